What follows belongs to an exercise in optimizing a design on an open flow for small area and a short achievable clock period; a production flow would make more cautious choices. At most, simulation tests tie the RTL to the original design; equivalence was not proved. The runs stand in the order in which they began. Some may have run side by side, so a run need not build on the results above it, and the first need not be the original design. The series may have gaps, and a smaller design here may also do less where the tests do not look. The RTL of runs 7 to 9, 12, 13, 15 and 16 was laid out without a check of its function. In runs 5 to 25 the design's own scripts or RTL, not TritonCTS, make the clock network. The clock port is modelled as an ideal driver, which makes a skipped or thinned clock tree look cheaper than it is; a real chip needs a root buffer or a tree. No activity file was given, so power comes from the tool's default toggle rates.

--- flow/config.mk ---
export PLATFORM = sky130hd
export DESIGN_NAME = sync_fifo
export DESIGN_NICKNAME = sync_fifo
export VERILOG_FILES = /design/flow/design.v
export SDC_FILE = /design/flow/constraint.sdc
export NUM_CORES = 4
export LEC_CHECK = 0
export CAP_MARGIN = 20
export CORE_MARGIN = 2
export CORE_UTILIZATION = 40
export SLEW_MARGIN = 20
export SYNTH_HIERARCHICAL = 1
export SYNTH_MINIMUM_KEEP_SIZE = 0
--- flow/constraint.sdc ---
create_clock -name core_clock -period 3.6 [get_ports {i_clk}]
set_input_delay 0.7200 -clock core_clock [delete_from_list [all_inputs] [get_ports {i_clk}]]
set_output_delay 0.7200 -clock core_clock [all_outputs]
set_load 0.01 [all_outputs]
--- flow/run.sh ---
#!/bin/bash
# synth_recipe.tcl (not shown) runs the flow's synth.tcl, then flattens the netlist and writes it again
# the make line also repeats each setting of config.mk as NAME=value (left out here)
make -C /OpenROAD-flow-scripts/flow DESIGN_CONFIG=/design/flow/config.mk WORK_HOME=/design/flow/orfs CLKGATE_MAP_FILE= SYNTH_SCRIPT=/design/flow/synth_recipe.tcl finish
--- flow/design.v ---
`timescale 1ns/1ps
module sync_fifo #(
    parameter WIDTH = 32,
    parameter DEPTH = 8,
    parameter ADDR_WIDTH = $clog2(DEPTH)
)(
    i_clk,
    i_rstn,
    i_wren,
    i_rden,
    i_wdata,
    o_rdata,
    o_empty,
    o_full
);
    input           i_clk;
    input           i_rstn;
    input           i_wren;
    input           i_rden;
    input [31:0]    i_wdata;
    output [31:0]   o_rdata;
    output          o_empty;
    output          o_full;
    reg  [31:0] head;            
    reg  [31:0] mem [0:6];       
    reg  [2:0]  rptr;            
    reg  [2:0]  wptr;            
    reg         empty;           
    reg         one;             
    reg         full;            
    function [2:0] lfsr_next;
        input [2:0] s;
        lfsr_next = {s[1:0], s[2] ^ s[1]};
    endfunction
    wire [2:0] rptr_nx = lfsr_next(rptr);
    wire [2:0] wptr_nx = lfsr_next(wptr);
    wire       two   = (wptr == rptr_nx);    
    wire       seven = (rptr == wptr_nx);    
    wire sel_w  = empty | (one & i_rden);    
    wire sel_m  = i_rden & ~one;             
    wire hold   = ~empty & ~i_rden;
    wire mem_we = i_wren & ~sel_w;           
    wire [6:0] sel_m_k;
    genvar g;
    generate
        for (g = 0; g < 7; g = g + 1) begin : g_sel
            assign sel_m_k[g] = sel_m & (rptr == g + 1);
        end
    endgenerate
    wire [31:0] head_nx;
    generate
        for (g = 0; g < 32; g = g + 1) begin : g_head
            wire y0, y1, y2;
            sync_fifo_aoi222 u0 (.a1(hold), .b1(head[g]), .a2(sel_w), .b2(i_wdata[g]), .a3(sel_m_k[0]), .b3(mem[0][g]), .y(y0));
            sync_fifo_aoi222 u1 (.a1(sel_m_k[1]), .b1(mem[1][g]), .a2(sel_m_k[2]), .b2(mem[2][g]), .a3(sel_m_k[3]), .b3(mem[3][g]), .y(y1));
            sync_fifo_aoi222 u2 (.a1(sel_m_k[4]), .b1(mem[4][g]), .a2(sel_m_k[5]), .b2(mem[5][g]), .a3(sel_m_k[6]), .b3(mem[6][g]), .y(y2));
            sync_fifo_nand3  u3 (.a(y0), .b(y1), .c(y2), .y(head_nx[g]));
        end
    endgenerate
    always @(posedge i_clk) begin
        head <= head_nx;
    end
    generate
        for (g = 0; g < 7; g = g + 1) begin : g_mem
            always @(posedge i_clk)
                if (mem_we && wptr == g + 1)
                    mem[g] <= i_wdata;
        end
    endgenerate
    always @(posedge i_clk or negedge i_rstn) begin
        if (!i_rstn) begin
            rptr  <= 3'd1;
            wptr  <= 3'd1;
            empty <= 1'b1;
            one   <= 1'b0;
            full  <= 1'b0;
        end else begin
            if (sel_m)  rptr <= rptr_nx;
            if (mem_we) wptr <= wptr_nx;
            empty <= ~i_wren & sel_w;
            one   <= (empty & i_wren) | (one & (i_wren == i_rden)) | (two & i_rden & ~i_wren);
            full  <= ~i_rden & (full | (i_wren & seven));
        end
    end
    assign o_rdata = head;
    assign o_empty = empty;
    assign o_full  = full;
endmodule
module sync_fifo_aoi222 (
    input  a1, b1, a2, b2, a3, b3,
    output y
);
    assign y = ~((a1 & b1) | (a2 & b2) | (a3 & b3));
endmodule
module sync_fifo_nand3 (
    input  a, b, c,
    output y
);
    assign y = ~(a & b & c);
endmodule
==> results by group, run 1 <==
Worst setup path
  – CP startpoint kind: input pin
  – Worst EP required: 4.06 ns
  – CP endpoint kind: register
  – Critical-path cell list: clkdlybuf4s50_1 -> buf_4 -> nor2b_4 -> nand2_1 -> nor2_2 -> buf_4 -> a222oi_1 -> nand3_1
  – Delay-heaviest family, CP: simple AND/OR/NAND/NOR gates
  – Buffers plus inverters on the worst setup path: 3
  – CP Class: in -> reg
  – Critical Path Most Common Cell: buf_4
  – Crit-path slowest cell: nor2_2
  – Arr. time, crit path: 3.09 ns
  – CP max stage delay: just over 0.6 ns
  – CP Max Fanout: 18

Flow run
  – Maxcap violations: 0

STA
  – Setup Skew: 0.00668 ns
  – Pins over their slew limit: 0
  – Worst slew margin: around half
  – Final Hold Fails: 0
  – Setup violators final: 0
  – RSZ-0062 raised after global routing: false
  – Crit share post-route: roughly three quarters
  – Fmax: 0.379 GHz
  – Worst slew pin tran: 0.734 ns
  – Final min period: approximately 2.6 ns
  – Setup TNS: 0 ns

Power
  – Sequential power share: between 40% and 50%
  – Sw Ratio: between 20% and 30%
  – Net switching power: roughly 0.002 W
  – Lkg Pwr: around 3.7 nW
  – Pwr/cell area: about 700 mW/mm²
  – Clock power frac: between 30% and 40%
  – Internal: about 0.0059 W
  – Worst VDD drop: 0.337 mV
  – Gate power share: between 10% and 20%

Logic synthesis
  – Synth unique cells: 28
  – Synth top area share: around 74%
  – Mapped Cells: 450
  – Synth top area cells: edfxtp_1 (74%), a222oi_1 (11%), dfxtp_1 (7.0%)
  – Seq cells post-synth: 265
  – Area leader, netlist: edfxtp_1
  – Syn Nets: ~490
  – Register area share after synthesis: roughly 83%
  – Synthesized cell area: roughly 0.0091 mm²
  – Yosys warns: 9
  – Syn Area/Cell: 20.3 µm²

Clock network
  – Clock sinks: between 200 and 300
  – Clock latency on the worst-skew pair: ~0.52 ns
  – Root Buffer: clkbuf_16
  – CTS tree: yes
  – Buffer levels on the longest clock path: 3
  – Post-CTS sizing: 0
  – TritonCTS Buffers: 28
  – Hold buffer count at CTS: 0
  – Reg clk slew, reported paths: about 0.060 ns
  – H-tree depth: 1
  – # Post-CTS Setup Buffers: 0

Routing
  – Vias: between 5000 and 6000
  – DRC violations left: 0
  – Initial drt markers: roughly 670
  – Post-route ant nets: 0
  – DR WL/cell: about 24 µm
  – Final wirelength: between 20 and 25 mm
  – First drt pass iteration count: 6
  – Vias per inst: ~5.9

Floorplanning
  – Chip Height: roughly 150 µm
  – Width of the die: around 150 µm
  – Placement row count: 55
  – Die area: between 0.02 and 0.025 mm²
  – IO Pins: 70
  – Initial Utilization: about 41%
  – Core ar.: 0.0225 mm²

Hold path
  – Hold WC Path Type: reg -> reg

Global routing
  – Total grt overflow: 0
  – Initial antenna violation count: 1
  – Vias in the first global route: between 5000 and 6000
  – Global-route wire length before repair: about 32 mm
  – Largest net degree at the start of global routing: 23
  – GRT Resource Usage Total: approximately 17%

Final layout
  – Core Util, Final: 50.3%
  – Growth of design area from synthesis to finish: 24.1%
  – Fin nets: 610
  – Diodes inserted: 0
  – Commonest cells after routing, fill and taps aside: edfxtp_1 (224), a222oi_1 (96), clkdlybuf4s50_1 (69)
  – Fillers: 1821
  – Share of layout cells above drive strength 1: ~16%
  – Commonest non-fill, non-tap cell in the layout: edfxtp_1

Placement
  – Port buffer count: 69
  – GPL Wtd Cong: around 0.75
  – Detail Placement HPWL: 12.1 mm

Outcome
  – Status: timing/DRC/antenna clean
## sequential cells by signal, summed over array words and instances (netlist names)
signal and count:
full 1, head 32, mem 224, wptr 3, one 1, empty 1, rptr 3
## Yosys stat by module (local to each module, per instance)
module	copies in the design	cells inside
sync_fifo	1	322
sync_fifo_aoi222	96	1
sync_fifo_nand3	32	1
## path summary, 6_finish.rpt
kind | slack (ns) | cells after the start | from | to
worst max-delay path | 0.96 | 8 | i_rden | head[21]$_DFF_P_
worst min-delay path | 0.46 | 2 | mem[2][4]$_DFFE_PP_ | head[4]$_DFF_P_
worst max register to register | 1.40 | 6 | one$_DFF_PN0_ | head[21]$_DFF_P_
worst min register to register | 0.46 | 2 | mem[2][4]$_DFFE_PP_ | head[4]$_DFF_P_
max in group asynchronous | 2.74 | 1 | i_rstn | rptr[0]$_DFFE_PN1P_
min in group asynchronous | 0.52 | 1 | i_rstn | rptr[2]$_DFFE_PN0P_
## power by group through the flow
stage,clock (W),sequential (W),combinational (W)
global route,0.00285,0.00374,0.00164
CTS,0.00274,0.00371,0.00153
finish,0.00268,0.00371,0.00152
detailed placement,0,0.00377,0.00152
global placement,0,0.00377,0.00149
floorplan,0,0.00380,0.000708
## per-layer routing
metal | share of wire, % | global-route usage, %
met3 | 7.9 | 2.95
met5 | 0 | 0
met4 | 1.2 | 3.53
met2 | 49 | 29.0
met1 | 42 | 24.5
## synth_stat cells (all sizes together)
master / number
edfxtp: 224
a222oi: 96
dfxtp: 32
nand3: 32
nor2: 8
nor3: 8
nand2: 7
xnor2: 7
dfrtp: 6
nand2b: 6
buf: 4
mux2: 4
dfstp: 3
nand4b: 3
clkbuf: 2
a22oi: 1
a31oi: 1
and2b: 1
inv: 1
nand3b: 1
nor2b: 1
o21ai: 1
o22ai: 1
## tightest hold or removal path: cells and delay by family, from the launching register on
family	cells	cell delay (ns)
AO/OA/AOI/OAI	1	0.06
flip-flops	1	0.31
AND/OR/NAND/NOR	1	0.06
## final cells by class
class | count | area (µm²) | area share, %
flip-flops and latches | 265 | 7600 | 67.1
multi-input cells | 178 | 1560 | 13.8
repair buffers | 100 | 927 | 8.19
clock buffers | 40 | 787 | 6.95
well taps | 285 | 357 | 3.15
clock inverters | 12 | 85.1 | 0.752
inverters | 1 | 3.75 | 0.0332
## kinds of logic (layout without fill, tap and decap cells)
family	count (synthesis)	after routing	synth area share, %
flops	265	265	83.3
compound gates	100	100	10.8
simple gates	67	67	4.06
xor+xnor	7	7	0.755
mux	4	4	0.617
buf+inv	7	153	0.466
## stage by stage
| stage | cells | hold WS (ns) | setup WS (ns) | cell area [µm²] | total power, W |
|---|---|---|---|---|---|
| 2_1_floorplan | 450 | 0.424 | -0.190 | 9130 | 0.00450 |
| 3_3_place_gp | 828 | 0.446 | 0.497 | 10400 | 0.00526 |
| 3_5_place_dp | 828 | 0.451 | 0.471 | 10400 | 0.00529 |
| 4_1_cts | 880 | 0.459 | 0.982 | 11300 | 0.00799 |
| 5_1_grt | 881 | 0.483 | 0.830 | 11300 | 0.00823 |
| 6_report | 881 | 0.463 | 0.962 | 11300 | 0.00791 |
==> run 2, diff against run 1 <==
--- a/flow/config.mk
+++ b/flow/config.mk
@@ -10,2 +10,3 @@
 export CORE_UTILIZATION = 40
+export SETUP_SLACK_MARGIN = 1.9
 export SLEW_MARGIN = 20
==> run 2 against run 1 <==
Against the previous run:
- non-clock buffer count is 38 higher
- critical path depth decreased by 7
- die area unchanged
- hold slack improved by 0.013 ns
- routed wire length rose by 4.2%
- clock skew rose by 0.0025 ns
- combinational power up 14%
- synthesized cell count unchanged
- via count is 2.2% higher
- global-route usage increased by 0.64 points
- critical endpoint is now o_empty
==> results by group, run 2 <==
Hold path
  – Min-Delay Path Depth: 2
  – Worst Hold Launch: mem[2][22]$_DFFE_PP_
  – Hold Path End: head[22]$_DFF_P_
  – Hold WC Path Type: reg -> reg

Logic synthesis
  – Most instantiated cells after synthesis: edfxtp_1 (224), a222oi_1 (96), dfxtp_1 (32), nand3_1 (32)
  – Register area share after synthesis: between 80% and 90%
  – Seq cells post-synth: around 270
  – Synth top area cells: edfxtp_1 (74%), a222oi_1 (11%), dfxtp_1 (7.0%)
  – Top_reg_cell synth: edfxtp_1
  – Yosys warns: 9
  – Syn Nets: just under 500
  – Count leader, synth: edfxtp_1
  – Synth top area share: roughly three quarters
  – Syn Area/Cell: 20.3 µm²
  – Synth unique cells: 28
  – Mapped Cells: 450
  – Area leader, netlist: edfxtp_1
  – Synth async-reset ratio: between 3 and 4%
  – EDFF count, synth: around 220
  – Synthesized cell area: roughly 0.0091 mm²

Final layout
  – Register name with the most flops: mem
  – Commonest cells after routing, fill and taps aside: edfxtp_1 (224), a222oi_1 (96), buf_6 (46)
  – Largest regs: mem (224), head (32)
  – Fillers: ~1700
  – Commonest non-fill, non-tap cell in the layout: edfxtp_1
  – Share of layout cells above drive strength 1: 33.4%
  – Diodes inserted: 0
  – Growth of design area from synthesis to finish: 32.1%
  – Fin nets: around 650
  – Finished Cell Area: 0.0120 mm²
  – Max reg flops: approximately 220

Global routing
  – Initial antenna violation count: 0
  – Layer with the highest usage: met2
  – Global-route wire length before repair: 32.9 mm
  – Vias in the first global route: around 5400
  – Total grt overflow: 0
  – Met2 Usage GRT: ~29%
  – Largest net degree at the start of global routing: 26
  – M3 GR Usage: roughly 3.1%
  – GRT Resource Usage Total: roughly 18%
  – Met1 usage: 25.4%

STA
  – Worst slew pin tran: 0.463 ns
  – Final Worst Setup Slack: around 1.7 ns
  – WHS: 0.476 ns
  – Pins over their slew limit: 0
  – Setup TNS: 0 ns
  – Fmax: roughly 0.53 GHz
  – Final Hold Fails: 0
  – Crit share post-route: between 50 and 60%
  – RSZ-0062 raised after global routing: true
  – Worst slew margin: between 60% and 70%
  – Setup Skew: 0.00916 ns
  – Final min period: approximately 1.9 ns
  – Setup violators final: 0

Routing
  – DRC violations left: 0
  – Vias: between 5000 and 6000
  – Initial drt markers: just under 800
  – DR WL/cell: approximately 24 µm
  – Vias per inst: ~5.8
  – Post-route ant nets: 0
  – Final wirelength: approximately 22 mm
  – First drt pass iteration count: 5

Worst setup path
  – CP Max Fanout: 2
  – CP Class: reg -> out
  – Worst R2R End: mem[6][13]$_DFFE_PP_
  – Worst Reg2Reg Path Length in Cells: 7
  – Critical-path cell list: buf_6
  – CP endpoint kind: output pin
  – Arr. time, crit path: roughly 1.2 ns
  – Delay-heaviest family, CP: flip-flops
  – Crit-path slowest cell: dfstp_2
  – Buffers plus inverters on the worst setup path: 1
  – Reg-to-Reg Start: empty$_DFF_PN1_
  – Worst EP required: ~2.9 ns
  – CP startpoint kind: register
  – CP max stage delay: 0.54 ns
  – FF-to-FF setup slack: about 1.9 ns

Clock network
  – Root Buffer: clkbuf_16
  – Buffer levels on the longest clock path: 3
  – Clock latency on the worst-skew pair: 0.52 ns
  – Clock sinks: 265
  – Hold buffer count at CTS: 0
  – CTS tree: yes
  – Reg clk slew, reported paths: approximately 0.06 ns
  – H-tree depth: 1
  – TritonCTS Buffers: 27

Flow run
  – Maxcap violations: 0

Power
  – Pwr/cell area: between 600 and 700 mW/mm²
  – Worst VDD drop: 0.313 mV
  – Lkg Pwr: 4.05 nW

Placement
  – Port buffer count: slightly below 70
  – GPL Wtd Cong: about 0.75
  – Area post-placement: between 0.01 and 0.015 mm²
  – Pre-CTS setup slack: about 0.52 ns
  – Detail Placement HPWL: between 10 and 15 mm

Floorplanning
  – IO Pins: 70
  – Die area: 0.0240 mm²
  – Core ar.: roughly 0.023 mm²
  – Width of the die: 155 µm
  – Chip Height: roughly 150 µm
  – Placement row count: 55
  – Initial Utilization: 40.5%

Outcome
  – Status: timing/DRC/antenna clean
==> run 2: cell types whose count changed in the layout (fill, tap and decap cells not counted), sizes merged <==
| cell | before | now |
|---|---|---|
| clkdlybuf4s15 | 0 | 1 |
| clkbuf | 40 | 39 |
| clkinvlp | 1 | 0 |
| inv | 2 | 3 |
| buf | 31 | 101 |
| bufinv | 1 | 2 |
| clkdlybuf4s50 | 69 | 33 |
==> run 2: worst max-delay path by stage <==
stage,startpoint,endpoint,slack (ns),depth (start not counted)
global route,empty$_DFF_PN1_,o_empty,1.70,1
finish,empty$_DFF_PN1_,o_empty,1.73,1
global placement,i_rden,head[24]$_DFF_P_,0.58,7
detailed placement,i_rden,head[24]$_DFF_P_,0.52,7
CTS,empty$_DFF_PN1_,o_empty,1.71,1
floorplan,i_rden,mem[2][0]$_DFFE_PP_,1.10,4
==> run 2: cells by family (layout without fill, tap and decap cells) <==
group | after synthesis | in the layout | synth area share, %
muxes | 4 | 4 | 0.617
AOI/OAI and AO/OA | 100 | 100 | 10.8
and+or+nand+nor | 67 | 67 | 4.06
DFF | 265 | 265 | 83.3
xor gates and xnor gates | 7 | 7 | 0.755
buffers and inverters | 7 | 188 | 0.466
==> run 2: stage by stage <==
| stage | instances | total power [W] | util, % |
|---|---|---|---|
| after floorplan | 450 | 0.00455 | - |
| after global placement | 824 | 0.00529 | 46.6 |
| after detailed placement | 824 | 0.00532 | 46.6 |
| after CTS | 902 | 0.00815 | 52.4 |
| after global routing | 916 | 0.00854 | 53.5 |
| final | 916 | 0.00821 | 53.5 |
==> run 2: area by class of cell <==
class                      instances  area, µm²  area share (%)
tap                              285        357            2.96
timing repair buffer             138       1550            12.8
multi-input combinational        178       1640            13.6
sequential                       265       7650            63.5
clock buffer                      36        729            6.06
inverter                           1       3.75          0.0312
clock inverter                    13        121            1.01
==> run 2: per-layer routing <==
layer | up-vias | part of all wire [%]
li1 | 2380 | -
met1 | 2709 | 42
met2 | 223 | 48
met3 | 31 | 7.6
met4 | 0 | 1.9
met5 | - | 0
==> run 2: where the power goes <==
group          switching [W]  internal [W]
clock                0.00111       0.00157
combinational       0.000832      0.000909
sequential          0.000201       0.00359
total                0.00214       0.00607
==> run 2: what timing repair did <==
item	4_1_cts	5_1_grt
setup buffers	25	11
setup endpoints to repair	290	179
pin swaps	16	9
resized for setup	233	20
cloned	4	3
==> run 2: modules after synthesis, one instance, submodules excluded <==
| module | cell area [µm²] | cells | times used |
|---|---|---|---|
| sync_fifo | 8000 | 322 | 1 |
| sync_fifo_nand3 | 5.00 | 1 | 32 |
| sync_fifo_aoi222 | 10.0 | 1 | 96 |
==> run 3, diff against run 2 <==
--- a/flow/config.mk
+++ b/flow/config.mk
@@ -9,3 +9,5 @@
 export CORE_MARGIN = 2
-export CORE_UTILIZATION = 40
+export CORE_UTILIZATION = 60
+export CTS_BUF_LIST = sky130_fd_sc_hd__clkbuf_4 sky130_fd_sc_hd__clkbuf_8
+export CTS_CLUSTER_SIZE = 30
 export SETUP_SLACK_MARGIN = 1.9
==> run 3 against run 2 <==
Against the previous run:
- cell count down 9.9%
- final area down 3.1%
- sequential power about the same
- still clean
- synthesized cell count unchanged
- highest routed layer unchanged
- worst setup slack better by 0.0055 ns
- clock skew up 0.011 ns
- critical path type unchanged
- clock-buffer cell count up 34
- critical path depth unchanged
- global-route usage up 7.4 points
- non-clock buffer count down 21
- largest power group unchanged
- die area down 33%
- sequential share of layout area up 2.0 points
==> results by group, run 3 <==
Hold path
  – Hold WC Path Type: reg -> reg
  – Worst Hold Launch: mem[2][23]$_DFFE_PP_
  – Min-Delay Path Depth: 2
  – Hold Path End: head[23]$_DFF_P_

Floorplanning
  – Placement row count: 45
  – Width of the die: 127 µm
  – IO Pins: 70
  – Core ar.: ~0.015 mm²
  – Chip Height: roughly 130 µm
  – Initial Utilization: 60.7%
  – Die area: between 0.015 and 0.02 mm²

Logic synthesis
  – EDFF count, synth: between 200 and 250
  – Xor and xnor area share after synthesis: 0.755%
  – Largest family of logic cells by synthesized area: compound AO/OA/AOI/OAI gates
  – Synth Area in Simple Gates: roughly 4%
  – Seq cells post-synth: between 200 and 300
  – Syn Area/Cell: a little over 20 µm²
  – Mapped Cells: 450
  – Top_reg_cell synth: edfxtp_1
  – Register area share after synthesis: between 80 and 90%
  – Yosys warns: 9
  – Synth top area share: approximately three quarters
  – Post-synthesis adder-cell area fraction: 0%
  – Area leader, netlist: edfxtp_1
  – Synth unique cells: 28
  – Post-synthesis compound-gate area fraction: a little over a tenth
  – Syn Nets: 486
  – Most instantiated cells after synthesis: edfxtp_1 (224), a222oi_1 (96), dfxtp_1 (32), nand3_1 (32)
  – Synth async-reset ratio: ~3.4%
  – Post-synthesis mux area share: less than 1%
  – Synthesized cell area: between 0.009 and 0.01 mm²
  – Synth top area cells: edfxtp_1 (74%), a222oi_1 (11%), dfxtp_1 (7.0%)
  – Count leader, synth: edfxtp_1

Worst setup path
  – Arr. time, crit path: between 1 and 1.5 ns
  – Worst EP required: about 2.9 ns
  – CP Class: reg -> out
  – Worst Reg2Reg Path Length in Cells: 6
  – FF-to-FF setup slack: about 1.9 ns
  – Reg-to-Reg Start: rptr[0]$_DFFE_PN1P_
  – Delay-heaviest family, CP: flip-flops
  – CP Max Fanout: 2
  – Worst R2R End: head[27]$_DFF_P_
  – Buffers plus inverters on the worst setup path: 1
  – Crit-path slowest cell: dfstp_2
  – CP max stage delay: 0.53 ns
  – CP startpoint kind: register
  – Critical-path cell list: buf_6
  – CP endpoint kind: output pin

Final layout
  – Share of layout cells above drive strength 1: between 30% and 40%
  – Max reg flops: between 200 and 250
  – Largest regs: mem (224), head (32)
  – Fin nets: roughly 640
  – Commonest cells after routing, fill and taps aside: edfxtp_1 (224), a222oi_1 (96), clkbuf_8 (48)
  – Growth of design area from synthesis to finish: 28.0%
  – Commonest non-fill, non-tap cell in the layout: edfxtp_1
  – Register name with the most flops: mem
  – Diodes inserted: 0

Clock network
  – Hold buffer count at CTS: 0
  – Clock sinks: 265
  – Buffer levels on the longest clock path: 3
  – Reg clk slew, reported paths: 0.06 ns
  – CTS tree: yes
  – Root Buffer: clkbuf_8
  – H-tree depth: 2
  – Clock latency on the worst-skew pair: approximately 0.53 ns
  – TritonCTS Buffers: 42

Placement
  – Port buffer count: 69
  – Detail Placement HPWL: around 11 mm
  – GPL Wtd Cong: roughly 0.75

Routing
  – Post-route ant nets: 0
  – Vias: around 5500
  – Vias per inst: 6.64
  – Initial drt markers: 796
  – DRC violations left: 0
  – DR WL/cell: approximately 25 µm
  – Final wirelength: slightly above 20 mm
  – First drt pass iteration count: 6

STA
  – Crit share post-route: between 50% and 60%
  – Fmax: around 0.54 GHz
  – Pins over their slew limit: 0
  – RSZ-0062 raised after global routing: true
  – Worst slew margin: a little under two thirds
  – Setup Skew: roughly 0.02 ns
  – Setup violators final: 0
  – Final Hold Fails: 0
  – Setup TNS: 0 ns
  – Worst slew pin tran: roughly 0.55 ns
  – Final min period: around 1.9 ns

Global routing
  – GRT Resource Usage Total: around 25%
  – Global-route wire length before repair: just over 30 mm
  – Initial antenna violation count: 0
  – Total grt overflow: 0
  – Largest net degree at the start of global routing: 33
  – Vias in the first global route: roughly 5700

Flow run
  – Maxcap violations: 0

Outcome
  – Status: timing/DRC/antenna clean

Power
  – Pwr/cell area: just over 700 mW/mm²
  – Lkg Pwr: 3.96 nW
  – Overall power: 0.00822 W
  – Worst VDD drop: 0.611 mV
run 3: kinds of logic (layout without fill, tap and decap cells):
| family | count (synthesis) | after routing |
|---|---|---|
| compound gates | 100 | 100 |
| xor+xnor | 7 | 7 |
| buf+inv | 7 | 194 |
| flops | 265 | 265 |
| mux | 4 | 4 |
| simple gates | 67 | 67 |
run 3: what timing repair did:
item	4_1_cts	5_1_grt
resized for setup	227	26
endpoints found under the setup margin	291	202
pin swaps	4	6
setup buffers	15	7
cloned	0	1
run 3: power by group:
group / switching [W] / internal (W) / total (W) / leakage [nW]
combinational: 0.000843 / 0.000934 / 0.00178 / 1.08
clock: 0.00108 / 0.00159 / 0.00266 / 0.484
sequential: 0.000195 / 0.00359 / 0.00379 / 2.39
run 3: worst max path at each step:
stage	from	end	slack, ns	cells past startpoint
after global placement	i_rden	mem[4][18]$_DFFE_PP_	0.63	5
after global routing	empty$_DFF_PN1_	o_empty	1.70	1
after floorplan	i_rden	mem[2][0]$_DFFE_PP_	1.10	4
after detailed placement	i_rden	mem[6][1]$_DFFE_PP_	0.59	5
after CTS	empty$_DFF_PN1_	o_empty	1.71	1
final	empty$_DFF_PN1_	o_empty	1.73	1
run 3: modules after synthesis (local to each module, per instance):
module | flip-flops and latches | times used
sync_fifo | 265 | 1
sync_fifo_nand3 | 0 | 32
sync_fifo_aoi222 | 0 | 96
run 3: per-layer routing:
metal	global-route usage [%]	routed length [µm]	up-vias	part of all wire, %
li1	-	-	2367	-
met1	36.2	8150	2765	40
met2	41.3	9960	317	49
met3	4.40	2030	30	9.9
met4	7.69	315	0	1.5
met5	0	0	-	0
run 3: per-stage QoR:
step	cells	hold WS, ns	setup WS (ns)	util, %	area (µm²)
finish	825	0.464	1.73	77.7	11700
global route	825	0.486	1.70	77.7	11700
CTS	817	0.465	1.71	76.5	11500
detailed placement	726	0.452	0.589	68.9	10400
global placement	726	0.450	0.631	68.9	10400
floorplan	450	0.424	1.10	-	9230
run 3: layout make-up:
cell class	instances	area (µm²)
multi-input cells	178	1660
clock inverters	6	81.3
flip-flops and latches	265	7640
well taps	188	235
fillers	846	3360
inverters	1	3.75
repair buffers	117	1230
clock buffers	70	826
==> run 4, diff against run 3 <==
--- a/flow/design.v
+++ b/flow/design.v
@@ -27,3 +27,4 @@
     reg  [2:0]  wptr;            
-    reg         empty;           
+    reg         nempty;          
+    wire        empty = ~nempty;
     reg         one;             
@@ -73,3 +74,3 @@
             wptr  <= 3'd1;
-            empty <= 1'b1;
+            nempty <= 1'b0;
             one   <= 1'b0;
@@ -79,3 +80,3 @@
             if (mem_we) wptr <= wptr_nx;
-            empty <= ~i_wren & sel_w;
+            nempty <= i_wren | ~sel_w;
             one   <= (empty & i_wren) | (one & (i_wren == i_rden)) | (two & i_rden & ~i_wren);
--- a/flow/config.mk
+++ b/flow/config.mk
@@ -9,6 +9,4 @@
 export CORE_MARGIN = 2
-export CORE_UTILIZATION = 60
-export CTS_BUF_LIST = sky130_fd_sc_hd__clkbuf_4 sky130_fd_sc_hd__clkbuf_8
-export CTS_CLUSTER_SIZE = 30
-export SETUP_SLACK_MARGIN = 1.9
+export CORE_UTILIZATION = 40
+export SETUP_SLACK_MARGIN = 2.0
 export SLEW_MARGIN = 20
==> run 4 against run 3 <==
Against the previous run:
- combinational power up 22%
- critical path type is now reg -> reg
- still clean on timing, DRC and antenna
- cell count up 18%
- critical endpoint is now mem[6][21]$_DFFE_PP_
- routed wire length up 31%
- first-iteration DRC count up 29%
==> results by group, run 4 <==
Worst setup path
  – Worst EP required: about 3.8 ns
  – Crit-path slowest cell: dfstp_2
  – Delay-heaviest family, CP: buffers and inverters
  – Arr. time, crit path: roughly 2.1 ns
  – CP startpoint kind: register
  – CP max stage delay: roughly 0.54 ns
  – CP Class: reg -> reg
  – Buffers plus inverters on the worst setup path: 6
  – CP Max Fanout: 6
  – Critical-path cell list: nand4_1 -> buf_6 -> buf_12 -> buf_8 -> nor2_4 -> buf_6 -> buf_12 -> buf_8
  – CP endpoint kind: register

Flow run
  – Maxcap violations: 0

Clock network
  – Clock sinks: 265
  – Reg clk slew, reported paths: around 0.06 ns
  – TritonCTS Buffers: 27
  – H-tree depth: 1
  – Root Buffer: clkbuf_16
  – Clock latency on the worst-skew pair: around 0.53 ns
  – CTS tree: yes
  – Buffer levels on the longest clock path: 3

Final layout
  – Reg area: 0.00765 mm²
  – Max reg flops: about 220
  – Register name with the most flops: mem
  – Largest regs: mem (224), head (32)
  – Growth of design area from synthesis to finish: 44.6%
  – Commonest non-fill, non-tap cell in the layout: edfxtp_1
  – Share of layout cells above drive strength 1: between 30% and 40%
  – Diodes inserted: 0
  – Fin nets: about 700
  – Final std cells w/o fill: 975
  – Fillers: approximately 1600
  – Commonest cells after routing, fill and taps aside: edfxtp_1 (224), a222oi_1 (96), buf_6 (69)
  – Area of the multi-input gates: 0.00167 mm²

Routing
  – Post-route ant nets: 0
  – First drt pass iteration count: 7
  – Final wirelength: 26.9 mm
  – Vias: 5894
  – Vias per inst: 6.05
  – Initial drt markers: slightly above 1000
  – DRC violations left: 0
  – DR WL/cell: approximately 28 µm

Logic synthesis
  – Area leader, netlist: edfxtp_1
  – Synth unique cells: 27
  – Count leader, synth: edfxtp_1
  – Synth top area share: about three quarters
  – Yosys warns: 9
  – Synthesized cell area: 0.00912 mm²
  – Synth top area cells: edfxtp_1 (74%), a222oi_1 (11%), dfxtp_1 (7.0%)
  – Top_reg_cell synth: edfxtp_1
  – EDFF count, synth: between 200 and 250
  – Synth async-reset ratio: 3.40%
  – Seq cells post-synth: roughly 270
  – Register area share after synthesis: 83.3%
  – Mapped Cells: 451
  – Most instantiated cells after synthesis: edfxtp_1 (224), a222oi_1 (96), dfxtp_1 (32), nand3_1 (32)
  – Syn Nets: ~500
  – Syn Area/Cell: between 20 and 25 µm²

STA
  – Final min period: between 1.5 and 2 ns
  – Pins over their slew limit: 0
  – Setup violators final: 0
  – Crit share post-route: between 50 and 60%
  – Worst slew pin tran: 0.516 ns
  – Fmax: 0.542 GHz
  – Worst slew margin: between 60% and 70%
  – RSZ-0062 raised after global routing: true
  – Setup Skew: roughly 0.011 ns
  – Final Hold Fails: 0
  – Setup TNS: 0 ns

Global routing
  – GRT Resource Usage Total: around a fifth
  – Initial antenna violation count: 0
  – Largest net degree at the start of global routing: 34
  – Global-route wire length before repair: approximately 36 mm
  – Total grt overflow: 0
  – Vias in the first global route: about 5800

Hold path
  – Hold WC Path Type: reg -> reg

Floorplanning
  – Placement row count: 55
  – Chip Height: between 150 and 200 µm
  – Initial Utilization: 40.5%
  – Width of the die: between 150 and 200 µm
  – Core ar.: 0.0225 mm²
  – Die area: around 0.024 mm²
  – IO Pins: 70

Power
  – Lkg Pwr: about 4.5 nW
  – Worst VDD drop: just over 0.3 mV
  – Pwr/cell area: ~660 mW/mm²

Placement
  – GPL Wtd Cong: between 0.7 and 0.8
  – Port buffer count: 69
  – Detail Placement HPWL: between 10 and 15 mm
  – Placed Cells: roughly 800

Outcome
  – Status: timing/DRC/antenna clean
-- run 4: per-stage QoR --
stage	hold WS [ns]	total power (W)	area (µm²)	utilization, %	worst slack (ns)
2_1_floorplan	0.424	0.00455	9230	-	1.11
3_3_place_gp	0.447	0.00530	10500	46.5	0.491
3_5_place_dp	0.454	0.00533	10500	46.5	0.484
4_1_cts	0.468	0.00847	12600	55.9	1.80
5_1_grt	0.483	0.00894	13200	58.6	1.74
6_report	0.468	0.00864	13200	58.6	1.75
-- run 4: metal layers --
metal | global-route usage, % | wire length, µm | vias up
li1 | - | - | 2510
met1 | 26.1 | 10300 | 3016
met2 | 33.5 | 13600 | 309
met3 | 3.54 | 2170 | 59
met4 | 7.76 | 750 | 0
met5 | 0 | 0 | -
-- run 4: kinds of logic (layout without fill, tap and decap cells) --
kind of cell / after synthesis / count (layout) / synth area share (%)
simple gates: 67 / 68 / 3.95
xor+xnor: 7 / 7 / 0.837
flops: 265 / 265 / 83.3
compound gates: 100 / 100 / 10.8
buf+inv: 8 / 246 / 0.467
mux: 4 / 4 / 0.618
-- run 4: modules after synthesis, one instance, submodules excluded --
module,cells inside,copies in the design
sync_fifo_nand3,1,32
sync_fifo_aoi222,1,96
sync_fifo,323,1
-- run 4: layout make-up --
| type | count | area share (%) |
|---|---|---|
| sequential | 265 | 58.1 |
| timing repair buffer | 196 | 20.1 |
| multi-input combinational | 179 | 12.7 |
| clock buffer | 39 | 5.85 |
| tap | 285 | 2.71 |
| clock inverter | 9 | 0.532 |
| inverter | 2 | 0.0570 |
-- run 4: path summary, 6_finish.rpt --
| path | from | slack, ns | cells after the start | to |
|---|---|---|---|---|
| max | wptr[0]$_DFFE_PN1P_ | 1.75 | 8 | mem[6][21]$_DFFE_PP_ |
| min | mem[5][12]$_DFFE_PP_ | 0.47 | 2 | head[12]$_DFF_P_ |
| max reg2reg | wptr[0]$_DFFE_PN1P_ | 1.75 | 8 | mem[6][21]$_DFFE_PP_ |
| min reg2reg | mem[5][12]$_DFFE_PP_ | 0.47 | 2 | head[12]$_DFF_P_ |
| max in group asynchronous | i_rstn | 2.76 | 1 | rptr[0]$_DFFE_PN1P_ |
| min in group asynchronous | i_rstn | 0.51 | 1 | full$_DFF_PN0_ |
-- run 4: where the power goes --
part / leakage (nW) / switching [W] / internal [W]
sequential: 2.39 / 0.000212 / 0.00360
combinational: 1.74 / 0.00100 / 0.00118
clock: 0.416 / 0.00110 / 0.00155
total: 4.55 / 0.00232 / 0.00632
-- run 4: tightest hold or removal path: cells and delay by family, from the launching register on --
| family | cells | cell delay, ns |
|---|---|---|
| compound gates | 1 | 0.05 |
| simple gates | 1 | 0.06 |
| flops | 1 | 0.32 |
-- run 4: timing repair --
item | 4_1_cts | 5_1_grt
resized for setup | 301 | 36
gates cloned | 16 | 14
pin swaps | 46 | 56
hold buffers | 0 | 0
setup endpoints to repair | 291 | 290
buffers inserted | 55 | 18
==> run 5, diff against run 4 <==
==> flow/flow/run.sh (new file) <==
#!/bin/bash
# Own layout flow: the standard flow (standard.sh) with a hand-built
# two-level clock tree (flow/mcts.tcl) in place of TritonCTS, and small
# port buffers. Each step's full output goes to a log file in this folder;
# ORFS's per-step logs are under orfs/logs/.
set -euo pipefail
W=$(pwd)
EXTRA=(
  "BUFFER_PORTS_ARGS=-buffer_cell sky130_fd_sc_hd__buf_2"
  "PRE_CTS_TCL=$W/flow/mcts.tcl"
)
bash standard.sh "${EXTRA[@]}" synth > synth.log 2>&1
bash standard.sh "${EXTRA[@]}" finish > layout.log 2>&1
==> flow/flow/mcts.tcl (new file) <==
proc mcts_bisect {sinks depth axis} {
  if {$depth == 0 || [llength $sinks] < 2} { return [list $sinks] }
  set idx [expr {$axis == 0 ? 1 : 2}]
  set s [lsort -real -index $idx $sinks]
  set h [expr {[llength $s] / 2}]
  set a [lrange $s 0 [expr {$h - 1}]]
  set b [lrange $s $h end]
  set na [expr {1 - $axis}]
  return [concat [mcts_bisect $a [expr {$depth - 1}] $na] [mcts_bisect $b [expr {$depth - 1}] $na]]
}
proc mcts_centroid {items} {
  set sx 0.0; set sy 0.0
  foreach s $items { set sx [expr {$sx + [lindex $s 1]}]; set sy [expr {$sy + [lindex $s 2]}] }
  set n [llength $items]
  return [list [expr {int($sx / $n)}] [expr {int($sy / $n)}]]
}
proc mcts_build {clk_port mid_depth leaf_depth mid_cell leaf_cell} {
  set block [ord::get_db_block]
  set db [ord::get_db]
  set clknet [[$block findBTerm $clk_port] getNet]
  set sinks {}
  foreach it [$clknet getITerms] {
    set bb [[$it getInst] getBBox]
    lappend sinks [list $it [expr {([$bb xMin] + [$bb xMax]) / 2}] [expr {([$bb yMin] + [$bb yMax]) / 2}]]
  }
  set mids [mcts_bisect $sinks $mid_depth 0]
  set m 0
  foreach mid $mids {
    set minst [odb::dbInst_create $block [$db findMaster $mid_cell] "clkbuf_mid_$m"]
    set mnet [odb::dbNet_create $block "clknet_mid_$m"]
    $mnet setSigType CLOCK
    [$minst findITerm A] connect $clknet
    [$minst findITerm X] connect $mnet
    set leaves [mcts_bisect $mid [expr {$leaf_depth - $mid_depth}] [expr {$mid_depth % 2}]]
    set lc {}
    set l 0
    foreach leaf $leaves {
      set linst [odb::dbInst_create $block [$db findMaster $leaf_cell] "clkbuf_leaf_${m}_$l"]
      set lnet [odb::dbNet_create $block "clknet_leaf_${m}_$l"]
      $lnet setSigType CLOCK
      foreach s $leaf { set it [lindex $s 0]; $it disconnect; $it connect $lnet }
      [$linst findITerm A] connect $mnet
      [$linst findITerm X] connect $lnet
      set c [mcts_centroid $leaf]
      $linst setLocation [lindex $c 0] [lindex $c 1]
      $linst setPlacementStatus PLACED
      lappend lc [list x [lindex $c 0] [lindex $c 1]]
      puts "mcts: leaf ${m}_$l drives [llength $leaf] sinks"
      incr l
    }
    set c [mcts_centroid $lc]
    $minst setLocation [lindex $c 0] [lindex $c 1]
    $minst setPlacementStatus PLACED
    incr m
  }
  $clknet setSigType CLOCK
}

# Used as PRE_CTS_TCL: build the tree here, then make the CTS step's own
# clock_tree_synthesis call a no-op so the rest of ORFS's CTS step
# (legalisation, timing repair, writing results) runs unchanged.
mcts_build i_clk 2 4 sky130_fd_sc_hd__clkbuf_16 sky130_fd_sc_hd__clkbuf_8
set_propagated_clock [all_clocks]
rename clock_tree_synthesis orig_clock_tree_synthesis
proc clock_tree_synthesis {args} { puts "clock tree built by flow/mcts.tcl" }
==> flow/standard.sh (new file) <==
#!/bin/bash
# synth_recipe.tcl (not shown) runs the flow's synth.tcl, then flattens the netlist and writes it again
# the make line also repeats each setting of config.mk as NAME=value (left out here)
make -C /OpenROAD-flow-scripts/flow DESIGN_CONFIG=/design/flow/config.mk WORK_HOME=/design/flow/orfs CLKGATE_MAP_FILE= SYNTH_SCRIPT=/design/flow/synth_recipe.tcl "${@:-finish}"
--- a/flow/config.mk
+++ b/flow/config.mk
@@ -9,4 +9,4 @@
 export CORE_MARGIN = 2
-export CORE_UTILIZATION = 40
-export SETUP_SLACK_MARGIN = 2.0
+export CORE_UTILIZATION = 55
+export SETUP_SLACK_MARGIN = 2.1
 export SLEW_MARGIN = 20
removed: flow/run.sh
==> run 5 against run 4 <==
Against the previous run:
- still clean
- global-route usage up 4.9 points
- first-iteration DRC count fell by 15%
- utilization grew 14 points
- critical path type unchanged
- critical endpoint is now mem[6][9]$_DFFE_PP_
==> results by group, run 5 <==
Routing
  – Post-Route M1 WL: roughly 9.2 mm
  – Initial drt markers: about 870
  – DRC violations left: 0
  – First drt pass iteration count: 8
  – Final wirelength: about 24 mm
  – Met2 wire len: between 10 and 15 mm
  – Vias: 5563
  – Top Metal Used: met4
  – DR WL/cell: between 20 and 30 µm
  – Post-route ant nets: 0
  – DR WL met3: 2.40 mm
  – Vias per inst: about 6.6

Outcome
  – Status: timing/DRC/antenna clean

Logic synthesis
  – Syn Area/Cell: 20.2 µm²
  – Syn Nets: about 500
  – Area leader, netlist: edfxtp_1
  – Mapped Cells: approximately 450
  – Synth top area share: around three quarters
  – Synth top area cells: edfxtp_1 (74%), a222oi_1 (11%), dfxtp_1 (7.0%)
  – Top_reg_cell synth: edfxtp_1
  – Synth async-reset ratio: under 10%
  – Most instantiated cells after synthesis: edfxtp_1 (224), a222oi_1 (96), dfxtp_1 (32), nand3_1 (32)
  – EDFF count, synth: 224
  – Synth unique cells: 27
  – Count leader, synth: edfxtp_1
  – Yosys warns: 9
  – Register area share after synthesis: about 83%
  – Seq cells post-synth: between 200 and 300
  – Synthesized cell area: slightly above 0.009 mm²

Clock network
  – Reg clk slew, reported paths: about 0.12 ns
  – Clock latency on the worst-skew pair: approximately 0.32 ns
  – Hold buffer count at CTS: 0

Final layout
  – Diodes inserted: 0
  – Share of layout cells above drive strength 1: around two fifths
  – Commonest non-fill, non-tap cell in the layout: edfxtp_1
  – Largest regs: mem (224), head (32)
  – Commonest cells after routing, fill and taps aside: edfxtp_1 (224), a222oi_1 (96), buf_6 (43)
  – Fin nets: 660
  – Max reg flops: around 220
  – Register name with the most flops: mem
  – Growth of design area from synthesis to finish: 29.8%

Floorplanning
  – Die area: 0.0176 mm²
  – Placement row count: 47
  – Core ar.: between 0.015 and 0.02 mm²
  – Chip Height: about 130 µm
  – Initial Utilization: a little under three fifths
  – IO Pins: 70
  – Width of the die: between 100 and 150 µm

Global routing
  – Total grt overflow: 0
  – Largest net degree at the start of global routing: 34
  – Global-route wire length before repair: 32.9 mm
  – Vias in the first global route: 5462
  – Initial antenna violation count: 0
  – GRT Resource Usage Total: 24.9%

STA
  – Pins over their slew limit: 0
  – Setup Skew: approximately 0.030 ns
  – Fmax: 0.570 GHz
  – Crit share post-route: 48.7%
  – Final Worst Setup Slack: between 1.5 and 2 ns
  – Worst slew pin tran: roughly 0.53 ns
  – Final Hold Fails: 0
  – Setup violators final: 0
  – Final min period: about 1.8 ns
  – WHS: about 0.24 ns
  – RSZ-0062 raised after global routing: true
  – Setup TNS: 0 ns
  – Worst slew margin: between 60% and 70%

Worst setup path
  – CP startpoint kind: register
  – Critical-path cell list: nand4_1 -> buf_6 -> buf_6 -> nor2_4 -> buf_12 -> buf_12 -> clkbuf_16
  – Worst EP required: ~3.6 ns
  – Crit-path slowest cell: dfstp_2
  – CP endpoint kind: register
  – CP Class: reg -> reg
  – CP Max Fanout: 4
  – CP max stage delay: 0.56 ns
  – Delay-heaviest family, CP: buffers and inverters
  – Arr. time, crit path: approximately 1.8 ns
  – Buffers plus inverters on the worst setup path: 5

Hold path
  – Hold WC Path Type: in -> async

Flow run
  – Maxcap violations: 0

Placement
  – Detail Placement HPWL: between 10 and 15 mm
  – GPL Wtd Cong: 0.756
  – Port buffer count: 69
  – Pre-CTS setup slack: ~1 ns

Power
  – Internal: 0.00509 W
  – Pwr/cell area: about 600 mW/mm²
  – Sw Ratio: a little over a quarter
  – Lkg Pwr: approximately 4.0 nW
  – Worst VDD drop: about 0.38 mV
  – Gate power share: 25.7%
  – Net switching power: between 0.0015 and 0.002 W
  – Clock power frac: 20.5%
  – Sequential power share: 53.8%
==> run 5: cell counts after synthesis <==
No cell type changed its count.
==> run 5: stage by stage <==
| stage | power (W) | cell area, µm² | std cells | util (%) |
|---|---|---|---|---|
| after floorplan | 0.00455 | 9230 | 451 | - |
| after global placement | 0.00505 | 9980 | 751 | 60.8 |
| after detailed placement | 0.00510 | 9980 | 751 | 60.8 |
| after CTS | 0.00666 | 11100 | 810 | 67.9 |
| after global routing | 0.00725 | 11800 | 842 | 72.1 |
| final | 0.00701 | 11800 | 842 | 72.1 |
==> run 5: area by class of cell <==
type	count	area (µm²)
sequential	265	7640
fill	987	4570
timing repair buffer	157	1940
multi-input combinational	178	1650
buffer	20	320
tap	220	275
inverter	2	7.51
==> run 5: power groups by stage <==
stage / combinational (W) / clock [W] / sequential (W)
2_1_floorplan: 0.000741 / 0 / 0.00381
3_3_place_gp: 0.00128 / 0 / 0.00377
3_5_place_dp: 0.00132 / 0 / 0.00378
4_1_cts: 0.00149 / 0.00145 / 0.00373
5_1_grt: 0.00192 / 0.00155 / 0.00379
6_report: 0.00180 / 0.00144 / 0.00377
==> run 5: worst register-to-register path, stage by stage (launching register included) <==
cell and delay [ns]:
dfstp_2 0.56, nand4_1 0.13, buf_6 0.16, buf_6 0.11, nor2_4 0.10, buf_12 0.12, buf_12 0.14, clkbuf_16 0.16
==> run 5: metal layers <==
| layer | vias to the layer above | global-route usage, % |
|---|---|---|
| met4 | 0 | 5.20 |
| met5 | - | 0 |
| met3 | 39 | 3.03 |
| met1 | 2839 | 33.9 |
| met2 | 301 | 43.8 |
| li1 | 2384 | - |
==> run 5: final timing paths <==
check                                     start                  end  slack (ns)  cells after the start
min reg2reg                mem[2][30]$_DFFE_PP_     head[30]$_DFF_P_        0.48                      2
max                         wptr[0]$_DFFE_PN1P_  mem[6][9]$_DFFE_PP_        1.85                      7
min                                      i_rstn       full$_DFF_PN0_        0.24                      1
max reg2reg                 wptr[0]$_DFFE_PN1P_  mem[6][9]$_DFFE_PP_        1.85                      7
max in group asynchronous                i_rstn  rptr[0]$_DFFE_PN1P_        3.09                      1
min in group core_clock    mem[2][30]$_DFFE_PP_     head[30]$_DFF_P_        0.48                      2
==> run 5: modules after synthesis, one instance, submodules excluded <==
module            flip-flops and latches  cells inside  copies in the design  area, µm²
sync_fifo                            265           323                     1       8000
sync_fifo_aoi222                       0             1                    96       10.0
sync_fifo_nand3                        0             1                    32       5.00
==> run 5: cell families after synthesis <==
| logic type | after synthesis | synth area share [%] |
|---|---|---|
| AO/OA/AOI/OAI | 100 | 10.8 |
| buffers and inverters | 8 | 0.467 |
| flip-flops | 265 | 83.3 |
| AND/OR/NAND/NOR | 67 | 3.95 |
| multiplexers | 4 | 0.618 |
| XOR/XNOR | 7 | 0.837 |
==> run 5: timing repair <==
item	CTS	global route
cloned	10	14
setup endpoints to repair	279	286
pin swaps	56	25
gates resized for setup	97	56
setup buffers	29	18
==> run 6, diff against run 5 <==
--- a/flow/config.mk
+++ b/flow/config.mk
@@ -9,4 +9,4 @@
 export CORE_MARGIN = 2
-export CORE_UTILIZATION = 55
-export SETUP_SLACK_MARGIN = 2.1
+export CORE_UTILIZATION = 40
+export SETUP_SLACK_MARGIN = 1.9
 export SLEW_MARGIN = 20
==> run 6 against run 5 <==
Against the previous run:
- highest routed layer unchanged
- largest power group unchanged
- still clean on timing, DRC and antenna
- die area up 36%
- critical path type is now in -> reg
- routed wire length down 7.4%
- clock skew down 0.016 ns
- sequential power down 2%
- power down 2.6%
- sequential share of layout area up 3.2 points
==> results by group, run 6 <==
Outcome
  – Status: timing/DRC/antenna clean

Logic synthesis
  – Synth unique cells: 27
  – Top_reg_cell synth: edfxtp_1
  – Synthesized cell area: 0.00912 mm²
  – Synth top area cells: edfxtp_1 (74%), a222oi_1 (11%), dfxtp_1 (7.0%)
  – Syn Nets: 487
  – Syn Area/Cell: slightly above 20 µm²
  – Synth top area share: around three quarters
  – Most instantiated cells after synthesis: edfxtp_1 (224), a222oi_1 (96), dfxtp_1 (32), nand3_1 (32)
  – Count leader, synth: edfxtp_1
  – Mapped Cells: between 400 and 500
  – Yosys warns: 9
  – EDFF count, synth: approximately 220
  – Seq cells post-synth: between 200 and 300
  – Register area share after synthesis: 83.3%
  – Area leader, netlist: edfxtp_1
  – Synth async-reset ratio: under 10%

Power
  – Pwr/cell area: ~610 mW/mm²
  – Sw Ratio: roughly 27%
  – Clock power frac: between 20% and 30%
  – Lkg Pwr: between 3 and 4 nW
  – Overall power: around 0.0068 W
  – Net switching power: 0.00187 W
  – Internal: between 0.004 and 0.005 W
  – Worst VDD drop: around 0.29 mV
  – Sequential power share: between 50% and 60%
  – Gate power share: between 20% and 30%

STA
  – Fmax: 0.550 GHz
  – Crit share post-route: 50.5%
  – Worst slew pin tran: just under 0.4 ns
  – Worst slew margin: 73.9%
  – Final Hold Fails: 0
  – Final min period: roughly 1.8 ns
  – Final Worst Setup Slack: roughly 1.8 ns
  – Pins over their slew limit: 0
  – RSZ-0062 raised after global routing: true
  – Setup Skew: approximately 0.015 ns
  – Setup TNS: 0 ns
  – Setup violators final: 0

Final layout
  – Commonest non-fill, non-tap cell in the layout: edfxtp_1
  – Register name with the most flops: mem
  – Share of layout cells above drive strength 1: 32.1%
  – Commonest cells after routing, fill and taps aside: edfxtp_1 (224), a222oi_1 (96), buf_2 (66)
  – Finished Cell Area: 0.0112 mm²
  – Largest regs: mem (224), head (32)
  – Diodes inserted: 0
  – Fin nets: 640
  – Fillers: about 1800
  – Growth of design area from synthesis to finish: 22.9%
  – Final std cells w/o fill: 887
  – Max reg flops: 224

Flow run
  – Maxcap violations: 0

Worst setup path
  – Worst EP required: roughly 3.8 ns
  – CP endpoint kind: register
  – CP Max Fanout: 7
  – CP startpoint kind: input pin
  – Arr. time, crit path: around 2 ns
  – CP Class: in -> reg

Placement
  – Area post-placement: ~0.01 mm²
  – Port buffer count: about 70
  – Placed Cells: between 800 and 900
  – GPL Wtd Cong: approximately 0.73
  – Detail Placement HPWL: between 10 and 15 mm
  – Pre-CTS setup slack: ~0.82 ns

Routing
  – Post-route ant nets: 0
  – DR WL/cell: 25.4 µm
  – First drt pass iteration count: 6
  – Vias per inst: 6.06
  – Vias: around 5400
  – Final wirelength: about 23 mm
  – DRC violations left: 0
  – Initial drt markers: between 800 and 900

Clock network
  – Hold buffer count at CTS: 0
  – Reg clk slew, reported paths: approximately 0.1 ns
  – Clock latency on the worst-skew pair: around 0.30 ns

Floorplanning
  – IO Pins: 70
  – Initial Utilization: between 40% and 50%
  – Width of the die: 155 µm
  – Die area: 0.0240 mm²
  – Chip Height: roughly 150 µm
  – Core ar.: between 0.02 and 0.025 mm²
  – Placement row count: 55

Global routing
  – GRT Resource Usage Total: 18.0%
  – Global-route wire length before repair: 33.3 mm
  – Largest net degree at the start of global routing: 33
  – Total grt overflow: 0
  – Initial antenna violation count: 0
  – Vias in the first global route: roughly 5500

Hold path
  – Hold WC Path Type: in -> async
## run 6: cell types whose count changed in the layout (fill, tap and decap cells not counted), sizes merged
cell / previous run / this run
buf: 146 / 132
clkbuf: 31 / 24
bufbuf: 0 / 1
## run 6: critical path, cell delays in order
cell and delay, ns:
buf_12 0.11, nor2b_4 0.13, nand2_4 0.13, nor3_4 0.07, buf_6 0.15, buf_6 0.11
buf_8 0.12, a222oi_1 0.33, nand3_1 0.11
## run 6: per-layer routing
layer  track usage (%)  vias up  routed length [µm]
met4              5.34        0                 503
met2              31.6      276               11400
li1                  -     2340                   -
met1              24.0     2726                8870
met3              1.78       35                1810
met5                 0        -                   0
## run 6: final cells by class
type / count / area (µm²) / area share, %
buffer: 20 / 320 / 2.86
inverter: 2 / 7.51 / 0.0670
multi-input combinational: 178 / 1640 / 14.6
sequential: 265 / 7600 / 67.8
tap: 285 / 357 / 3.18
timing repair buffer: 137 / 1280 / 11.5
## run 6: per-module statistics from Yosys, one instance, submodules excluded
module,times used,cells inside,flops+latches,area [µm²]
sync_fifo,1,323,265,8000
sync_fifo_aoi222,96,1,0,10.0
sync_fifo_nand3,32,1,0,5.00
## run 6: per-stage QoR
step                      hold WS (ns)  util, %
after floorplan                  0.424        -
after global placement           0.450     44.8
after detailed placement         0.457     44.8
after CTS                        0.252     48.8
after global routing             0.254     49.8
final                            0.258     49.8
## run 6: kinds of logic (layout without fill, tap and decap cells)
kind of cell,Yosys count,after routing,share of synthesized area (%)
flops,265,265,83.3
compound gates,100,100,10.8
simple gates,67,67,3.95
buf+inv,8,159,0.467
xor+xnor,7,7,0.837
mux,4,4,0.618
## run 6: final timing paths
check	start	to	slack, ns	depth (start not counted)
worst max register to register	rptr[2]$_DFFE_PN0P_	head[31]$_DFF_P_	1.90	5
worst max-delay path	i_rden	head[17]$_DFF_P_	1.78	9
worst min register to register	mem[5][28]$_DFFE_PP_	head[28]$_DFF_P_	0.48	2
worst min-delay path	i_rstn	rptr[2]$_DFFE_PN0P_	0.26	1
min in group core_clock	mem[5][28]$_DFFE_PP_	head[28]$_DFF_P_	0.48	2
max in group asynchronous	i_rstn	rptr[0]$_DFFE_PN1P_	3.09	1
## run 6: power groups by stage
| stage | clock (W) | sequential (W) | combinational [W] |
|---|---|---|---|
| after global placement | 0 | 0.00378 | 0.00132 |
| final | 0.00143 | 0.00370 | 0.00169 |
| after floorplan | 0 | 0.00381 | 0.000741 |
| after detailed placement | 0 | 0.00379 | 0.00134 |
| after CTS | 0.00147 | 0.00371 | 0.00164 |
| after global routing | 0.00158 | 0.00373 | 0.00182 |
## run 6: timing repair
action	in CTS	in global routing
pin swaps	49	56
cloned	6	5
gates resized for setup	42	23
setup endpoints to repair	231	148
setup buffers	31	5
==> run 7, diff against run 6 <==
--- a/flow/design.v
+++ b/flow/design.v
@@ -28,5 +28,5 @@
     reg         nempty;          
-    wire        empty = ~nempty;
     reg         one;             
     reg         full;            
+    wire        empty = ~nempty;
     function [2:0] lfsr_next;
@@ -39,11 +39,23 @@
     wire       seven = (rptr == wptr_nx);    
-    wire sel_w  = empty | (one & i_rden);    
-    wire sel_m  = i_rden & ~one;             
-    wire hold   = ~empty & ~i_rden;
-    wire mem_we = i_wren & ~sel_w;           
-    wire [6:0] sel_m_k;
+    wire [6:0] rslot;    
+    wire [6:0] wslot;    
     genvar g;
     generate
-        for (g = 0; g < 7; g = g + 1) begin : g_sel
-            assign sel_m_k[g] = sel_m & (rptr == g + 1);
+        for (g = 0; g < 7; g = g + 1) begin : g_dec
+            assign rslot[g] = ~one & (rptr == g + 1);
+            assign wslot[g] = nempty & (wptr == g + 1);
+        end
+    endgenerate
+    wire       hold;     
+    wire       sel_w;    
+    wire       wok;      
+    wire [6:0] sel_m;    
+    wire [6:0] mem_we;   
+    sync_fifo_andn2 u_hold  (.a(nempty), .b(i_rden), .y(hold));
+    sync_fifo_a21o  u_selw  (.a1(one), .a2(i_rden), .b1(empty), .y(sel_w));
+    sync_fifo_a21n  u_wok   (.b1(i_wren), .a1(one), .a2(i_rden), .y(wok));
+    generate
+        for (g = 0; g < 7; g = g + 1) begin : g_gate
+            sync_fifo_and2 u_selm (.a(i_rden), .b(rslot[g]), .y(sel_m[g]));
+            sync_fifo_and2 u_we   (.a(wok),    .b(wslot[g]), .y(mem_we[g]));
         end
@@ -54,5 +66,5 @@
             wire y0, y1, y2;
-            sync_fifo_aoi222 u0 (.a1(hold), .b1(head[g]), .a2(sel_w), .b2(i_wdata[g]), .a3(sel_m_k[0]), .b3(mem[0][g]), .y(y0));
-            sync_fifo_aoi222 u1 (.a1(sel_m_k[1]), .b1(mem[1][g]), .a2(sel_m_k[2]), .b2(mem[2][g]), .a3(sel_m_k[3]), .b3(mem[3][g]), .y(y1));
-            sync_fifo_aoi222 u2 (.a1(sel_m_k[4]), .b1(mem[4][g]), .a2(sel_m_k[5]), .b2(mem[5][g]), .a3(sel_m_k[6]), .b3(mem[6][g]), .y(y2));
+            sync_fifo_aoi222 u0 (.a1(hold), .b1(head[g]), .a2(sel_w), .b2(i_wdata[g]), .a3(sel_m[0]), .b3(mem[0][g]), .y(y0));
+            sync_fifo_aoi222 u1 (.a1(sel_m[1]), .b1(mem[1][g]), .a2(sel_m[2]), .b2(mem[2][g]), .a3(sel_m[3]), .b3(mem[3][g]), .y(y1));
+            sync_fifo_aoi222 u2 (.a1(sel_m[4]), .b1(mem[4][g]), .a2(sel_m[5]), .b2(mem[5][g]), .a3(sel_m[6]), .b3(mem[6][g]), .y(y2));
             sync_fifo_nand3  u3 (.a(y0), .b(y1), .c(y2), .y(head_nx[g]));
@@ -66,3 +78,3 @@
             always @(posedge i_clk)
-                if (mem_we && wptr == g + 1)
+                if (mem_we[g])
                     mem[g] <= i_wdata;
@@ -72,13 +84,13 @@
         if (!i_rstn) begin
-            rptr  <= 3'd1;
-            wptr  <= 3'd1;
+            rptr   <= 3'd1;
+            wptr   <= 3'd1;
             nempty <= 1'b0;
-            one   <= 1'b0;
-            full  <= 1'b0;
+            one    <= 1'b0;
+            full   <= 1'b0;
         end else begin
-            if (sel_m)  rptr <= rptr_nx;
-            if (mem_we) wptr <= wptr_nx;
+            if (i_rden & ~one)       rptr <= rptr_nx;
+            if (wok & nempty)        wptr <= wptr_nx;
             nempty <= i_wren | ~sel_w;
-            one   <= (empty & i_wren) | (one & (i_wren == i_rden)) | (two & i_rden & ~i_wren);
-            full  <= ~i_rden & (full | (i_wren & seven));
+            one    <= (empty & i_wren) | (one & (i_wren == i_rden)) | (two & i_rden & ~i_wren);
+            full   <= ~i_rden & (full | (i_wren & seven));
         end
@@ -101 +113,25 @@
 endmodule
+module sync_fifo_and2 (
+    input  a, b,
+    output y
+);
+    assign y = a & b;
+endmodule
+module sync_fifo_andn2 (
+    input  a, b,
+    output y
+);
+    assign y = a & ~b;
+endmodule
+module sync_fifo_a21o (
+    input  a1, a2, b1,
+    output y
+);
+    assign y = (a1 & a2) | b1;
+endmodule
+module sync_fifo_a21n (
+    input  a1, a2, b1,
+    output y
+);
+    assign y = b1 & ~(a1 & a2);
+endmodule
--- a/flow/config.mk
+++ b/flow/config.mk
@@ -10,3 +10,3 @@
 export CORE_UTILIZATION = 40
-export SETUP_SLACK_MARGIN = 1.9
+export SETUP_SLACK_MARGIN = 2.05
 export SLEW_MARGIN = 20
==> run 7 against run 6 <==
Against the previous run:
- still clean
- utilization is 1.5 points higher
- global-route usage is 2.5 points higher
- sequential share of layout area is 2.0 points lower
- maximum frequency is 1.6% higher
- critical path type is now reg -> reg
==> results by group, run 7 <==
Routing
  – Post-route ant nets: 0
  – Vias: approximately 5800
  – First drt pass iteration count: 7
  – DRC violations left: 0
  – Vias per inst: approximately 6.3
  – Final wirelength: 25.4 mm
  – Initial drt markers: ~960
  – DR WL/cell: 27.7 µm

Floorplanning
  – Placement row count: 55
  – Core ar.: about 0.023 mm²
  – Width of the die: between 150 and 200 µm
  – Chip Height: 156 µm
  – Die area: between 0.02 and 0.025 mm²
  – Initial Utilization: about two fifths
  – IO Pins: 70

STA
  – Crit share post-route: between 40% and 50%
  – Worst slew margin: ~55%
  – Setup Skew: 0.0198 ns
  – Final Hold Fails: 0
  – Final min period: around 1.8 ns
  – Pins over their slew limit: 0
  – Worst slew pin tran: roughly 0.68 ns
  – Final Worst Setup Slack: 1.81 ns
  – Setup violators final: 0
  – Setup TNS: 0 ns
  – Fmax: 0.559 GHz
  – RSZ-0062 raised after global routing: true

Global routing
  – Vias in the first global route: around 5900
  – Largest net degree at the start of global routing: 34
  – Initial antenna violation count: 2
  – Total grt overflow: 0
  – Global-route wire length before repair: approximately 37 mm
  – GRT Resource Usage Total: between 20% and 30%

Logic synthesis
  – Register area share after synthesis: around 83%
  – Synth top area share: between 70% and 80%
  – Syn Area/Cell: slightly below 20 µm²
  – EDFF count, synth: 224
  – Mapped Cells: between 400 and 500
  – Synthesized cell area: around 0.0092 mm²
  – Synth top area cells: edfxtp_1 (73%), a222oi_1 (10%), dfxtp_1 (7.0%)
  – Seq cells post-synth: 265
  – Area leader, netlist: edfxtp_1
  – Synth unique cells: 26
  – Syn Nets: roughly 500
  – Synth async-reset ratio: under 10%
  – Yosys warns: 9
  – Top_reg_cell synth: edfxtp_1
  – Count leader, synth: edfxtp_1
  – Most instantiated cells after synthesis: edfxtp_1 (224), a222oi_1 (96), dfxtp_1 (32), nand3_1 (32), and2_1 (14)

Clock network
  – Hold buffer count at CTS: 0
  – Clock latency on the worst-skew pair: slightly above 0.3 ns
  – Reg clk slew, reported paths: roughly 0.11 ns

Power
  – Pwr/cell area: slightly above 600 mW/mm²
  – Worst VDD drop: 0.478 mV
  – Net switching power: 0.00202 W
  – Sequential power share: 52.7%
  – Sw Ratio: ~28%
  – Internal: ~0.0051 W
  – Clock power frac: between 20% and 30%
  – Gate power share: a little over a quarter
  – Lkg Pwr: between 3 and 4 nW

Final layout
  – Area of the multi-input gates: around 0.0019 mm²
  – Commonest cells after routing, fill and taps aside: edfxtp_1 (224), a222oi_1 (96), buf_2 (60)
  – Finished Cell Area: around 0.012 mm²
  – Share of layout cells above drive strength 1: 37.6%
  – Reg area: 0.00762 mm²
  – Fillers: between 1500 and 2000
  – Diodes inserted: 0
  – Core Util, Final: 51.3%
  – Commonest non-fill, non-tap cell in the layout: edfxtp_1
  – Register name with the most flops: mem
  – Largest regs: mem (224), head (32)
  – Max reg flops: between 200 and 250
  – Fin nets: approximately 670
  – Growth of design area from synthesis to finish: 26.0%

Worst setup path
  – Critical-path cell list: buf_4 -> nor3_2 -> and2_4 -> a222oi_1 -> nand3_1
  – Worst Reg2Reg Path Length in Cells: 5
  – Buffers plus inverters on the worst setup path: 1
  – Crit-path slowest cell: dfrtp_2
  – Worst EP required: ~3.8 ns
  – Arr. time, crit path: slightly above 2 ns
  – Worst R2R End: head[10]$_DFF_P_
  – Delay-heaviest family, CP: simple AND/OR/NAND/NOR gates
  – FF-to-FF setup slack: around 1.8 ns
  – CP Max Fanout: 16
  – CP startpoint kind: register
  – Reg-to-Reg Start: one$_DFF_PN0_
  – CP max stage delay: around 0.44 ns
  – CP Class: reg -> reg
  – CP endpoint kind: register

Placement
  – Detail Placement HPWL: roughly 11 mm
  – Port buffer count: between 60 and 70
  – GPL Wtd Cong: between 0.7 and 0.8
  – Area post-placement: 0.00990 mm²
  – Pre-CTS setup slack: between 1 and 1.5 ns

Hold path
  – Hold WC Path Type: in -> async

Outcome
  – Status: timing/DRC/antenna clean

Flow run
  – Maxcap violations: 0
==> run 7: cell types whose count changed in the layout (fill, tap and decap cells not counted), moves of 5 or more <==
| cell | delta |
|---|---|
| buf_12 | +27 |
| buf_16 | -5 |
| dfxtp_1 | -17 |
| buf_2 | -6 |
| buf_4 | -10 |
| nor3_4 | -5 |
| dfxtp_2 | +17 |
| and2_4 | +30 |
==> run 7: power groups by stage <==
stage | clock network, W | logic [W] | registers [W]
6_report | 0.00145 | 0.00190 | 0.00374
5_1_grt | 0.00160 | 0.00201 | 0.00377
4_1_cts | 0.00148 | 0.00181 | 0.00372
3_5_place_dp | 0 | 0.00129 | 0.00380
3_3_place_gp | 0 | 0.00124 | 0.00379
2_1_floorplan | 0 | 0.000754 | 0.00379
==> run 7: per-module statistics from Yosys, one instance, submodules excluded <==
| module | cells | copies in the design | flip-flops and latches | area [µm²] |
|---|---|---|---|---|
| sync_fifo | 318 | 1 | 265 | 7950 |
| sync_fifo_a21o | 1 | 1 | 0 | 7.51 |
| sync_fifo_andn2 | 1 | 1 | 0 | 13.8 |
| sync_fifo_a21n | 1 | 1 | 0 | 11.3 |
| sync_fifo_aoi222 | 1 | 96 | 0 | 10.0 |
| sync_fifo_and2 | 1 | 14 | 0 | 6.26 |
| sync_fifo_nand3 | 1 | 32 | 0 | 5.00 |
==> run 7: cells by family after synthesis <==
family	Yosys count	synth area share, %
DFF	265	82.6
AOI/OAI and AO/OA	103	11.0
and+or+nand+nor	77	4.55
xor gates and xnor gates	8	0.926
buffers and inverters	6	0.436
muxes	4	0.490
==> run 7: metrics by stage <==
step | hold WS [ns] | instances | total power, W
after global routing | 0.249 | 916 | 0.00738
final | 0.243 | 916 | 0.00709
after global placement | 0.447 | 813 | 0.00503
after CTS | 0.247 | 912 | 0.00701
after detailed placement | 0.451 | 813 | 0.00508
after floorplan | 0.424 | 463 | 0.00455
==> run 7: layout make-up <==
type                    count  area share [%]
plain buffers              20            2.77
inverters                   2          0.0648
multi-input cells         209            16.0
flip-flops and latches    265            65.8
well taps                 285            3.08
repair buffers            135            12.2
==> run 7: worst register-to-register path: stages, from the launching register on <==
cell and delay, ns:
dfrtp_2 0.44, buf_4 0.18, nor3_2 0.41, and2_4 0.40
a222oi_1 0.17, nand3_1 0.12
==> run 7: routing by layer <==
| metal | global-route usage [%] | wire, µm | part of all wire [%] |
|---|---|---|---|
| met3 | 2.92 | 2410 | 9.5 |
| met4 | 5.55 | 667 | 2.6 |
| met2 | 33.5 | 12100 | 48 |
| met1 | 29.1 | 10200 | 40 |
| met5 | 0 | 27 | 0.11 |
==> run 7: repair_timing <==
action                     in CTS  in global routing
setup buffers                  61                  3
cloned                         18                  1
setup endpoints to repair     266                273
pin swaps                      44                 16
resized for setup              58                 20
==> run 7: how the worst max path moves through the flow <==
stage	cells after the start	end	slack, ns	from
global placement	4	head[30]$_DFF_P_	1.39	i_rden
finish	5	head[10]$_DFF_P_	1.81	one$_DFF_PN0_
global route	6	head[2]$_DFF_P_	1.77	rptr[2]$_DFFE_PN0P_
detailed placement	4	head[25]$_DFF_P_	1.33	i_rden
floorplan	2	mem[3][0]$_DFFE_PP_	1.95	i_wren
CTS	7	head[19]$_DFF_P_	1.91	rptr[0]$_DFFE_PN1P_
==> run 8, diff against run 7 <==
--- a/flow/design.v
+++ b/flow/design.v
@@ -30,2 +30,5 @@
     reg         full;            
+    reg         nempty_o;        
+    reg         full_o;          
+    reg  [6:0]  rsel;            
     wire        empty = ~nempty;
@@ -39,4 +42,3 @@
     wire       seven = (rptr == wptr_nx);    
-    wire [6:0] rslot;    
-    wire [6:0] wslot;    
+    wire [6:0] wslot;
     genvar g;
@@ -44,3 +46,2 @@
         for (g = 0; g < 7; g = g + 1) begin : g_dec
-            assign rslot[g] = ~one & (rptr == g + 1);
             assign wslot[g] = nempty & (wptr == g + 1);
@@ -50,3 +51,2 @@
     wire       sel_w;    
-    wire       wok;      
     wire [6:0] sel_m;    
@@ -55,7 +55,18 @@
     sync_fifo_a21o  u_selw  (.a1(one), .a2(i_rden), .b1(empty), .y(sel_w));
-    sync_fifo_a21n  u_wok   (.b1(i_wren), .a1(one), .a2(i_rden), .y(wok));
     generate
         for (g = 0; g < 7; g = g + 1) begin : g_gate
-            sync_fifo_and2 u_selm (.a(i_rden), .b(rslot[g]), .y(sel_m[g]));
-            sync_fifo_and2 u_we   (.a(wok),    .b(wslot[g]), .y(mem_we[g]));
+            sync_fifo_and2 u_selm (.a(i_rden), .b(rsel[g]),  .y(sel_m[g]));
+            sync_fifo_and2 u_we   (.a(i_wren), .b(wslot[g]), .y(mem_we[g]));
+        end
+    endgenerate
+    wire       rd_adv    = i_rden & (~one | i_wren);
+    wire       wr_adv    = i_wren & nempty;
+    wire [2:0] rptr_n    = rd_adv ? rptr_nx : rptr;
+    wire       nempty_n  = i_wren | ~sel_w;
+    wire       one_n     = (empty & i_wren) | (one & (i_wren == i_rden)) | (two & i_rden & ~i_wren);
+    wire       full_n    = ~i_rden & (full | (i_wren & seven));
+    wire [6:0] rsel_n;
+    generate
+        for (g = 0; g < 7; g = g + 1) begin : g_rsel
+            assign rsel_n[g] = nempty_n & ~one_n & (rptr_n == g + 1);
         end
@@ -84,18 +95,25 @@
         if (!i_rstn) begin
-            rptr   <= 3'd1;
-            wptr   <= 3'd1;
-            nempty <= 1'b0;
-            one    <= 1'b0;
-            full   <= 1'b0;
+            rptr     <= 3'd1;
+            wptr     <= 3'd1;
+            nempty   <= 1'b0;
+            one      <= 1'b0;
+            full     <= 1'b0;
+            nempty_o <= 1'b0;
+            full_o   <= 1'b0;
         end else begin
-            if (i_rden & ~one)       rptr <= rptr_nx;
-            if (wok & nempty)        wptr <= wptr_nx;
-            nempty <= i_wren | ~sel_w;
-            one    <= (empty & i_wren) | (one & (i_wren == i_rden)) | (two & i_rden & ~i_wren);
-            full   <= ~i_rden & (full | (i_wren & seven));
+            rptr     <= rptr_n;
+            if (wr_adv) wptr <= wptr_nx;
+            nempty   <= nempty_n;
+            one      <= one_n;
+            full     <= full_n;
+            nempty_o <= nempty_n;
+            full_o   <= full_n;
         end
     end
+    always @(posedge i_clk) begin
+        rsel <= rsel_n;
+    end
     assign o_rdata = head;
-    assign o_empty = empty;
-    assign o_full  = full;
+    assign o_empty = ~nempty_o;
+    assign o_full  = full_o;
 endmodule
@@ -131,7 +149 @@
 endmodule
-module sync_fifo_a21n (
-    input  a1, a2, b1,
-    output y
-);
-    assign y = b1 & ~(a1 & a2);
-endmodule
--- a/flow/config.mk
+++ b/flow/config.mk
@@ -9,4 +9,4 @@
 export CORE_MARGIN = 2
-export CORE_UTILIZATION = 40
-export SETUP_SLACK_MARGIN = 2.05
+export CORE_UTILIZATION = 50
+export SETUP_SLACK_MARGIN = 2.1
 export SLEW_MARGIN = 20
==> run 8 against run 7 <==
Against the previous run:
- critical path type is now reg -> out
- worst setup slack improved by 0.14 ns
- sequential share of layout area decreased by 1.1 points
- power increased by 2.3%
- die area decreased by 17%
- largest power group unchanged
- routed wire length increased by 6.0%
- synthesized area increased by 3.0%
- global-route usage increased by 5.1 points
- final area increased by 3.9%
- synthesized cell count increased by 6.0%
- largest cell class unchanged
- utilization increased by 13 points
- register-to-register slack improved by 0.18 ns
==> results by group, run 8 <==
Outcome
  – Status: timing/DRC/antenna clean

Logic synthesis
  – Yosys warns: 9
  – Register area share after synthesis: 81.7%
  – Synth top area share: a little under three quarters
  – Largest family of logic cells by synthesized area: compound AO/OA/AOI/OAI gates
  – Synthesized cell area: about 0.0095 mm²
  – EDFF count, synth: 224
  – Synth Area in Simple Gates: under 10%
  – Most instantiated cells after synthesis: edfxtp_1 (224), a222oi_1 (96), dfxtp_1 (39), nand3_1 (35), and2_1 (15)
  – Synth unique cells: 35
  – Post-synthesis adder-cell area fraction: 0%
  – Seq cells post-synth: around 270
  – Top_reg_cell synth: edfxtp_1
  – Area leader, netlist: edfxtp_1
  – Xor and xnor area share after synthesis: 1.07%
  – Mapped Cells: approximately 490
  – Syn Nets: 527
  – Synth top area cells: edfxtp_1 (71%), a222oi_1 (10%), dfxtp_1 (8.2%)
  – Post-synthesis mux area share: less than 1%
  – Post-synthesis compound-gate area fraction: 11.2%
  – Count leader, synth: edfxtp_1
  – Synth async-reset ratio: between 3 and 4%
  – Syn Area/Cell: between 15 and 20 µm²

Routing
  – DRC violations left: 0
  – Vias: 5933
  – Final wirelength: 26.9 mm
  – Post-route ant nets: 0
  – Vias per inst: 6.63
  – Initial drt markers: ~900
  – DR WL/cell: between 30 and 40 µm
  – First drt pass iteration count: 6

Worst setup path
  – FF-to-FF setup slack: 1.99 ns
  – CP Max Fanout: 4
  – Buffers plus inverters on the worst setup path: 2
  – Arr. time, crit path: slightly above 0.9 ns
  – Crit-path slowest cell: dfrtp_2
  – Delay-heaviest family, CP: flip-flops
  – CP endpoint kind: output pin
  – CP Class: reg -> out
  – CP max stage delay: between 0.4 and 0.5 ns
  – Critical-path cell list: inv_4 -> buf_6
  – Worst EP required: roughly 2.9 ns
  – CP startpoint kind: register

STA
  – Setup Skew: between 0.01 and 0.015 ns
  – Final min period: 1.65 ns
  – Final Hold Fails: 0
  – Pins over their slew limit: 0
  – Fmax: ~0.61 GHz
  – Worst slew margin: approximately 75%
  – RSZ-0062 raised after global routing: true
  – Setup violators final: 0
  – Crit share post-route: a little under half
  – Setup TNS: 0 ns
  – Worst slew pin tran: around 0.37 ns

Power
  – Pwr/cell area: approximately 600 mW/mm²
  – Lkg Pwr: 4.11 nW
  – Worst VDD drop: roughly 0.4 mV

Global routing
  – Initial antenna violation count: 1
  – Vias in the first global route: 5914
  – M3 GR Usage: under 10%
  – Layer with the highest usage: met2
  – Met1 usage: approximately 36%
  – Largest net degree at the start of global routing: 32
  – Met2 Usage GRT: ~43%
  – Global-route wire length before repair: between 30 and 40 mm
  – GRT Resource Usage Total: 25.7%
  – Total grt overflow: 0

Clock network
  – Clock latency on the worst-skew pair: roughly 0.31 ns
  – Reg clk slew, reported paths: 0.11 ns
  – Hold buffer count at CTS: 0

Flow run
  – Maxcap violations: 0

Final layout
  – Fin nets: ~700
  – Share of layout cells above drive strength 1: around 40%
  – Finished Cell Area: between 0.01 and 0.015 mm²
  – Register name with the most flops: mem
  – Max reg flops: approximately 220
  – Growth of design area from synthesis to finish: 27.1%
  – Commonest cells after routing, fill and taps aside: edfxtp_1 (224), a222oi_1 (96), buf_6 (47)
  – Largest regs: mem (224), head (32), rsel (7)
  – Commonest non-fill, non-tap cell in the layout: edfxtp_1

Placement
  – Detail Placement HPWL: 10.4 mm
  – Area post-placement: 0.0102 mm²
  – GPL Wtd Cong: roughly 0.76
  – Port buffer count: 69

Floorplanning
  – Width of the die: roughly 140 µm
  – IO Pins: 70
  – Initial Utilization: roughly half
  – Core ar.: between 0.015 and 0.02 mm²
  – Placement row count: 50
  – Die area: roughly 0.020 mm²
  – Chip Height: 142 µm

Hold path
  – Hold WC Path Type: in -> async
==> run 8: final cells by class <==
| type | instances | area [µm²] |
|---|---|---|
| flip-flops and latches | 272 | 7780 |
| fillers | 1300 | 6610 |
| inverters | 4 | 17.5 |
| well taps | 234 | 293 |
| multi-input cells | 226 | 2050 |
| plain buffers | 20 | 320 |
| repair buffers | 138 | 1570 |
| diodes | 1 | 2.50 |
==> run 8: stage by stage <==
stage / hold slack, ns / utilization (%) / setup WS [ns] / instances / power (W)
2_1_floorplan: 0.424 / - / 2.00 / 491 / 0.00471
3_3_place_gp: 0.446 / 54.6 / 1.41 / 788 / 0.00519
3_5_place_dp: 0.450 / 54.6 / 1.37 / 788 / 0.00522
4_1_cts: 0.251 / 62.2 / 1.94 / 881 / 0.00703
5_1_grt: 0.248 / 64.5 / 1.90 / 894 / 0.00754
6_report: 0.255 / 64.6 / 1.95 / 895 / 0.00726
==> run 8: cell families (layout without fill, tap and decap cells) <==
group / after synthesis / count (layout)
AND/OR/NAND/NOR: 85 / 103
multiplexers: 3 / 3
XOR/XNOR: 10 / 10
flip-flops: 272 / 272
other: 0 / 1
AO/OA/AOI/OAI: 109 / 110
buffers and inverters: 12 / 162
==> run 8: final timing paths <==
check / from / end / cells past startpoint
setup / recovery: nempty$_DFF_PN0_ / o_empty / 2
hold / removal: i_rstn / rptr[2]$_DFF_PN0_ / 1
setup reg to reg: nempty$_DFF_PN0_ / mem[1][11]$_DFFE_PP_ / 6
hold reg to reg: mem[2][4]$_DFFE_PP_ / head[4]$_DFF_P_ / 2
max in group asynchronous: i_rstn / wptr[0]$_DFFE_PN1P_ / 1
min in group core_clock: mem[2][4]$_DFFE_PP_ / head[4]$_DFF_P_ / 2
==> run 8: what timing repair did <==
action	in CTS	in global routing
endpoints found under the setup margin	297	280
gates cloned	20	4
pin swaps	59	37
gates resized for setup	84	56
setup buffers	53	9
==> run 8: where the power goes <==
part / internal (W) / total [W] / leakage [nW] / switching [W]
Clock: 0.000605 / 0.00146 / 0.164 / 0.000852
Combinational: 0.000966 / 0.00189 / 1.50 / 0.000927
Sequential: 0.00368 / 0.00391 / 2.45 / 0.000227
==> run 8: metal layers <==
| layer | vias to the layer above | share of wire [%] |
|---|---|---|
| li1 | 2519 | - |
| met1 | 3034 | 39 |
| met2 | 340 | 49 |
| met3 | 40 | 9.9 |
| met4 | 0 | 2.1 |
| met5 | - | 0 |
==> run 8: per-module statistics from Yosys (local to each module, per instance) <==
module,area (µm²),times used
sync_fifo_andn2,13.8,1
sync_fifo_a21o,7.51,1
sync_fifo_nand3,5.00,32
sync_fifo_and2,6.26,14
sync_fifo_aoi222,10.0,96
sync_fifo,8240,1
==> run 8: worst register-to-register path, stage by stage (launching register included) <==
cell,delay (ns)
dfrtp_2,0.43
buf_4,0.13
buf_6,0.09
nand2b_4,0.09
nor2_4,0.17
and2_4,0.22
clkbuf_16,0.19
==> run 9, diff against run 8 <==
--- a/flow/config.mk
+++ b/flow/config.mk
@@ -9,3 +9,3 @@
 export CORE_MARGIN = 2
-export CORE_UTILIZATION = 50
+export CORE_UTILIZATION = 40
 export SETUP_SLACK_MARGIN = 2.1
==> run 9 against run 8 <==
Against the previous run:
- via count is 1.4% lower
- clock skew is 0.0030 ns higher
- critical path depth stayed put
- highest routed layer is now met5
- synthesized area stayed put
- still clean on timing, DRC and antenna
- sequential power hardly changed
- hold slack worse by 0.015 ns
- cell count is 8.0% higher
- global-route usage is 5.3 points lower
- combinational power is 4% lower
- sequential share of layout area is 0.77 points higher
==> results by group, run 9 <==
Outcome
  – Status: timing/DRC/antenna clean

Global routing
  – Largest net degree at the start of global routing: 28
  – Global-route wire length before repair: approximately 37 mm
  – GRT Resource Usage Total: 20.4%
  – Total grt overflow: 0
  – Vias in the first global route: a little under 6000
  – Initial antenna violation count: 3

Final layout
  – Growth of design area from synthesis to finish: 25.6%
  – Finished Cell Area: ~0.012 mm²
  – Core Util, Final: between 50% and 60%
  – Commonest cells after routing, fill and taps aside: edfxtp_1 (224), a222oi_1 (96), buf_2 (40)
  – Max reg flops: between 200 and 250
  – Largest regs: mem (224), head (32), rsel (7)
  – Register name with the most flops: mem
  – Fillers: 1917
  – Commonest non-fill, non-tap cell in the layout: edfxtp_1
  – Share of layout cells above drive strength 1: between 30% and 40%
  – Fin nets: ~680

Logic synthesis
  – Register area share after synthesis: roughly 80%
  – Syn Area/Cell: 19.3 µm²
  – Synth async-reset ratio: between 3 and 4%
  – Synthesized cell area: between 0.009 and 0.01 mm²
  – Most instantiated cells after synthesis: edfxtp_1 (224), a222oi_1 (96), dfxtp_1 (39), nand3_1 (35), and2_1 (15)
  – EDFF count, synth: 224
  – Syn Nets: about 530
  – Area leader, netlist: edfxtp_1
  – Synth top area share: between 70% and 80%
  – Synth top area cells: edfxtp_1 (71%), a222oi_1 (10%), dfxtp_1 (8.2%)
  – Yosys warns: 9
  – Top_reg_cell synth: edfxtp_1
  – Seq cells post-synth: roughly 270
  – Mapped Cells: ~490
  – Synth unique cells: 35
  – Count leader, synth: edfxtp_1

Worst setup path
  – CP max stage delay: approximately 0.45 ns
  – Crit-path slowest cell: dfrtp_2
  – CP endpoint kind: output pin
  – Critical-path cell list: inv_4 -> buf_6
  – CP Class: reg -> out
  – CP startpoint kind: register
  – Worst EP required: between 2 and 3 ns
  – Buffers plus inverters on the worst setup path: 2
  – Arr. time, crit path: slightly above 0.9 ns
  – CP Max Fanout: 3
  – Delay-heaviest family, CP: flip-flops

Floorplanning
  – Chip Height: about 160 µm
  – IO Pins: 70
  – Die area: between 0.02 and 0.025 mm²
  – Core ar.: approximately 0.023 mm²
  – Initial Utilization: between 40% and 50%
  – Width of the die: 158 µm
  – Placement row count: 56

Power
  – Overall power: between 0.007 and 0.008 W
  – Gate power share: between 20% and 30%
  – Lkg Pwr: 4.00 nW
  – Internal: ~0.0052 W
  – Worst VDD drop: around 0.40 mV
  – Net switching power: 0.00199 W
  – Clock power frac: between 20% and 30%
  – Sw Ratio: between 20% and 30%
  – Pwr/cell area: between 600 and 700 mW/mm²
  – Sequential power share: a little over half

Flow run
  – Maxcap violations: 0

STA
  – Worst slew pin tran: approximately 0.46 ns
  – Fmax: between 0.6 and 0.7 GHz
  – Crit share post-route: a little under half
  – RSZ-0062 raised after global routing: true
  – Final Hold Fails: 0
  – Setup Skew: about 0.016 ns
  – Worst slew margin: a little over two thirds
  – Final min period: roughly 1.6 ns
  – Pins over their slew limit: 0
  – Setup TNS: 0 ns
  – Setup violators final: 0

Placement
  – Area post-placement: around 0.010 mm²
  – Port buffer count: between 60 and 70
  – Detail Placement HPWL: ~11 mm
  – GPL Wtd Cong: between 0.7 and 0.8

Clock network
  – Clock latency on the worst-skew pair: just over 0.3 ns
  – Reg clk slew, reported paths: 0.11 ns

Hold path
  – Hold WC Path Type: in -> async

Routing
  – Final wirelength: about 26 mm
  – Initial drt markers: approximately 910
  – DRC violations left: 0
  – Vias per inst: around 6
  – DR WL/cell: between 20 and 30 µm
  – Vias: between 5000 and 6000
  – First drt pass iteration count: 6
  – Post-route ant nets: 0
[run 9: cell counts after synthesis]
No cell type changed its count.
[run 9: area by class of cell]
type                    instances  area [µm²]  share of cell area [%]
repair buffers                128        1380                    11.6
well taps                     319         399                    3.36
multi-input cells             222        1990                    16.7
flip-flops and latches        272        7780                    65.4
plain buffers                  20         320                    2.69
diodes                          2        5.00                  0.0421
inverters                       4        17.5                   0.147
[run 9: logic make-up after synthesis]
group | after synthesis | synth area share, %
flops | 272 | 81.7
compound gates | 109 | 11.2
simple gates | 85 | 5.03
buf+inv | 12 | 0.634
xor+xnor | 10 | 1.07
mux | 3 | 0.357
[run 9: per-stage QoR]
step	worst slack, ns	cells	hold WS, ns
after floorplan	2.00	491	0.424
after global placement	1.47	872	0.446
after detailed placement	1.42	872	0.455
after CTS	1.97	957	0.246
after global routing	1.93	966	0.242
final	1.97	967	0.241
[run 9: path summary, 6_finish.rpt]
path	startpoint	to	slack, ns	cells past startpoint
worst max register to register	nempty$_DFF_PN0_	head[26]$_DFF_P_	2.03	5
max in group asynchronous	i_rstn	wptr[0]$_DFFE_PN1P_	3.10	1
worst max-delay path	nempty$_DFF_PN0_	o_empty	1.97	2
worst min register to register	mem[2][30]$_DFFE_PP_	head[30]$_DFF_P_	0.48	2
min in group core_clock	mem[2][30]$_DFFE_PP_	head[30]$_DFF_P_	0.48	2
worst min-delay path	i_rstn	rptr[2]$_DFF_PN0_	0.24	1
[run 9: power groups by stage]
| stage | Clock [W] | Combinational (W) | Sequential (W) |
|---|---|---|---|
| 6_report | 0.00145 | 0.00182 | 0.00390 |
| 2_1_floorplan | 0 | 0.000818 | 0.00390 |
| 5_1_grt | 0.00159 | 0.00194 | 0.00392 |
| 4_1_cts | 0.00148 | 0.00168 | 0.00388 |
| 3_3_place_gp | 0 | 0.00130 | 0.00389 |
| 3_5_place_dp | 0 | 0.00135 | 0.00390 |
[run 9: layer usage]
layer / vias to the layer above / global-route usage [%] / part of all wire, %
met3: 54 / 4.41 / 11
met1: 2954 / 27.0 / 38
met5: - / 0 / 0.049
met2: 339 / 34.0 / 48
met4: 2 / 6.02 / 2.6
li1: 2500 / - / -
[run 9: what timing repair did]
item,4_1_cts,5_1_grt
hold buffers,0,0
hold endpoints to repair,0,0
setup endpoints to repair,294,275
setup buffers,47,7
gates cloned,18,1
pin swaps,50,34
gates resized for setup,89,37
[run 9: modules after synthesis, one instance, submodules excluded]
module            cells  copies in the design  area [µm²]  flip-flops and latches
sync_fifo           347                     1        8240                     272
sync_fifo_andn2       1                     1        13.8                       0
sync_fifo_aoi222      1                    96        10.0                       0
sync_fifo_a21o        1                     1        7.51                       0
sync_fifo_and2        1                    14        6.26                       0
sync_fifo_nand3       1                    32        5.00                       0
==> run 10, diff against run 9 <==
--- a/flow/design.v
+++ b/flow/design.v
@@ -67,2 +67,6 @@
     wire       full_n    = ~i_rden & (full | (i_wren & seven));
+    wire       nempty_on;
+    wire       full_on;
+    sync_fifo_orn2   u_ne_o (.a(i_wren), .b(sel_w), .y(nempty_on));
+    sync_fifo_fullnx u_fu_o (.rd(i_rden), .wr(i_wren), .full(full), .seven(seven), .y(full_on));
     wire [6:0] rsel_n;
@@ -108,4 +112,4 @@
             full     <= full_n;
-            nempty_o <= nempty_n;
-            full_o   <= full_n;
+            nempty_o <= nempty_on;
+            full_o   <= full_on;
         end
@@ -149 +153,13 @@
 endmodule
+module sync_fifo_orn2 (
+    input  a, b,
+    output y
+);
+    assign y = a | ~b;
+endmodule
+module sync_fifo_fullnx (
+    input  rd, wr, full, seven,
+    output y
+);
+    assign y = ~rd & (full | (wr & seven));
+endmodule
--- a/flow/config.mk
+++ b/flow/config.mk
@@ -10,3 +10,3 @@
 export CORE_UTILIZATION = 40
-export SETUP_SLACK_MARGIN = 2.1
+export SETUP_SLACK_MARGIN = 2.15
 export SLEW_MARGIN = 20
==> run 10 against run 9 <==
Against the previous run:
- utilization is 2.1 points higher
- critical path depth is 3 higher
- critical endpoint is now mem[0][10]$_DFFE_PP_
- final area is 4.8% higher
- maximum frequency is 2.6% lower
- via count is 6.7% higher
- still clean
- worst setup slack worse by 0.043 ns
- clock power hardly changed
- flip-flop and latch count is 2 higher
- sequential share of layout area is 2.6 points lower
- sequential power is 2% higher
- synthesized area is 0.91% higher
==> results by group, run 10 <==
STA
  – Crit share post-route: 46.5%
  – Pins over their slew limit: 0
  – Fmax: 0.597 GHz
  – Final Worst Setup Slack: roughly 1.9 ns
  – Worst slew margin: 63.3%
  – Setup Skew: ~0.013 ns
  – Final min period: 1.67 ns
  – Setup violators final: 0
  – Setup TNS: 0 ns
  – RSZ-0062 raised after global routing: true
  – Final Hold Fails: 0
  – Worst slew pin tran: roughly 0.55 ns
  – WHS: 0.267 ns

Routing
  – DRC violations left: 0
  – Met2 wire len: 13.8 mm
  – Post-route ant nets: 0
  – Vias: approximately 6200
  – First drt pass iteration count: 6
  – Post-Route M1 WL: 11.2 mm
  – Initial drt markers: approximately 1000
  – DR WL met3: 3.29 mm
  – Final wirelength: between 20 and 30 mm
  – Top Metal Used: met5
  – DR WL/cell: 28.8 µm
  – Vias per inst: 6.16

Logic synthesis
  – Register area share after synthesis: approximately four fifths
  – Most instantiated cells after synthesis: edfxtp_1 (224), a222oi_1 (96), dfxtp_1 (39), nand3_1 (35), and2_1 (15)
  – Synth unique cells: 38
  – Synthesized cell area: around 0.0096 mm²
  – Area leader, netlist: edfxtp_1
  – Top_reg_cell synth: edfxtp_1
  – Mapped Cells: 500
  – Syn Nets: roughly 540
  – Seq cells post-synth: 274
  – Syn Area/Cell: around 19 µm²
  – EDFF count, synth: roughly 220
  – Synth top area share: a little over two thirds
  – Synth async-reset ratio: 4.01%
  – Count leader, synth: edfxtp_1
  – Synth top area cells: edfxtp_1 (70%), a222oi_1 (10%), dfxtp_1 (8.2%)
  – Yosys warns: 9

Power
  – Clock power frac: between 10% and 20%
  – Worst VDD drop: between 0.3 and 0.4 mV
  – Sw Ratio: between 20% and 30%
  – Net switching power: around 0.0021 W
  – Gate power share: ~28%
  – Pwr/cell area: approximately 600 mW/mm²
  – Sequential power share: between 50% and 60%
  – Internal: ~0.0054 W
  – Lkg Pwr: between 4 and 5 nW

Worst setup path
  – CP endpoint kind: register
  – CP Class: reg -> reg
  – Worst EP required: 3.63 ns
  – Worst Reg2Reg Path Length in Cells: 5
  – CP startpoint kind: register
  – Arr. time, crit path: 1.70 ns
  – CP Max Fanout: 6

Final layout
  – Final std cells w/o fill: just over 1000
  – Share of layout cells above drive strength 1: between 40% and 50%
  – Largest regs: mem (224), head (32), rsel (7)
  – Commonest cells after routing, fill and taps aside: edfxtp_1 (224), a222oi_1 (96), buf_6 (42)
  – Commonest non-fill, non-tap cell in the layout: edfxtp_1
  – Fillers: between 1500 and 2000
  – Reg area: 0.00784 mm²
  – Fin nets: 731
  – Register name with the most flops: mem
  – Area of the multi-input gates: roughly 0.0021 mm²
  – Growth of design area from synthesis to finish: 30.5%
  – Max reg flops: ~220

Clock network
  – Hold buffer count at CTS: 0
  – Clock latency on the worst-skew pair: approximately 0.30 ns
  – Reg clk slew, reported paths: 0.11 ns

Global routing
  – GRT Resource Usage Total: ~22%
  – Largest net degree at the start of global routing: 28
  – Initial antenna violation count: 3
  – Vias in the first global route: between 6000 and 7000
  – Global-route wire length before repair: ~40 mm
  – Total grt overflow: 0

Placement
  – Placed Cells: around 880
  – GPL Wtd Cong: ~0.74
  – Pre-CTS setup slack: between 1 and 1.5 ns
  – Detail Placement HPWL: 11.1 mm
  – Port buffer count: approximately 70

Floorplanning
  – Width of the die: between 150 and 200 µm
  – Core ar.: 0.0235 mm²
  – IO Pins: 70
  – Initial Utilization: between 40% and 50%
  – Placement row count: 56
  – Chip Height: 159 µm
  – Die area: 0.0251 mm²

Flow run
  – Maxcap violations: 0

Outcome
  – Status: timing/DRC/antenna clean

Hold path
  – Hold WC Path Type: in -> async
## run 10: power groups by stage
stage          Clock (W)  Combinational, W  Sequential (W)
6_report         0.00147           0.00208         0.00396
5_1_grt          0.00159           0.00220         0.00398
4_1_cts          0.00149           0.00186         0.00397
3_5_place_dp           0           0.00135         0.00393
3_3_place_gp           0           0.00131         0.00393
2_1_floorplan          0          0.000824         0.00392
## run 10: cell families after synthesis
kind of cell    after synthesis  synth area share [%]
compound gates              113                  11.4
xor+xnor                      8                 0.877
buf+inv                      13                 0.668
flops                       274                  81.5
mux                           2                 0.236
simple gates                 90                  5.35
## run 10: worst max-delay path, stage by stage, from the launching register on
cell and delay, ns:
dfstp_2 0.60, nand2_4 0.09, nor3_4 0.24, and2_4 0.23
buf_12 0.11, buf_12 0.12
## run 10: path summary, 6_finish.rpt
check	startpoint	endpoint	slack, ns
min	i_rstn	rptr[1]$_DFF_PN0_	0.27
max in group asynchronous	i_rstn	wptr[0]$_DFFE_PN1P_	3.06
min in group core_clock	mem[2][13]$_DFFE_PP_	head[13]$_DFF_P_	0.48
max reg2reg	wptr[0]$_DFFE_PN1P_	mem[0][10]$_DFFE_PP_	1.93
min reg2reg	mem[2][13]$_DFFE_PP_	head[13]$_DFF_P_	0.48
max	wptr[0]$_DFFE_PN1P_	mem[0][10]$_DFFE_PP_	1.93
## run 10: area by class of cell
cell class                 count  share of cell area, %
sequential                   274                   62.9
buffer                        20                   2.57
multi-input combinational    239                   17.1
tap                          319                   3.20
antenna                        2                 0.0401
timing repair buffer         155                   14.0
inverter                       5                  0.211
## run 10: timing repair
item                                    in CTS  in global routing
endpoints found under the setup margin     300                297
buffers inserted                            59                 20
cloned                                      27                  4
gates resized for setup                    122                 21
pin swaps                                   33                 59
## run 10: Yosys stat by module (local to each module, per instance)
| module | area [µm²] | times used |
|---|---|---|
| sync_fifo_aoi222 | 10.0 | 96 |
| sync_fifo_a21o | 7.51 | 1 |
| sync_fifo_and2 | 6.26 | 14 |
| sync_fifo_andn2 | 13.8 | 1 |
| sync_fifo_orn2 | 6.26 | 1 |
| sync_fifo_fullnx | 8.76 | 1 |
| sync_fifo | 8310 | 1 |
| sync_fifo_nand3 | 5.00 | 32 |
## run 10: routing by layer
metal	track usage (%)	vias to the layer above
li1	-	2612
met1	30.0	3210
met2	36.7	367
met3	5.31	52
met4	4.93	2
met5	0	-
## run 10: metrics by stage
stage | util (%) | cell area [µm²] | total power, W
2_1_floorplan | - | 9680 | 0.00475
3_5_place_dp | 44.1 | 10400 | 0.00528
3_3_place_gp | 44.1 | 10400 | 0.00524
5_1_grt | 53.1 | 12500 | 0.00778
4_1_cts | 51.7 | 12100 | 0.00732
6_report | 53.1 | 12500 | 0.00751
==> run 11, diff against run 10 <==
--- a/flow/config.mk
+++ b/flow/config.mk
@@ -10,3 +10,3 @@
 export CORE_UTILIZATION = 40
-export SETUP_SLACK_MARGIN = 2.15
+export SETUP_SLACK_MARGIN = 2.05
 export SLEW_MARGIN = 20
==> run 11 against run 10 <==
Against the previous run:
- sequential share of layout area grew 4.2 points
- synthesized cell count is the same
- register-to-register slack gained 0.09 ns
==> results by group, run 11 <==
Global routing
  – M3 GR Usage: 2.83%
  – Met2 Usage GRT: between 30% and 40%
  – Global-route wire length before repair: between 30 and 40 mm
  – Initial antenna violation count: 1
  – GRT Resource Usage Total: around a fifth
  – Met1 usage: between 20% and 30%
  – Largest net degree at the start of global routing: 33
  – Total grt overflow: 0
  – Vias in the first global route: approximately 5700
  – Layer with the highest usage: met2

Placement
  – Port buffer count: ~70
  – GPL Wtd Cong: approximately 0.72
  – Detail Placement HPWL: roughly 11 mm
  – Pre-CTS setup slack: about 1.3 ns
  – Area post-placement: just over 0.01 mm²

Worst setup path
  – Reg-to-Reg Start: wptr[0]$_DFFE_PN1P_
  – CP endpoint kind: register
  – CP Max Fanout: 6
  – Worst EP required: 3.62 ns
  – CP Class: reg -> reg
  – CP startpoint kind: register
  – CP max stage delay: a little under 0.6 ns
  – Buffers plus inverters on the worst setup path: 1
  – Worst Setup SP: wptr[0]$_DFFE_PN1P_
  – Critical-path cell list: nand2_4 -> nor3_4 -> and2_4 -> buf_12
  – Delay-heaviest family, CP: flip-flops
  – Crit-path slowest cell: dfstp_2
  – Arr. time, crit path: 1.60 ns

Floorplanning
  – Initial Utilization: around 40%
  – Chip Height: 159 µm
  – Width of the die: between 150 and 200 µm
  – Core ar.: 0.0235 mm²
  – IO Pins: 70
  – Die area: roughly 0.025 mm²
  – Placement row count: 56

Routing
  – Vias per inst: 6.00
  – Vias: approximately 5800
  – Initial drt markers: ~1000
  – Post-route ant nets: 0
  – DR WL/cell: between 20 and 30 µm
  – First drt pass iteration count: 6
  – DRC violations left: 0
  – Final wirelength: roughly 25 mm

Final layout
  – Commonest cells after routing, fill and taps aside: edfxtp_1 (224), a222oi_1 (96), buf_2 (63)
  – Diodes inserted: 0
  – Register name with the most flops: mem
  – Commonest non-fill, non-tap cell in the layout: edfxtp_1
  – Fin nets: between 600 and 700
  – Finished Cell Area: between 0.01 and 0.015 mm²
  – Area of the multi-input gates: roughly 0.0020 mm²
  – Largest regs: mem (224), head (32), rsel (7)
  – Reg area: between 0.007 and 0.008 mm²
  – Fillers: slightly below 2000
  – Growth of design area from synthesis to finish: 21.9%
  – Share of layout cells above drive strength 1: between 30% and 40%
  – Max reg flops: between 200 and 250

Logic synthesis
  – Top_reg_cell synth: edfxtp_1
  – Count leader, synth: edfxtp_1
  – Register area share after synthesis: around 81%
  – Seq cells post-synth: approximately 270
  – Synth top area cells: edfxtp_1 (70%), a222oi_1 (10%), dfxtp_1 (8.2%)
  – Area leader, netlist: edfxtp_1
  – Post-synthesis compound-gate area fraction: 11.4%
  – Synth async-reset ratio: between 4 and 5%
  – Largest family of logic cells by synthesized area: compound AO/OA/AOI/OAI gates
  – Post-synthesis adder-cell area fraction: 0%
  – Synth Area in Simple Gates: roughly 5.4%
  – Mapped Cells: 500
  – Yosys warns: 9
  – Syn Nets: about 540
  – Synth top area share: a little over two thirds
  – Xor and xnor area share after synthesis: less than 1%
  – Post-synthesis mux area share: less than 1%
  – Synthesized cell area: about 0.0096 mm²
  – EDFF count, synth: between 200 and 250
  – Syn Area/Cell: around 19 µm²
  – Most instantiated cells after synthesis: edfxtp_1 (224), a222oi_1 (96), dfxtp_1 (39), nand3_1 (35), and2_1 (15)
  – Synth unique cells: 38

STA
  – Final Hold Fails: 0
  – Pins over their slew limit: 0
  – RSZ-0062 raised after global routing: true
  – Setup Skew: between 0.015 and 0.02 ns
  – Worst slew margin: about two thirds
  – Worst slew pin tran: ~0.52 ns
  – Final min period: between 1.5 and 2 ns
  – Setup violators final: 0
  – Fmax: approximately 0.63 GHz
  – Setup TNS: 0 ns
  – Final Worst Setup Slack: 2.02 ns
  – Crit share post-route: between 40% and 50%
  – WHS: 0.262 ns

Hold path
  – Hold WC Path Type: in -> async

Clock network
  – Hold buffer count at CTS: 0
  – Clock latency on the worst-skew pair: just over 0.3 ns
  – Reg clk slew, reported paths: roughly 0.11 ns

Flow run
  – Maxcap violations: 0

Power
  – Lkg Pwr: around 4 nW
  – Pwr/cell area: approximately 590 mW/mm²
  – Worst VDD drop: between 0.3 and 0.4 mV

Outcome
  – Status: timing/DRC/antenna clean
## run 11: cell counts after synthesis
No cell type changed its count.
## run 11: final timing paths
| kind | to | slack (ns) | cells after the start |
|---|---|---|---|
| max | mem[0][22]$_DFFE_PP_ | 2.02 | 4 |
| min | full_o$_DFF_PN0_ | 0.26 | 1 |
| max reg2reg | mem[0][22]$_DFFE_PP_ | 2.02 | 4 |
| min reg2reg | head[0]$_DFF_P_ | 0.48 | 2 |
| max in group asynchronous | rptr[0]$_DFF_PN1_ | 3.07 | 1 |
| min in group core_clock | head[0]$_DFF_P_ | 0.48 | 2 |
## run 11: worst register-to-register path, stage by stage, from the launching register on
cell,delay [ns]
dfstp_2,0.58
nand2_4,0.09
nor3_4,0.19
and2_4,0.27
buf_12,0.15
## run 11: where the power goes
| group | total, W | internal [W] | switching (W) |
|---|---|---|---|
| Combinational | 0.00155 | 0.000696 | 0.000855 |
| Sequential | 0.00389 | 0.00369 | 0.000206 |
| Clock | 0.00146 | 0.000605 | 0.000858 |
## run 11: area by class of cell
class	count	share of cell area, %
Sequential cell	274	67.1
Multi-Input combinational cell	226	16.9
Timing Repair Buffer	119	9.66
Tap cell	319	3.43
Buffer	20	2.75
Inverter	5	0.161
## run 11: metal layers
layer | part of all wire [%] | routed length, µm
met1 | 40 | 10000
met2 | 47 | 12000
met3 | 11 | 2690
met4 | 2.1 | 518
met5 | 0.052 | 13
## run 11: cells by family after synthesis
kind of cell	Yosys count
AND/OR/NAND/NOR	90
AO/OA/AOI/OAI	113
XOR/XNOR	8
buffers and inverters	13
flip-flops	274
multiplexers	2
## run 11: Yosys stat by module, one instance, submodules excluded
module,cells inside,cell area (µm²),times used,flip-flops and latches
sync_fifo,353,8310,1,274
sync_fifo_a21o,1,7.51,1,0
sync_fifo_and2,1,6.26,14,0
sync_fifo_andn2,1,13.8,1,0
sync_fifo_aoi222,1,10.0,96,0
sync_fifo_fullnx,2,8.76,1,0
sync_fifo_nand3,1,5.00,32,0
sync_fifo_orn2,1,6.26,1,0
## run 11: what timing repair did
action | 4_1_cts | 5_1_grt
setup endpoints to repair | 273 | 262
gates cloned | 9 | 4
buffers inserted | 39 | 10
gates resized for setup | 34 | 35
pin swaps | 8 | 10
## run 11: stage by stage
step | power, W | std cells | util (%)
after floorplan | 0.00475 | 500 | -
final | 0.00691 | 963 | 49.6
after global placement | 0.00523 | 881 | 44.0
after CTS | 0.00678 | 949 | 48.7
after global routing | 0.00720 | 963 | 49.6
after detailed placement | 0.00527 | 881 | 44.0
==> run 12, diff against run 11 <==
--- a/flow/design.v
+++ b/flow/design.v
@@ -28,2 +28,3 @@
     reg         nempty;          
+    reg         nempty_h;        
     reg         one;             
@@ -36,3 +37,3 @@
         input [2:0] s;
-        lfsr_next = {s[1:0], s[2] ^ s[1]};
+        lfsr_next = {s[1:0], ~(s[2] ^ s[1])};
     endfunction
@@ -46,3 +47,3 @@
         for (g = 0; g < 7; g = g + 1) begin : g_dec
-            assign wslot[g] = nempty & (wptr == g + 1);
+            assign wslot[g] = nempty & (wptr == g);
         end
@@ -53,4 +54,4 @@
     wire [6:0] mem_we;   
-    sync_fifo_andn2 u_hold  (.a(nempty), .b(i_rden), .y(hold));
-    sync_fifo_a21o  u_selw  (.a1(one), .a2(i_rden), .b1(empty), .y(sel_w));
+    sync_fifo_andn2 u_hold  (.a(nempty_h), .b(i_rden), .y(hold));
+    sync_fifo_a21bo u_selw  (.a1(one), .a2(i_rden), .b1n(nempty_h), .y(sel_w));
     generate
@@ -68,4 +69,6 @@
     wire       nempty_on;
+    wire       nempty_hn;
     wire       full_on;
     sync_fifo_orn2   u_ne_o (.a(i_wren), .b(sel_w), .y(nempty_on));
+    sync_fifo_orn2   u_ne_h (.a(i_wren), .b(sel_w), .y(nempty_hn));
     sync_fifo_fullnx u_fu_o (.rd(i_rden), .wr(i_wren), .full(full), .seven(seven), .y(full_on));
@@ -74,3 +77,3 @@
         for (g = 0; g < 7; g = g + 1) begin : g_rsel
-            assign rsel_n[g] = nempty_n & ~one_n & (rptr_n == g + 1);
+            assign rsel_n[g] = nempty_n & ~one_n & (rptr_n == g);
         end
@@ -99,5 +102,6 @@
         if (!i_rstn) begin
-            rptr     <= 3'd1;
-            wptr     <= 3'd1;
+            rptr     <= 3'd0;
+            wptr     <= 3'd0;
             nempty   <= 1'b0;
+            nempty_h <= 1'b0;
             one      <= 1'b0;
@@ -110,2 +114,3 @@
             nempty   <= nempty_n;
+            nempty_h <= nempty_hn;
             one      <= one_n;
@@ -147,7 +152,7 @@
 endmodule
-module sync_fifo_a21o (
-    input  a1, a2, b1,
+module sync_fifo_a21bo (
+    input  a1, a2, b1n,
     output y
 );
-    assign y = (a1 & a2) | b1;
+    assign y = (a1 & a2) | ~b1n;
 endmodule
==> run 12 against run 11 <==
Against the previous run:
- die area up 0.52%
- power up 26%
- critical path depth unchanged
- largest cell class unchanged
- highest routed layer is now met4
==> results by group, run 12 <==
Outcome
  – Status: timing/DRC/antenna clean

Routing
  – Post-route ant nets: 0
  – DRC violations left: 0
  – Vias per inst: around 6.1
  – Vias: between 5000 and 6000
  – Final wirelength: ~27 mm
  – DR WL/cell: approximately 28 µm
  – First drt pass iteration count: 5
  – Initial drt markers: about 1000

STA
  – Fmax: approximately 0.61 GHz
  – Worst slew pin tran: roughly 0.6 ns
  – Final Hold Fails: 0
  – Final min period: 1.63 ns
  – Crit share post-route: 45.3%
  – RSZ-0062 raised after global routing: true
  – Setup violators final: 0
  – Setup Skew: roughly 0.018 ns
  – Worst slew margin: between 50% and 60%
  – Pins over their slew limit: 0
  – Setup TNS: 0 ns
  – WHS: 0.262 ns

Floorplanning
  – Width of the die: around 160 µm
  – Die area: between 0.02 and 0.03 mm²
  – Placement row count: 56
  – IO Pins: 70
  – Initial Utilization: between 40 and 50%
  – Core ar.: 0.0235 mm²
  – Chip Height: between 150 and 200 µm

Final layout
  – Share of layout cells above drive strength 1: roughly a third
  – Max reg flops: 224
  – Final std cells w/o fill: between 900 and 1000
  – Commonest non-fill, non-tap cell in the layout: edfxtp_1
  – Register name with the most flops: mem
  – Fin nets: just under 700
  – Commonest cells after routing, fill and taps aside: edfxtp_1 (224), a222oi_1 (96), buf_2 (63)
  – Largest regs: mem (224), head (32), rsel (7)
  – Core Util, Final: roughly half
  – Growth of design area from synthesis to finish: 22.4%

Global routing
  – GRT Resource Usage Total: roughly a fifth
  – Initial antenna violation count: 3
  – Vias in the first global route: 5888
  – Total grt overflow: 0
  – Largest net degree at the start of global routing: 33
  – Global-route wire length before repair: between 30 and 40 mm

Clock network
  – Clock latency on the worst-skew pair: 0.31 ns
  – Reg clk slew, reported paths: 0.11 ns

Logic synthesis
  – Synthesized cell area: between 0.009 and 0.01 mm²
  – Syn Area/Cell: ~19 µm²
  – Yosys warns: 9
  – Synth async-reset ratio: 4.36%
  – Synth top area cells: edfxtp_1 (70%), a222oi_1 (10%), dfxtp_1 (8.1%)
  – Top_reg_cell synth: edfxtp_1
  – Mapped Cells: approximately 500
  – Count leader, synth: edfxtp_1
  – Syn Nets: 535
  – Area leader, netlist: edfxtp_1
  – Synth top area share: between 70% and 80%
  – Synth unique cells: 40
  – Seq cells post-synth: 275
  – Most instantiated cells after synthesis: edfxtp_1 (224), a222oi_1 (96), dfxtp_1 (39), nand3_1 (34), and2_1 (14)
  – EDFF count, synth: 224
  – Register area share after synthesis: just over 80%

Flow run
  – Maxcap violations: 0

Worst setup path
  – Worst EP required: between 3 and 4 ns
  – CP endpoint kind: register
  – CP startpoint kind: register
  – CP Class: reg -> reg
  – CP Max Fanout: 7
  – Arr. time, crit path: around 1.7 ns

Placement
  – Placed Cells: ~880
  – Port buffer count: 69
  – GPL Wtd Cong: a little under 0.7
  – Detail Placement HPWL: around 11 mm

Power
  – Lkg Pwr: 4.02 nW
  – Worst VDD drop: about 0.38 mV
  – Pwr/cell area: between 700 and 800 mW/mm²
  – Overall power: between 0.008 and 0.009 W

Hold path
  – Hold WC Path Type: in -> async
## run 12: what timing repair did
action                                  in CTS  in global routing
pin swaps                                   19                 10
gates resized for setup                     45                 29
endpoints found under the setup margin     276                212
hold buffers                                 0                  0
gates cloned                                11                  9
setup buffers                               33                 13
## run 12: layer usage
metal	part of all wire [%]	up-vias	GRT usage, %
li1	-	2507	-
met4	2.7	0	4.67
met3	12	54	2.76
met1	39	3038	27.1
met5	0	-	0
met2	46	358	32.0
## run 12: power breakdown
group / leakage, nW / switching (W) / internal [W] / total [W]
logic: 1.36 / 0.00150 / 0.00124 / 0.00275
registers: 2.50 / 0.000337 / 0.00413 / 0.00446
clock network: 0.164 / 0.000876 / 0.000605 / 0.00148
total: 4.02 / 0.00272 / 0.00598 / 0.00869
## run 12: worst paths after layout
kind	start	end	slack [ns]	cells past startpoint
max	wptr[0]$_DFFE_PN0P_	mem[0][11]$_DFFE_PP_	1.97	4
min	i_rstn	rptr[2]$_DFF_PN0_	0.26	1
max reg2reg	wptr[0]$_DFFE_PN0P_	mem[0][11]$_DFFE_PP_	1.97	4
min reg2reg	mem[2][22]$_DFFE_PP_	head[22]$_DFF_P_	0.47	2
max in group asynchronous	i_rstn	rptr[1]$_DFF_PN0_	3.09	1
min in group core_clock	mem[2][22]$_DFFE_PP_	head[22]$_DFF_P_	0.47	2
## run 12: per-stage QoR
stage | setup WS, ns | cell area [µm²]
global placement | 1.32 | 10400
global route | 1.97 | 11800
detailed placement | 1.26 | 10400
finish | 1.97 | 11800
floorplan | 2.04 | 9670
CTS | 2.03 | 11400
## run 12: area by class of cell
cell class / instances / area, µm²
multi-input cells: 228 / 2030
repair buffers: 121 / 1160
diodes: 2 / 5.00
fillers: 1953 / 11800
inverters: 4 / 15.0
flip-flops and latches: 275 / 7840
plain buffers: 20 / 320
well taps: 319 / 399
## run 12: critical path, stage by stage (launching register included)
cell	delay, ns
dfrtp_2	0.45
nand2b_4	0.20
nor3_4	0.24
and2_4	0.27
clkbuf_16	0.18
## run 12: kinds of logic after synthesis
kind of cell	count (synthesis)	share of synthesized area, %
flops	275	81.3
xor+xnor	7	0.794
simple gates	94	5.72
compound gates	109	11.2
buf+inv	11	0.586
mux	3	0.469
## run 12: modules after synthesis, one instance, submodules excluded
| module | cells | area [µm²] | times used | flip-flops and latches |
|---|---|---|---|---|
| sync_fifo_and2 | 1 | 6.26 | 14 | 0 |
| sync_fifo_a21bo | 1 | 10.0 | 1 | 0 |
| sync_fifo_aoi222 | 1 | 10.0 | 96 | 0 |
| sync_fifo_andn2 | 1 | 13.8 | 1 | 0 |
| sync_fifo | 351 | 8350 | 1 | 275 |
| sync_fifo_orn2 | 1 | 6.26 | 2 | 0 |
| sync_fifo_fullnx | 2 | 8.76 | 1 | 0 |
| sync_fifo_nand3 | 1 | 5.00 | 32 | 0 |
==> run 13, diff against run 12 <==
--- a/flow/config.mk
+++ b/flow/config.mk
@@ -10,2 +10,3 @@
 export CORE_UTILIZATION = 40
+export PLACE_DENSITY = 0.8
 export SETUP_SLACK_MARGIN = 2.05
==> run 13 against run 12 <==
Against the previous run:
- maximum frequency grew 2.1%
- final area shrank 1.1%
- routed wire length shrank 2.5%
- sequential power grew 0.9%
- clock skew grew 0.00082 ns
- flip-flop and latch count is the same
- sequential share of layout area grew 0.78 points
- critical path type unchanged
- critical endpoint is now mem[0][5]$_DFFE_PP_
==> results by group, run 13 <==
STA
  – Worst slew pin tran: a little under 0.5 ns
  – Setup Skew: 0.0189 ns
  – Crit share post-route: roughly 44%
  – Setup violators final: 0
  – Final Hold Fails: 0
  – RSZ-0062 raised after global routing: true
  – Setup TNS: 0 ns
  – Final Worst Setup Slack: around 2.0 ns
  – Fmax: between 0.6 and 0.7 GHz
  – Worst slew margin: about two thirds
  – Final min period: between 1.5 and 2 ns
  – Pins over their slew limit: 0

Final layout
  – Growth of design area from synthesis to finish: 21.1%
  – Max reg flops: approximately 220
  – Register name with the most flops: mem
  – Commonest non-fill, non-tap cell in the layout: edfxtp_1
  – Largest regs: mem (224), head (32), rsel (7)
  – Share of layout cells above drive strength 1: between 30% and 40%
  – Commonest cells after routing, fill and taps aside: edfxtp_1 (224), a222oi_1 (96), buf_2 (61)
  – Fin nets: around 680

Worst setup path
  – CP Class: reg -> reg
  – CP endpoint kind: register
  – CP max stage delay: 0.49 ns
  – Arr. time, crit path: ~1.6 ns
  – FF-to-FF setup slack: between 2 and 2.5 ns
  – CP startpoint kind: register
  – Critical-path cell list: buf_4 -> nor3_4 -> and2_4 -> buf_12
  – Worst EP required: between 3 and 4 ns
  – Crit-path slowest cell: dfrtp_2
  – CP Max Fanout: 16

Logic synthesis
  – Syn Nets: around 540
  – Synth top area share: a little over two thirds
  – Syn Area/Cell: 19.3 µm²
  – Yosys warns: 9
  – Synthesized cell area: slightly below 0.01 mm²
  – Area leader, netlist: edfxtp_1
  – Register area share after synthesis: 81.3%
  – Mapped Cells: approximately 500
  – Top_reg_cell synth: edfxtp_1
  – EDFF count, synth: ~220
  – Synth unique cells: 40
  – Synth top area cells: edfxtp_1 (70%), a222oi_1 (10%), dfxtp_1 (8.1%)
  – Most instantiated cells after synthesis: edfxtp_1 (224), a222oi_1 (96), dfxtp_1 (39), nand3_1 (34), and2_1 (14)
  – Seq cells post-synth: 275
  – Count leader, synth: edfxtp_1
  – Synth async-reset ratio: 4.36%

Hold path
  – Hold WC Path Type: in -> async

Floorplanning
  – Width of the die: roughly 160 µm
  – Chip Height: 159 µm
  – Initial Utilization: between 40 and 50%
  – Placement row count: 56
  – Die area: 0.0253 mm²
  – IO Pins: 70
  – Core ar.: around 0.024 mm²

Routing
  – Post-route ant nets: 0
  – Vias: roughly 6000
  – Vias per inst: approximately 6.2
  – First drt pass iteration count: 9
  – DRC violations left: 0
  – DR WL/cell: around 28 µm
  – Final wirelength: about 27 mm
  – Initial drt markers: 1054

Clock network
  – Hold buffer count at CTS: 0
  – Clock latency on the worst-skew pair: roughly 0.31 ns
  – Reg clk slew, reported paths: 0.10 ns

Power
  – Pwr/cell area: ~740 mW/mm²
  – Sw Ratio: 31.6%
  – Clock power frac: between 10% and 20%
  – Internal: approximately 0.006 W
  – Lkg Pwr: between 3 and 4 nW
  – Net switching power: around 0.0027 W
  – Worst VDD drop: approximately 0.53 mV
  – Overall power: between 0.008 and 0.009 W
  – Gate power share: 30.8%
  – Sequential power share: 52.3%

Outcome
  – Status: timing/DRC/antenna clean

Placement
  – Detail Placement HPWL: 10.7 mm
  – GPL Wtd Cong: 0.740
  – Port buffer count: 69
  – Pre-CTS setup slack: 1.32 ns

Global routing
  – Initial antenna violation count: 5
  – Total grt overflow: 0
  – Global-route wire length before repair: around 37 mm
  – GRT Resource Usage Total: approximately a fifth
  – Vias in the first global route: around 5800
  – Largest net degree at the start of global routing: 33

Flow run
  – Maxcap violations: 0
## run 13: repair_timing
item | 4_1_cts | 5_1_grt
resized for setup | 47 | 36
cloned | 19 | 3
pin swaps | 17 | 15
endpoints found under the setup margin | 271 | 276
buffers inserted | 22 | 14
## run 13: Yosys stat by module, one instance, submodules excluded
module            cells  times used  area [µm²]
sync_fifo_nand3       1          32        5.00
sync_fifo_a21bo       1           1        10.0
sync_fifo_orn2        1           2        6.26
sync_fifo_andn2       1           1        13.8
sync_fifo_fullnx      2           1        8.76
sync_fifo           351           1        8350
sync_fifo_and2        1          14        6.26
sync_fifo_aoi222      1          96        10.0
## run 13: metrics by stage
step	area (µm²)	util, %	cells	hold WS, ns
after floorplan	9670	-	499	0.424
after global placement	10400	44.1	880	0.450
after detailed placement	10400	44.1	880	0.454
after CTS	11300	48.1	941	0.287
after global routing	11600	49.4	960	0.291
final	11600	49.4	962	0.276
## run 13: final timing paths
check	startpoint	endpoint	cells past startpoint
min in group core_clock	mem[2][29]$_DFFE_PP_	head[29]$_DFF_P_	2
max reg2reg	wptr[1]$_DFFE_PN0P_	mem[0][5]$_DFFE_PP_	4
max	wptr[1]$_DFFE_PN0P_	mem[0][5]$_DFFE_PP_	4
min reg2reg	mem[2][29]$_DFFE_PP_	head[29]$_DFF_P_	2
min	i_rstn	full_o$_DFF_PN0_	1
max in group asynchronous	i_rstn	one$_DFF_PN0_	1
## run 13: power by group through the flow
| stage | Clock, W | Sequential (W) | Combinational, W |
|---|---|---|---|
| 2_1_floorplan | 0 | 0.00441 | 0.00124 |
| 3_3_place_gp | 0 | 0.00446 | 0.00180 |
| 3_5_place_dp | 0 | 0.00448 | 0.00188 |
| 4_1_cts | 0.00146 | 0.00447 | 0.00231 |
| 5_1_grt | 0.00160 | 0.00454 | 0.00278 |
| 6_report | 0.00146 | 0.00450 | 0.00265 |
## run 13: logic make-up after synthesis
kind of cell	share of synthesized area [%]
DFF	81.3
xor gates and xnor gates	0.794
muxes	0.469
AOI/OAI and AO/OA	11.2
and+or+nand+nor	5.72
buffers and inverters	0.586
## run 13: layout make-up
class	instances	area, µm²
Antenna cell	4	10.0
Sequential cell	275	7840
Tap cell	319	399
Timing Repair Buffer	108	971
Fill cell	1913	11900
Multi-Input combinational cell	232	2080
Buffer	20	320
Inverter	4	15.0
## run 13: worst max-delay path, delay by kind of cell (launching register included)
kind	cells	cell delay, ns
flip-flops	1	0.49
AND/OR/NAND/NOR	2	0.45
buffers and inverters	2	0.34
## run 13: layer usage
metal / global-route usage [%] / part of all wire [%]
met5: 0 / 0.053
met4: 5.79 / 2.9
met3: 5.42 / 15
met2: 31.1 / 47
met1: 26.2 / 35
==> run 14, diff against run 13 <==
--- a/flow/design.v
+++ b/flow/design.v
@@ -34,2 +34,3 @@
     reg  [6:0]  rsel;            
+    reg  [6:0]  wslot;           
     wire        empty = ~nempty;
@@ -43,9 +44,3 @@
     wire       seven = (rptr == wptr_nx);    
-    wire [6:0] wslot;
     genvar g;
-    generate
-        for (g = 0; g < 7; g = g + 1) begin : g_dec
-            assign wslot[g] = nempty & (wptr == g);
-        end
-    endgenerate
     wire       hold;     
@@ -65,2 +60,3 @@
     wire [2:0] rptr_n    = rd_adv ? rptr_nx : rptr;
+    wire [2:0] wptr_n    = wr_adv ? wptr_nx : wptr;
     wire       nempty_n  = i_wren | ~sel_w;
@@ -75,5 +71,7 @@
     wire [6:0] rsel_n;
+    wire [6:0] wslot_n;
     generate
         for (g = 0; g < 7; g = g + 1) begin : g_rsel
-            assign rsel_n[g] = nempty_n & ~one_n & (rptr_n == g);
+            assign rsel_n[g]  = nempty_n & ~one_n & (rptr_n == g);
+            assign wslot_n[g] = nempty_n & (wptr_n == g);
         end
@@ -112,3 +110,3 @@
             rptr     <= rptr_n;
-            if (wr_adv) wptr <= wptr_nx;
+            wptr     <= wptr_n;
             nempty   <= nempty_n;
@@ -122,3 +120,4 @@
     always @(posedge i_clk) begin
-        rsel <= rsel_n;
+        rsel  <= rsel_n;
+        wslot <= wslot_n;
     end
--- a/flow/config.mk
+++ b/flow/config.mk
@@ -10,3 +10,2 @@
 export CORE_UTILIZATION = 40
-export PLACE_DENSITY = 0.8
 export SETUP_SLACK_MARGIN = 2.05
==> run 14 against run 13 <==
Against the previous run:
- power is 2.3% lower
- register-to-register slack better by 0.03 ns
- critical path depth is 1 higher
- flip-flop and latch count is 7 higher
- global-route usage is 1.7 points lower
- synthesized cell count is 1.0% higher
- clock skew is 0.0067 ns lower
- utilization is 1.8 points lower
- worst setup slack better by 0.013 ns
- first-iteration DRC count is 2.8% lower
- combinational power is 15% lower
==> results by group, run 14 <==
Outcome
  – Status: timing/DRC/antenna clean

Power
  – Sw Ratio: between 30% and 40%
  – Gate power share: 26.8%
  – Net switching power: 0.00257 W
  – Internal: 0.00585 W
  – Sequential power share: between 50% and 60%
  – Lkg Pwr: 3.76 nW
  – Clock power frac: 17.6%
  – Overall power: around 0.0084 W
  – Worst VDD drop: roughly 0.4 mV
  – Pwr/cell area: 748 mW/mm²

Final layout
  – Commonest non-fill, non-tap cell in the layout: edfxtp_1
  – Largest regs: mem (224), head (32)
  – Commonest cells after routing, fill and taps aside: edfxtp_1 (224), a222oi_1 (96), buf_2 (61)
  – Max reg flops: approximately 220
  – Final std cells w/o fill: ~930
  – Fin nets: 647
  – Growth of design area from synthesis to finish: 16.2%
  – Share of layout cells above drive strength 1: between 20% and 30%
  – Core Util, Final: 47.6%
  – Register name with the most flops: mem

Logic synthesis
  – Synth async-reset ratio: 4.26%
  – EDFF count, synth: between 200 and 250
  – Synth top area cells: edfxtp_1 (70%), a222oi_1 (9.9%), dfxtp_1 (9.5%)
  – Synth unique cells: 35
  – Syn Area/Cell: 19.2 µm²
  – Most instantiated cells after synthesis: edfxtp_1 (224), a222oi_1 (96), dfxtp_1 (46), nand3_1 (33), and2_1 (14)
  – Synthesized cell area: 0.00967 mm²
  – Seq cells post-synth: approximately 280
  – Count leader, synth: edfxtp_1
  – Syn Nets: 540
  – Top_reg_cell synth: edfxtp_1
  – Area leader, netlist: edfxtp_1
  – Register area share after synthesis: between 80% and 90%
  – Synth top area share: 69.5%
  – Mapped Cells: roughly 500
  – Yosys warns: 9

Worst setup path
  – Worst Reg2Reg Path Length in Cells: 5
  – Worst Setup SP: i_wren
  – FF-to-FF setup slack: 2.03 ns
  – CP endpoint kind: register
  – Worst Setup EP: rsel[5]$_DFF_P_
  – Reg-to-Reg Start: rptr[1]$_DFF_PN0_
  – Arr. time, crit path: about 1.8 ns
  – CP startpoint kind: input pin
  – Worst R2R End: rsel[5]$_DFF_P_
  – CP Class: in -> reg
  – CP Max Fanout: 17
  – Worst EP required: about 3.8 ns

Global routing
  – Vias in the first global route: 5704
  – Initial antenna violation count: 2
  – Total grt overflow: 0
  – Largest net degree at the start of global routing: 33
  – GRT Resource Usage Total: between 15 and 20%
  – Global-route wire length before repair: between 30 and 40 mm

Placement
  – GPL Wtd Cong: between 0.7 and 0.8
  – Detail Placement HPWL: 10.7 mm
  – Placed Cells: around 890
  – Port buffer count: 69

STA
  – Setup TNS: 0 ns
  – RSZ-0062 raised after global routing: true
  – WHS: between 0.2 and 0.3 ns
  – Worst slew margin: between 60 and 70%
  – Setup violators final: 0
  – Final Hold Fails: 0
  – Pins over their slew limit: 0
  – Crit share post-route: a little over two fifths
  – Fmax: roughly 0.63 GHz
  – Final min period: ~1.6 ns
  – Worst slew pin tran: around 0.6 ns
  – Setup Skew: approximately 0.012 ns

Hold path
  – Hold WC Path Type: in -> async

Routing
  – Vias: between 5000 and 6000
  – Vias per inst: 6.00
  – First drt pass iteration count: 6
  – DRC violations left: 0
  – Initial drt markers: about 1000
  – Post-route ant nets: 0
  – Final wirelength: between 20 and 25 mm
  – DR WL/cell: between 20 and 30 µm

Floorplanning
  – Width of the die: 159 µm
  – Chip Height: ~160 µm
  – Placement row count: 56
  – Die area: 0.0254 mm²
  – Core ar.: roughly 0.024 mm²
  – Initial Utilization: about two fifths
  – IO Pins: 70

Clock network
  – Reg clk slew, reported paths: between 0.1 and 0.15 ns
  – Clock latency on the worst-skew pair: 0.31 ns
  – Hold buffer count at CTS: 0

Flow run
  – Maxcap violations: 0
==> run 14: cell types whose count changed after synthesis, moves of 2 or more <==
cell	delta
mux2i_1	+4
xor2_1	+3
nor2_1	-2
nor2b_1	-2
nand2_1	-3
inv_1	+5
a2bb2oi_1	-3
nor3b_2	-3
nor4_1	+3
dfxtp_1	+7
==> run 14: kinds of logic after synthesis <==
logic type | Yosys count | share of synthesized area [%]
buffers and inverters | 14 | 0.569
AOI/OAI and AO/OA | 108 | 10.9
xor gates and xnor gates | 10 | 1.05
muxes | 5 | 0.530
DFF | 282 | 82.2
and+or+nand+nor | 85 | 4.83
==> run 14: through the flow <==
| step | cell area [µm²] | worst slack, ns |
|---|---|---|
| final | 11200 | 2.02 |
| after global placement | 10500 | 1.34 |
| after floorplan | 9740 | 2.01 |
| after global routing | 11200 | 1.98 |
| after CTS | 10900 | 1.98 |
| after detailed placement | 10500 | 1.30 |
==> run 14: layout make-up <==
type / instances / area, µm²
diodes: 1 / 2.50
plain buffers: 20 / 320
fillers: 1983 / 12400
inverters: 9 / 36.3
multi-input cells: 214 / 1900
flip-flops and latches: 282 / 7990
well taps: 319 / 399
repair buffers: 84 / 601
==> run 14: worst min-delay path by stage <==
stage	cells after the start	end	slack, ns	from
floorplan	0	full$_DFF_PN0_	0.42	i_rstn
detailed placement	2	head[19]$_DFF_P_	0.45	mem[2][19]$_DFFE_PP_
global placement	2	head[6]$_DFF_P_	0.45	mem[2][6]$_DFFE_PP_
CTS	1	rptr[0]$_DFF_PN0_	0.28	i_rstn
finish	1	rptr[0]$_DFF_PN0_	0.28	i_rstn
global route	1	full_o$_DFF_PN0_	0.28	i_rstn
==> run 14: modules after synthesis, one instance, submodules excluded <==
module,flip-flops and latches,cells inside,copies in the design
sync_fifo_and2,0,1,14
sync_fifo,282,356,1
sync_fifo_aoi222,0,1,96
sync_fifo_a21bo,0,1,1
sync_fifo_andn2,0,1,1
sync_fifo_fullnx,0,2,1
sync_fifo_orn2,0,1,2
sync_fifo_nand3,0,1,32
==> run 14: repair_timing <==
action                                  in CTS  in global routing
setup buffers                                6                  5
endpoints found under the setup margin     287                290
pin swaps                                    5                 12
gates cloned                                 5                  4
gates resized for setup                     32                 46
==> run 14: worst max-delay path, stage by stage <==
cell and delay [ns]:
buf_6 0.15, nand2b_4 0.17, or4_4 0.54, nand3_4 0.14, nor3b_2 0.06
==> run 14: power groups by stage <==
stage,combinational (W),sequential [W],clock [W]
finish,0.00226,0.00468,0.00148
global route,0.00244,0.00474,0.00163
CTS,0.00208,0.00465,0.00152
detailed placement,0.00191,0.00471,0
global placement,0.00186,0.00467,0
floorplan,0.00117,0.00464,0
==> run 14: metal layers <==
| layer | wire (µm) | vias up | global-route usage (%) |
|---|---|---|---|
| met4 | 467 | 2 | 3.47 |
| met2 | 11400 | 299 | 29.1 |
| met5 | 11 | - | 0 |
| li1 | - | 2416 | - |
| met3 | 2480 | 42 | 2.55 |
| met1 | 9720 | 2819 | 25.5 |
==> run 15, diff against run 14 <==
==> flow/design.v (replaced) <==
`timescale 1ns/1ps
module sync_fifo #(
    parameter WIDTH = 32,
    parameter DEPTH = 8,
    parameter ADDR_WIDTH = $clog2(DEPTH)
)(
    i_clk,
    i_rstn,
    i_wren,
    i_rden,
    i_wdata,
    o_rdata,
    o_empty,
    o_full
);
    input           i_clk;
    input           i_rstn;
    input           i_wren;
    input           i_rden;
    input [31:0]    i_wdata;
    output [31:0]   o_rdata;
    output          o_empty;
    output          o_full;
    reg  [31:0] head;            
    reg  [31:0] mem [0:6];       
    reg         nempty;          
    reg         nempty_h;        
    reg         one;             
    reg         full;            
    reg         nempty_o;        
    reg         full_o;          
    reg  [6:0]  rsel;            
    reg  [6:0]  wslot;           
    wire        empty = ~nempty;
    wire [6:0] rnx = {rsel[3], rsel[6], rsel[2], rsel[1], rsel[5], rsel[0], rsel[4]};
    wire [6:0] wnx = {wslot[3], wslot[6], wslot[2], wslot[1], wslot[5], wslot[0], wslot[4]};
    wire       two   = |(rnx & wslot);       
    wire       seven = |(rsel & wnx);        
    wire [1:0] hold;     
    wire [1:0] sel_w;    
    wire [6:0] sel_m  [0:1];    
    wire [6:0] mem_we [0:1];    
    genvar g, h;
    generate
        for (h = 0; h < 2; h = h + 1) begin : g_half
            sync_fifo_andn2 u_hold (.a(nempty_h), .b(i_rden), .y(hold[h]));
            sync_fifo_a21bo u_selw (.a1(one), .a2(i_rden), .b1n(nempty_h), .y(sel_w[h]));
            for (g = 0; g < 7; g = g + 1) begin : g_gate
                sync_fifo_and2 u_selm (.a(i_rden), .b(rsel[g]),  .y(sel_m[h][g]));
                sync_fifo_and2 u_we   (.a(i_wren), .b(wslot[g]), .y(mem_we[h][g]));
            end
        end
    endgenerate
    wire       nempty_n  = i_wren | ~sel_w[0];
    wire       one_n     = (empty & i_wren) | (one & (i_wren == i_rden)) | (two & i_rden & ~i_wren);
    wire       full_n    = ~i_rden & (full | (i_wren & seven));
    wire       nempty_on;
    wire       nempty_hn;
    wire       full_on;
    sync_fifo_orn2   u_ne_o (.a(i_wren), .b(sel_w[0]), .y(nempty_on));
    sync_fifo_orn2   u_ne_h (.a(i_wren), .b(sel_w[0]), .y(nempty_hn));
    sync_fifo_fullnx u_fu_o (.rd(i_rden), .wr(i_wren), .full(full), .seven(seven), .y(full_on));
    wire [6:0] rsel_n  = i_rden ? (rnx & ~{7{two & ~i_wren}})
                                : (rsel | ({7{i_wren & one}} & wslot));
    wire [6:0] wslot_n = i_wren ? (nempty ? wnx : 7'b0000001)
                                : (wslot & ~{7{i_rden & one}});
    wire [31:0] head_nx;
    generate
        for (g = 0; g < 32; g = g + 1) begin : g_head
            wire y0, y1, y2;
            sync_fifo_aoi222 u0 (.a1(hold[g/16]), .b1(head[g]), .a2(sel_w[g/16]), .b2(i_wdata[g]), .a3(sel_m[g/16][0]), .b3(mem[0][g]), .y(y0));
            sync_fifo_aoi222 u1 (.a1(sel_m[g/16][1]), .b1(mem[1][g]), .a2(sel_m[g/16][2]), .b2(mem[2][g]), .a3(sel_m[g/16][3]), .b3(mem[3][g]), .y(y1));
            sync_fifo_aoi222 u2 (.a1(sel_m[g/16][4]), .b1(mem[4][g]), .a2(sel_m[g/16][5]), .b2(mem[5][g]), .a3(sel_m[g/16][6]), .b3(mem[6][g]), .y(y2));
            sync_fifo_nand3  u3 (.a(y0), .b(y1), .c(y2), .y(head_nx[g]));
        end
    endgenerate
    always @(posedge i_clk) begin
        head <= head_nx;
    end
    generate
        for (g = 0; g < 7; g = g + 1) begin : g_mem
            always @(posedge i_clk)
                if (mem_we[0][g])
                    mem[g][15:0] <= i_wdata[15:0];
            always @(posedge i_clk)
                if (mem_we[1][g])
                    mem[g][31:16] <= i_wdata[31:16];
        end
    endgenerate
    always @(posedge i_clk or negedge i_rstn) begin
        if (!i_rstn) begin
            nempty   <= 1'b0;
            nempty_h <= 1'b0;
            one      <= 1'b0;
            full     <= 1'b0;
            nempty_o <= 1'b0;
            full_o   <= 1'b0;
            rsel     <= 7'b0;
            wslot    <= 7'b0;
        end else begin
            nempty   <= nempty_n;
            nempty_h <= nempty_hn;
            one      <= one_n;
            full     <= full_n;
            nempty_o <= nempty_on;
            full_o   <= full_on;
            rsel     <= rsel_n;
            wslot    <= wslot_n;
        end
    end
    assign o_rdata = head;
    assign o_empty = ~nempty_o;
    assign o_full  = full_o;
endmodule
module sync_fifo_aoi222 (
    input  a1, b1, a2, b2, a3, b3,
    output y
);
    assign y = ~((a1 & b1) | (a2 & b2) | (a3 & b3));
endmodule
module sync_fifo_nand3 (
    input  a, b, c,
    output y
);
    assign y = ~(a & b & c);
endmodule
module sync_fifo_and2 (
    input  a, b,
    output y
);
    assign y = a & b;
endmodule
module sync_fifo_andn2 (
    input  a, b,
    output y
);
    assign y = a & ~b;
endmodule
module sync_fifo_a21bo (
    input  a1, a2, b1n,
    output y
);
    assign y = (a1 & a2) | ~b1n;
endmodule
module sync_fifo_orn2 (
    input  a, b,
    output y
);
    assign y = a | ~b;
endmodule
module sync_fifo_fullnx (
    input  rd, wr, full, seven,
    output y
);
    assign y = ~rd & (full | (wr & seven));
endmodule
==> run 15 against run 14 <==
Against the previous run:
- critical endpoint is now rsel[3]$_DFF_PN0_
- critical path type is now reg -> reg
- die area shrank 0.83%
- first-iteration DRC count grew 1.2%
- clock power shrank 3%
- still clean on timing, DRC and antenna
- hold slack gained 0.078 ns
- critical path depth shrank 1
- sequential power shrank 7.9%
==> results by group, run 15 <==
STA
  – Worst slew margin: around three fifths
  – Setup Skew: 0.0148 ns
  – Final Worst Setup Slack: 1.92 ns
  – WHS: around 0.35 ns
  – Setup TNS: 0 ns
  – Fmax: between 0.5 and 0.6 GHz
  – Pins over their slew limit: 0
  – RSZ-0062 raised after global routing: true
  – Final Hold Fails: 0
  – Worst slew pin tran: approximately 0.57 ns
  – Crit share post-route: a little under half
  – Final min period: ~1.7 ns
  – Setup violators final: 0

Routing
  – Initial drt markers: roughly 1000
  – First drt pass iteration count: 8
  – Final wirelength: roughly 22 mm
  – Vias per inst: between 5 and 6
  – Vias: about 5600
  – DR WL/cell: approximately 24 µm
  – Post-route ant nets: 0
  – DRC violations left: 0

Logic synthesis
  – Syn Area/Cell: 19.0 µm²
  – Synth async-reset ratio: 7.25%
  – EDFF count, synth: between 200 and 250
  – Synth top area share: 70.1%
  – Mapped Cells: 504
  – Synthesized cell area: 0.00959 mm²
  – Synth unique cells: 24
  – Top_reg_cell synth: edfxtp_1
  – Seq cells post-synth: about 280
  – Register area share after synthesis: between 80% and 90%
  – Count leader, synth: edfxtp_1
  – Syn Nets: 540
  – Yosys warns: 9
  – Synth top area cells: edfxtp_1 (70%), a222oi_1 (10%), dfxtp_1 (6.7%)
  – Most instantiated cells after synthesis: edfxtp_1 (224), a222oi_1 (98), nand3_1 (39), dfxtp_1 (32), and2_1 (28)
  – Area leader, netlist: edfxtp_1

Power
  – Pwr/cell area: around 680 mW/mm²
  – Lkg Pwr: about 3.6 nW
  – Worst VDD drop: about 0.28 mV

Worst setup path
  – Worst R2R End: rsel[3]$_DFF_PN0_
  – Reg-to-Reg Start: rsel[6]$_DFF_PN0_
  – CP startpoint kind: register
  – CP Max Fanout: 4
  – FF-to-FF setup slack: 1.92 ns
  – Arr. time, crit path: 1.90 ns
  – Worst EP required: 3.82 ns
  – CP Class: reg -> reg
  – Worst Reg2Reg Path Length in Cells: 4
  – CP endpoint kind: register

Floorplanning
  – IO Pins: 70
  – Core ar.: ~0.023 mm²
  – Placement row count: 56
  – Chip Height: ~160 µm
  – Die area: 0.0252 mm²
  – Initial Utilization: 40.9%
  – Width of the die: between 150 and 200 µm

Final layout
  – Share of layout cells above drive strength 1: about 28%
  – Commonest non-fill, non-tap cell in the layout: edfxtp_1
  – Diodes inserted: 0
  – Register name with the most flops: mem
  – Fillers: between 1500 and 2000
  – Fin nets: around 650
  – Commonest cells after routing, fill and taps aside: edfxtp_1 (224), a222oi_1 (98), buf_2 (67)
  – Growth of design area from synthesis to finish: 15.3%
  – Largest regs: mem (224), head (32)
  – Max reg flops: 224

Placement
  – GPL Wtd Cong: between 0.7 and 0.8
  – Pre-CTS setup slack: about 1.1 ns
  – Detail Placement HPWL: roughly 13 mm
  – Port buffer count: 69

Global routing
  – GRT Resource Usage Total: between 10% and 20%
  – Initial antenna violation count: 0
  – Vias in the first global route: between 5000 and 6000
  – Largest net degree at the start of global routing: around 40
  – Global-route wire length before repair: around 33 mm
  – Total grt overflow: 0

Clock network
  – Clock latency on the worst-skew pair: roughly 0.3 ns
  – Reg clk slew, reported paths: 0.11 ns

Flow run
  – Maxcap violations: 0

Hold path
  – Hold WC Path Type: in -> async

Outcome
  – Status: timing/DRC/antenna clean
-- run 15: worst max path at each step --
stage	startpoint	to	slack (ns)	depth (start not counted)
3_3_place_gp	i_wren	mem[0][12]$_DFFE_PP_	1.19	2
4_1_cts	i_wren	mem[6][17]$_DFFE_PP_	1.98	2
3_5_place_dp	i_wren	mem[0][15]$_DFFE_PP_	1.08	2
6_report	rsel[6]$_DFF_PN0_	rsel[3]$_DFF_PN0_	1.92	4
5_1_grt	rsel[6]$_DFF_PN0_	rsel[3]$_DFF_PN0_	1.90	4
2_1_floorplan	i_rden	rsel[0]$_DFF_PN0_	2.05	4
-- run 15: critical path, cell delays in order, from the launching register on --
cell and delay (ns):
dfrtp_1 0.44, a222oi_1 0.54, a311oi_4 0.22, buf_12 0.19
nor3_2 0.20
-- run 15: area by class of cell --
class / count / area (µm²) / area share [%]
Sequential cell: 276 / 7900 / 71.4
Inverter: 4 / 15.0 / 0.136
Timing Repair Buffer: 86 / 587 / 5.31
Tap cell: 319 / 399 / 3.61
Multi-Input combinational cell: 223 / 1840 / 16.6
Buffer: 20 / 320 / 2.90
-- run 15: cells by family (layout without fill, tap and decap cells) --
kind of cell	after synthesis	count (layout)	share of synthesized area, %
flip-flops	276	276	82.0
AO/OA/AOI/OAI	124	124	12.3
AND/OR/NAND/NOR	95	99	5.31
buffers and inverters	9	110	0.365
-- run 15: metrics by stage --
stage | cell area [µm²] | cells | utilization, % | power [W]
final | 11100 | 928 | 47.1 | 0.00757
after global routing | 11100 | 928 | 47.1 | 0.00791
after CTS | 10900 | 920 | 46.4 | 0.00745
after detailed placement | 10300 | 887 | 44.0 | 0.00590
after global placement | 10300 | 887 | 44.0 | 0.00583
after floorplan | 9610 | 504 | - | 0.00519
-- run 15: what timing repair did --
action / 4_1_cts / 5_1_grt
setup endpoints to repair: 271 / 192
resized for setup: 54 / 36
cloned: 1 / 5
hold buffers: 0 / 0
pin swaps: 17 / 40
buffers inserted: 12 / 3
-- run 15: power by group --
group	leakage [nW]	total (W)	switching [W]	internal (W)
Clock	0.164	0.00143	0.000829	0.000604
Sequential	2.54	0.00431	0.000321	0.00399
Combinational	0.915	0.00183	0.00107	0.000754
-- run 15: per-layer routing --
metal  vias up  part of all wire [%]  GRT usage [%]
met1      2851                    43           23.3
li1       2443                     -              -
met4         0                   1.4           2.46
met3        28                   7.4           1.85
met5         -                     0              0
met2       244                    49           26.9
-- run 15: Yosys stat by module (local to each module, per instance) --
module	flops+latches	cells inside	copies in the design
sync_fifo_orn2	0	1	2
sync_fifo_a21bo	0	1	2
sync_fifo_aoi222	0	1	96
sync_fifo_nand3	0	1	32
sync_fifo	276	340	1
sync_fifo_andn2	0	1	2
sync_fifo_and2	0	1	28
sync_fifo_fullnx	0	2	1
==> run 16, diff against run 15 <==
--- a/flow/design.v
+++ b/flow/design.v
@@ -25,2 +25,4 @@
     reg  [31:0] mem [0:6];       
+    reg  [2:0]  rptr;            
+    reg  [2:0]  wptr;            
     reg         nempty;          
@@ -34,6 +36,11 @@
     wire        empty = ~nempty;
-    wire [6:0] rnx = {rsel[3], rsel[6], rsel[2], rsel[1], rsel[5], rsel[0], rsel[4]};
-    wire [6:0] wnx = {wslot[3], wslot[6], wslot[2], wslot[1], wslot[5], wslot[0], wslot[4]};
-    wire       two   = |(rnx & wslot);       
-    wire       seven = |(rsel & wnx);        
+    function [2:0] lfsr_next;
+        input [2:0] s;
+        lfsr_next = {s[1:0], ~(s[2] ^ s[1])};
+    endfunction
+    wire [2:0] rptr_nx = lfsr_next(rptr);
+    wire [2:0] wptr_nx = lfsr_next(wptr);
+    wire       two   = (wptr == rptr_nx);    
+    wire       seven = (rptr == wptr_nx);    
+    genvar g;
     wire [1:0] hold;     
@@ -42,3 +49,3 @@
     wire [6:0] mem_we [0:1];    
-    genvar g, h;
+    genvar h;
     generate
@@ -53,2 +60,6 @@
     endgenerate
+    wire       rd_adv    = i_rden & (~one | i_wren);
+    wire       wr_adv    = i_wren & nempty;
+    wire [2:0] rptr_n    = rd_adv ? rptr_nx : rptr;
+    wire [2:0] wptr_n    = wr_adv ? wptr_nx : wptr;
     wire       nempty_n  = i_wren | ~sel_w[0];
@@ -62,6 +73,10 @@
     sync_fifo_fullnx u_fu_o (.rd(i_rden), .wr(i_wren), .full(full), .seven(seven), .y(full_on));
-    wire [6:0] rsel_n  = i_rden ? (rnx & ~{7{two & ~i_wren}})
-                                : (rsel | ({7{i_wren & one}} & wslot));
-    wire [6:0] wslot_n = i_wren ? (nempty ? wnx : 7'b0000001)
-                                : (wslot & ~{7{i_rden & one}});
+    wire [6:0] rsel_n;
+    wire [6:0] wslot_n;
+    generate
+        for (g = 0; g < 7; g = g + 1) begin : g_rsel
+            assign rsel_n[g]  = nempty_n & ~one_n & (rptr_n == g);
+            assign wslot_n[g] = nempty_n & (wptr_n == g);
+        end
+    endgenerate
     wire [31:0] head_nx;
@@ -91,2 +106,4 @@
         if (!i_rstn) begin
+            rptr     <= 3'd0;
+            wptr     <= 3'd0;
             nempty   <= 1'b0;
@@ -97,5 +114,5 @@
             full_o   <= 1'b0;
-            rsel     <= 7'b0;
-            wslot    <= 7'b0;
         end else begin
+            rptr     <= rptr_n;
+            wptr     <= wptr_n;
             nempty   <= nempty_n;
@@ -106,5 +123,7 @@
             full_o   <= full_on;
-            rsel     <= rsel_n;
-            wslot    <= wslot_n;
         end
+    end
+    always @(posedge i_clk) begin
+        rsel  <= rsel_n;
+        wslot <= wslot_n;
     end
==> run 16 against run 15 <==
Against the previous run:
- sequential share of layout area decreased by 0.25 points
- maximum frequency grew 4.4%
- power increased by 8.6%
- synthesized area increased by 2.0%
- critical endpoint is now rsel[6]$_DFF_P_
- largest cell class unchanged
==> results by group, run 16 <==
STA
  – Setup TNS: 0 ns
  – RSZ-0062 raised after global routing: true
  – Final min period: between 1.5 and 2 ns
  – Worst slew margin: about two thirds
  – Fmax: 0.623 GHz
  – Final Hold Fails: 0
  – Crit share post-route: ~45%
  – Worst slew pin tran: roughly 0.50 ns
  – Setup violators final: 0
  – Pins over their slew limit: 0
  – Setup Skew: between 0.015 and 0.02 ns
  – WHS: around 0.27 ns

Routing
  – Initial drt markers: ~780
  – Vias: roughly 5400
  – DRC violations left: 0
  – First drt pass iteration count: 6
  – DR WL/cell: around 22 µm
  – Final wirelength: 20.7 mm
  – Vias per inst: around 5.7
  – Post-route ant nets: 0

Floorplanning
  – Die area: 0.0257 mm²
  – IO Pins: 70
  – Initial Utilization: about two fifths
  – Width of the die: approximately 160 µm
  – Placement row count: 57
  – Core ar.: between 0.02 and 0.025 mm²
  – Chip Height: 160 µm

Logic synthesis
  – Largest family of logic cells by synthesized area: compound AO/OA/AOI/OAI gates
  – Syn Area/Cell: around 19 µm²
  – Xor and xnor area share after synthesis: under 10%
  – Most instantiated cells after synthesis: edfxtp_1 (224), a222oi_1 (96), dfxtp_1 (46), nand3_1 (33), and2_1 (28)
  – Syn Nets: between 500 and 600
  – Top_reg_cell synth: edfxtp_1
  – Synth unique cells: 35
  – Synth top area share: just under 70%
  – Seq cells post-synth: between 200 and 300
  – Post-synthesis compound-gate area fraction: 10.8%
  – Post-synthesis adder-cell area fraction: 0%
  – Synth Area in Simple Gates: approximately 5.8%
  – Synth async-reset ratio: 4.26%
  – Yosys warns: 9
  – Synthesized cell area: between 0.009 and 0.01 mm²
  – EDFF count, synth: about 220
  – Register area share after synthesis: about four fifths
  – Count leader, synth: edfxtp_1
  – Mapped Cells: 520
  – Post-synthesis mux area share: 0.524%
  – Area leader, netlist: edfxtp_1
  – Synth top area cells: edfxtp_1 (69%), a222oi_1 (9.8%), dfxtp_1 (9.4%)

Final layout
  – Share of layout cells above drive strength 1: approximately 29%
  – Fin nets: 653
  – Area of the multi-input gates: between 0.0015 and 0.002 mm²
  – Largest regs: mem (224), head (32)
  – Commonest cells after routing, fill and taps aside: edfxtp_1 (224), a222oi_1 (96), buf_2 (65)
  – Commonest non-fill, non-tap cell in the layout: edfxtp_1
  – Max reg flops: approximately 220
  – Growth of design area from synthesis to finish: 14.6%
  – Register name with the most flops: mem
  – Reg area: about 0.008 mm²
  – Fillers: between 2000 and 2500

Global routing
  – GRT Resource Usage Total: ~16%
  – Total grt overflow: 0
  – Global-route wire length before repair: 31.6 mm
  – Initial antenna violation count: 3
  – Vias in the first global route: about 5500
  – Largest net degree at the start of global routing: 25

Worst setup path
  – Delay-heaviest family, CP: compound AO/OA/AOI/OAI gates
  – Arr. time, crit path: between 1.5 and 2 ns
  – Buffers plus inverters on the worst setup path: 2
  – Critical-path cell list: buf_8 -> o21ai_4 -> buf_4 -> or3_1 -> a211oi_2
  – Crit-path slowest cell: or3_1
  – Worst EP required: about 3.8 ns
  – CP Class: in -> reg
  – CP max stage delay: 0.32 ns
  – CP endpoint kind: register
  – CP startpoint kind: input pin
  – CP Max Fanout: 24

Placement
  – Port buffer count: between 60 and 70
  – Detail Placement HPWL: roughly 12 mm
  – GPL Wtd Cong: roughly 0.72

Power
  – Worst VDD drop: ~0.3 mV
  – Pwr/cell area: ~730 mW/mm²
  – Overall power: 0.00822 W
  – Lkg Pwr: between 3 and 4 nW

Clock network
  – Hold buffer count at CTS: 0
  – Clock latency on the worst-skew pair: 0.31 ns
  – Reg clk slew, reported paths: between 0.1 and 0.15 ns

Hold path
  – Hold WC Path Type: in -> async

Outcome
  – Status: timing/DRC/antenna clean

Flow run
  – Maxcap violations: 0
run 16: changes by cell type in the layout (fill, tap and decap cells not counted), sizes merged, moves of 5 or more:
cell	change
a311oi	-8
buf	-6
dfrtp	-8
dfxtp	+14
inv	+5
nand3	-5
xor2	+5
run 16: path summary, 6_finish.rpt:
path / endpoint / depth (start not counted) / startpoint / slack (ns)
max: rsel[6]$_DFF_P_ / 5 / i_rden / 1.99
min: full_o$_DFF_PN0_ / 1 / i_rstn / 0.27
max reg2reg: rsel[6]$_DFF_P_ / 5 / one$_DFF_PN0_ / 2.01
min reg2reg: head[26]$_DFF_P_ / 2 / mem[2][26]$_DFFE_PP_ / 0.48
max in group asynchronous: wptr[2]$_DFF_PN0_ / 1 / i_rstn / 3.07
min in group core_clock: head[26]$_DFF_P_ / 2 / mem[2][26]$_DFFE_PP_ / 0.48
run 16: layer usage:
| metal | wire [µm] | GRT usage [%] |
|---|---|---|
| met5 | 27 | 0 |
| met4 | 456 | 3.24 |
| met3 | 1270 | 2.07 |
| met2 | 10700 | 28.3 |
| met1 | 8310 | 20.1 |
run 16: logic make-up after synthesis:
| logic type | Yosys count |
|---|---|
| compound gates | 109 |
| simple gates | 100 |
| mux | 5 |
| buf+inv | 14 |
| flops | 282 |
| xor+xnor | 10 |
run 16: final cells by class:
type,instances,area share [%]
Sequential cell,282,71.2
Multi-Input combinational cell,224,17.6
Timing Repair Buffer,80,4.48
Tap cell,324,3.62
Buffer,20,2.86
Inverter,9,0.301
Antenna cell,1,0.0223
run 16: power by group:
group	total (W)	switching, W	internal (W)	leakage [nW]
Sequential	0.00465	0.000316	0.00434	2.55
Clock	0.00146	0.000856	0.000605	0.164
Combinational	0.00211	0.00126	0.000843	1.05
run 16: timing repair:
| action | CTS | global route |
|---|---|---|
| setup endpoints to repair | 284 | 45 |
| setup buffers | 6 | 4 |
| gates cloned | 1 | 0 |
| resized for setup | 65 | 26 |
| pin swaps | 11 | 11 |
run 16: stage by stage:
step                cells  utilization, %  cell area, µm²  worst slack [ns]
finish                940            46.4           11200              1.99
global route          939            46.4           11200              1.98
CTS                   935            45.9           11100              2.01
detailed placement    908            43.7           10600              1.19
global placement      908            43.7           10600              1.31
floorplan             520               -            9830              2.00
run 16: modules after synthesis (local to each module, per instance):
module,cells,flops+latches,copies in the design
sync_fifo,356,282,1
sync_fifo_a21bo,1,0,2
sync_fifo_and2,1,0,28
sync_fifo_andn2,1,0,2
sync_fifo_aoi222,1,0,96
sync_fifo_fullnx,2,0,1
sync_fifo_nand3,1,0,32
sync_fifo_orn2,1,0,2
==> run 17, diff against run 16 <==
==> flow/design.v: back to that of run 14 <==
--- a/flow/config.mk
+++ b/flow/config.mk
@@ -10,2 +10,3 @@
 export CORE_UTILIZATION = 40
+export PLACE_DENSITY = 0.8
 export SETUP_SLACK_MARGIN = 2.05
==> run 17 against run 16 <==
Against the previous run:
- still clean on timing, DRC and antenna
- utilization grew 0.80 points
- synthesized cell count shrank 3.1%
- synthesized area shrank 1.1%
- critical path type is now reg -> out
- critical endpoint is now o_empty
- highest routed layer unchanged
==> results by group, run 17 <==
Global routing
  – Largest net degree at the start of global routing: 33
  – GRT Resource Usage Total: roughly 17%
  – Total grt overflow: 0
  – Vias in the first global route: roughly 5400
  – Initial antenna violation count: 5
  – Global-route wire length before repair: between 30 and 40 mm

STA
  – Final Hold Fails: 0
  – Worst slew margin: between 60% and 70%
  – Setup Skew: 0.0194 ns
  – Crit share post-route: 43.4%
  – RSZ-0062 raised after global routing: true
  – Final min period: 1.56 ns
  – Fmax: around 0.64 GHz
  – Pins over their slew limit: 0
  – Setup TNS: 0 ns
  – Worst slew pin tran: about 0.57 ns
  – WHS: about 0.27 ns
  – Setup violators final: 0

Placement
  – Port buffer count: 69
  – Detail Placement HPWL: ~11 mm
  – GPL Wtd Cong: just under 0.8

Final layout
  – Share of layout cells above drive strength 1: 25.4%
  – Largest regs: mem (224), head (32)
  – Commonest non-fill, non-tap cell in the layout: edfxtp_1
  – Core Util, Final: 47.2%
  – Register name with the most flops: mem
  – Growth of design area from synthesis to finish: 15.1%
  – Max reg flops: approximately 220
  – Commonest cells after routing, fill and taps aside: edfxtp_1 (224), a222oi_1 (96), buf_2 (60)
  – Fillers: between 1500 and 2000
  – Fin nets: approximately 650

Routing
  – Vias per inst: ~6
  – Final wirelength: roughly 23 mm
  – First drt pass iteration count: 6
  – Initial drt markers: around 930
  – Post-route ant nets: 0
  – DRC violations left: 0
  – Vias: approximately 5600
  – DR WL/cell: around 25 µm

Power
  – Clock power frac: ~18%
  – Net switching power: roughly 0.0025 W
  – Internal: 0.00578 W
  – Gate power share: 26.3%
  – Sequential power share: a little under three fifths
  – Lkg Pwr: between 3 and 4 nW
  – Worst VDD drop: 0.411 mV
  – Sw Ratio: a little under a third
  – Overall power: 0.00826 W
  – Pwr/cell area: between 700 and 800 mW/mm²

Flow run
  – Maxcap violations: 0

Worst setup path
  – Reg-to-Reg Start: rptr[2]$_DFF_PN0_
  – CP Class: reg -> out
  – Worst Reg2Reg Path Length in Cells: 4
  – Worst Setup EP: o_empty
  – CP Max Fanout: 1
  – Worst R2R End: rsel[0]$_DFF_P_
  – FF-to-FF setup slack: approximately 2.1 ns
  – Crit-path slowest cell: dfrtp_1
  – CP max stage delay: roughly 0.38 ns
  – Arr. time, crit path: between 0.8 and 0.9 ns
  – CP endpoint kind: output pin
  – Critical-path cell list: inv_1 -> buf_2
  – Worst EP required: 2.88 ns
  – CP startpoint kind: register
  – Worst Setup SP: nempty_o$_DFF_PN0_

Floorplanning
  – IO Pins: 70
  – Core ar.: ~0.024 mm²
  – Placement row count: 56
  – Initial Utilization: 41.0%
  – Chip Height: approximately 160 µm
  – Die area: about 0.025 mm²
  – Width of the die: between 150 and 200 µm

Logic synthesis
  – Syn Area/Cell: 19.2 µm²
  – EDFF count, synth: 224
  – Area leader, netlist: edfxtp_1
  – Synthesized cell area: 0.00967 mm²
  – Syn Nets: 540
  – Synth top area cells: edfxtp_1 (70%), a222oi_1 (9.9%), dfxtp_1 (9.5%)
  – Register area share after synthesis: slightly above 80%
  – Most instantiated cells after synthesis: edfxtp_1 (224), a222oi_1 (96), dfxtp_1 (46), nand3_1 (33), and2_1 (14)
  – Top_reg_cell synth: edfxtp_1
  – Synth unique cells: 35
  – Count leader, synth: edfxtp_1
  – Synth top area share: approximately 70%
  – Seq cells post-synth: between 200 and 300
  – Synth async-reset ratio: under 10%
  – Yosys warns: 9
  – Mapped Cells: just over 500

Outcome
  – Status: timing/DRC/antenna clean

Clock network
  – Clock latency on the worst-skew pair: 0.30 ns
  – Reg clk slew, reported paths: 0.11 ns

Hold path
  – Hold WC Path Type: in -> async
run 17: cell count changes after synthesis:
cell     before  now
nor2b_4       2    1
and2_1       28   14
a21bo_1       2    1
run 17: how the worst min path moves through the flow:
stage	startpoint	to	cells past startpoint
5_1_grt	i_rstn	full_o$_DFF_PN0_	1
3_3_place_gp	mem[2][23]$_DFFE_PP_	head[23]$_DFF_P_	2
2_1_floorplan	i_rstn	full$_DFF_PN0_	0
4_1_cts	i_rstn	rptr[0]$_DFF_PN0_	1
3_5_place_dp	mem[2][23]$_DFFE_PP_	head[23]$_DFF_P_	2
6_report	i_rstn	rptr[0]$_DFF_PN0_	1
run 17: power by group through the flow:
| stage | Clock (W) | Combinational, W | Sequential, W |
|---|---|---|---|
| floorplan | 0 | 0.00117 | 0.00464 |
| global placement | 0 | 0.00186 | 0.00464 |
| detailed placement | 0 | 0.00192 | 0.00468 |
| CTS | 0.00146 | 0.00208 | 0.00461 |
| global route | 0.00158 | 0.00233 | 0.00470 |
| finish | 0.00145 | 0.00217 | 0.00464 |
run 17: cells by family after synthesis:
group | after synthesis | synth area share, %
XOR/XNOR | 10 | 1.05
multiplexers | 5 | 0.530
AO/OA/AOI/OAI | 108 | 10.9
buffers and inverters | 14 | 0.569
AND/OR/NAND/NOR | 85 | 4.83
flip-flops | 282 | 82.2
run 17: worst max-delay path, delay by kind of cell (launching register included):
| family | cells | cell delay, ns |
|---|---|---|
| flops | 1 | 0.38 |
| buf+inv | 2 | 0.17 |
run 17: final cells by class:
cell class / count / area [µm²] / share of cell area, %
antenna: 4 / 10.0 / 0.0899
buffer: 20 / 320 / 2.88
inverter: 9 / 33.8 / 0.303
multi-input combinational: 214 / 1840 / 16.5
sequential: 282 / 7970 / 71.5
tap: 319 / 399 / 3.58
timing repair buffer: 86 / 573 / 5.15
run 17: routing by layer:
metal	wire length (µm)	share of wire [%]	track usage (%)
met5	13	0.056	0
met3	2270	9.9	3.52
met2	10800	47	26.5
met4	555	2.4	4.30
met1	9380	41	23.3
run 17: metrics by stage:
step,setup WS [ns],cells,area [µm²]
2_1_floorplan,2.01,504,9740
3_3_place_gp,1.37,889,10500
3_5_place_dp,1.32,889,10500
4_1_cts,2.03,920,11000
5_1_grt,2.00,932,11100
6_report,2.04,934,11100
run 17: Yosys stat by module, one instance, submodules excluded, a selection:
module            times used  flip-flops and latches  cells inside  area (µm²)
sync_fifo_and2            14                       0             1        6.26
sync_fifo_aoi222          96                       0             1        10.0
sync_fifo_nand3           32                       0             1        5.00
sync_fifo_fullnx           1                       0             2        8.76
sync_fifo                  1                     282           356        8420
sync_fifo_andn2            1                       0             1        13.8
run 17: timing repair:
item | 4_1_cts | 5_1_grt
endpoints found under the hold margin | 0 | 0
pin swaps | 11 | 16
gates cloned | 4 | 3
setup endpoints to repair | 280 | 57
setup buffers | 7 | 7
hold buffers | 0 | 0
gates resized for setup | 20 | 26
==> run 18, diff against run 17 <==
--- a/flow/config.mk
+++ b/flow/config.mk
@@ -9,4 +9,4 @@
 export CORE_MARGIN = 2
-export CORE_UTILIZATION = 40
-export PLACE_DENSITY = 0.8
+export CORE_UTILIZATION = 50
+export PLACE_DENSITY = 0.85
 export SETUP_SLACK_MARGIN = 2.05
==> run 18 against run 17 <==
Against the previous run:
- still clean on timing, DRC and antenna
- clock power barely moved
- synthesized area did not move
- maximum frequency fell by 4.2%
- final area rose by 0.76%
- worst setup slack got worse by 0.069 ns
- flip-flop and latch count did not move
- power rose by 2.1%
- combinational power rose by 5%
- utilization rose by 12 points
- largest power group unchanged
==> results by group, run 18 <==
Flow run
  – Maxcap violations: 0

Logic synthesis
  – Area leader, netlist: edfxtp_1
  – Synthesized cell area: approximately 0.0097 mm²
  – Count leader, synth: edfxtp_1
  – Most instantiated cells after synthesis: edfxtp_1 (224), a222oi_1 (96), dfxtp_1 (46), nand3_1 (33), and2_1 (14)
  – Synth top area share: a little over two thirds
  – Synth unique cells: 35
  – Seq cells post-synth: roughly 280
  – Mapped Cells: between 500 and 600
  – Syn Nets: 540
  – Syn Area/Cell: about 19 µm²
  – Synth async-reset ratio: 4.26%
  – Top_reg_cell synth: edfxtp_1
  – EDFF count, synth: 224
  – Yosys warns: 9
  – Register area share after synthesis: 82.2%
  – Synth top area cells: edfxtp_1 (70%), a222oi_1 (9.9%), dfxtp_1 (9.5%)

Floorplanning
  – Core ar.: 0.0188 mm²
  – IO Pins: 70
  – Die area: just over 0.02 mm²
  – Placement row count: 50
  – Chip Height: ~140 µm
  – Initial Utilization: between 50% and 60%
  – Width of the die: between 100 and 150 µm

Final layout
  – Fillers: approximately 1300
  – Fin nets: between 600 and 700
  – Commonest cells after routing, fill and taps aside: edfxtp_1 (224), a222oi_1 (96), buf_2 (65)
  – Growth of design area from synthesis to finish: 16.0%
  – Largest regs: mem (224), head (32)
  – Finished Cell Area: approximately 0.011 mm²
  – Commonest non-fill, non-tap cell in the layout: edfxtp_1
  – Reg area: approximately 0.0080 mm²
  – Register name with the most flops: mem
  – Core Util, Final: between 50% and 60%
  – Area of the multi-input gates: ~0.0019 mm²
  – Final std cells w/o fill: between 800 and 900
  – Share of layout cells above drive strength 1: a little under 30%
  – Max reg flops: 224

Worst setup path
  – Worst R2R End: head[12]$_DFF_P_
  – CP Class: in -> reg
  – CP Max Fanout: 32
  – CP endpoint kind: register
  – Worst Reg2Reg Path Length in Cells: 4
  – Worst EP required: between 3 and 4 ns
  – Reg-to-Reg Start: one$_DFF_PN0_
  – Arr. time, crit path: ~1.8 ns
  – CP startpoint kind: input pin
  – FF-to-FF setup slack: between 1.5 and 2 ns

Global routing
  – Initial antenna violation count: 3
  – GRT Resource Usage Total: between 20% and 30%
  – Global-route wire length before repair: roughly 34 mm
  – Largest net degree at the start of global routing: 33
  – Vias in the first global route: just under 6000
  – Total grt overflow: 0

STA
  – Pins over their slew limit: 0
  – Final min period: around 1.6 ns
  – Setup Skew: 0.0139 ns
  – RSZ-0062 raised after global routing: true
  – Worst slew margin: between 50% and 60%
  – Final Hold Fails: 0
  – Setup violators final: 0
  – Worst slew pin tran: around 0.64 ns
  – Fmax: just over 0.6 GHz
  – Crit share post-route: a little under half
  – Setup TNS: 0 ns

Placement
  – GPL Wtd Cong: 0.873
  – Detail Placement HPWL: 11.3 mm
  – Placed Cells: 828
  – Area post-placement: 0.0104 mm²
  – Port buffer count: 69

Power
  – Overall power: 0.00843 W
  – Sw Ratio: roughly 30%
  – Pwr/cell area: about 750 mW/mm²
  – Lkg Pwr: 3.82 nW
  – Clock power frac: ~17%
  – Sequential power share: between 50% and 60%
  – Worst VDD drop: 0.448 mV
  – Net switching power: between 0.002 and 0.003 W
  – Gate power share: 27.1%
  – Internal: 0.00585 W

Routing
  – DR WL/cell: roughly 27 µm
  – DRC violations left: 0
  – Vias: a little under 6000
  – Vias per inst: roughly 6.6
  – Initial drt markers: approximately 1200
  – Final wirelength: 24.1 mm
  – First drt pass iteration count: 6
  – Post-route ant nets: 0

Hold path
  – Hold WC Path Type: in -> async

Clock network
  – Reg clk slew, reported paths: ~0.1 ns
  – Clock latency on the worst-skew pair: 0.31 ns
  – Hold buffer count at CTS: 0

Outcome
  – Status: timing/DRC/antenna clean
-- run 18: cell counts after synthesis --
Identical to the previous run, type by type.
-- run 18: power groups by stage --
stage | combinational, W | clock [W] | sequential, W
after floorplan | 0.00117 | 0 | 0.00464
after global placement | 0.00180 | 0 | 0.00466
after detailed placement | 0.00190 | 0 | 0.00472
after CTS | 0.00204 | 0.00146 | 0.00466
after global routing | 0.00241 | 0.00158 | 0.00476
final | 0.00228 | 0.00144 | 0.00470
-- run 18: Yosys stat by module, one instance, submodules excluded --
| module | flops+latches | area, µm² |
|---|---|---|
| sync_fifo_a21bo | 0 | 10.0 |
| sync_fifo_nand3 | 0 | 5.00 |
| sync_fifo_and2 | 0 | 6.26 |
| sync_fifo_fullnx | 0 | 8.76 |
| sync_fifo_andn2 | 0 | 13.8 |
| sync_fifo | 282 | 8420 |
| sync_fifo_aoi222 | 0 | 10.0 |
| sync_fifo_orn2 | 0 | 6.26 |
-- run 18: what timing repair did --
item / CTS / global route
pin swaps: 14 / 9
endpoints found under the setup margin: 282 / 88
resized for setup: 23 / 36
cloned: 6 / 3
setup buffers: 5 / 16
-- run 18: final cells by class --
| class | instances | share of cell area (%) |
|---|---|---|
| Sequential cell | 282 | 71.1 |
| Multi-Input combinational cell | 214 | 16.7 |
| Timing Repair Buffer | 93 | 6.08 |
| Tap cell | 260 | 2.90 |
| Buffer | 20 | 2.85 |
| Inverter | 9 | 0.301 |
| Antenna cell | 2 | 0.0446 |
-- run 18: metrics by stage --
step                      hold slack (ns)  setup WS, ns
final                               0.286          1.97
after global routing                0.283          1.94
after CTS                           0.286          2.03
after detailed placement            0.456          1.29
after global placement              0.444          1.39
after floorplan                     0.424          2.01
-- run 18: logic make-up (layout without fill, tap and decap cells) --
| kind of cell | after synthesis | count (layout) | synth area share (%) |
|---|---|---|---|
| flip-flops | 282 | 282 | 82.2 |
| AO/OA/AOI/OAI | 108 | 109 | 10.9 |
| AND/OR/NAND/NOR | 85 | 90 | 4.83 |
| buffers and inverters | 14 | 122 | 0.569 |
| XOR/XNOR | 10 | 10 | 1.05 |
| multiplexers | 5 | 5 | 0.530 |
| other | 0 | 2 | 0 |
-- run 18: metal layers --
metal,track usage [%],up-vias,wire length (µm)
met5,0,-,11
met1,28.9,2874,8330
met2,38.9,449,12300
met3,4.16,55,3040
met4,5.99,2,481
li1,-,2438,-
-- run 18: worst max-delay path by stage --
stage / end / slack, ns / start
final: head[7]$_DFF_P_ / 1.97 / i_rden
after global routing: head[7]$_DFF_P_ / 1.94 / i_rden
after CTS: o_empty / 2.03 / nempty_o$_DFF_PN0_
after detailed placement: rsel[1]$_DFF_P_ / 1.29 / i_wren
after global placement: wslot[5]$_DFF_P_ / 1.39 / i_rden
after floorplan: wslot[5]$_DFF_P_ / 2.01 / i_rden
-- run 18: worst max-delay path, cell delays in order --
cell,delay [ns]
buf_16,0.12
and2_4,0.27
a222oi_1,0.45
nand3_1,0.19
==> run 19, diff against run 18 <==
--- a/flow/config.mk
+++ b/flow/config.mk
@@ -9,5 +9,5 @@
 export CORE_MARGIN = 2
-export CORE_UTILIZATION = 50
-export PLACE_DENSITY = 0.85
-export SETUP_SLACK_MARGIN = 2.05
+export CORE_UTILIZATION = 40
+export PLACE_DENSITY = 0.8
+export SETUP_SLACK_MARGIN = 2.1
 export SLEW_MARGIN = 20
==> run 19 against run 18 <==
Against the previous run:
- synthesized area unchanged
- still clean on timing, DRC and antenna
- power up 3.8%
- utilization down 10 points
- final area up 3.8%
- sequential power about the same
- die area up 24%
==> results by group, run 19 <==
Global routing
  – Total grt overflow: 0
  – Initial antenna violation count: 1
  – Vias in the first global route: about 5700
  – Largest net degree at the start of global routing: 33
  – GRT Resource Usage Total: around 18%
  – Global-route wire length before repair: roughly 36 mm

Final layout
  – Commonest cells after routing, fill and taps aside: edfxtp_1 (224), a222oi_1 (96), buf_2 (35)
  – Reg area: about 0.0080 mm²
  – Growth of design area from synthesis to finish: 20.4%
  – Share of layout cells above drive strength 1: 32.5%
  – Area of the multi-input gates: a little under 0.002 mm²
  – Max reg flops: approximately 220
  – Largest regs: mem (224), head (32)
  – Fillers: about 1900
  – Register name with the most flops: mem
  – Fin nets: 666
  – Commonest non-fill, non-tap cell in the layout: edfxtp_1

Clock network
  – Reg clk slew, reported paths: about 0.10 ns
  – Clock latency on the worst-skew pair: between 0.3 and 0.4 ns

Logic synthesis
  – Count leader, synth: edfxtp_1
  – Synth top area cells: edfxtp_1 (70%), a222oi_1 (9.9%), dfxtp_1 (9.5%)
  – Area leader, netlist: edfxtp_1
  – Synth top area share: a little over two thirds
  – Yosys warns: 9
  – Synth async-reset ratio: under 10%
  – Synthesized cell area: between 0.009 and 0.01 mm²
  – Seq cells post-synth: about 280
  – EDFF count, synth: between 200 and 250
  – Syn Nets: 540
  – Mapped Cells: about 500
  – Synth unique cells: 35
  – Register area share after synthesis: between 80% and 90%
  – Most instantiated cells after synthesis: edfxtp_1 (224), a222oi_1 (96), dfxtp_1 (46), nand3_1 (33), and2_1 (14)
  – Top_reg_cell synth: edfxtp_1
  – Syn Area/Cell: roughly 19 µm²

Routing
  – First drt pass iteration count: 5
  – Initial drt markers: 1100
  – Post-route ant nets: 0
  – Vias per inst: around 6.2
  – DR WL/cell: ~27 µm
  – DRC violations left: 0
  – Final wirelength: between 20 and 30 mm
  – Vias: about 5900

Floorplanning
  – Core ar.: ~0.024 mm²
  – Placement row count: 56
  – IO Pins: 70
  – Die area: between 0.02 and 0.03 mm²
  – Initial Utilization: around 41%
  – Width of the die: roughly 160 µm
  – Chip Height: between 150 and 200 µm

Worst setup path
  – Worst Setup SP: nempty_o$_DFF_PN0_
  – Worst Reg2Reg Path Length in Cells: 4
  – Reg-to-Reg Start: wptr[0]$_DFF_PN0_
  – CP startpoint kind: register
  – Worst Setup EP: o_empty
  – FF-to-FF setup slack: between 2 and 2.5 ns
  – CP endpoint kind: output pin
  – Arr. time, crit path: 0.85 ns
  – Worst R2R End: rsel[0]$_DFF_P_
  – Worst EP required: around 2.9 ns
  – CP Max Fanout: 1
  – CP Class: reg -> out

STA
  – Setup Skew: 0.0140 ns
  – Crit share post-route: a little over two fifths
  – WHS: between 0.2 and 0.3 ns
  – Fmax: around 0.64 GHz
  – Pins over their slew limit: 0
  – Worst slew pin tran: 0.565 ns
  – RSZ-0062 raised after global routing: true
  – Final Hold Fails: 0
  – Final min period: about 1.6 ns
  – Setup violators final: 0
  – Worst slew margin: 62.4%
  – Setup TNS: 0 ns

Placement
  – Detail Placement HPWL: ~11 mm
  – GPL Wtd Cong: roughly 0.8
  – Port buffer count: between 60 and 70

Power
  – Worst VDD drop: roughly 0.52 mV
  – Pwr/cell area: about 750 mW/mm²
  – Lkg Pwr: a little under 4 nW

Outcome
  – Status: timing/DRC/antenna clean

Hold path
  – Hold WC Path Type: in -> async

Flow run
  – Maxcap violations: 0
==> run 19: cell counts after synthesis <==
No cell type changed its count.
==> run 19: report_power, final <==
part / total (W) / switching (W) / internal (W)
logic: 0.00255 / 0.00144 / 0.00111
registers: 0.00473 / 0.000374 / 0.00436
clock network: 0.00147 / 0.000866 / 0.000605
==> run 19: worst min-delay path by stage <==
stage,from,endpoint,slack (ns),depth (start not counted)
global route,i_rstn,nempty_o$_DFF_PN0_,0.29,1
global placement,mem[2][18]$_DFFE_PP_,head[18]$_DFF_P_,0.45,2
floorplan,i_rstn,full$_DFF_PN0_,0.42,0
finish,i_rstn,full$_DFF_PN0_,0.27,1
CTS,i_rstn,nempty_o$_DFF_PN0_,0.28,1
detailed placement,mem[2][15]$_DFFE_PP_,head[15]$_DFF_P_,0.45,2
==> run 19: critical path: stages, from the launching register on <==
cell and delay [ns]:
dfrtp_1 0.37, inv_1 0.05, buf_2 0.12
==> run 19: routing by layer <==
metal	GRT usage, %	up-vias	wire length, µm
met3	4.25	46	3160
met5	0	-	0
met1	24.3	2979	9620
met2	30.3	415	12500
met4	5.17	0	573
li1	-	2473	-
==> run 19: cell type report <==
class / count / share of cell area [%]
diodes: 2 / 0.0430
plain buffers: 20 / 2.75
inverters: 9 / 0.290
multi-input cells: 222 / 16.9
flip-flops and latches: 282 / 68.7
well taps: 319 / 3.43
repair buffers: 95 / 7.96
==> run 19: cells by family (layout without fill, tap and decap cells) <==
group                  count (synthesis)  in the layout  share of synthesized area [%]
XOR/XNOR                              10             10                           1.05
multiplexers                           5              5                          0.530
AND/OR/NAND/NOR                       85             98                           4.83
AO/OA/AOI/OAI                        108            109                           10.9
buffers and inverters                 14            124                          0.569
flip-flops                           282            282                           82.2
other                                  0              2                              0
==> run 19: what timing repair did <==
action | in CTS | in global routing
pin swaps | 21 | 17
hold buffers | 0 | 0
setup endpoints to repair | 306 | 77
resized for setup | 77 | 46
buffers inserted | 14 | 7
gates cloned | 12 | 7
==> run 19: per-stage QoR <==
stage                     cell area (µm²)  util, %  setup WS, ns  power, W  std cells
after floorplan                      9740        -          2.01   0.00582        504
after global placement              10500     44.3          1.32   0.00650        887
after detailed placement            10500     44.3          1.27   0.00660        887
after CTS                           11300     47.7          2.03   0.00844        933
after global routing                11600     49.3          2.00   0.00909        947
final                               11600     49.3          2.03   0.00875        949
==> run 19: per-module statistics from Yosys, one instance, submodules excluded <==
module | flip-flops and latches | copies in the design | area, µm² | cells inside
sync_fifo | 282 | 1 | 8420 | 356
sync_fifo_a21bo | 0 | 1 | 10.0 | 1
sync_fifo_and2 | 0 | 14 | 6.26 | 1
sync_fifo_andn2 | 0 | 1 | 13.8 | 1
sync_fifo_aoi222 | 0 | 96 | 10.0 | 1
sync_fifo_fullnx | 0 | 1 | 8.76 | 2
sync_fifo_nand3 | 0 | 32 | 5.00 | 1
sync_fifo_orn2 | 0 | 2 | 6.26 | 1
==> run 20, diff against run 19 <==
--- a/flow/config.mk
+++ b/flow/config.mk
@@ -9,5 +9,5 @@
 export CORE_MARGIN = 2
-export CORE_UTILIZATION = 40
+export CORE_UTILIZATION = 35
 export PLACE_DENSITY = 0.8
-export SETUP_SLACK_MARGIN = 2.1
+export SETUP_SLACK_MARGIN = 2.05
 export SLEW_MARGIN = 20
==> run 20 against run 19 <==
Against the previous run:
- hold slack got worse by 0.0010 ns
- critical path depth increased by 2
- sequential power decreased by 2%
- flip-flop and latch count unchanged
- critical path type is now reg -> reg
- die area increased by 14%
- worst setup slack got worse by 0.084 ns
- still clean
==> results by group, run 20 <==
STA
  – Crit share post-route: about 46%
  – Setup violators final: 0
  – Pins over their slew limit: 0
  – Worst slew margin: between 50% and 60%
  – Fmax: between 0.6 and 0.7 GHz
  – RSZ-0062 raised after global routing: true
  – Worst slew pin tran: roughly 0.66 ns
  – Setup Skew: ~0.014 ns
  – Final min period: roughly 1.7 ns
  – Final Hold Fails: 0
  – Setup TNS: 0 ns

Logic synthesis
  – Post-synthesis mux area share: less than 1%
  – Mapped Cells: between 500 and 600
  – Syn Nets: 540
  – Syn Area/Cell: around 19 µm²
  – Synthesized cell area: between 0.009 and 0.01 mm²
  – Yosys warns: 9
  – Synth unique cells: 35
  – Post-synthesis adder-cell area fraction: 0%
  – Synth Area in Simple Gates: about 4.8%
  – Area leader, netlist: edfxtp_1
  – Post-synthesis compound-gate area fraction: 10.9%
  – EDFF count, synth: around 220
  – Top_reg_cell synth: edfxtp_1
  – Seq cells post-synth: roughly 280
  – Synth top area cells: edfxtp_1 (70%), a222oi_1 (9.9%), dfxtp_1 (9.5%)
  – Xor and xnor area share after synthesis: 1.05%
  – Register area share after synthesis: 82.2%
  – Synth async-reset ratio: under 10%
  – Count leader, synth: edfxtp_1
  – Most instantiated cells after synthesis: edfxtp_1 (224), a222oi_1 (96), dfxtp_1 (46), nand3_1 (33), and2_1 (14)
  – Synth top area share: 69.5%
  – Largest family of logic cells by synthesized area: compound AO/OA/AOI/OAI gates

Power
  – Sw Ratio: between 30% and 40%
  – Sequential power share: ~55%
  – Internal: about 0.0058 W
  – Gate power share: between 20 and 30%
  – Pwr/cell area: roughly 750 mW/mm²
  – Lkg Pwr: 3.79 nW
  – Clock power frac: ~18%
  – Worst VDD drop: approximately 0.47 mV
  – Net switching power: around 0.0026 W

Global routing
  – GRT Resource Usage Total: around 15%
  – Largest net degree at the start of global routing: 33
  – Initial antenna violation count: 5
  – Vias in the first global route: between 5000 and 6000
  – Global-route wire length before repair: roughly 33 mm
  – Total grt overflow: 0

Final layout
  – Finished Cell Area: roughly 0.011 mm²
  – Fin nets: 653
  – Final std cells w/o fill: 960
  – Commonest cells after routing, fill and taps aside: edfxtp_1 (224), a222oi_1 (96), buf_2 (63)
  – Growth of design area from synthesis to finish: 16.6%
  – Max reg flops: between 200 and 250
  – Commonest non-fill, non-tap cell in the layout: edfxtp_1
  – Register name with the most flops: mem
  – Share of layout cells above drive strength 1: 28.0%
  – Largest regs: mem (224), head (32)
  – Fillers: between 2000 and 2500

Worst setup path
  – Worst EP required: roughly 3.8 ns
  – CP max stage delay: ~0.46 ns
  – CP startpoint kind: register
  – Delay-heaviest family, CP: compound AO/OA/AOI/OAI gates
  – CP Max Fanout: 17
  – Critical-path cell list: buf_4 -> a21bo_4 -> a222oi_1 -> nand3_1
  – WP depth: 4
  – Buffers plus inverters on the worst setup path: 1
  – Crit-path slowest cell: dfrtp_2
  – Worst Reg2Reg Path Length in Cells: 4
  – CP endpoint kind: register
  – CP Class: reg -> reg
  – Arr. time, crit path: ~1.8 ns

Routing
  – First drt pass iteration count: 7
  – Post-route ant nets: 0
  – DR WL/cell: about 26 µm
  – Vias: between 5000 and 6000
  – Final wirelength: ~25 mm
  – DRC violations left: 0
  – Initial drt markers: 1216
  – Vias per inst: just over 6

Floorplanning
  – IO Pins: 70
  – Chip Height: ~170 µm
  – Placement row count: 60
  – Die area: between 0.02 and 0.03 mm²
  – Core ar.: 0.0270 mm²
  – Initial Utilization: between 30% and 40%
  – Width of the die: 170 µm

Clock network
  – Reg clk slew, reported paths: around 0.11 ns
  – Clock latency on the worst-skew pair: about 0.31 ns

Placement
  – Area post-placement: 0.0105 mm²
  – Placed Cells: slightly above 900
  – Detail Placement HPWL: around 11 mm
  – Port buffer count: between 60 and 70
  – GPL Wtd Cong: 0.763

Flow run
  – Maxcap violations: 0

Hold path
  – Hold WC Path Type: in -> async

Outcome
  – Status: timing/DRC/antenna clean
run 20: cell count changes in the layout (fill, tap and decap cells not counted), moves of 3 or more:
cell | previous run | this run
buf_6 | 33 | 0
dfxtp_1 | 14 | 32
mux2i_2 | 0 | 3
dfxtp_2 | 31 | 14
buf_2 | 35 | 63
and2_4 | 22 | 18
run 20: cells by family after synthesis:
family                 after synthesis
XOR/XNOR                            10
flip-flops                         282
buffers and inverters               14
multiplexers                         5
AND/OR/NAND/NOR                     85
AO/OA/AOI/OAI                      108
run 20: timing repair:
item,in CTS,in global routing
resized for setup,25,29
hold buffers,0,0
setup endpoints to repair,282,52
setup buffers,5,8
gates cloned,3,11
pin swaps,10,15
run 20: metrics by stage:
| step | setup slack [ns] | util [%] | power (W) | hold slack [ns] |
|---|---|---|---|---|
| after floorplan | 2.01 | - | 0.00582 | 0.424 |
| after global placement | 1.37 | 38.8 | 0.00650 | 0.449 |
| after detailed placement | 1.29 | 38.8 | 0.00661 | 0.454 |
| after CTS | 2.03 | 40.6 | 0.00816 | 0.286 |
| after global routing | 1.88 | 41.7 | 0.00879 | 0.271 |
| final | 1.95 | 41.7 | 0.00845 | 0.273 |
run 20: final timing paths:
kind | startpoint | to | slack [ns]
setup / recovery | one$_DFF_PN0_ | head[8]$_DFF_P_ | 1.95
hold / removal | i_rstn | wptr[1]$_DFF_PN0_ | 0.27
setup reg to reg | one$_DFF_PN0_ | head[8]$_DFF_P_ | 1.95
hold reg to reg | mem[2][26]$_DFFE_PP_ | head[26]$_DFF_P_ | 0.48
max in group asynchronous | i_rstn | nempty_h$_DFF_PN0_ | 3.08
min in group core_clock | mem[2][26]$_DFFE_PP_ | head[26]$_DFF_P_ | 0.48
run 20: power groups by stage:
stage	registers [W]	logic [W]	clock network (W)
final	0.00465	0.00233	0.00148
after global routing	0.00471	0.00248	0.00160
after CTS	0.00461	0.00207	0.00148
after detailed placement	0.00468	0.00193	0
after global placement	0.00464	0.00187	0
after floorplan	0.00464	0.00117	0
run 20: per-layer routing:
layer	global-route usage, %	part of all wire (%)
met1	20.2	35
met2	24.2	49
met3	2.79	13
met4	3.79	2.3
met5	0	0.028
run 20: area by class of cell:
class	count	area (µm²)	share of cell area, %
diodes	4	10.0	0.0887
repair buffers	86	611	5.41
multi-input cells	218	1910	16.9
inverters	9	33.8	0.299
well taps	341	427	3.78
plain buffers	20	320	2.84
flip-flops and latches	282	7970	70.7
run 20: per-module statistics from Yosys, one instance, submodules excluded:
module | cells inside | copies in the design | area, µm²
sync_fifo | 356 | 1 | 8420
sync_fifo_andn2 | 1 | 1 | 13.8
sync_fifo_a21bo | 1 | 1 | 10.0
sync_fifo_aoi222 | 1 | 96 | 10.0
sync_fifo_fullnx | 2 | 1 | 8.76
sync_fifo_and2 | 1 | 14 | 6.26
sync_fifo_orn2 | 1 | 2 | 6.26
sync_fifo_nand3 | 1 | 32 | 5.00
run 20: worst register-to-register path: cells and delay by family (launching register included):
kind / cells / cell delay [ns]
AO/OA/AOI/OAI: 2 / 0.72
AND/OR/NAND/NOR: 1 / 0.18
buffers and inverters: 1 / 0.16
flip-flops: 1 / 0.46
==> run 21, diff against run 20 <==
--- a/flow/flow/mcts.tcl
+++ b/flow/flow/mcts.tcl
@@ -61,3 +61,3 @@
 # (legalisation, timing repair, writing results) runs unchanged.
-mcts_build i_clk 2 4 sky130_fd_sc_hd__clkbuf_16 sky130_fd_sc_hd__clkbuf_8
+mcts_build i_clk 2 4 sky130_fd_sc_hd__clkbuf_16 sky130_fd_sc_hd__clkbuf_16
 set_propagated_clock [all_clocks]
--- a/flow/config.mk
+++ b/flow/config.mk
@@ -9,3 +9,3 @@
 export CORE_MARGIN = 2
-export CORE_UTILIZATION = 35
+export CORE_UTILIZATION = 40
 export PLACE_DENSITY = 0.8
==> run 21 against run 20 <==
Against the previous run:
- utilization grew 6.1 points
- worst setup slack gained 0.093 ns
- critical endpoint is now o_empty
- hold slack better by 0.011 ns
- cell count shrank 2.7%
- synthesized area did not move
- sequential share of layout area is 0.23 points lower
- flip-flop and latch count stayed put
- highest routed layer unchanged
- synthesized cell count is the same
- critical path depth shrank 2
- global-route usage is 1.9 points higher
- power increased by 2.8%
- die area is 12% lower
==> results by group, run 21 <==
Outcome
  – Status: timing/DRC/antenna clean

Floorplanning
  – Chip Height: between 150 and 200 µm
  – Initial Utilization: 41.0%
  – IO Pins: 70
  – Die area: about 0.025 mm²
  – Placement row count: between 50 and 60
  – Width of the die: about 160 µm
  – Core ar.: between 0.02 and 0.025 mm²

Worst setup path
  – Worst EP required: ~2.9 ns
  – CP Max Fanout: 1
  – Crit-path slowest cell: dfrtp_1
  – CP max stage delay: around 0.37 ns
  – Reg-to-Reg Start: wptr[2]$_DFF_PN0_
  – Worst Reg2Reg Path Length in Cells: 4
  – CP endpoint kind: output pin
  – CP Class: reg -> out
  – Worst R2R End: rsel[3]$_DFF_P_
  – CP startpoint kind: register
  – Critical-path cell list: inv_1 -> buf_2
  – FF-to-FF setup slack: roughly 2.1 ns
  – Arr. time, crit path: about 0.84 ns

Logic synthesis
  – EDFF count, synth: around 220
  – Syn Nets: 540
  – Synthesized cell area: ~0.0097 mm²
  – Count leader, synth: edfxtp_1
  – Top_reg_cell synth: edfxtp_1
  – Seq cells post-synth: about 280
  – Area leader, netlist: edfxtp_1
  – Mapped Cells: just over 500
  – Register area share after synthesis: 82.2%
  – Yosys warns: 9
  – Synth async-reset ratio: roughly 4.3%
  – Synth top area cells: edfxtp_1 (70%), a222oi_1 (9.9%), dfxtp_1 (9.5%)
  – Most instantiated cells after synthesis: edfxtp_1 (224), a222oi_1 (96), dfxtp_1 (46), nand3_1 (33), and2_1 (14)
  – Synth unique cells: 35
  – Synth top area share: 69.5%
  – Syn Area/Cell: between 15 and 20 µm²

Global routing
  – Largest net degree at the start of global routing: 33
  – GRT Resource Usage Total: around 17%
  – Total grt overflow: 0
  – Initial antenna violation count: 5
  – Vias in the first global route: about 5500
  – Global-route wire length before repair: roughly 33 mm

Power
  – Worst VDD drop: 0.413 mV
  – Pwr/cell area: 769 mW/mm²
  – Lkg Pwr: 3.83 nW
  – Overall power: 0.00869 W

Placement
  – GPL Wtd Cong: around 0.77
  – Detail Placement HPWL: 11.1 mm
  – Port buffer count: around 70

Final layout
  – Commonest cells after routing, fill and taps aside: edfxtp_1 (224), a222oi_1 (96), buf_2 (63)
  – Largest regs: mem (224), head (32)
  – Fin nets: around 650
  – Commonest non-fill, non-tap cell in the layout: edfxtp_1
  – Max reg flops: between 200 and 250
  – Growth of design area from synthesis to finish: 16.8%
  – Area of the multi-input gates: 0.00184 mm²
  – Register name with the most flops: mem
  – Fillers: between 1500 and 2000
  – Reg area: between 0.007 and 0.008 mm²
  – Share of layout cells above drive strength 1: between 20% and 30%

STA
  – Setup TNS: 0 ns
  – Fmax: 0.642 GHz
  – Pins over their slew limit: 0
  – Setup Skew: 0.0213 ns
  – Final min period: about 1.6 ns
  – Setup violators final: 0
  – Final Hold Fails: 0
  – Worst slew pin tran: 0.574 ns
  – RSZ-0062 raised after global routing: true
  – Crit share post-route: approximately 43%
  – Worst slew margin: ~62%

Flow run
  – Maxcap violations: 0

Clock network
  – Clock latency on the worst-skew pair: 0.31 ns
  – Hold buffer count at CTS: 0
  – Reg clk slew, reported paths: around 0.070 ns

Routing
  – Post-route ant nets: 0
  – Final wirelength: ~23 mm
  – Vias: 5684
  – DR WL/cell: 24.8 µm
  – DRC violations left: 0
  – Initial drt markers: a little over 1000
  – Vias per inst: about 6
  – First drt pass iteration count: 5

Hold path
  – Hold WC Path Type: in -> async
==> run 21: critical path, delay by kind of cell (launching register included) <==
| family | cells | cell delay, ns |
|---|---|---|
| buffers and inverters | 2 | 0.17 |
| DFF | 1 | 0.37 |
==> run 21: power by group <==
group	internal [W]	switching, W
logic	0.000830	0.00132
clock network	0.000990	0.000906
registers	0.00432	0.000319
total	0.00614	0.00255
==> run 21: cell families after synthesis <==
family                 Yosys count  synth area share (%)
AND/OR/NAND/NOR                 85                  4.83
buffers and inverters           14                 0.569
XOR/XNOR                        10                  1.05
flip-flops                     282                  82.2
AO/OA/AOI/OAI                  108                  10.9
multiplexers                     5                 0.530
==> run 21: area by class of cell <==
cell class | instances | share of cell area (%)
Buffer | 20 | 4.43
Sequential cell | 282 | 70.5
Multi-Input combinational cell | 215 | 16.3
Inverter | 9 | 0.299
Tap cell | 319 | 3.53
Antenna cell | 4 | 0.0886
Timing Repair Buffer | 85 | 4.87
==> run 21: per-module statistics from Yosys (local to each module, per instance), excerpt <==
module            cells inside  flip-flops and latches  cell area (µm²)  times used
sync_fifo_orn2               1                       0             6.26           2
sync_fifo_and2               1                       0             6.26          14
sync_fifo_fullnx             2                       0             8.76           1
sync_fifo_andn2              1                       0             13.8           1
sync_fifo_aoi222             1                       0             10.0          96
sync_fifo_nand3              1                       0             5.00          32
==> run 21: through the flow <==
stage | setup WS [ns] | util (%) | std cells | area (µm²) | hold slack, ns
6_report | 2.04 | 47.8 | 934 | 11300 | 0.285
5_1_grt | 2.01 | 47.8 | 932 | 11300 | 0.304
4_1_cts | 2.02 | 47.2 | 920 | 11100 | 0.290
3_3_place_gp | 1.37 | 44.3 | 889 | 10500 | 0.451
3_5_place_dp | 1.32 | 44.3 | 889 | 10500 | 0.452
2_1_floorplan | 2.01 | - | 504 | 9740 | 0.424
==> run 21: worst max-delay path by stage <==
| stage | end | from | slack (ns) |
|---|---|---|---|
| after floorplan | wslot[5]$_DFF_P_ | i_rden | 2.01 |
| after global placement | wslot[5]$_DFF_P_ | i_rden | 1.37 |
| after detailed placement | wslot[5]$_DFF_P_ | i_rden | 1.32 |
| after CTS | head[17]$_DFF_P_ | i_rden | 2.02 |
| after global routing | o_empty | nempty_o$_DFF_PN0_ | 2.01 |
| final | o_empty | nempty_o$_DFF_PN0_ | 2.04 |
==> run 21: repair_timing <==
action | 4_1_cts | 5_1_grt
pin swaps | 12 | 17
resized for setup | 20 | 18
setup buffers | 7 | 6
endpoints found under the setup margin | 280 | 70
gates cloned | 4 | 4
==> run 21: per-layer routing <==
layer / global-route usage (%) / part of all wire (%) / up-vias
li1: - / - / 2428
met1: 23.7 / 40 / 2885
met2: 26.4 / 47 / 333
met3: 3.70 / 10 / 36
met4: 3.60 / 2.0 / 2
met5: 0 / 0.056 / -
==> run 22, diff against run 21 <==
--- a/flow/flow/mcts.tcl
+++ b/flow/flow/mcts.tcl
@@ -61,3 +61,3 @@
 # (legalisation, timing repair, writing results) runs unchanged.
-mcts_build i_clk 2 4 sky130_fd_sc_hd__clkbuf_16 sky130_fd_sc_hd__clkbuf_16
+mcts_build i_clk 2 4 sky130_fd_sc_hd__clkbuf_16 sky130_fd_sc_hd__clkbuf_8
 set_propagated_clock [all_clocks]
--- a/flow/config.mk
+++ b/flow/config.mk
@@ -15 +15,2 @@
 export SYNTH_MINIMUM_KEEP_SIZE = 0
+export TNS_END_PERCENT = 0
==> run 22 against run 21 <==
Against the previous run:
- power is 6.8% lower
- worst setup slack worse by 0.022 ns
- largest power group unchanged
- highest routed layer unchanged
- first-iteration DRC count is 6.5% lower
- sequential share of layout area is 2.0 points higher
- die area stayed put
- still clean on timing, DRC and antenna
- clock skew is 0.0070 ns higher
- global-route usage is 0.99 points lower
==> results by group, run 22 <==
Placement
  – Port buffer count: 69
  – GPL Wtd Cong: about 0.77
  – Detail Placement HPWL: between 10 and 15 mm
  – Placed Cells: around 890

Clock network
  – Clock latency on the worst-skew pair: 0.31 ns
  – Hold buffer count at CTS: 0
  – Reg clk slew, reported paths: approximately 0.11 ns

Power
  – Lkg Pwr: about 3.7 nW
  – Overall power: approximately 0.0081 W
  – Pwr/cell area: 738 mW/mm²
  – Worst VDD drop: around 0.54 mV

Worst setup path
  – Crit-path slowest cell: a222oi_1
  – CP endpoint kind: register
  – CP startpoint kind: input pin
  – Critical-path cell list: buf_6 -> a21bo_4 -> buf_4 -> a222oi_1 -> nand3_1
  – CP Class: in -> reg
  – Arr. time, crit path: between 1.5 and 2 ns
  – CP max stage delay: a little over 0.3 ns
  – Worst EP required: 3.77 ns
  – CP Max Fanout: 21
  – Delay-heaviest family, CP: compound AO/OA/AOI/OAI gates
  – Buffers plus inverters on the worst setup path: 2

STA
  – Final min period: between 1.5 and 2 ns
  – Setup TNS: 0 ns
  – Worst slew margin: between 60% and 70%
  – Setup violators final: 0
  – Worst slew pin tran: about 0.57 ns
  – RSZ-0062 raised after global routing: true
  – Fmax: 0.633 GHz
  – Pins over their slew limit: 0
  – Crit share post-route: between 40% and 50%
  – Setup Skew: approximately 0.028 ns
  – Final Hold Fails: 0

Logic synthesis
  – Yosys warns: 9
  – Count leader, synth: edfxtp_1
  – Synth async-reset ratio: 4.26%
  – Xor and xnor area share after synthesis: 1.05%
  – Most instantiated cells after synthesis: edfxtp_1 (224), a222oi_1 (96), dfxtp_1 (46), nand3_1 (33), and2_1 (14)
  – Synth top area cells: edfxtp_1 (70%), a222oi_1 (9.9%), dfxtp_1 (9.5%)
  – Seq cells post-synth: 282
  – Area leader, netlist: edfxtp_1
  – Synthesized cell area: just under 0.01 mm²
  – Syn Area/Cell: approximately 19 µm²
  – Top_reg_cell synth: edfxtp_1
  – Synth Area in Simple Gates: under 10%
  – Post-synthesis adder-cell area fraction: 0%
  – EDFF count, synth: between 200 and 250
  – Syn Nets: 540
  – Post-synthesis compound-gate area fraction: between 10% and 20%
  – Mapped Cells: between 500 and 600
  – Register area share after synthesis: between 80% and 90%
  – Post-synthesis mux area share: less than 1%
  – Synth unique cells: 35
  – Synth top area share: 69.5%
  – Largest family of logic cells by synthesized area: compound AO/OA/AOI/OAI gates

Final layout
  – Fin nets: between 600 and 700
  – Commonest non-fill, non-tap cell in the layout: edfxtp_1
  – Final std cells w/o fill: approximately 920
  – Largest regs: mem (224), head (32)
  – Commonest cells after routing, fill and taps aside: edfxtp_1 (224), a222oi_1 (96), buf_2 (67)
  – Register name with the most flops: mem
  – Growth of design area from synthesis to finish: 13.5%
  – Max reg flops: between 200 and 250
  – Core Util, Final: a little under half
  – Share of layout cells above drive strength 1: ~23%
  – Fillers: between 1500 and 2000

Outcome
  – Status: timing/DRC/antenna clean

Routing
  – Final wirelength: 21.3 mm
  – First drt pass iteration count: 5
  – DRC violations left: 0
  – DR WL/cell: 23.1 µm
  – Initial drt markers: 963
  – Post-route ant nets: 0
  – Vias per inst: 5.89
  – Vias: approximately 5400

Hold path
  – Hold WC Path Type: in -> async

Floorplanning
  – Die area: 0.0254 mm²
  – Chip Height: 159 µm
  – Initial Utilization: around two fifths
  – Placement row count: 56
  – Core ar.: between 0.02 and 0.025 mm²
  – IO Pins: 70
  – Width of the die: 159 µm

Global routing
  – Largest net degree at the start of global routing: 33
  – Initial antenna violation count: 3
  – Total grt overflow: 0
  – GRT Resource Usage Total: approximately 16%
  – Vias in the first global route: roughly 5300
  – Global-route wire length before repair: between 30 and 40 mm

Flow run
  – Maxcap violations: 0
## run 22: cell count changes in the layout (fill, tap and decap cells not counted), sizes merged
| cell | previous run | this run |
|---|---|---|
| buf | 84 | 77 |
| nor2b | 3 | 4 |
| clkbuf | 21 | 20 |
| and2 | 20 | 18 |
| diode | 4 | 2 |
## run 22: cell type report
type                       instances  area (µm²)  share of cell area, %
sequential                       282        7960                   72.5
tap                              319         399                   3.64
inverter                           9        33.8                  0.308
buffer                            20         320                   2.92
timing repair buffer              77         434                   3.96
antenna                            2        5.00                 0.0456
multi-input combinational        214        1830                   16.6
## run 22: path summary, 6_finish.rpt
path / start / endpoint / slack (ns) / cells past startpoint
worst max-delay path: i_rden / head[0]$_DFF_P_ / 2.02 / 5
worst min-delay path: i_rstn / nempty_h$_DFF_PN0_ / 0.27 / 1
worst max register to register: rptr[1]$_DFF_PN0_ / rsel[4]$_DFF_P_ / 2.05 / 4
worst min register to register: mem[2][19]$_DFFE_PP_ / head[19]$_DFF_P_ / 0.46 / 2
max in group asynchronous: i_rstn / wptr[0]$_DFF_PN0_ / 3.08 / 1
min in group core_clock: mem[2][19]$_DFFE_PP_ / head[19]$_DFF_P_ / 0.46 / 2
## run 22: repair_timing
item	CTS	global route
pin swaps	14	9
gates cloned	5	1
setup buffers	4	4
setup endpoints to repair	284	56
resized for setup	30	5
## run 22: per-module statistics from Yosys, one instance, submodules excluded
module	area, µm²	times used	flops+latches	cells inside
sync_fifo	8420	1	282	356
sync_fifo_a21bo	10.0	1	0	1
sync_fifo_and2	6.26	14	0	1
sync_fifo_andn2	13.8	1	0	1
sync_fifo_aoi222	10.0	96	0	1
sync_fifo_fullnx	8.76	1	0	2
sync_fifo_nand3	5.00	32	0	1
sync_fifo_orn2	6.26	2	0	1
## run 22: per-stage QoR
step | hold slack, ns | instance area, µm² | setup slack [ns]
4_1_cts | 0.279 | 10900 | 2.00
5_1_grt | 0.284 | 11000 | 1.96
6_report | 0.266 | 11000 | 2.02
3_3_place_gp | 0.450 | 10400 | 1.39
3_5_place_dp | 0.454 | 10400 | 1.32
2_1_floorplan | 0.424 | 9720 | 2.01
## run 22: per-layer routing
layer / GRT usage [%] / share of wire [%]
met5: 0 / 0.066
met4: 3.02 / 1.8
met3: 2.66 / 12
met2: 26.8 / 49
met1: 21.2 / 38
## run 22: kinds of logic after synthesis
kind of cell	after synthesis
simple gates	85
buf+inv	14
flops	282
compound gates	108
mux	5
xor+xnor	10
## run 22: where the power goes
group	switching [W]	total [W]	internal, W
registers	0.000333	0.00465	0.00431
logic	0.00122	0.00199	0.000769
clock network	0.000852	0.00146	0.000605
==> run 23, diff against run 22 <==
--- a/flow/config.mk
+++ b/flow/config.mk
@@ -9,3 +9,3 @@
 export CORE_MARGIN = 2
-export CORE_UTILIZATION = 40
+export CORE_UTILIZATION = 45
 export PLACE_DENSITY = 0.8
@@ -15,2 +15 @@
 export SYNTH_MINIMUM_KEEP_SIZE = 0
-export TNS_END_PERCENT = 0
==> run 23 against run 22 <==
Against the previous run:
- still clean
- combinational power rose by 18%
- utilization rose by 7.1 points
- register-to-register slack got worse by 0.02 ns
- flip-flop and latch count did not move
- routed wire length rose by 18%
- power rose by 4.8%
- global-route usage rose by 4.5 points
- cell count fell by 2.6%
- critical path depth did not move
- hold slack improved by 0.0058 ns
- critical endpoint is now wslot[2]$_DFF_P_
- highest routed layer unchanged
==> results by group, run 23 <==
Final layout
  – Final std cells w/o fill: ~900
  – Largest regs: mem (224), head (32)
  – Growth of design area from synthesis to finish: 16.7%
  – Share of layout cells above drive strength 1: between 20% and 30%
  – Register name with the most flops: mem
  – Commonest non-fill, non-tap cell in the layout: edfxtp_1
  – Max reg flops: 224
  – Fin nets: 660
  – Fillers: approximately 1600
  – Commonest cells after routing, fill and taps aside: edfxtp_1 (224), a222oi_1 (96), buf_2 (65)

Worst setup path
  – Worst R2R End: rsel[4]$_DFF_P_
  – CP max stage delay: 0.41 ns
  – Worst EP required: 3.81 ns
  – FF-to-FF setup slack: approximately 2 ns
  – CP Class: in -> reg
  – Reg-to-Reg Start: wptr[0]$_DFF_PN0_
  – Arr. time, crit path: 1.83 ns
  – Crit-path slowest cell: mux2_2
  – CP startpoint kind: input pin
  – Worst Reg2Reg Path Length in Cells: 4
  – CP Max Fanout: 9
  – CP endpoint kind: register
  – Critical-path cell list: buf_16 -> nand2_2 -> mux2_2 -> nand2b_1 -> nor3_1

Power
  – Worst VDD drop: between 0.6 and 0.7 mV
  – Lkg Pwr: 3.84 nW
  – Pwr/cell area: 752 mW/mm²

Global routing
  – GRT Resource Usage Total: around 20%
  – Layer with the highest usage: met2
  – Met2 Usage GRT: between 30% and 40%
  – Total grt overflow: 0
  – M3 GR Usage: about 4%
  – Global-route wire length before repair: roughly 34 mm
  – Vias in the first global route: around 5800
  – Met1 usage: between 20% and 30%
  – Largest net degree at the start of global routing: 33
  – Initial antenna violation count: 2

Clock network
  – Reg clk slew, reported paths: about 0.1 ns
  – Hold buffer count at CTS: 0
  – Clock latency on the worst-skew pair: approximately 0.31 ns

Logic synthesis
  – Synth async-reset ratio: between 4 and 5%
  – Area leader, netlist: edfxtp_1
  – Synthesized cell area: between 0.009 and 0.01 mm²
  – Synth top area cells: edfxtp_1 (70%), a222oi_1 (9.9%), dfxtp_1 (9.5%)
  – Seq cells post-synth: approximately 280
  – Synth unique cells: 35
  – Top_reg_cell synth: edfxtp_1
  – Syn Area/Cell: between 15 and 20 µm²
  – Register area share after synthesis: 82.2%
  – EDFF count, synth: 224
  – Mapped Cells: just over 500
  – Synth top area share: a little over two thirds
  – Most instantiated cells after synthesis: edfxtp_1 (224), a222oi_1 (96), dfxtp_1 (46), nand3_1 (33), and2_1 (14)
  – Count leader, synth: edfxtp_1
  – Yosys warns: 9
  – Syn Nets: 540

Routing
  – Post-route ant nets: 0
  – DR WL/cell: about 28 µm
  – Vias: 5887
  – Initial drt markers: around 1100
  – Vias per inst: roughly 6.5
  – Final wirelength: between 20 and 30 mm
  – DRC violations left: 0
  – First drt pass iteration count: 7

Floorplanning
  – IO Pins: 70
  – Initial Utilization: between 40% and 50%
  – Chip Height: ~150 µm
  – Core ar.: approximately 0.021 mm²
  – Die area: roughly 0.023 mm²
  – Width of the die: between 150 and 200 µm
  – Placement row count: 53

Hold path
  – Hold WC Path Type: in -> async

STA
  – Setup TNS: 0 ns
  – RSZ-0062 raised after global routing: true
  – Worst slew pin tran: roughly 0.59 ns
  – Setup Skew: around 0.02 ns
  – Setup violators final: 0
  – Pins over their slew limit: 0
  – Fmax: approximately 0.62 GHz
  – Worst slew margin: 60.9%
  – Final Hold Fails: 0
  – Final min period: roughly 1.6 ns
  – Crit share post-route: 44.9%

Placement
  – Placed Cells: 843
  – GPL Wtd Cong: 0.805
  – Port buffer count: slightly below 70
  – Detail Placement HPWL: ~11 mm

Outcome
  – Status: timing/DRC/antenna clean

Flow run
  – Maxcap violations: 0
-- run 23: cells by family after synthesis --
kind of cell	count (synthesis)	synth area share [%]
buffers and inverters	14	0.569
and+or+nand+nor	85	4.83
AOI/OAI and AO/OA	108	10.9
muxes	5	0.530
DFF	282	82.2
xor gates and xnor gates	10	1.05
-- run 23: layout make-up --
cell class                 instances  area [µm²]  share of cell area, %
antenna                            2        5.00                 0.0443
buffer                            20         320                   2.84
inverter                           9        33.8                  0.299
multi-input combinational        218        1920                   17.0
sequential                       282        7980                   70.7
tap                              275         344                   3.05
timing repair buffer              93         691                   6.12
-- run 23: modules after synthesis (local to each module, per instance) --
module / flip-flops and latches / area [µm²]
sync_fifo_andn2: 0 / 13.8
sync_fifo_nand3: 0 / 5.00
sync_fifo_orn2: 0 / 6.26
sync_fifo_a21bo: 0 / 10.0
sync_fifo_and2: 0 / 6.26
sync_fifo_aoi222: 0 / 10.0
sync_fifo_fullnx: 0 / 8.76
sync_fifo: 282 / 8420
-- run 23: critical path, delay by kind of cell --
kind | cells | cell delay, ns
buffers and inverters | 1 | 0.12
AND/OR/NAND/NOR | 3 | 0.58
multiplexers | 1 | 0.41
-- run 23: what timing repair did --
action	4_1_cts	5_1_grt
setup buffers	6	14
setup endpoints to repair	285	49
cloned	6	8
resized for setup	33	33
pin swaps	15	14
-- run 23: per-stage QoR --
stage	setup slack [ns]	util, %	hold slack (ns)	total power, W	instance area [µm²]
after floorplan	2.01	-	0.424	0.00582	9740
after global placement	1.38	49.3	0.443	0.00648	10400
after detailed placement	1.30	49.3	0.456	0.00662	10400
after CTS	1.99	51.8	0.278	0.00820	10900
after global routing	2.00	53.5	0.277	0.00882	11300
final	1.98	53.5	0.271	0.00849	11300
-- run 23: worst max path at each step --
| stage | depth (start not counted) | endpoint | slack (ns) | from |
|---|---|---|---|---|
| floorplan | 5 | wslot[5]$_DFF_P_ | 2.01 | i_rden |
| global placement | 4 | rsel[5]$_DFF_P_ | 1.38 | i_wren |
| detailed placement | 4 | rsel[5]$_DFF_P_ | 1.30 | i_wren |
| global route | 4 | rsel[4]$_DFF_P_ | 2.00 | rptr[1]$_DFF_PN0_ |
| CTS | 4 | rsel[5]$_DFF_P_ | 1.99 | one$_DFF_PN0_ |
| finish | 5 | wslot[2]$_DFF_P_ | 1.98 | i_wren |
-- run 23: routing by layer --
| metal | vias to the layer above | share of wire, % |
|---|---|---|
| met5 | - | 0.064 |
| met4 | 2 | 2.0 |
| met3 | 46 | 14 |
| met2 | 462 | 49 |
| met1 | 2915 | 35 |
| li1 | 2462 | - |
-- run 23: power breakdown --
group	total [W]	internal, W	switching (W)
clock	0.00146	0.000605	0.000851
sequential	0.00469	0.00434	0.000349
combinational	0.00234	0.000909	0.00143
==> run 24, diff against run 23 <==
--- a/flow/flow/run.sh
+++ b/flow/flow/run.sh
@@ -10,2 +10,3 @@
   "PRE_CTS_TCL=$W/flow/mcts.tcl"
+  "RECOVER_POWER=100"
 )
--- a/flow/config.mk
+++ b/flow/config.mk
@@ -9,3 +9,3 @@
 export CORE_MARGIN = 2
-export CORE_UTILIZATION = 45
+export CORE_UTILIZATION = 40
 export PLACE_DENSITY = 0.8
==> run 24 against run 23 <==
Against the previous run:
- the layout now fails its checks (capacitance limit, slew limit)
- global-route usage down 3.5 points
- largest power group unchanged
- sequential power down 0.9%
- sequential share of layout area up 2.3 points
- power down 4.4%
- hold slack better by 0.14 ns
- critical endpoint is now mem[5][28]$_DFFE_PP_
- synthesized cell count unchanged
==> results by group, run 24 <==
Routing
  – Initial drt markers: just over 1000
  – DRC violations left: 0
  – Post-route ant nets: 0
  – DR WL/cell: about 25 µm
  – Final wirelength: roughly 23 mm
  – Vias: 5609
  – First drt pass iteration count: 8
  – Vias per inst: about 6

STA
  – Pins over their slew limit: approximately 230
  – Setup Skew: 0.0227 ns
  – Worst slew margin: -26.5%
  – RSZ-0062 raised after global routing: true
  – Setup TNS: 0 ns
  – Worst slew pin tran: approximately 1.9 ns
  – Final Hold Fails: 0
  – WHS: roughly 0.41 ns
  – Setup violators final: 0
  – Final min period: 2.41 ns
  – Crit share post-route: roughly 67%
  – Fmax: 0.415 GHz

Logic synthesis
  – Count leader, synth: edfxtp_1
  – EDFF count, synth: between 200 and 250
  – Register area share after synthesis: slightly above 80%
  – Synth async-reset ratio: about 4.3%
  – Synthesized cell area: around 0.0097 mm²
  – Syn Nets: 540
  – Most instantiated cells after synthesis: edfxtp_1 (224), a222oi_1 (96), dfxtp_1 (46), nand3_1 (33), and2_1 (14)
  – Yosys warns: 9
  – Synth unique cells: 35
  – Synth top area cells: edfxtp_1 (70%), a222oi_1 (9.9%), dfxtp_1 (9.5%)
  – Mapped Cells: approximately 500
  – Syn Area/Cell: between 15 and 20 µm²
  – Seq cells post-synth: approximately 280
  – Area leader, netlist: edfxtp_1
  – Top_reg_cell synth: edfxtp_1
  – Synth top area share: a little over two thirds

Worst setup path
  – CP max stage delay: about 1.4 ns
  – CP Class: in -> reg
  – CP Max Fanout: 32
  – Worst EP required: roughly 3.5 ns
  – Buffers plus inverters on the worst setup path: 1
  – Arr. time, crit path: between 2 and 2.5 ns
  – CP startpoint kind: input pin
  – Delay-heaviest family, CP: simple AND/OR/NAND/NOR gates
  – CP endpoint kind: register
  – Crit-path slowest cell: and2_1
  – Critical-path cell list: buf_8 -> and2_1

Clock network
  – Hold buffer count at CTS: 0
  – Clock latency on the worst-skew pair: ~0.31 ns
  – Reg clk slew, reported paths: 0.11 ns

Final layout
  – Reg area: 0.00796 mm²
  – Fin nets: 649
  – Largest regs: mem (224), head (32)
  – Register name with the most flops: mem
  – Commonest non-fill, non-tap cell in the layout: edfxtp_1
  – Commonest cells after routing, fill and taps aside: edfxtp_1 (224), a222oi_1 (96), clkbuf_1 (63)
  – Growth of design area from synthesis to finish: 12.8%
  – Share of layout cells above drive strength 1: between 10% and 20%
  – Area of the multi-input gates: 0.00174 mm²
  – Max reg flops: roughly 220
  – Fillers: approximately 2000

Power
  – Lkg Pwr: 3.53 nW
  – Worst VDD drop: slightly below 0.4 mV
  – Pwr/cell area: roughly 740 mW/mm²

Floorplanning
  – Initial Utilization: between 40% and 50%
  – IO Pins: 70
  – Chip Height: between 150 and 200 µm
  – Die area: between 0.02 and 0.03 mm²
  – Core ar.: 0.0236 mm²
  – Width of the die: around 160 µm
  – Placement row count: between 50 and 60

Placement
  – Detail Placement HPWL: 11.1 mm
  – GPL Wtd Cong: around 0.77
  – Port buffer count: 69

Global routing
  – Initial antenna violation count: 1
  – Total grt overflow: 0
  – Vias in the first global route: roughly 5400
  – GRT Resource Usage Total: approximately 17%
  – Largest net degree at the start of global routing: 33
  – Global-route wire length before repair: 33.0 mm

Hold path
  – Hold WC Path Type: in -> async

Outcome
  – Layout Check Fails: capacitance limit, slew limit
  – Status: finished with violations

Flow run
  – Maxcap violations: 7
==> run 24: cell counts after synthesis <==
No cell type changed its count.
==> run 24: worst paths after layout <==
| check | startpoint | end | slack, ns | depth (start not counted) |
|---|---|---|---|---|
| setup / recovery | i_wren | mem[5][28]$_DFFE_PP_ | 1.19 | 2 |
| hold / removal | i_rstn | full_o$_DFF_PN0_ | 0.41 | 1 |
| setup reg to reg | wslot[5]$_DFF_P_ | mem[5][28]$_DFFE_PP_ | 1.43 | 1 |
| hold reg to reg | mem[2][23]$_DFFE_PP_ | head[23]$_DFF_P_ | 0.47 | 2 |
| max in group asynchronous | i_rstn | one$_DFF_PN0_ | 2.71 | 1 |
| min in group core_clock | mem[2][23]$_DFFE_PP_ | head[23]$_DFF_P_ | 0.47 | 2 |
==> run 24: timing repair <==
| action | CTS | global route |
|---|---|---|
| buffers inserted | 7 | 7 |
| endpoints found under the setup margin | 280 | 57 |
| gates resized for setup | 20 | 26 |
| gates cloned | 4 | 3 |
| pin swaps | 11 | 16 |
==> run 24: kinds of logic after synthesis <==
logic type	count (synthesis)	synth area share, %
flip-flops	282	82.2
AO/OA/AOI/OAI	108	10.9
AND/OR/NAND/NOR	85	4.83
buffers and inverters	14	0.569
XOR/XNOR	10	1.05
multiplexers	5	0.530
==> run 24: through the flow <==
stage	total power (W)	area, µm²	cells	util [%]	setup slack, ns
5_1_grt	0.00846	10900	931	46.2	1.10
2_1_floorplan	0.00582	9740	504	-	2.01
3_5_place_dp	0.00659	10500	889	44.3	1.32
3_3_place_gp	0.00651	10500	889	44.3	1.37
4_1_cts	0.00815	11000	920	46.4	2.03
6_report	0.00812	10900	932	46.2	1.19
==> run 24: cell type report <==
cell class | instances | area share, %
Sequential cell | 282 | 73.0
Inverter | 9 | 0.310
Antenna cell | 2 | 0.0459
Tap cell | 319 | 3.66
Timing Repair Buffer | 86 | 4.10
Buffer | 20 | 2.94
Multi-Input combinational cell | 214 | 16.0
==> run 24: layer usage <==
metal | wire (µm) | vias to the layer above | track usage (%) | part of all wire, %
met5 | 0 | - | 0 | 0
met2 | 10900 | 360 | 26.5 | 47
met3 | 2640 | 39 | 3.52 | 11
met4 | 490 | 0 | 4.30 | 2.1
met1 | 9050 | 2787 | 23.3 | 39
li1 | - | 2423 | - | -
==> run 24: per-module statistics from Yosys, one instance, submodules excluded, a selection <==
module	copies in the design	cells inside	area, µm²
sync_fifo_orn2	2	1	6.26
sync_fifo_and2	14	1	6.26
sync_fifo_andn2	1	1	13.8
sync_fifo_nand3	32	1	5.00
sync_fifo_fullnx	1	2	8.76
sync_fifo	1	356	8420
==> run 24: where the power goes <==
group          switching [W]  internal (W)
combinational        0.00130      0.000718
clock               0.000848      0.000605
sequential          0.000307       0.00434
==> run 25, diff against run 24 <==
--- a/flow/flow/run.sh
+++ b/flow/flow/run.sh
@@ -10,3 +10,3 @@
   "PRE_CTS_TCL=$W/flow/mcts.tcl"
-  "RECOVER_POWER=100"
+  "RECOVER_POWER=40"
 )
==> run 25 against run 24 <==
Against the previous run:
- the run now finishes clean
- register-to-register slack improved by 0.66 ns
- critical path depth unchanged
- first-iteration DRC count up 0.99%
- routed wire length shrank 0.37%
- flip-flop and latch count unchanged
- sequential power about the same
- hold slack worse by 0.0040 ns
- power up 1.6%
- synthesized cell count is the same
- final area rose by 1.7%
- worst setup slack better by 0.85 ns
- largest power group unchanged
- highest routed layer unchanged
==> results by group, run 25 <==
STA
  – Setup violators final: 0
  – RSZ-0062 raised after global routing: true
  – Final min period: approximately 1.6 ns
  – Final Worst Setup Slack: around 2.0 ns
  – Worst slew margin: 55.5%
  – Setup Skew: between 0.015 and 0.02 ns
  – Fmax: 0.640 GHz
  – Pins over their slew limit: 0
  – Crit share post-route: 43.4%
  – Setup TNS: 0 ns
  – Final Hold Fails: 0
  – Worst slew pin tran: about 0.67 ns

Logic synthesis
  – Seq cells post-synth: roughly 280
  – Syn Nets: 540
  – Synth top area cells: edfxtp_1 (70%), a222oi_1 (9.9%), dfxtp_1 (9.5%)
  – Most instantiated cells after synthesis: edfxtp_1 (224), a222oi_1 (96), dfxtp_1 (46), nand3_1 (33), and2_1 (14)
  – Count leader, synth: edfxtp_1
  – Synth async-reset ratio: 4.26%
  – Area leader, netlist: edfxtp_1
  – Top_reg_cell synth: edfxtp_1
  – Synth unique cells: 35
  – Register area share after synthesis: slightly above 80%
  – EDFF count, synth: 224
  – Synth top area share: 69.5%
  – Synthesized cell area: around 0.0097 mm²
  – Syn Area/Cell: around 19 µm²
  – Mapped Cells: 504
  – Yosys warns: 9

Placement
  – Pre-CTS setup slack: 1.32 ns
  – Port buffer count: just under 70
  – GPL Wtd Cong: between 0.7 and 0.8
  – Detail Placement HPWL: between 10 and 15 mm

Global routing
  – Initial antenna violation count: 1
  – Total grt overflow: 0
  – Largest net degree at the start of global routing: 33
  – Vias in the first global route: between 5000 and 6000
  – GRT Resource Usage Total: around 17%
  – Global-route wire length before repair: approximately 33 mm

Final layout
  – Register name with the most flops: mem
  – Commonest cells after routing, fill and taps aside: edfxtp_1 (224), a222oi_1 (96), dfxtp_1 (37)
  – Fin nets: about 650
  – Share of layout cells above drive strength 1: 20.1%
  – Max reg flops: roughly 220
  – Largest regs: mem (224), head (32)
  – Commonest non-fill, non-tap cell in the layout: edfxtp_1
  – Growth of design area from synthesis to finish: 14.7%

Routing
  – Post-route ant nets: 0
  – Initial drt markers: ~1000
  – Top Metal Used: met4
  – DR WL met3: approximately 2.6 mm
  – Met2 wire len: around 11 mm
  – First drt pass iteration count: 6
  – DR WL/cell: 24.7 µm
  – Final wirelength: roughly 23 mm
  – Vias per inst: about 6
  – Post-Route M1 WL: 8.95 mm
  – Vias: approximately 5600
  – DRC violations left: 0

Floorplanning
  – Die area: ~0.025 mm²
  – Chip Height: between 150 and 200 µm
  – Width of the die: roughly 160 µm
  – Core ar.: 0.0236 mm²
  – Placement row count: 56
  – Initial Utilization: 41.0%
  – IO Pins: 70

Hold path
  – Hold WC Path Type: in -> async

Worst setup path
  – CP Class: reg -> out
  – Delay-heaviest family, CP: flip-flops
  – CP max stage delay: between 0.3 and 0.4 ns
  – Worst EP required: about 2.9 ns
  – Critical-path cell list: inv_1 -> buf_2
  – Arr. time, crit path: roughly 0.84 ns
  – CP Max Fanout: 1
  – Buffers plus inverters on the worst setup path: 2
  – CP startpoint kind: register
  – CP endpoint kind: output pin
  – Crit-path slowest cell: dfrtp_1

Clock network
  – Hold buffer count at CTS: 0
  – Reg clk slew, reported paths: about 0.10 ns
  – Clock latency on the worst-skew pair: ~0.30 ns

Flow run
  – Maxcap violations: 0

Power
  – Lkg Pwr: roughly 3.7 nW
  – Overall power: approximately 0.0082 W
  – Pwr/cell area: about 740 mW/mm²
  – Worst VDD drop: roughly 0.41 mV

Outcome
  – Status: timing/DRC/antenna clean
run 25: timing repair:
action | in CTS | in global routing
resized for setup | 20 | 26
setup buffers | 7 | 7
endpoints found under the setup margin | 280 | 57
cloned | 4 | 3
pin swaps | 11 | 16
run 25: per-module statistics from Yosys, one instance, submodules excluded:
module,cells inside,area (µm²),times used
sync_fifo,356,8420,1
sync_fifo_a21bo,1,10.0,1
sync_fifo_and2,1,6.26,14
sync_fifo_andn2,1,13.8,1
sync_fifo_aoi222,1,10.0,96
sync_fifo_fullnx,2,8.76,1
sync_fifo_nand3,1,5.00,32
sync_fifo_orn2,1,6.26,2
run 25: area by class of cell:
| class | count | area [µm²] |
|---|---|---|
| diodes | 1 | 2.50 |
| plain buffers | 20 | 320 |
| fillers | 1956 | 12500 |
| inverters | 9 | 33.8 |
| multi-input cells | 214 | 1840 |
| flip-flops and latches | 282 | 7970 |
| well taps | 319 | 399 |
| repair buffers | 86 | 533 |
run 25: logic make-up (layout without fill, tap and decap cells):
family / Yosys count / after routing / share of synthesized area, %
other: 0 / 1 / 0
buffers and inverters: 14 / 115 / 0.569
multiplexers: 5 / 5 / 0.530
flip-flops: 282 / 282 / 82.2
AO/OA/AOI/OAI: 108 / 109 / 10.9
AND/OR/NAND/NOR: 85 / 90 / 4.83
XOR/XNOR: 10 / 10 / 1.05
run 25: per-stage QoR:
step | utilization (%) | std cells | hold WS (ns) | instance area (µm²)
final | 47.0 | 931 | 0.408 | 11100
after floorplan | - | 504 | 0.424 | 9740
after CTS | 46.4 | 920 | 0.276 | 11000
after global routing | 47.0 | 931 | 0.462 | 11100
after detailed placement | 44.3 | 889 | 0.452 | 10500
after global placement | 44.3 | 889 | 0.451 | 10500
run 25: power by group:
part,switching [W],leakage [nW],internal [W]
registers,0.000309,2.55,0.00433
logic,0.00132,0.946,0.000845
clock network,0.000848,0.164,0.000605
run 25: worst paths after layout:
kind	startpoint	to	slack, ns	cells after the start
hold reg to reg	mem[2][23]$_DFFE_PP_	head[23]$_DFF_P_	0.47	2
max in group asynchronous	i_rstn	one$_DFF_PN0_	2.73	1
setup reg to reg	rptr[2]$_DFF_PN0_	rsel[0]$_DFF_P_	2.09	4
hold / removal	i_rstn	rptr[0]$_DFF_PN0_	0.41	1
min in group core_clock	mem[2][23]$_DFFE_PP_	head[23]$_DFF_P_	0.47	2
setup / recovery	nempty_o$_DFF_PN0_	o_empty	2.04	2
run 25: metal layers:
layer / vias up / GRT usage (%)
met2: 339 / 26.5
met1: 2806 / 23.3
met4: 0 / 4.30
met5: - / 0
met3: 42 / 3.52
li1: 2418 / -

what the ideal ports hide:
How much do the figures lean on ideal ports? The routed layouts below were timed once more, with nothing changed but the port constraints. Step 1, drivers: a clkbuf_16 drives i_clk and a buf_2 each remaining input, both assumed. Step 2 also shifts input and output timing later by t, the mid clock arrival at the registers, as if the neighbouring blocks saw the same clock. Slacks: ideal / step 1 / step 2; pairs: ideal / step 1.
run	shift t [ns]	setup slack, ns	worst setup path after step 2	latest minus earliest clock arrival (ns)
run 1	0.558	0.962 / 0.965 / 0.407	input to register	0.010 / 0.010
run 2	0.558	1.729 / 1.685 / 1.359	input to register	0.012 / 0.012
run 3	0.558	1.734 / 1.697 / 1.323	input to register	0.028 / 0.027
run 4	0.569	1.754 / 1.754 / 1.221	input to register	0.015 / 0.015
run 5	0.399	1.846 / 1.823 / 1.497	input to register	0.031 / 0.031
run 6	0.392	1.782 / 1.827 / 1.435	input to register	0.019 / 0.019
run 7	0.395	1.811 / 1.811 / 1.609	input to register	0.022 / 0.022
run 8	0.395	1.950 / 1.855 / 1.644	input to register	0.014 / 0.014
run 9	0.398	1.969 / 1.868 / 1.715	input to register	0.017 / 0.017
run 10	0.394	1.926 / 1.872 / 1.479	input to register	0.014 / 0.015
run 11	0.390	2.019 / 1.947 / 1.721	input to register	0.019 / 0.019
run 12	0.397	1.971 / 1.942 / 1.551	input to register	0.019 / 0.019
run 13	0.392	2.004 / 1.958 / 1.579	input to register	0.030 / 0.030
run 14	0.393	2.017 / 1.952 / 1.608	input to register	0.013 / 0.014
run 15	0.391	1.923 / 1.923 / 1.573	input to register	0.015 / 0.015
run 16	0.396	1.994 / 1.957 / 1.581	input to register	0.020 / 0.020
run 17	0.391	2.037 / 1.941 / 1.636	input to register	0.019 / 0.019
run 18	0.392	1.968 / 1.940 / 1.548	input to register	0.018 / 0.017
run 19	0.400	2.032 / 1.931 / 1.580	input to register	0.017 / 0.017
run 20	0.404	1.949 / 1.938 / 1.543	input to register	0.014 / 0.014
run 21	0.387	2.042 / 1.949 / 1.660	input to register	0.023 / 0.023
run 22	0.401	2.020 / 1.937 / 1.692	input to register	0.029 / 0.028
run 23	0.390	1.983 / 1.936 / 1.555	input to register	0.020 / 0.021
run 24	0.388	1.191 / 1.234 / 0.847	input to register	0.023 / 0.023
run 25	0.385	2.037 / 1.946 / 1.655	input to register	0.020 / 0.020
For run 1, which loses most, drivers alone change the setup slack by +0.003 ns; drivers and shift together by -0.555 ns.
